Context: an optimization exercise on an open-source flow, tuned for small area. The choices shown serve that exercise and are no tape-out recipe. RTL that was checked went through simulation tests only; none was proved equivalent to the original. Order is by start time. A run may have started before the one above it ended, and the first run may already hold edits. Some runs may be left out. An edit can pass the tests and still lose a function that they never use. Only the layout flow was run in runs 13, 16 and 17; the RTL was not checked for function there.

==> flow/design.v <==
`timescale 1ns / 1ps
module calculator_hex(
    input clk,
    input rst,
    input button,
    input [7:0]num1,
    input [7:0]num2,
    input [2:0]func,
    output reg [31:0]cal_result
    );
    reg flag;
    always @(posedge clk or posedge rst) begin
        if(rst)
            flag <= 1'b0;
        else if(button)
            flag <= 1'b1;
        else;
    end
    reg button_pos;
    always @(posedge clk or posedge rst) begin
        if(rst)
            button_pos <= 1'b0;
        else
            button_pos <= button;
    end
    always @(negedge clk or posedge rst) begin
        if(rst)
            cal_result <= 32'b0;
        else if(button&&!button_pos)
        begin
            case({flag,func})
                4'b0000: cal_result <= num1 + num2;
                4'b0001: cal_result <= num1 - num2;
                4'b0010: cal_result <= num1 * num2;
                4'b0011: cal_result <= num1 / num2;
                4'b0100: cal_result <= num1 % num2;
                4'b0101: cal_result <= num1 * num1;
                4'b1000: cal_result <= cal_result + num2;
                4'b1001: cal_result <= cal_result - num2;
                4'b1010: cal_result <= cal_result * num2;
                4'b1011: cal_result <= cal_result / num2;
                4'b1100: cal_result <= cal_result % num2;
                4'b1101: cal_result <= cal_result * cal_result;
            endcase
        end
        else;
    end
endmodule
==> flow/run.sh <==
#!/bin/bash
# synth_recipe.tcl (not shown) runs the flow's synth.tcl, then flattens the netlist and writes it again
# the make line also repeats each setting of config.mk as NAME=value (left out here)
make -C /OpenROAD-flow-scripts/flow DESIGN_CONFIG=/design/flow/config.mk WORK_HOME=/design/flow/orfs CLKGATE_MAP_FILE= SYNTH_SCRIPT=/design/flow/synth_recipe.tcl finish
==> flow/config.mk <==
export PLATFORM = sky130hd
export DESIGN_NAME = calculator_hex
export DESIGN_NICKNAME = calculator_hex
export VERILOG_FILES = /design/flow/design.v
export SDC_FILE = /design/flow/constraint.sdc
export NUM_CORES = 8
export LEC_CHECK = 0
export CAP_MARGIN = 20
export CORE_MARGIN = 2
export CORE_UTILIZATION = 40
export SLEW_MARGIN = 20
==> flow/constraint.sdc <==
create_clock -name core_clock -period 350.0 [get_ports {clk}]
set_input_delay 70.0000 -clock core_clock [delete_from_list [all_inputs] [get_ports {clk}]]
set_output_delay 70.0000 -clock core_clock [all_outputs]
set_load 0.01 [all_outputs]
==> results.txt, run 1 <==
- Measured along the y axis, the die boundary spans 407 µm.
- The final setup slack of the worst path is between 7 and 8 ns.
- The final number of hold-violating endpoints is 0.
- The data arrival time of the critical path is 167.18 ns.
- The path with the worst hold slack has its endpoint at cal_result[10].
- The total half-perimeter wirelength after legalization and detailed placement is 178 mm.
- The library cell contributing the largest single delay on the critical path is sky130_fd_sc_hd__or4_1.
- 54 I/O pins were placed.
- The setup slack of the most critical reg-to-reg path is 78.02 ns.
- The die covers 166000 µm².
- Summed over all layers, the global routing overflow is 0.
- The root buffer cell chosen for the clock tree is sky130_fd_sc_hd__clkbuf_16.
- The final count of negative-setup-slack endpoints is 0.
- The synthesized design contains 0 enable-type register cells.
- The net count of the mapped netlist is between 9000 and 10000.
- The fraction of layout instances using a drive strength above 1 is 6.41%.
- The tool flagged a number of max-cap violations equal to 0.
- The number of hold buffers added after CTS was 0.
- The final layout contains routed wiring with a total length of 223 mm.
- The pin count of the biggest net entering global routing is 51.
- The endpoint identified for the worst register-to-register timing path is cal_result[0].
- The library cells used most frequently in the layout, excluding fill and tap cells, are sky130_fd_sc_hd__nand2_1, sky130_fd_sc_hd__inv_1, sky130_fd_sc_hd__ha_1, sky130_fd_sc_hd__nor2_1, sky130_fd_sc_hd__fa_1.
- The width of the die is 407 µm.
- In this run the critical register-to-register path is launched from flag.
- The setup path with the least slack is of type input port to flop.
- For this run, asynchronously set or reset flops after synthesis account for 100%.
- The class of the tightest hold or removal check is flop to flop.
- Once layout is complete, the cells apart from fillers number 10700.
- The total number of yosys warnings is 1.
- The via count of the first global-routing pass came to 63000.
- The largest driver fanout on the critical path is 43.
- TritonCTS built the clock tree.
- STA classifies the critical path endpoint as a flop.
- The floorplan has 148 rows.
- The growth of design area from synthesis to finish is 4.79%.
- The total number of clock tree sinks is 34.
- The critical path required time is 175.10 ns.
- The worst register-to-register path has a depth of about 400.
- The layout has 16800 filler cells.
- Dividing the detail-routed wire length by the instance count gives 20.8 µm.
- The cell total after placement is 10700.
- The peak per-stage delay on the critical path is 0.78 ns.
- Clock-pin slew was measured on the worst setup and hold paths at approximately 0.050 ns.
- The worst hold path passes through 2 cells.
- Setup total negative slack on the finished layout was measured at 0 ns.
- The flip-flop and latch count after synthesis is 34.
- The run finished with no timing, DRC or antenna violations.
- The count of unique library cells instantiated by Yosys is 153.
- The clock skew after layout is between 0.015 and 0.02 ns.
- Tracing the worst setup path back leads to its startpoint at num2[0].
- By instance count, the cell type seen most on the critical path is sky130_fd_sc_hd__o21a_1.
- The maximum buffer depth of the clock tree is 2.
- Clock latency on the worst-skew pair, taken at its later pin, is 0.31 ns.
- Once the floorplan was initialized, standard cells occupied 40.1% of the core.
- After detailed routing, the number of remaining DRC violations is 0.
- The tightest hold margin is 0.522 ns.
- The number of search-and-repair iterations in the first detailed-routing pass is 6.
- The most common library cell in the layout ignoring fill and taps is sky130_fd_sc_hd__nand2_1.
- The first routing iteration left 4832 violations.
- The number of buffers created by CTS is 5.
- In this run the most critical hold path is launched from cal_result[10].
- In the synthesized netlist the dominant register cell turns out to be sky130_fd_sc_hd__dfrtn_1.
- After synthesis, flip-flops and latches occupy 1.31% of the total area.
- Before CTS, the worst setup slack after placement is 7.50 ns.
- The pin slew with the least headroom to its limit is approximately 1.1 ns.
- The count of nets left with antenna violations after detail routing is 0.
- The overall global routing resource usage is 26.1%.
- Setup repair after global routing left no endpoint under its margin.
- In the routed layout, each cell is associated on average with a via count of 6.02.
- The cell count after synthesis came out at 8646.
- For this run, the post-layout net count is 9893.
- The standard cell core area is 162000 µm².
- The post-synthesis instance area is ~65000 µm².
- The initial antenna violation count was 9.
- The max-slew violation total from the final report is 0.
- The headroom to the max-slew limit is 24.1%.
- The total via count in the routed design is 64600.
- The synthesized area per cell is 7.53 µm².
- During placement, the flow inserted port buffers numbering 53.
- The level count of the clock H-tree is 2.
- STA classifies the critical path startpoint as an input port.
- The first global-routing pass estimated roughly 350 mm of wire.
- The final RePlAce weighted congestion is between 0.9 and 1.
==> cell usage after synthesis, drive strengths merged, types with 32 or more instances <==
master	number	area (µm²)
nor4	65	601
o21a	322	2420
nand2b	83	519
nor3	376	1950
and2	311	1950
nand4	102	644
buf	87	504
nor2	702	2660
mux2	112	1270
and3	86	544
a21boi	44	338
a21o	180	1350
inv	830	3120
o22ai	49	325
a221oi	38	358
dfrtn	32	801
and4	36	320
or4	42	357
ha	741	9270
nand2	856	3230
o21ai	330	1680
xnor2	339	2980
nand3	175	901
a211oi	70	583
nor2b	67	419
o31ai	132	1030
fa	588	11800
a31oi	88	572
o211ai	87	688
o21bai	82	616
a22oi	38	290
clkbuf	198	746
or3	89	557
mux2i	89	923
a21oi	476	2470
or2	100	628
xor2	158	1390
==> worst max-delay path: cells and delay by family <==
family | cells | cell delay, ns
compound gates | 220 | 48.30
simple gates | 123 | 33.34
fa+ha+maj | 32 | 9.87
buf+inv | 22 | 3.71
mux | 5 | 1.65
==> final cells by class <==
class / count / area (µm²) / area share, %
Multi-Input combinational cell: 7493 / 59900 / 87.8
Inverter: 834 / 3140 / 4.60
Tap cell: 2175 / 2720 / 3.99
Timing Repair Buffer: 174 / 1430 / 2.10
Sequential cell: 34 / 851 / 1.25
Clock buffer: 7 / 143 / 0.209
Antenna cell: 5 / 12.5 / 0.0183
Clock inverter: 1 / 5.00 / 0.00733
==> flip-flops by register name, indices dropped and copies added, names as in the netlist <==
| signal | count |
|---|---|
| cal_result | 32 |
| button_pos | 1 |
| flag | 1 |
==> worst max-delay path by stage <==
stage | to | cells after the start
detailed placement | cal_result[0] | 399
floorplan | cal_result[0] | 429
global placement | cal_result[0] | 395
global route | cal_result[0] | 402
finish | cal_result[0] | 402
CTS | cal_result[0] | 399
==> metrics by stage <==
step | cell area [µm²] | utilization [%]
floorplan | 65100 | -
global placement | 68000 | 41.9
detailed placement | 68000 | 41.9
CTS | 68200 | 42.0
global route | 68200 | 42.1
finish | 68200 | 42.1
==> cells by family after synthesis <==
kind of cell / share of synthesized area, %
AOI/OAI and AO/OA: 24.4
xor gates and xnor gates: 6.72
adders and majority gates: 32.4
buffers and inverters: 6.73
DFF: 1.31
muxes: 3.37
and+or+nand+nor: 25.1
==> metal layers <==
layer	global-route usage (%)	routed length, µm
met3	2.51	12500
met5	0	13
met2	44.4	104000
met1	34.1	96700
met4	9.41	9520
==> what timing repair did <==
| item | CTS | global route |
|---|---|---|
| gates resized for setup | 0 | 4 |
| buffers inserted | 0 | 3 |
| setup endpoints to repair | 0 | 1 |
Power of run 1 is not shown: default switching activity piles up to over one toggle a cycle in this logic, so the estimate is an artifact.
==> run 2, diff against run 1 <==
==> flow/design.v (replaced) <==
`timescale 1ns / 1ps
module calculator_hex(
    input clk,
    input rst,
    input button,
    input [7:0]num1,
    input [7:0]num2,
    input [2:0]func,
    output [31:0]cal_result
    );
    reg flag;           
    reg button_pos;     
    reg [31:0] R;       
    reg p;              
    reg q;              
    reg [23:0] T;       
    reg [15:0] U;       
    always @(posedge clk or posedge rst) begin
        if (rst)
            flag <= 1'b0;
        else if (button)
            flag <= 1'b1;
    end
    always @(posedge clk or posedge rst) begin
        if (rst)
            button_pos <= 1'b0;
        else
            button_pos <= button;
    end
    always @(posedge clk or posedge rst) begin
        if (rst)
            p <= 1'b1;
        else
            p <= ~p;
    end
    always @(negedge clk or posedge rst) begin
        if (rst)
            q <= 1'b0;
        else
            q <= p;
    end
    wire h2 = ~(p ^ q);                      
    wire take = button & ~button_pos & ~rst;
    wire f_add = (func == 3'd0);
    wire f_sub = (func == 3'd1);
    wire f_mul = (func == 3'd2);
    wire f_div = (func == 3'd3);
    wire f_mod = (func == 3'd4);
    wire f_sq  = (func == 3'd5);
    wire [31:0] A = {R[31:8], R[7:0] | (num1 & {8{~flag}})};
    wire [7:0]  B = num2;
    wire [7:0] y = h2 ? (take ? (f_mul ? B : A[7:0]) : A[23:16])
                      : (take ? A[15:8] : A[31:24]);
    wire [23:0] Z = h2 ? ((take & (f_mul | ~flag)) ? 24'd0 : T)
                       : (take ? {8'd0, U} : 24'd0);
    wire [31:0] acc [0:8];
    assign acc[0] = {Z, 8'd0};
    genvar k, i;
    generate
        for (k = 0; k < 8; k = k + 1) begin : mrow
            wire [32:0] c;
            assign c[k] = 1'b0;
            for (i = 0; i < 32; i = i + 1) begin : mbit
                if (i < k) begin : lo
                    assign acc[k+1][i] = acc[k][i];
                end else begin : fa
                    wire pp = A[i-k] & y[k];
                    assign acc[k+1][i] = acc[k][i] ^ pp ^ c[i];
                    assign c[i+1] = (acc[k][i] & pp) | (acc[k][i] & c[i]) | (pp & c[i]);
                end
            end
        end
    endgenerate
    wire [31:0] mac = acc[8];
    wire [15:0] dd = h2 ? A[15:0] : A[31:16];
    wire [7:0] rem [0:16];
    wire [15:0] qb;
    assign rem[0] = h2 ? T[7:0] : 8'd0;
    generate
        for (k = 0; k < 16; k = k + 1) begin : drow
            wire [8:0] x = {rem[k], dd[15-k]};
            wire [8:0] c;
            wire [7:0] s;
            assign c[0] = 1'b1;
            for (i = 0; i < 8; i = i + 1) begin : dbit
                assign s[i] = x[i] ^ ~B[i] ^ c[i];
                assign c[i+1] = (x[i] & ~B[i]) | (x[i] & c[i]) | (~B[i] & c[i]);
            end
            assign qb[15-k] = x[8] | c[8];
            assign rem[k+1] = qb[15-k] ? s : x[7:0];
        end
    endgenerate
    wire [31:0] addsub;
    wire [32:0] ca;
    assign ca[0] = f_sub;
    generate
        for (i = 0; i < 32; i = i + 1) begin : abit
            wire bb = (i < 8 ? B[i] : 1'b0) ^ f_sub;
            assign addsub[i] = A[i] ^ bb ^ ca[i];
            assign ca[i+1] = (A[i] & bb) | (A[i] & ca[i]) | (bb & ca[i]);
        end
    endgenerate
    always @(negedge clk or posedge rst) begin
        if (rst)
            T <= 24'd0;
        else
            T <= (take & (f_div | f_mod)) ? {qb, rem[16]} : mac[23:0];
    end
    always @(posedge clk or posedge rst) begin
        if (rst)
            U <= 16'd0;
        else
            U <= mac[15:0];
    end
    reg [31:0] Y;
    always @(*) begin
        case (func)
            3'd0, 3'd1: Y = addsub;
            3'd2, 3'd5: Y = mac;
            3'd3:       Y = {T[23:8], qb};
            3'd4:       Y = {24'd0, rem[16]};
            default:    Y = R;
        endcase
    end
    wire [31:0] N = take ? Y : R;
    assign cal_result = N;
    always @(posedge clk or posedge rst) begin
        if (rst)
            R <= 32'd0;
        else
            R <= N;
    end
endmodule
==> run 2 against run 1 <==
  * Clock skew shrank 0.0047 ns
  * Synthesized area fell by 76%
  * Still clean
  * Global-route usage decreased by 0.77 points
  * Flip-flop and latch count is 42 higher
  * Via count down 81%
  * Wire length decreased by 78%
  * Non-clock buffer count down 86
  * Setup slack better by 38 ns
  * Die area down 76%
  * Utilization grew 2.2 points
  * Critical path type is now flop to output pin
  * First-iteration DRC count is 77% lower
==> results.txt, run 2 <==
- The endpoint of the lowest-slack register-to-register path is R[7].
- The combined buffer and inverter count along the critical path is 22 (unchanged).
- The antenna cell count is 0 (-5).
- The count of buffers inserted at the top-level ports is 53 (unchanged).
- The global-route wire length before repair is 78.3 mm (-78%).
- The sequential element share of the synthesized area was 12.2% (+11 points).
- The library cell used most frequently in the layout, excluding fill and tap cells, is sky130_fd_sc_hd__fa_1.
- The total negative setup slack is 0 ns (unchanged).
- The final count of negative-setup-slack endpoints is 0 (unchanged).
- The depth of the most critical reg-to-reg path is 193 (-52%).
- The final routed DRC violation total is 0 (unchanged).
- The net count of the mapped netlist is 2005 (-80%).
- The launching element type of the critical path is a flop.
- The clock root buffer is sky130_fd_sc_hd__clkbuf_16.
- The largest driver fanout on the critical path is 54 (+26%).
- The final number of hold-violating endpoints is 0 (unchanged).
- The violation count after the first detailed-route iteration was 1096 (-77%).
- The insertion delay of the later-clocked pin in the worst-skew pair is 0.36 ns (+0.05 ns).
- Compared with the post-synthesis result, the final layout area differs by 9.41%.
- The post-detailed-route via-to-cell ratio is 5.78 (-4.0%).
- The largest registers in the layout are R: 32 flops, T: 24 flops, U: 16 flops.
- The headroom to the max-slew limit was 26.7% (+2.6 points).
- The initial antenna violation count is 1 (-8).
- The critical path is of the flop to output pin type.
- The buffer count from post-CTS setup fixing is 0 (unchanged).
- The filler cell count is 3807 (-77%).
- By area the synthesized netlist is led by sky130_fd_sc_hd__fa_1, sky130_fd_sc_hd__dfrtp_1, sky130_fd_sc_hd__nor2_1.
- The number of buffers created by CTS was 9 (+4).
- The flow ran to the end and the layout has no timing, DRC or antenna violations.
- The mean routed wirelength per cell is 23.0 µm (+11%).
- The most common flop cell mapped by yosys is sky130_fd_sc_hd__dfrtp_1.
- The width of the die came to 202 µm (-51%).
- The flip-flop count of the largest register after layout was 32 (unchanged).
- The die boundary height is 202 µm (-51%).
- The count of nets after finishing was 2021 (-80%).
- The pin count of the biggest net entering global routing is 67 (+31%).
- The detailed-route wire length is 49.6 mm (-78%).
- The maximum buffer depth of the clock tree was 2 (unchanged).
- The number of synthesized flops with an enable pin is 0 (unchanged).
- The fraction of layout instances using a drive strength above 1 is 8.81% (+2.4 points).
- The cell type group with the largest total delay on the critical path is adder cells.
- The total number of yosys warnings is 1 (unchanged).
- The post-synthesis instance area is 15600 µm² (-76%).
- The clock skew after layout came to 0.0150 ns (-0.00473 ns).
- The clock transition at the register clock pins on the worst setup and hold paths after CTS is 0.06 ns (about the same).
- The total half-perimeter wirelength after legalization and detailed placement is 39.0 mm (-78%).
- The number of placement rows is 72 (-51%).
- The count of unique library cells instantiated by Yosys is 91 (-41%).
- The number of max-cap violations is 0 (unchanged).
- Leaving out fill and tap cells, the most frequent cells in the layout are sky130_fd_sc_hd__fa_1, sky130_fd_sc_hd__nor2_1, sky130_fd_sc_hd__inv_1, sky130_fd_sc_hd__nand2_1, sky130_fd_sc_hd__a21oi_1.
- The CTS tree is done.
- The total area of sequential cells is 1900 µm² (+120%).
- The max-slew violation total from the final report was 0 (unchanged).
- The library cell contributing the largest single delay on the critical path is sky130_fd_sc_hd__clkdlybuf4s50_1.
- The level count of the clock H-tree is 3 (+1).
- The startpoint identified for the worst register-to-register timing path is q.
- The critical path required time is 280.00 ns (+104.90 ns).
- The total via count in the routed design is 12500 (-81%).
- The flip-flop and latch count after synthesis came to 76 (+120%).
- The leftover overflow at the end of global routing was 0 (unchanged).
- The register with the most flip-flops is R.
- The number of top-level design ports is 54 (unchanged).
- The area occupied by multi-input gates was 12900 µm² (-79%).
- The effective utilization at floorplan is 40.5% (+0.34 points).
- The final RePlAce weighted congestion was 0.969 (-0.27%).
- The overall die area is 40600 µm² (-76%).
- The post-cts sizing count is 0 (unchanged).
- The beginning of the critical path is q.
- The number of search-and-repair iterations in the first detailed-routing pass is 5 (-1).
- The logic depth of the worst setup path including buffers came to 194 (-52%).
- The synthesized area per cell is 9.67 µm² (+28%).
- The fraction of registers with async set or reset after synthesis came to 100% (unchanged).
- The commonest cells after synthesis are sky130_fd_sc_hd__fa_1, sky130_fd_sc_hd__nor2_1, sky130_fd_sc_hd__inv_1, sky130_fd_sc_hd__nand2_1, sky130_fd_sc_hd__a21oi_1.
- In the post-synthesis netlist, the cell with the most instances is sky130_fd_sc_hd__fa_1.
- Of all cell types, the one taking the most synthesized area is sky130_fd_sc_hd__fa_1.
- The via count of the first global-routing pass came to 13200 (-79%).
- The total number of clock tree sinks is 76 (+120%).
- The data arrival time of the critical path was 233.62 ns (+66.44 ns).
- The class of the tightest hold or removal check is flop to flop.
- The kind of end point of the critical path is an output pin.
- The setup slack of the most critical reg-to-reg path is 117.22 ns (+39.20 ns).
- The area share of the largest cell type after synthesis is 44.1% (+26 points).
- The number of buffers inserted for hold repair after clock tree synthesis is 0 (unchanged).
- The count of nets left with antenna violations after detail routing is 0 (unchanged).
- The pin slew with the least headroom to its limit is 1.10 ns (-0.0292 ns).
- The setup slack at placement is 46.75 ns (+39.25 ns).
- The overall global routing resource usage is 25.3% (-0.77 points).
- The peak per-stage delay on the critical path came to 0.65 ns (-0.13 ns).
- The final setup slack of the worst path is 46.38 ns (+38.46 ns).
- The standard cell core area is 38600 µm² (-76%).
- Counting stages on the worst path, the most repeated cell is sky130_fd_sc_hd__fa_1.
- The cell count after synthesis is 1614 (-81%).
- Setup repair after global routing left no endpoint under its margin.
- The timing endpoint of the critical path is cal_result[7].
-- run 2: final cells by class --
| cell class | instances | area share (%) |
|---|---|---|
| Multi-Input combinational cell | 1300 | 75.3 |
| Sequential cell | 76 | 11.1 |
| Timing Repair Buffer | 88 | 4.64 |
| Tap cell | 518 | 3.79 |
| Inverter | 155 | 3.41 |
| Clock buffer | 12 | 1.44 |
| Clock inverter | 4 | 0.293 |
-- run 2: worst reg2reg max path, delay by kind of cell (launching register included) --
kind / cells / cell delay, ns
XOR/XNOR: 1 / 0.13
AND/OR/NAND/NOR: 22 / 4.66
AO/OA/AOI/OAI: 24 / 4.44
multiplexers: 13 / 4.68
flip-flops: 1 / 0.51
buffers and inverters: 21 / 2.29
adder cells (fa/ha/maj): 112 / 40.93
-- run 2: how the worst min path moves through the flow --
stage          endpoint  startpoint  depth (start not counted)
6_report              p           p                          1
3_3_place_gp          p           p                          1
5_1_grt               p           p                          1
2_1_floorplan         p           p                          1
3_5_place_dp          p           p                          1
4_1_cts               p           p                          1
-- run 2: logic make-up (layout without fill, tap and decap cells) --
logic type               Yosys count  after routing  share of synthesized area [%]
AND/OR/NAND/NOR                  506            506                           14.7
adder cells (fa/ha/maj)          369            369                           46.1
AO/OA/AOI/OAI                    331            331                           14.8
buffers and inverters            238            259                           5.88
flip-flops                        76             76                           12.2
multiplexers                      66             66                           4.64
XOR/XNOR                          28             28                           1.62
-- run 2: routing by layer --
metal	wire length (µm)	track usage [%]
met3	3600	3.47
met2	23200	40.8
met1	20900	34.8
met5	13	0
met4	1870	9.74
-- run 2: per-stage QoR --
| stage | instance area [µm²] | hold slack (ns) | instances | util [%] |
|---|---|---|---|---|
| after floorplan | 15600 | 0.452 | 1614 | - |
| after global placement | 16800 | 0.482 | 2136 | 43.5 |
| after detailed placement | 16800 | 0.484 | 2136 | 43.5 |
| after CTS | 17100 | 0.498 | 2152 | 44.3 |
| final | 17100 | 0.499 | 2153 | 44.3 |
| after global routing | 17100 | 0.508 | 2153 | 44.3 |
Power of run 2 is left out for the same reason.
==> run 3, diff against run 2 <==
--- a/flow/design.v
+++ b/flow/design.v
@@ -14,5 +14,5 @@
     reg p;              
     reg q;              
-    reg [23:0] T;       
+    reg [27:0] T;       
     reg [15:0] U;       
     always @(posedge clk or posedge rst) begin
@@ -50,20 +50,70 @@
     wire [31:0] A = {R[31:8], R[7:0] | (num1 & {8{~flag}})};
     wire [7:0]  B = num2;
-    wire [7:0] y = h2 ? (take ? (f_mul ? B : A[7:0]) : A[23:16])
-                      : (take ? A[15:8] : A[31:24]);
-    wire [23:0] Z = h2 ? ((take & (f_mul | ~flag)) ? 24'd0 : T)
-                       : (take ? {8'd0, U} : 24'd0);
-    wire [31:0] acc [0:8];
-    assign acc[0] = {Z, 8'd0};
+    wire sqp  = ~take | (f_sq & flag);           
+    wire mulp = take & (f_mul | (f_sq & ~flag));  
+    wire addp = take & (f_add | f_sub) & h2;
+    wire subp = take & f_sub;
+    wire [1:0] j = {~take, ~h2};                  
+    wire [7:0] M = f_mul ? B : A[7:0];
+    reg [31:0] X;
+    always @(*) begin
+        if (!sqp)
+            X = A;
+        else begin
+            X = 32'd0;
+            case (j)
+                2'd0: X = {A[30:4], 1'b0, A[3:0]};
+                2'd1: X = {A[26:8], 1'b0, A[7:4]} & 32'h00ffffff;
+                2'd2: X = {A[22:12], 1'b0, A[11:8]} & 32'h0000ffff;
+                2'd3: X = {A[18:16], 1'b0, A[15:12]} & 32'h000000ff;
+            endcase
+        end
+    end
+    reg [3:0] n;
+    always @(*) begin
+        if (sqp) begin
+            case (j)
+                2'd0: n = A[3:0];
+                2'd1: n = A[7:4];
+                2'd2: n = A[11:8];
+                default: n = A[15:12];
+            endcase
+        end else if (mulp)
+            n = h2 ? M[3:0] : M[7:4];
+        else if (addp)
+            n = 4'd1;
+        else
+            n = 4'd0;
+    end
+    reg [31:0] AD;
+    reg [3:0]  cin;
+    always @(*) begin
+        AD = 32'd0;
+        cin = 4'd0;
+        if (sqp) begin
+            if (h2)
+                AD = {T[23:0], 8'd0};
+            else if (take)
+                AD = {8'd0, U, 8'd0};
+        end else if (mulp) begin
+            if (h2)
+                AD = {T, 4'd0};
+        end else if (addp) begin
+            AD = {{24{subp}}, B[7:4] ^ {4{subp}}, 3'd0, subp};
+            cin = B[3:0] ^ {4{subp}};
+        end
+    end
+    wire [31:0] acc [0:4];
+    assign acc[0] = AD;
     genvar k, i;
     generate
-        for (k = 0; k < 8; k = k + 1) begin : mrow
+        for (k = 0; k < 4; k = k + 1) begin : mrow
             wire [32:0] c;
-            assign c[k] = 1'b0;
+            assign c[k] = cin[k];
             for (i = 0; i < 32; i = i + 1) begin : mbit
                 if (i < k) begin : lo
                     assign acc[k+1][i] = acc[k][i];
                 end else begin : fa
-                    wire pp = A[i-k] & y[k];
+                    wire pp = X[i-k] & n[k];
                     assign acc[k+1][i] = acc[k][i] ^ pp ^ c[i];
                     assign c[i+1] = (acc[k][i] & pp) | (acc[k][i] & c[i]) | (pp & c[i]);
@@ -72,5 +122,5 @@
         end
     endgenerate
-    wire [31:0] mac = acc[8];
+    wire [31:0] mac = acc[4];
     wire [15:0] dd = h2 ? A[15:0] : A[31:16];
     wire [7:0] rem [0:16];
@@ -91,19 +141,9 @@
         end
     endgenerate
-    wire [31:0] addsub;
-    wire [32:0] ca;
-    assign ca[0] = f_sub;
-    generate
-        for (i = 0; i < 32; i = i + 1) begin : abit
-            wire bb = (i < 8 ? B[i] : 1'b0) ^ f_sub;
-            assign addsub[i] = A[i] ^ bb ^ ca[i];
-            assign ca[i+1] = (A[i] & bb) | (A[i] & ca[i]) | (bb & ca[i]);
-        end
-    endgenerate
     always @(negedge clk or posedge rst) begin
         if (rst)
-            T <= 24'd0;
+            T <= 28'd0;
         else
-            T <= (take & (f_div | f_mod)) ? {qb, rem[16]} : mac[23:0];
+            T <= (take & (f_div | f_mod)) ? {4'd0, qb, rem[16]} : mac[27:0];
     end
     always @(posedge clk or posedge rst) begin
@@ -116,9 +156,8 @@
     always @(*) begin
         case (func)
-            3'd0, 3'd1: Y = addsub;
-            3'd2, 3'd5: Y = mac;
             3'd3:       Y = {T[23:8], qb};
             3'd4:       Y = {24'd0, rem[16]};
-            default:    Y = R;
+            3'd6, 3'd7: Y = R;
+            default:    Y = mac;
         endcase
     end
==> run 3 against run 2 <==
  * Worst hold slack gained 0.015 ns
  * Synthesized area fell by 13%
  * Via count fell by 4.4%
  * Sequential share of layout area increased by 2.3 points
  * Critical path type unchanged
  * Largest cell class unchanged
  * Highest routed layer unchanged
==> results.txt, run 3 <==
- Setup repair after global routing left no endpoint under its margin.
- The critical path required time is 280.00 ns (about the same).
- The level count of the clock H-tree came to 3 (unchanged).
- The net count of the mapped netlist came to 1827 (-8.9%).
- The count of nets after finishing is 1831 (-9.4%).
- The final RePlAce weighted congestion is 0.932 (-3.9%).
- The library cells used most frequently in the layout, excluding fill and tap cells, are sky130_fd_sc_hd__nand2_1, sky130_fd_sc_hd__fa_1, sky130_fd_sc_hd__nor2_1, sky130_fd_sc_hd__inv_1, sky130_fd_sc_hd__a21oi_1.
- The leading area contributor after synthesis is sky130_fd_sc_hd__fa_1.
- The leftover overflow at the end of global routing is 0 (unchanged).
- The final number of hold-violating endpoints came to 0 (unchanged).
- The class of the tightest hold or removal check is flop to flop.
- The fraction of layout instances using a drive strength above 1 was 8.67% (-0.14 points).
- The total number of clock tree sinks is 80 (+5.3%).
- The core occupancy in the finished layout came to 44.5% (+0.25 points).
- The most frequently used cell type in the post-synthesis netlist is sky130_fd_sc_hd__nand2_1.
- The headroom to the max-slew limit is 23.2% (-3.5 points).
- The via count of the first global-routing pass came to 12000 (-9.3%).
- The post-cts sizing count is 0 (unchanged).
- The final routed DRC violation total came to 0 (unchanged).
- The most numerous cell type found on the critical path is sky130_fd_sc_hd__fa_1.
- The post-synthesis instance area is 13600 µm² (-13%).
- The die boundary height is 188 µm (-6.6%).
- The startpoint of the worst hold path is flag.
- The total number of yosys warnings is 1 (unchanged).
- The total negative setup slack is 0 ns (unchanged).
- The critical path start-end classification is flop to output pin.
- Relative to the synthesized area, the layout overhead comes to 9.73%.
- The violation count after the first detailed-route iteration is 1215 (+11%).
- The synthesized area per cell is 8.70 µm² (-10%).
- The most common library cell in the layout ignoring fill and taps is sky130_fd_sc_hd__nand2_1.
- The count of unique library cells instantiated by Yosys is 83 (-8.8%).
- The peak per-stage delay on the critical path is 0.73 ns (+0.08 ns).
- The width of the die is 188 µm (-6.6%).
- The pin count of the biggest net entering global routing is 82 (+22%).
- The mean routed wirelength per cell is 22.3 µm (-3.0%).
- The global-route wire length before repair is 70.8 mm (-9.5%).
- The total via count in the routed design is 11900 (-4.4%).
- The number of top-level design ports is 54 (unchanged).
- The detailed-route wire length was 45.1 mm (-9.1%).
- The number of placement rows is 67 (-6.9%).
- The overall global routing resource usage is 26.1% (+0.83 points).
- The run finished with no timing, DRC or antenna violations.
- The kind of end point of the critical path is an output pin.
- The flip-flop and latch count after synthesis is 80 (+5.3%).
- The slowest stage of the critical path belongs to the cell sky130_fd_sc_hd__a221o_1.
- The largest driver fanout on the critical path came to 28 (-48%).
- The tightest hold margin is 0.514 ns (+0.0147 ns).
- The count of buffers inserted at the top-level ports came to 53 (unchanged).
- Tracing the worst setup path back leads to its startpoint at q.
- Counting instances in the post-synthesis netlist gives the leading cell types as sky130_fd_sc_hd__nand2_1, sky130_fd_sc_hd__fa_1, sky130_fd_sc_hd__nor2_1, sky130_fd_sc_hd__inv_1, sky130_fd_sc_hd__a21oi_1.
- The number of max-cap violations is 0 (unchanged).
- The tree is rooted in a sky130_fd_sc_hd__clkbuf_16.
- The number of buffers inserted for hold repair after clock tree synthesis is 0 (unchanged).
- The count of nets left with antenna violations after detail routing is 0 (unchanged).
- The register with the most flip-flops is R.
- The clock transition at the register clock pins on the worst setup and hold paths after CTS is 0.07 ns (about the same).
- The number of search-and-repair iterations in the first detailed-routing pass is 7 (+2).
- The effective utilization at floorplan was 40.6% (+0.11 points).
- The total half-perimeter wirelength after legalization and detailed placement is 35.9 mm (-8.0%).
- The flip-flop count of the largest register after layout is 32 (unchanged).
- The startpoint identified for the worst register-to-register timing path is q.
- The number of buffers created by CTS is 9 (unchanged).
- The standard cell core area came to 33400 µm² (-13%).
- The most common flop cell mapped by yosys is sky130_fd_sc_hd__dfrtp_1.
- The buffer count from post-CTS setup fixing came to 0 (unchanged).
- The data arrival time of the critical path is 233.80 ns (+0.18 ns).
- The max-slew violation total from the final report is 0 (unchanged).
- The maximum buffer depth of the clock tree was 2 (unchanged).
- By area the synthesized netlist is led by sky130_fd_sc_hd__fa_1, sky130_fd_sc_hd__dfrtp_1, sky130_fd_sc_hd__nand2_1.
- The initial antenna violation count is 2 (+1).
- The number of synthesized flops with an enable pin is 0 (unchanged).
- The overall die area came to 35400 µm² (-13%).
- The post-detailed-route via-to-cell ratio was 5.90 (+2.0%).
- The fraction of registers with async set or reset after synthesis is 100% (unchanged).
- STA classifies the critical path startpoint as a flop.
- The largest registers in the layout are R: 32 flops, T: 28 flops, U: 16 flops.
- The insertion delay of the later-clocked pin in the worst-skew pair is 0.36 ns (about the same).
- The area share of the largest cell type after synthesis is 33.2% (-11 points).
- The cell count after synthesis was 1560 (-3.3%).
- The pin slew with the least headroom to its limit was 1.15 ns (+0.0529 ns).
- The final count of negative-setup-slack endpoints came to 0 (unchanged).
- The clock skew after layout is 0.0118 ns (-0.00314 ns).
- TritonCTS built the clock tree.
- The sequential element share of the synthesized area is 14.8% (+2.6 points).
run 3: cell types whose count changed after synthesis, sizes merged, moves of 15 or more:
cell	change
fa	-119
nand2	+109
nor2	-100
o21ai	+59
and2	-41
inv	-21
a21oi	+15
run 3: worst paths after layout:
kind                                       to  slack (ns)  cells past startpoint
worst max-delay path            cal_result[3]       46.20                    191
worst min-delay path                     flag        0.51                      1
worst max register to register           R[7]      116.95                    190
worst min register to register           flag        0.51                      1
max in group asynchronous               T[27]      103.92                      3
min in group asynchronous          button_pos       70.08                      2
run 3: stage by stage:
step | setup WS [ns] | instances | instance area (µm²)
after CTS | 46.27 | 2017 | 14900
after global routing | 43.23 | 2017 | 14900
final | 46.20 | 2018 | 14900
after global placement | 47.40 | 2001 | 14600
after floorplan | 50.79 | 1560 | 13600
after detailed placement | 46.77 | 2001 | 14600
run 3: critical path: cells and delay by family (launching register included):
family                     cells  cell delay [ns]
AOI/OAI and AO/OA             28             5.89
xor gates and xnor gates       1             0.31
adders and majority gates    112            40.67
buffers and inverters         20             2.16
DFF                            1             0.59
muxes                         15             5.54
and+or+nand+nor               15             3.14
run 3: routing by layer:
| layer | track usage [%] | vias up | wire length (µm) |
|---|---|---|---|
| met2 | 40.2 | 538 | 20300 |
| met4 | 10.5 | 2 | 1760 |
| met1 | 36.6 | 5978 | 19600 |
| met5 | 0 | - | 12 |
| li1 | - | 5291 | - |
| met3 | 4.47 | 96 | 3450 |
run 3: logic make-up after synthesis:
family / after synthesis / synth area share [%]
AND/OR/NAND/NOR: 507 / 16.4
multiplexers: 74 / 5.99
buffers and inverters: 222 / 6.30
adder cells (fa/ha/maj): 246 / 35.1
flip-flops: 80 / 14.8
AO/OA/AOI/OAI: 411 / 20.1
XOR/XNOR: 20 / 1.35
run 3: layout make-up:
| cell class | instances | area (µm²) |
|---|---|---|
| Antenna cell | 1 | 2.50 |
| Clock buffer | 9 | 225 |
| Clock inverter | 7 | 77.6 |
| Fill cell | 3339 | 18500 |
| Inverter | 134 | 504 |
| Multi-Input combinational cell | 1258 | 10800 |
| Sequential cell | 80 | 2000 |
| Tap cell | 448 | 561 |
| Timing Repair Buffer | 81 | 741 |
Power of run 3 is left out for the same reason.
==> run 4, diff against run 3 <==
==> flow/design.v (replaced) <==
`timescale 1ns / 1ps
module calculator_hex(
    input clk,
    input rst,
    input button,
    input [7:0]num1,
    input [7:0]num2,
    input [2:0]func,
    output [31:0]cal_result
    );
    reg flag;           
    reg button_pos;     
    reg [31:0] R;       
    reg p;              
    reg q;              
    reg [27:0] T;       
    reg [15:0] U;       
    always @(posedge clk or posedge rst) begin
        if (rst)
            flag <= 1'b0;
        else if (button)
            flag <= 1'b1;
    end
    always @(posedge clk or posedge rst) begin
        if (rst)
            button_pos <= 1'b0;
        else
            button_pos <= button;
    end
    always @(posedge clk or posedge rst) begin
        if (rst)
            p <= 1'b1;
        else
            p <= ~p;
    end
    always @(negedge clk or posedge rst) begin
        if (rst)
            q <= 1'b0;
        else
            q <= p;
    end
    wire h2 = ~(p ^ q);                      
    wire take = button & ~button_pos & ~rst;
    wire f_add = (func == 3'd0);
    wire f_sub = (func == 3'd1);
    wire f_mul = (func == 3'd2);
    wire f_div = (func == 3'd3);
    wire f_mod = (func == 3'd4);
    wire f_sq  = (func == 3'd5);
    wire [31:0] A = {R[31:8], R[7:0] | (num1 & {8{~flag}})};
    wire [7:0]  B = num2;
    wire divp = take & (f_div | f_mod);
    wire sqp  = ~take | (f_sq & flag);            
    wire mulp = take & (f_mul | (f_sq & ~flag));  
    wire addp = take & (f_add | f_sub) & h2;
    wire subp = f_sub;
    wire [1:0] j = {~take, ~h2};                  
    wire [7:0] M = f_mul ? B : A[7:0];
    wire [15:0] D = h2 ? A[15:0] : A[31:16];      
    reg [35:0] X;
    always @(*) begin
        X = 36'd0;
        if (divp)
            X = {4{1'b1, ~B}};
        else if (!sqp)
            X = {4'd0, A};
        else begin
            case (j)
                2'd0: X = {4'd0, A[30:4], 1'b0, A[3:0]};
                2'd1: X = {12'd0, A[26:8], 1'b0, A[7:4]};
                2'd2: X = {20'd0, A[22:12], 1'b0, A[11:8]};
                2'd3: X = {28'd0, A[18:16], 1'b0, A[15:12]};
            endcase
        end
    end
    reg [3:0] n;
    always @(*) begin
        if (divp)
            n = 4'b1111;
        else if (sqp) begin
            case (j)
                2'd0: n = A[3:0];
                2'd1: n = A[7:4];
                2'd2: n = A[11:8];
                default: n = A[15:12];
            endcase
        end else if (mulp)
            n = h2 ? M[3:0] : M[7:4];
        else if (addp)
            n = 4'd1;
        else
            n = 4'd0;
    end
    wire [3:0] nn = {n[0], n[1], n[2], n[3]};
    reg [35:0] ADm;
    reg [3:0]  cin;
    reg [3:1]  inj;
    always @(*) begin
        ADm = 36'd0;
        cin = 4'd0;
        inj = 3'd0;
        if (divp) begin
            cin = 4'b1111;
            inj = {D[12], D[13], D[14]};
        end else if (sqp) begin
            if (h2)
                ADm[28:5] = T[23:0];
            else if (take)
                ADm[20:5] = U;
        end else if (mulp) begin
            if (h2)
                ADm[28:1] = T;
        end else if (addp) begin
            ADm[28:0] = {{24{subp}}, B[7:3] ^ {5{subp}}};
            cin = {B[0], B[1], B[2], 1'b0} ^ {4{subp}} & 4'b1110;
            inj = {subp, 2'b00};
        end
    end
    wire [15:0] Drev;
    genvar k, i, s;
    generate
        for (i = 0; i < 16; i = i + 1) begin : drv
            assign Drev[i] = D[15 - i];
        end
    endgenerate
    wire [15:0] qb;
    wire [31:0] mac;
    wire [7:0]  rem;
    generate
        for (k = 0; k < 4; k = k + 1) begin : mrow
            for (s = 0; s < 4; s = s + 1) begin : seg
                wire [8:0] in;
                wire [8:0] sum;
                wire [8:0] o;
                wire [9:0] c;
                wire       ci0;
                wire [8:0] pp = X[9*s+8:9*s] & {9{nn[k]}};
                if (k == 0) begin : r0
                    if (s == 0) begin : s0
                        assign in = divp ? {(h2 ? T[7:0] : 8'd0), D[15]} : ADm[8:0];
                    end else begin : sn
                        assign in = divp ? {mrow[3].seg[s-1].o[7:0], Drev[4*s]} : ADm[9*s+8:9*s];
                    end
                end else begin : rk
                    if (s == 0) begin : s0
                        assign in = {mrow[k-1].seg[0].o[7:0], inj[k]};
                    end else begin : sn
                        assign in = {mrow[k-1].seg[s].o[7:0],
                                     divp ? Drev[4*s+k] : mrow[k-1].seg[s-1].o[8]};
                    end
                end
                if (s == 0) begin : c0
                    assign ci0 = cin[k];
                end else begin : cn
                    assign ci0 = mrow[k].seg[s-1].c[9] | divp;
                end
                assign c[0] = ci0;
                for (i = 0; i < 9; i = i + 1) begin : fab
                    assign sum[i] = in[i] ^ pp[i] ^ c[i];
                    assign c[i+1] = (in[i] & pp[i]) | (in[i] & c[i]) | (pp[i] & c[i]);
                end
                assign qb[15 - (4*s + k)] = c[9];
                wire keep = divp & ~c[9];
                assign o[7:0] = keep ? in[7:0] : sum[7:0];
                assign o[8] = sum[8];
            end
        end
    endgenerate
    assign mac = {mrow[3].seg[3].o[4:0], mrow[3].seg[2].o, mrow[3].seg[1].o, mrow[3].seg[0].o};
    assign rem = mrow[3].seg[3].o[7:0];
    always @(negedge clk or posedge rst) begin
        if (rst)
            T <= 28'd0;
        else
            T <= divp ? {4'd0, qb, rem} : mac[27:0];
    end
    always @(posedge clk or posedge rst) begin
        if (rst)
            U <= 16'd0;
        else
            U <= mac[15:0];
    end
    reg [31:0] Y;
    always @(*) begin
        case (func)
            3'd3:       Y = {T[23:8], qb};
            3'd4:       Y = {24'd0, rem};
            3'd6, 3'd7: Y = R;
            default:    Y = mac;
        endcase
    end
    wire [31:0] N = take ? Y : R;
    assign cal_result = N;
    always @(posedge clk or posedge rst) begin
        if (rst)
            R <= 32'd0;
        else
            R <= N;
    end
endmodule
==> run 4 against run 3 <==
  * Critical path type unchanged
  * Still clean on timing, DRC and antenna
  * Utilization rose by 0.52 points
  * Setup slack got worse by 12 ns
  * Synthesized area fell by 14%
  * Flip-flop and latch count did not move
  * Clock skew rose by 0.0061 ns
  * Non-clock buffer count rose by 10
  * Final cell count fell by 10%
  * Sequential share of layout area rose by 2.0 points
  * Register-to-register slack got worse by 12 ns
  * First-iteration DRC count rose by 63%
  * Die area fell by 14%
  * Wire length rose by 23%
==> results.txt, run 4 <==
- The run finished with no timing, DRC or antenna violations.
- The initial antenna violation count was 1 (-1).
- The data arrival time of the critical path is 246.19 ns (+12.39 ns).
- The total number of clock tree sinks is 80 (unchanged).
- The area share of the largest cell type after synthesis was 23.5% (-9.6 points).
- The combined buffer and inverter count along the critical path came to 37 (+85%).
- Compared with the post-synthesis result, the final layout area differs by 11.0%.
- The total via count in the routed design is 12000 (+0.79%).
- Leaving out fill and tap cells, the most frequent cells in the layout are sky130_fd_sc_hd__nor2_1, sky130_fd_sc_hd__nand2_1, sky130_fd_sc_hd__fa_1, sky130_fd_sc_hd__a21oi_1, sky130_fd_sc_hd__o21ai_0.
- On the critical path, the stage with the largest delay is an instance of sky130_fd_sc_hd__and3_1.
- The number of buffers created by CTS came to 9 (unchanged).
- The pin slew with the least headroom to its limit was 1.14 ns (-0.00986 ns).
- The placement-stage cell area is 12600 µm² (-13%).
- The synthesized area per cell was 8.23 µm² (-5.5%).
- The net count of the mapped netlist is 1576 (-14%).
- The cell type group with the largest total delay on the critical path is adder cells.
- The pin count of the biggest net entering global routing is 98 (+20%).
- The final count of negative-setup-slack endpoints was 0 (unchanged).
- TritonCTS built the clock tree.
- The final number of hold-violating endpoints is 0 (unchanged).
- The area of all placed cells without fillers was 12900 µm² (-13%).
- The most common library cell in the layout ignoring fill and taps is sky130_fd_sc_hd__nor2_1.
- The final setup slack of the worst path is 33.81 ns (-12.39 ns).
- The leading area contributor after synthesis is sky130_fd_sc_hd__fa_1.
- The largest registers in the layout are R: 32 flops, T: 28 flops, U: 16 flops.
- The count of buffers inserted at the top-level ports is 53 (unchanged).
- The final RePlAce weighted congestion is 1.00 (+7.5%).
- The worst hold path belongs to the class flop to flop.
- The fraction of layout instances using a drive strength above 1 was 11.7% (+3.1 points).
- The commonest cells after synthesis are sky130_fd_sc_hd__nor2_1, sky130_fd_sc_hd__nand2_1, sky130_fd_sc_hd__fa_1, sky130_fd_sc_hd__a21oi_1, sky130_fd_sc_hd__o21ai_0.
- The count of unique library cells instantiated by Yosys was 93 (+12%).
- The buffer count from post-CTS setup fixing is 0 (unchanged).
- The number of synthesized flops with an enable pin is 0 (unchanged).
- The overall global routing resource usage is 36.6% (+11 points).
- The number of max-cap violations is 0 (unchanged).
- The clock skew after layout is 0.0179 ns (+0.00612 ns).
- The critical path required time was 280.00 ns (about the same).
- The filler cell count was 2882 (-14%).
- The largest driver fanout on the critical path is 48 (+71%).
- Clock tree synthesis selected as its root buffer the cell sky130_fd_sc_hd__clkbuf_16.
- The width of the die is 175 µm (-7.2%).
- The count of nets left with antenna violations after detail routing is 0 (unchanged).
- The cell count after synthesis is 1416 (-9.2%).
- The clock transition at the register clock pins on the worst setup and hold paths after CTS was 0.07 ns (about the same).
- In the post-synthesis netlist, the biggest area contributors are sky130_fd_sc_hd__fa_1, sky130_fd_sc_hd__dfrtp_1, sky130_fd_sc_hd__dfrtn_1.
- The insertion delay of the later-clocked pin in the worst-skew pair is 0.37 ns (about the same).
- The max-slew violation total from the final report came to 0 (unchanged).
- The global-route wire length before repair is 81.6 mm (+15%).
- The total negative setup slack is 0 ns (unchanged).
- The number of search-and-repair iterations in the first detailed-routing pass is 8 (+1).
- STA classifies the critical path startpoint as a flop.
- The number of top-level design ports is 54 (unchanged).
- The detailed-route wire length is 55.4 mm (+23%).
- The fraction of registers with async set or reset after synthesis is 100% (unchanged).
- The total half-perimeter wirelength after legalization and detailed placement was 42.2 mm (+18%).
- The via count of the first global-routing pass is 11700 (-2.4%).
- The mean routed wirelength per cell is 30.5 µm (+37%).
- The final routed DRC violation total is 0 (unchanged).
- The headroom to the max-slew limit is 23.2% (about the same).
- The maximum buffer depth of the clock tree is 2 (unchanged).
- The most common cell type on the critical path is sky130_fd_sc_hd__fa_1.
- The most common flop cell mapped by yosys is sky130_fd_sc_hd__dfrtp_1.
- The setup slack at placement is 34.78 ns (-11.99 ns).
- The flip-flop and latch count after synthesis came to 80 (unchanged).
- The overall die area was 30500 µm² (-14%).
- The die boundary height is 175 µm (-7.2%).
- The leftover overflow at the end of global routing is 0 (unchanged).
- The worst setup path is captured at an output pin.
- The effective utilization at floorplan is 40.6% (about the same).
- Setup repair after global routing left no endpoint under its margin.
- The post-detailed-route via-to-cell ratio is 6.61 (+12%).
- The violation count after the first detailed-route iteration is 1982 (+63%).
- More flip-flops sit in one register than any other, and that register is R.
- The level count of the clock H-tree is 3 (unchanged).
- The post-cts sizing count is 0 (unchanged).
- The standard cell core area is 28700 µm² (-14%).
- The critical path in this run is classified as flop to output pin.
- The count of nets after finishing is 1585 (-13%).
- The sequential element share of the synthesized area came to 17.2% (+2.4 points).
- The peak per-stage delay on the critical path is 0.75 ns (+0.02 ns).
- The total number of yosys warnings is 1 (unchanged).
- The number of buffers inserted for hold repair after clock tree synthesis is 0 (unchanged).
- The number of placement rows came to 62 (-7.5%).
- Among all cell types in the netlist, the one instantiated most often is sky130_fd_sc_hd__nor2_1.
- The flip-flop count of the largest register after layout is 32 (unchanged).
- The post-synthesis instance area is 11600 µm² (-14%).
-- run 4: cell count changes in the layout (fill, tap and decap cells not counted), sizes merged, moves of 10 or more --
cell,change
a22oi,+11
and2,-11
buf,+10
fa,-88
ha,-19
inv,-51
mux2,-13
mux2i,+29
nand2,-72
nor2,+36
o211ai,+10
o22ai,+11
or2,+22
xnor2,-12
-- run 4: per-stage QoR --
step / hold WS [ns] / std cells / utilization, %
6_report: 0.525 / 1815 / 45.1
5_1_grt: 0.548 / 1814 / 45.1
4_1_cts: 0.530 / 1814 / 45.1
3_5_place_dp: 0.513 / 1798 / 44.1
3_3_place_gp: 0.506 / 1798 / 44.1
2_1_floorplan: 0.461 / 1416 / -
-- run 4: final cells by class --
type	count	area, µm²	share of cell area, %
multi-input combinational	1162	9030	69.8
tap	384	480	3.71
inverter	81	305	2.36
clock buffer	9	225	1.74
clock inverter	7	60.1	0.464
antenna	1	2.50	0.0193
timing repair buffer	91	828	6.40
sequential	80	2000	15.5
-- run 4: cell families after synthesis --
group | share of synthesized area (%)
simple gates | 19.2
compound gates | 24.6
buf+inv | 5.82
fa+ha+maj | 23.7
mux | 8.68
flops | 17.2
xor+xnor | 0.881
-- run 4: final timing paths --
check	startpoint	end	slack [ns]	depth (start not counted)
worst min register to register	p	p	0.52	1
worst min-delay path	p	p	0.52	1
max in group asynchronous	rst	T[1]	103.85	3
worst max-delay path	q	cal_result[2]	33.81	208
min in group asynchronous	rst	button_pos	70.02	2
worst max register to register	q	R[2]	104.64	207
-- run 4: metal layers --
layer | vias up | routed length (µm) | global-route usage, %
li1 | 5012 | - | -
met1 | 5939 | 21500 | 49.0
met2 | 848 | 24000 | 54.7
met3 | 200 | 6590 | 9.81
met4 | 0 | 3300 | 18.3
met5 | - | 0 | 0
Power of run 4 is not shown: the default activity estimate is doubtful for this run.
==> run 5, diff against run 4 <==
--- a/flow/config.mk
+++ b/flow/config.mk
@@ -9,3 +9,4 @@
 export CORE_MARGIN = 2
 export CORE_UTILIZATION = 40
+export CTS_BUF_LIST = sky130_fd_sc_hd__clkbuf_8
 export SLEW_MARGIN = 20
==> run 5 against run 4 <==
  * Critical path depth is 1 lower
  * Die area unchanged
  * Wire length down 0.30%
  * Final area down 0.76%
  * Still clean
  * Global-route usage about the same
  * Non-clock buffer count is the same
  * Via count is 0.69% lower
  * Critical endpoint unchanged
  * Synthesized area unchanged
  * Critical path type unchanged
  * Flip-flop and latch count is the same
  * Final cell count hardly changed
  * Sequential share of layout area increased by 0.12 points
  * Clock-buffer cell count unchanged
==> results.txt, run 5 <==
- The final routed DRC violation total is 0 (unchanged).
- Ranked by total cell area, the synthesized netlist is headed by sky130_fd_sc_hd__fa_1, sky130_fd_sc_hd__dfrtp_1, sky130_fd_sc_hd__dfrtn_1.
- The post-cts sizing count is 0 (unchanged).
- The die boundary height is 175 µm (unchanged).
- The total area of sequential cells is 2000 µm² (unchanged).
- The data arrival time of the critical path was 246.21 ns (+0.02 ns).
- In the post-synthesis netlist, the cell with the most instances is sky130_fd_sc_hd__nor2_1.
- The flip-flop and latch count after synthesis is 80 (unchanged).
- The final RePlAce weighted congestion came to 1.00 (unchanged).
- The largest registers in the layout are R: 32 flops, T: 28 flops, U: 16 flops.
- The clock skew after layout is 0.0506 ns (+0.0327 ns).
- The standard cell core area came to 28700 µm² (unchanged).
- The width of the die is 175 µm (unchanged).
- The area occupied by multi-input gates is 9030 µm² (unchanged).
- The worst hold path cell count is 1 (unchanged).
- By area, the combinational part of the netlist is dominated by compound AO/OA/AOI/OAI gates.
- The fraction of registers with async set or reset after synthesis was 100% (unchanged).
- The level count of the clock H-tree is 3 (unchanged).
- The leftover overflow at the end of global routing is 0 (unchanged).
- The top routing layer in use is met4.
- The overall die area is 30500 µm² (unchanged).
- The count of unique library cells instantiated by Yosys was 93 (unchanged).
- The number of top-level design ports is 54 (unchanged).
- The most critical setup path has its startpoint at q.
- The growth of design area from synthesis to finish is 10.2%.
- The global-route wire length before repair is 81.5 mm (-0.20%).
- The overall global routing resource usage came to 36.7% (about the same).
- The endpoint of the lowest-slack register-to-register path is R[2].
- The flip-flop count of the largest register after layout is 32 (unchanged).
- The sequential element share of the synthesized area is 17.2% (unchanged).
- The largest driver fanout on the critical path came to 48 (unchanged).
- The cell count after synthesis is 1416 (unchanged).
- The number of search-and-repair iterations in the first detailed-routing pass is 9 (+1).
- The clock transition at the register clock pins on the worst setup and hold paths after CTS came to 0.10 ns (+0.03 ns).
- The final count of negative-setup-slack endpoints came to 0 (unchanged).
- In the synthesized netlist, the cells that appear most often are sky130_fd_sc_hd__nor2_1, sky130_fd_sc_hd__nand2_1, sky130_fd_sc_hd__fa_1, sky130_fd_sc_hd__a21oi_1, sky130_fd_sc_hd__o21ai_0.
- The count of buffers inserted at the top-level ports was 53 (unchanged).
- The mux contribution to synthesized area is 8.68% (unchanged).
- The pin slew with the least headroom to its limit is 1.17 ns (+0.0308 ns).
- The pin count of the biggest net entering global routing was 98 (unchanged).
- The via count of the first global-routing pass is 11700 (+0.11%).
- The library cells used most frequently in the layout, excluding fill and tap cells, are sky130_fd_sc_hd__nor2_1, sky130_fd_sc_hd__nand2_1, sky130_fd_sc_hd__fa_1, sky130_fd_sc_hd__a21oi_1, sky130_fd_sc_hd__o21ai_0.
- The core occupancy in the finished layout was 44.7% (-0.34 points).
- The setup slack of the most critical reg-to-reg path came to 104.65 ns (about the same).
- The count of nets after finishing is 1585 (unchanged).
- The number of max-cap violations is 0 (unchanged).
- The area fraction in compound gates after synthesis was 24.6% (unchanged).
- The initial antenna violation count came to 3 (+2).
- The insertion delay of the later-clocked pin in the worst-skew pair was 0.41 ns (+0.04 ns).
- The source of the worst register-to-register timing path is q.
- The depth of the most critical reg-to-reg path is 206 (-0.48%).
- In this design, the critical path's most frequently occurring cell is sky130_fd_sc_hd__fa_1.
- The clock root buffer is sky130_fd_sc_hd__clkbuf_8.
- The peak per-stage delay on the critical path is 0.88 ns (+0.13 ns).
- The area share of the largest cell type after synthesis is 23.5% (unchanged).
- The max-slew violation total from the final report came to 0 (unchanged).
- In this run the most critical hold path is launched from p.
- The buffer count from post-CTS setup fixing came to 0 (unchanged).
- The terminating pin of the worst hold path is p.
- The wire length on met1 came to 21.3 mm (-1.2%).
- The most common flop cell mapped by yosys is sky130_fd_sc_hd__dfrtp_1.
- The total via count in the routed design is 11900 (-0.69%).
- The register with the most flip-flops is R.
- The number of placement rows was 62 (unchanged).
- The total met3 wirelength after detailed routing is 6.87 mm (+4.2%).
- The maximum buffer depth of the clock tree is 2 (unchanged).
- The mean routed wirelength per cell was 30.4 µm (-0.35%).
- The path class of the tightest hold or removal check is flop to flop.
- The filler cell count is 2893 (+0.38%).
- The adder-cell share of the synthesized area is 23.7% (unchanged).
- The number of buffers inserted for hold repair after clock tree synthesis is 0 (unchanged).
- The wire length on met2 is 23.7 mm (-1.3%).
- The detailed-route wire length is 55.2 mm (-0.30%).
- The headroom to the max-slew limit is 21.1% (-2.1 points).
- The total negative setup slack is 0 ns (unchanged).
- The final setup slack of the worst path was 33.79 ns (-0.0191 ns).
- TritonCTS built the clock tree.
- The synthesized area per cell was 8.23 µm² (unchanged).
- The critical path in this run is classified as flop to output pin.
- The worst setup path is launched from a flop.
- STA classifies the critical path endpoint as an output pin.
- The leading area contributor after synthesis is sky130_fd_sc_hd__fa_1.
- The slowest stage of the critical path belongs to the cell sky130_fd_sc_hd__a311oi_1.
- The violation count after the first detailed-route iteration is 1841 (-7.1%).
- The count of nets left with antenna violations after detail routing is 0 (unchanged).
- The final number of hold-violating endpoints came to 0 (unchanged).
- The total number of clock tree sinks came to 80 (unchanged).
- The total half-perimeter wirelength after legalization and detailed placement was 42.2 mm (unchanged).
- The fraction of layout instances using a drive strength above 1 is 11.7% (unchanged).
- The fraction of synthesized cell area in xor and xnor cells came to 0.881% (unchanged).
- The number of buffers created by CTS is 9 (unchanged).
- The setup slack at placement is 34.78 ns (unchanged).
- The tightest hold margin is 0.532 ns (+0.00756 ns).
- The post-detailed-route via-to-cell ratio is 6.56 (-0.75%).
- The post-synthesis instance area was 11600 µm² (unchanged).
- The net count of the mapped netlist was 1576 (unchanged).
- The most common library cell in the layout ignoring fill and taps is sky130_fd_sc_hd__nor2_1.
- The simple logic cell fraction of the synthesized area is 19.2% (unchanged).
- Setup repair after global routing left no endpoint under its margin.
- The run finished with no timing, DRC or antenna violations.
- The effective utilization at floorplan was 40.6% (unchanged).
- The total number of yosys warnings was 1 (unchanged).
- The number of synthesized flops with an enable pin is 0 (unchanged).
- The critical path required time came to 280.00 ns (about the same).
==> run 5: cell counts after synthesis <==
No cell type changed its count.
==> run 5: worst max path at each step <==
| stage | cells after the start | end |
|---|---|---|
| detailed placement | 208 | cal_result[2] |
| global placement | 208 | cal_result[1] |
| finish | 207 | cal_result[2] |
| global route | 208 | cal_result[2] |
| floorplan | 223 | cal_result[2] |
| CTS | 208 | cal_result[2] |
==> run 5: worst max-delay path, delay by kind of cell, from the launching register on <==
| kind | cells | cell delay, ns |
|---|---|---|
| fa+ha+maj | 122 | 51.63 |
| compound gates | 26 | 7.58 |
| xor+xnor | 1 | 0.53 |
| mux | 5 | 1.91 |
| buf+inv | 37 | 4.85 |
| simple gates | 16 | 3.79 |
| flops | 1 | 0.46 |
==> run 5: through the flow <==
step	instance area (µm²)	instances
5_1_grt	12800	1814
2_1_floorplan	11600	1416
3_3_place_gp	12600	1798
3_5_place_dp	12600	1798
4_1_cts	12800	1814
6_report	12800	1816
==> run 5: logic make-up after synthesis <==
kind of cell | after synthesis
flip-flops | 80
adder cells (fa/ha/maj) | 138
XOR/XNOR | 10
AO/OA/AOI/OAI | 435
multiplexers | 92
AND/OR/NAND/NOR | 487
buffers and inverters | 174
==> run 5: cell type report <==
| cell class | count | share of cell area, % |
|---|---|---|
| Multi-Input combinational cell | 1162 | 70.3 |
| Sequential cell | 80 | 15.6 |
| Timing Repair Buffer | 91 | 6.45 |
| Tap cell | 384 | 3.74 |
| Inverter | 81 | 2.38 |
| Clock buffer | 9 | 0.965 |
| Clock inverter | 7 | 0.468 |
| Antenna cell | 2 | 0.0390 |
==> run 5: layer usage <==
layer | global-route usage, % | vias up
li1 | - | 5004
met1 | 48.9 | 5850
met2 | 53.9 | 881
met3 | 10.2 | 181
met4 | 20.1 | 0
met5 | 0 | -
Power of run 5 is not shown: the default activity estimate is doubtful for this run.
==> run 6, diff against run 5 <==
--- a/flow/design.v
+++ b/flow/design.v
@@ -15,5 +15,4 @@
     reg q;              
     reg [27:0] T;       
-    reg [15:0] U;       
     always @(posedge clk or posedge rst) begin
         if (rst)
@@ -50,12 +49,18 @@
     wire [31:0] A = {R[31:8], R[7:0] | (num1 & {8{~flag}})};
     wire [7:0]  B = num2;
-    wire divp = take & (f_div | f_mod);
-    wire sqp  = ~take | (f_sq & flag);            
-    wire mulp = take & (f_mul | (f_sq & ~flag));  
-    wire addp = take & (f_add | f_sub) & h2;
-    wire subp = f_sub;
-    wire [1:0] j = {~take, ~h2};                  
+    wire divp  = take & (f_div | f_mod);
+    wire sqsel = f_sq & flag;
+    wire sqdbl = ~take & ~h2;                     
+    wire sq1   = take & sqsel & ~h2;              
+    wire sq0   = take & sqsel & h2;               
+    wire mulp  = take & (f_mul | (f_sq & ~flag));  
+    wire addp  = take & (f_add | f_sub) & h2;
+    wire subp  = f_sub;
     wire [7:0] M = f_mul ? B : A[7:0];
     wire [15:0] D = h2 ? A[15:0] : A[31:16];      
+    wire [7:0]  W3 = {A[18:16], 1'b0, A[15:12]};
+    wire [15:0] W2 = {A[22:12], 1'b0, A[11:8]};
+    wire [23:0] W1 = {A[26:8], 1'b0, A[7:4]};
+    wire [31:0] W0 = {A[30:4], 1'b0, A[3:0]};
     reg [35:0] X;
     always @(*) begin
@@ -63,14 +68,12 @@
         if (divp)
             X = {4{1'b1, ~B}};
-        else if (!sqp)
+        else if (sqdbl)
+            X = {11'd0, W2, 1'b0, W3};
+        else if (sq1)
+            X = {12'd0, W1};
+        else if (sq0)
+            X = {4'd0, W0};
+        else
             X = {4'd0, A};
-        else begin
-            case (j)
-                2'd0: X = {4'd0, A[30:4], 1'b0, A[3:0]};
-                2'd1: X = {12'd0, A[26:8], 1'b0, A[7:4]};
-                2'd2: X = {20'd0, A[22:12], 1'b0, A[11:8]};
-                2'd3: X = {28'd0, A[18:16], 1'b0, A[15:12]};
-            endcase
-        end
     end
     reg [3:0] n;
@@ -78,12 +81,11 @@
         if (divp)
             n = 4'b1111;
-        else if (sqp) begin
-            case (j)
-                2'd0: n = A[3:0];
-                2'd1: n = A[7:4];
-                2'd2: n = A[11:8];
-                default: n = A[15:12];
-            endcase
-        end else if (mulp)
+        else if (sqdbl)
+            n = A[11:8];
+        else if (sq1)
+            n = A[7:4];
+        else if (sq0)
+            n = A[3:0];
+        else if (mulp)
             n = h2 ? M[3:0] : M[7:4];
         else if (addp)
@@ -92,5 +94,7 @@
             n = 4'd0;
     end
-    wire [3:0] nn = {n[0], n[1], n[2], n[3]};
+    wire [3:0] n3 = sqdbl ? A[15:12] : n;
+    wire [3:0] nn  = {n[0], n[1], n[2], n[3]};
+    wire [3:0] nn3 = {n3[0], n3[1], n3[2], n3[3]};
     reg [35:0] ADm;
     reg [3:0]  cin;
@@ -103,10 +107,9 @@
             cin = 4'b1111;
             inj = {D[12], D[13], D[14]};
-        end else if (sqp) begin
-            if (h2)
-                ADm[28:5] = T[23:0];
-            else if (take)
-                ADm[20:5] = U;
-        end else if (mulp) begin
+        end else if (sq1)
+            ADm[20:5] = T[24:9];
+        else if (sq0)
+            ADm[28:5] = T[23:0];
+        else if (mulp) begin
             if (h2)
                 ADm[28:1] = T;
@@ -126,5 +129,4 @@
     wire [15:0] qb;
     wire [31:0] mac;
-    wire [7:0]  rem;
     generate
         for (k = 0; k < 4; k = k + 1) begin : mrow
@@ -134,15 +136,25 @@
                 wire [8:0] o;
                 wire [9:0] c;
-                wire       ci0;
-                wire [8:0] pp = X[9*s+8:9*s] & {9{nn[k]}};
+                wire [8:0] pp = X[9*s+8:9*s] & {9{(s == 0) ? nn3[k] : nn[k]}};
                 if (k == 0) begin : r0
                     if (s == 0) begin : s0
-                        assign in = divp ? {(h2 ? T[7:0] : 8'd0), D[15]} : ADm[8:0];
-                    end else begin : sn
-                        assign in = divp ? {mrow[3].seg[s-1].o[7:0], Drev[4*s]} : ADm[9*s+8:9*s];
+                        assign in = divp ? {(h2 ? T[7:0] : 8'd0), Drev[0]} : ADm[8:0];
+                    end else if (s == 1) begin : s1
+                        assign in = divp ? {mrow[3].seg[0].o[7:0], Drev[4]}
+                                  : sqdbl ? {mrow[3].seg[0].o[3:0], 5'd0}
+                                  : ADm[17:9];
+                    end else if (s == 2) begin : s2
+                        assign in = divp ? {mrow[3].seg[1].o[7:0], Drev[8]}
+                                  : sqdbl ? {5'd0, mrow[3].seg[0].o[7:4]}
+                                  : ADm[26:18];
+                    end else begin : s3
+                        assign in = divp ? {mrow[3].seg[2].o[7:0], Drev[12]} : ADm[35:27];
                     end
                 end else begin : rk
                     if (s == 0) begin : s0
                         assign in = {mrow[k-1].seg[0].o[7:0], inj[k]};
+                    end else if (s == 1) begin : s1
+                        assign in = {mrow[k-1].seg[1].o[7:0],
+                                     divp ? Drev[4*s+k] : (mrow[k-1].seg[0].o[8] & ~sqdbl)};
                     end else begin : sn
                         assign in = {mrow[k-1].seg[s].o[7:0],
@@ -151,9 +163,10 @@
                 end
                 if (s == 0) begin : c0
-                    assign ci0 = cin[k];
+                    assign c[0] = cin[k];
+                end else if (s == 1) begin : c1
+                    assign c[0] = (mrow[k].seg[0].c[9] & ~sqdbl) | divp;
                 end else begin : cn
-                    assign ci0 = mrow[k].seg[s-1].c[9] | divp;
+                    assign c[0] = mrow[k].seg[s-1].c[9] | divp;
                 end
-                assign c[0] = ci0;
                 for (i = 0; i < 9; i = i + 1) begin : fab
                     assign sum[i] = in[i] ^ pp[i] ^ c[i];
@@ -167,6 +180,6 @@
         end
     endgenerate
+    wire [7:0] rem = mrow[3].seg[3].o[7:0];
     assign mac = {mrow[3].seg[3].o[4:0], mrow[3].seg[2].o, mrow[3].seg[1].o, mrow[3].seg[0].o};
-    assign rem = mrow[3].seg[3].o[7:0];
     always @(negedge clk or posedge rst) begin
         if (rst)
@@ -174,10 +187,4 @@
         else
             T <= divp ? {4'd0, qb, rem} : mac[27:0];
-    end
-    always @(posedge clk or posedge rst) begin
-        if (rst)
-            U <= 16'd0;
-        else
-            U <= mac[15:0];
     end
     reg [31:0] Y;
--- a/flow/config.mk
+++ b/flow/config.mk
@@ -9,4 +9,3 @@
 export CORE_MARGIN = 2
 export CORE_UTILIZATION = 40
-export CTS_BUF_LIST = sky130_fd_sc_hd__clkbuf_8
 export SLEW_MARGIN = 20
==> run 6 against run 5 <==
  * Synthesized area decreased by 2.0%
  * Critical path depth grew 7
  * Via count is 6.5% higher
  * Final area down 0.70%
  * Utilization is 0.91 points higher
  * Clock skew is 0.039 ns lower
  * Wire length up 9.1%
  * Worst hold slack got worse by 0.0054 ns
  * Non-clock buffer count is 10 higher
  * Largest cell class unchanged
==> results.txt, run 6 <==
- The mean routed wirelength per cell is 32.3 µm (+6.1%).
- The standard cell core area is 27900 µm² (-2.7%).
- The insertion delay of the later-clocked pin in the worst-skew pair came to 0.36 ns (-0.05 ns).
- The total number of yosys warnings was 1 (unchanged).
- Setup repair after global routing left no endpoint under its margin.
- The pin count of the biggest net entering global routing was 53 (-46%).
- The CTS tree is done.
- The leftover overflow at the end of global routing is 0 (unchanged).
- The number of top-level design ports is 54 (unchanged).
- The final count of negative-setup-slack endpoints is 0 (unchanged).
- The width of the die came to 173 µm (-0.98%).
- The final RePlAce weighted congestion came to 1.08 (+7.8%).
- The net count of the mapped netlist is 1634 (+3.7%).
- The clock skew after layout is 0.0116 ns (-0.0390 ns).
- The setup slack of the most critical reg-to-reg path is 102.92 ns (-1.73 ns).
- The flow ran to the end and the layout has no timing, DRC or antenna violations.
- The area occupied by multi-input gates is 9180 µm² (+1.6%).
- The setup slack at placement is 33.08 ns (-1.70 ns).
- The worst setup path is captured at an output pin.
- The area share of the largest cell type after synthesis is 24.2% (+0.66 points).
- The number of max-cap violations came to 0 (unchanged).
- The filler cell count is 2902 (+0.31%).
- The startpoint identified for the worst hold timing path is p.
- The number of synthesized flops with an enable pin was 0 (unchanged).
- The critical path is of the flop to output pin type.
- Sorting the synthesized cells by how often they occur yields sky130_fd_sc_hd__nor2_1, sky130_fd_sc_hd__nand2_1, sky130_fd_sc_hd__fa_1, sky130_fd_sc_hd__a21oi_1, sky130_fd_sc_hd__o21ai_0.
- The final setup slack of the worst path is 32.20 ns (-1.59 ns).
- The maximum buffer depth of the clock tree is 2 (unchanged).
- The leading area contributor after synthesis is sky130_fd_sc_hd__fa_1.
- The total number of clock tree sinks is 64 (-20%).
- sky130_fd_sc_hd__nor2_1 is the most common cell in the netlist.
- The startpoint identified for the worst register-to-register timing path is q.
- The level count of the clock H-tree came to 3 (unchanged).
- The largest registers in the layout are R: 32 flops, T: 28 flops.
- The die boundary height is 173 µm (-0.98%).
- The register with the most flip-flops is R.
- The overall die area is 29900 µm² (-2.0%).
- The sequential element share of the synthesized area is 14.0% (-3.2 points).
- The max-slew violation total from the final report was 0 (unchanged).
- The count of buffers inserted at the top-level ports is 53 (unchanged).
- The library cells used most frequently in the layout, excluding fill and tap cells, are sky130_fd_sc_hd__nor2_1, sky130_fd_sc_hd__nand2_1, sky130_fd_sc_hd__fa_1, sky130_fd_sc_hd__a21oi_1, sky130_fd_sc_hd__o21ai_0.
- The overall global routing resource usage came to 40.3% (+3.6 points).
- The number of placement rows was 61 (-1.6%).
- The peak per-stage delay on the critical path is 0.83 ns (-0.05 ns).
- The most common cell type on the critical path is sky130_fd_sc_hd__fa_1.
- Among all flip-flop cells after synthesis, the most frequent one is sky130_fd_sc_hd__dfrtp_1.
- The largest driver fanout on the critical path is 45 (-6.3%).
- The count of nets left with antenna violations after detail routing is 0 (unchanged).
- The worst hold path cell count came to 1 (unchanged).
- The cell count after synthesis is 1474 (+4.1%).
- The fraction of layout instances using a drive strength above 1 was 9.21% (-2.5 points).
- The growth of design area from synthesis to finish is 11.7%.
- The final routed DRC violation total was 0 (unchanged).
- The most common library cell in the layout ignoring fill and taps is sky130_fd_sc_hd__nor2_1.
- The final number of hold-violating endpoints is 0 (unchanged).
- The clock transition at the register clock pins on the worst setup and hold paths after CTS is 0.07 ns (-0.03 ns).
- The total half-perimeter wirelength after legalization and detailed placement came to 46.9 mm (+11%).
- The post-synthesis instance area was 11400 µm² (-2.0%).
- The count of unique library cells instantiated by Yosys came to 92 (-1.1%).
- The tightest hold margin is 0.527 ns (-0.00535 ns).
- The total negative setup slack came to 0 ns (unchanged).
- The pin slew with the least headroom to its limit is 1.14 ns (-0.0296 ns).
- The library cell contributing the largest single delay on the critical path is sky130_fd_sc_hd__or4bb_1.
- The global-route wire length before repair is 87.3 mm (+7.2%).
- The worst setup path is launched from a flop.
- The buffer count from post-CTS setup fixing is 0 (unchanged).
- The clock root buffer is sky130_fd_sc_hd__clkbuf_16.
- The number of buffers created by CTS was 9 (unchanged).
- The total via count in the routed design is 12700 (+6.5%).
- The via count of the first global-routing pass came to 12300 (+4.4%).
- The violation count after the first detailed-route iteration is 1707 (-7.3%).
- In this run the worst hold path is classified as flop to flop.
- The headroom to the max-slew limit came to 23.6% (+2.5 points).
- The data arrival time of the critical path is 247.80 ns (+1.59 ns).
- The detailed-route wire length was 60.2 mm (+9.1%).
- The fraction of registers with async set or reset after synthesis is 100% (unchanged).
- The endpoint identified for the worst register-to-register timing path is R[2].
- The post-detailed-route via-to-cell ratio is 6.80 (+3.7%).
- The effective utilization at floorplan is 40.9% (+0.28 points).
- The terminating pin of the worst hold path is p.
- The number of search-and-repair iterations in the first detailed-routing pass was 6 (-3).
- The initial antenna violation count was 2 (-1).
- The critical path required time is 280.00 ns (about the same).
- The count of nets after finishing was 1642 (+3.6%).
- The flip-flop count of the largest register after layout is 32 (unchanged).
- The total area of sequential cells is 1600 µm² (-20%).
- The flip-flop and latch count after synthesis is 64 (-20%).
- The depth of the most critical reg-to-reg path is 213 (+3.4%).
- The synthesized area per cell came to 7.74 µm² (-5.9%).
- The number of buffers inserted for hold repair after clock tree synthesis was 0 (unchanged).
- By area the synthesized netlist is led by sky130_fd_sc_hd__fa_1, sky130_fd_sc_hd__nor2_1, sky130_fd_sc_hd__dfrtp_1.
- The post-cts sizing count is 0 (unchanged).
-- run 6: worst max-delay path by stage --
stage          cells past startpoint  from       endpoint  slack, ns
6_report                         214     q  cal_result[2]      32.20
3_3_place_gp                     213     q  cal_result[2]      33.71
5_1_grt                          216     q  cal_result[2]      28.47
4_1_cts                          213     q  cal_result[2]      32.65
2_1_floorplan                    229     q  cal_result[2]      39.69
3_5_place_dp                     213     q  cal_result[2]      33.08
-- run 6: cell families (layout without fill, tap and decap cells) --
family / Yosys count / in the layout / share of synthesized area [%]
AO/OA/AOI/OAI: 487 / 487 / 27.7
other: 0 / 1 / 0
multiplexers: 72 / 72 / 6.93
adder cells (fa/ha/maj): 138 / 138 / 24.2
flip-flops: 64 / 64 / 14.0
XOR/XNOR: 11 / 11 / 0.910
buffers and inverters: 172 / 185 / 6.03
AND/OR/NAND/NOR: 530 / 530 / 20.2
-- run 6: metrics by stage --
stage	std cells	cell area (µm²)	utilization, %
after floorplan	1474	11400	-
after global placement	1848	12400	44.4
after detailed placement	1848	12400	44.4
after CTS	1864	12700	45.6
after global routing	1865	12700	45.6
final	1866	12700	45.6
-- run 6: worst max-delay path, delay by kind of cell (launching register included) --
family / cells / cell delay (ns)
multiplexers: 10 / 3.09
AND/OR/NAND/NOR: 18 / 5.05
adder cells (fa/ha/maj): 122 / 51.09
buffers and inverters: 37 / 5.54
AO/OA/AOI/OAI: 25 / 6.59
flip-flops: 1 / 0.59
XOR/XNOR: 2 / 0.35
-- run 6: layout make-up --
cell class                 instances  area share (%)
clock inverter                     4           0.422
multi-input combinational       1238            72.0
timing repair buffer             101            6.99
clock buffer                      12            2.27
sequential                        64            12.6
antenna                            1          0.0196
inverter                          68            2.00
tap                              378            3.71
-- run 6: layer usage --
| metal | vias up | routed length, µm | GRT usage, % |
|---|---|---|---|
| met5 | - | 13 | 0 |
| met4 | 2 | 4910 | 26.0 |
| met3 | 266 | 7160 | 10.6 |
| met2 | 998 | 24900 | 58.6 |
| met1 | 6220 | 23200 | 52.9 |
| li1 | 5208 | - | - |
Power of run 6 is not shown: the default activity estimate is doubtful for this run.
==> run 7, diff against run 6 <==
--- a/flow/design.v
+++ b/flow/design.v
@@ -71,5 +71,5 @@
             X = {11'd0, W2, 1'b0, W3};
         else if (sq1)
-            X = {12'd0, W1};
+            X = {8'd0, W1, 4'd0};
         else if (sq0)
             X = {4'd0, W0};
@@ -97,4 +97,5 @@
     wire [3:0] nn  = {n[0], n[1], n[2], n[3]};
     wire [3:0] nn3 = {n3[0], n3[1], n3[2], n3[3]};
+    wire selT1 = take & h2 & (f_mul | f_sq | f_div | f_mod);
     reg [35:0] ADm;
     reg [3:0]  cin;
@@ -104,15 +105,13 @@
         cin = 4'd0;
         inj = 3'd0;
+        if (selT1)
+            ADm[28:1] = T;
+        if (sq1)
+            ADm[24:9] = T[24:9];
         if (divp) begin
             cin = 4'b1111;
             inj = {D[12], D[13], D[14]};
-        end else if (sq1)
-            ADm[20:5] = T[24:9];
-        else if (sq0)
-            ADm[28:5] = T[23:0];
-        else if (mulp) begin
-            if (h2)
-                ADm[28:1] = T;
-        end else if (addp) begin
+        end
+        if (addp) begin
             ADm[28:0] = {{24{subp}}, B[7:3] ^ {5{subp}}};
             cin = {B[0], B[1], B[2], 1'b0} ^ {4{subp}} & 4'b1110;
@@ -136,8 +135,9 @@
                 wire [8:0] o;
                 wire [9:0] c;
-                wire [8:0] pp = X[9*s+8:9*s] & {9{(s == 0) ? nn3[k] : nn[k]}};
+                wire [8:0] ppm = (s == 3) ? 9'h01f : 9'h1ff;
+                wire [8:0] pp = X[9*s+8:9*s] & ({9{(s == 0) ? nn3[k] : nn[k]}} | ~ppm);
                 if (k == 0) begin : r0
                     if (s == 0) begin : s0
-                        assign in = divp ? {(h2 ? T[7:0] : 8'd0), Drev[0]} : ADm[8:0];
+                        assign in = {ADm[8:1], divp ? Drev[0] : ADm[0]};
                     end else if (s == 1) begin : s1
                         assign in = divp ? {mrow[3].seg[0].o[7:0], Drev[4]}
==> run 7 against run 6 <==
  * Register-to-register slack better by 1.3 ns
  * Utilization down 0.57 points
  * Worst hold slack worse by 0.026 ns
  * Global-route usage decreased by 5.8 points
  * Setup slack gained 1.3 ns
  * Clock skew hardly changed
  * Clock-buffer cell count shrank 1
  * Die area decreased by 5.4%
  * Final cell count down 9.1%
==> results.txt, run 7 <==
- The width of the die is 168 µm (-2.7%).
- The effective utilization at floorplan is 40.4% (-0.50 points).
- The growth of design area from synthesis to finish was 11.6% (about the same).
- Counting flops per register, the top entry is R.
- The die boundary height came to 168 µm (-2.7%).
- In the synthesized netlist the dominant register cell turns out to be sky130_fd_sc_hd__dfrtp_1.
- The overall global routing resource usage is 34.5% (-5.8 points).
- The final RePlAce weighted congestion came to 1.02 (-5.6%).
- The buffer count from post-CTS setup fixing is 0 (unchanged).
- The antenna cell count is 0 (-1).
- The critical path in this run is classified as flop to output pin.
- The class of the tightest hold or removal check is flop to flop.
- The sequential element share of the synthesized area was 14.9% (+0.82 points).
- The most common library cell in the layout ignoring fill and taps is sky130_fd_sc_hd__nor2_1.
- The initial antenna violation count came to 0 (-2).
- The data arrival time of the critical path is 246.52 ns (-1.28 ns).
- Among all cell types in the netlist, the one instantiated most often is sky130_fd_sc_hd__nor2_1.
- The violation count after the first detailed-route iteration is 1710 (+0.18%).
- Setup repair after global routing left no endpoint under its margin.
- The global-route wire length before repair was 71.5 mm (-18%).
- The combined buffer and inverter count along the critical path is 29 (-22%).
- The global routing met1 resource utilization is 46.2% (-6.7 points).
- The total area of sequential cells was 1600 µm² (unchanged).
- The final number of hold-violating endpoints is 0 (unchanged).
- The fraction of registers with async set or reset after synthesis was 100% (unchanged).
- The area share of the largest cell type after synthesis is 26.0% (+1.8 points).
- The maximum buffer depth of the clock tree is 2 (unchanged).
- The headroom to the max-slew limit is 20.3% (-3.3 points).
- The total half-perimeter wirelength after legalization and detailed placement is 37.4 mm (-20%).
- The mean routed wirelength per cell was 28.6 µm (-11%).
- The max-slew violation total from the final report is 0 (unchanged).
- The total negative setup slack is 0 ns (unchanged).
- The level count of the clock H-tree came to 3 (unchanged).
- By instance count, the cell type seen most on the critical path is sky130_fd_sc_hd__fa_1.
- The met3 global-route usage was 10.2% (-0.44 points).
- The peak per-stage delay on the critical path came to 0.65 ns (-0.18 ns).
- The final count of negative-setup-slack endpoints is 0 (unchanged).
- The cell count after synthesis is 1337 (-9.3%).
- The count of unique library cells instantiated by Yosys is 79 (-14%).
- The post-cts sizing count is 0 (unchanged).
- The count of buffers inserted at the top-level ports was 53 (unchanged).
- The standard cell core area was 26700 µm² (-4.3%).
- The number of buffers inserted for hold repair after clock tree synthesis came to 0 (unchanged).
- Sorting the synthesized cells by area gives the leading types as sky130_fd_sc_hd__fa_1, sky130_fd_sc_hd__dfrtp_1, sky130_fd_sc_hd__nor2_1.
- TritonCTS built the clock tree.
- STA classifies the critical path endpoint as an output pin.
- The global-route met2 utilization came to 50.7% (-7.9 points).
- The total number of clock tree sinks is 64 (unchanged).
- The clock transition at the register clock pins on the worst setup and hold paths after CTS was 0.06 ns (about the same).
- The clock skew after layout is 0.0117 ns (+0.0000915 ns).
- The insertion delay of the later-clocked pin in the worst-skew pair is 0.36 ns (about the same).
- The number of placement rows is 60 (-1.6%).
- The global-route layer with the greatest usage is met2.
- The number of synthesized flops with an enable pin is 0 (unchanged).
- The net count of the mapped netlist came to 1501 (-8.1%).
- The synthesized area per cell is 8.07 µm² (+4.2%).
- The number of max-cap violations is 0 (unchanged).
- sky130_fd_sc_hd__fa_1 takes more of the synthesized area than any other cell.
- The pin count of the biggest net entering global routing is 54 (+1.9%).
- The fraction of layout instances using a drive strength above 1 is 10.0% (+0.82 points).
- The total via count in the routed design is 11000 (-13%).
- The setup slack of the most critical reg-to-reg path is 104.25 ns (+1.33 ns).
- The filler cell count was 2756 (-5.0%).
- The leftover overflow at the end of global routing is 0 (unchanged).
- The post-detailed-route via-to-cell ratio is 6.47 (-4.8%).
- The count of nets left with antenna violations after detail routing is 0 (unchanged).
- The total number of yosys warnings is 1 (unchanged).
- The overall die area is 28300 µm² (-5.4%).
- The library cell contributing the largest single delay on the critical path is sky130_fd_sc_hd__fa_1.
- The cell type group with the largest total delay on the critical path is adder cells.
- The number of top-level design ports is 54 (unchanged).
- The largest driver fanout on the critical path is 33 (-27%).
- The final routed DRC violation total was 0 (unchanged).
- The number of buffers created by CTS is 9 (unchanged).
- The number of search-and-repair iterations in the first detailed-routing pass is 8 (+2).
- The critical path required time came to 280.00 ns (about the same).
- The largest registers in the layout are R: 32 flops, T: 28 flops.
- The detailed-route wire length is 48.6 mm (-19%).
- The count of nets after finishing is 1515 (-7.7%).
- In the layout the commonest cells are sky130_fd_sc_hd__nor2_1, sky130_fd_sc_hd__nand2_1, sky130_fd_sc_hd__fa_1, sky130_fd_sc_hd__a21oi_1, sky130_fd_sc_hd__o21ai_0.
- The post-synthesis instance area was 10800 µm² (-5.5%).
- The via count of the first global-routing pass is 10700 (-13%).
- The flip-flop and latch count after synthesis is 64 (unchanged).
- The area occupied by multi-input gates is 8630 µm² (-6.0%).
- By count the netlist is led by sky130_fd_sc_hd__nor2_1, sky130_fd_sc_hd__nand2_1, sky130_fd_sc_hd__fa_1, sky130_fd_sc_hd__a21oi_1, sky130_fd_sc_hd__o21ai_0.
- The tree is rooted in a sky130_fd_sc_hd__clkbuf_16.
- The run finished with no timing, DRC or antenna violations.
- The flip-flop count of the largest register after layout is 32 (unchanged).
- The pin slew with the least headroom to its limit is 1.19 ns (+0.0518 ns).
- The launching element type of the critical path is a flop.
==> run 7: logic make-up after synthesis <==
kind of cell               Yosys count  share of synthesized area, %
buffers and inverters              154                          5.60
muxes                               88                          8.78
AOI/OAI and AO/OA                  363                          22.4
xor gates and xnor gates            10                         0.882
adders and majority gates          142                          26.2
and+or+nand+nor                    516                          21.2
DFF                                 64                          14.9
==> run 7: final timing paths <==
kind	start	to	depth (start not counted)
worst max-delay path	q	cal_result[28]	207
worst min register to register	p	p	1
min in group asynchronous	rst	R[16]	2
max in group asynchronous	rst	T[12]	3
worst max register to register	p	T[0]	206
worst min-delay path	p	p	1
==> run 7: metrics by stage <==
step                      cells  setup slack [ns]  hold WS [ns]  area (µm²)  utilization [%]
final                      1697             33.48         0.501       12000             45.1
after global routing       1697             30.28         0.532       12000             45.1
after global placement     1680             34.98         0.489       11700             43.8
after CTS                  1696             33.55         0.505       12000             45.0
after floorplan            1337             39.04         0.452       10800                -
after detailed placement   1680             33.84         0.491       11700             43.8
==> run 7: metal layers <==
metal / wire length (µm) / vias to the layer above
li1: - / 4652
met1: 19000 / 5394
met2: 20600 / 756
met3: 5960 / 184
met4: 3040 / 0
met5: 0 / -
==> run 7: area by class of cell <==
class                           count  share of cell area [%]
Multi-Input combinational cell   1119                    71.6
Tap cell                          341                    3.54
Clock buffer                       11                    2.02
Timing Repair Buffer               91                    6.77
Inverter                           66                    2.06
Clock inverter                      5                   0.665
Sequential cell                    64                    13.3
Power of run 7 is not shown: the default activity estimate is doubtful for this run.
==> run 8, diff against run 7 <==
--- a/flow/design.v
+++ b/flow/design.v
@@ -63,17 +63,16 @@
     wire [23:0] W1 = {A[26:8], 1'b0, A[7:4]};
     wire [31:0] W0 = {A[30:4], 1'b0, A[3:0]};
-    reg [35:0] X;
-    always @(*) begin
-        X = 36'd0;
+    reg [31:0] X;
+    always @(*) begin
         if (divp)
-            X = {4{1'b1, ~B}};
+            X = {4{~B}};
         else if (sqdbl)
-            X = {11'd0, W2, 1'b0, W3};
+            X = {8'd0, W2, W3};
         else if (sq1)
-            X = {8'd0, W1, 4'd0};
+            X = {4'd0, W1, 4'd0};
         else if (sq0)
-            X = {4'd0, W0};
-        else
-            X = {4'd0, A};
+            X = W0;
+        else
+            X = A;
     end
     reg [3:0] n;
@@ -98,9 +97,9 @@
     wire [3:0] nn3 = {n3[0], n3[1], n3[2], n3[3]};
     wire selT1 = take & h2 & (f_mul | f_sq | f_div | f_mod);
-    reg [35:0] ADm;
+    reg [31:0] ADm;
     reg [3:0]  cin;
     reg [3:1]  inj;
     always @(*) begin
-        ADm = 36'd0;
+        ADm = 32'd0;
         cin = 4'd0;
         inj = 3'd0;
@@ -108,5 +107,5 @@
             ADm[28:1] = T;
         if (sq1)
-            ADm[24:9] = T[24:9];
+            ADm[24:9] = T[23:8];
         if (divp) begin
             cin = 4'b1111;
@@ -128,58 +127,63 @@
     wire [15:0] qb;
     wire [31:0] mac;
+    wire [7:0]  rem;
     generate
         for (k = 0; k < 4; k = k + 1) begin : mrow
             for (s = 0; s < 4; s = s + 1) begin : seg
-                wire [8:0] in;
-                wire [8:0] sum;
-                wire [8:0] o;
-                wire [9:0] c;
-                wire [8:0] ppm = (s == 3) ? 9'h01f : 9'h1ff;
-                wire [8:0] pp = X[9*s+8:9*s] & ({9{(s == 0) ? nn3[k] : nn[k]}} | ~ppm);
+                wire [7:0] in;          
+                wire       x8;          
+                wire [7:0] sum;
+                wire [7:0] o;
+                wire [8:0] c;
+                wire [7:0] pp = X[8*s+7:8*s] & {8{(s == 0) ? nn3[k] : nn[k]}};
                 if (k == 0) begin : r0
                     if (s == 0) begin : s0
-                        assign in = {ADm[8:1], divp ? Drev[0] : ADm[0]};
-                    end else if (s == 1) begin : s1
-                        assign in = divp ? {mrow[3].seg[0].o[7:0], Drev[4]}
-                                  : sqdbl ? {mrow[3].seg[0].o[3:0], 5'd0}
-                                  : ADm[17:9];
-                    end else if (s == 2) begin : s2
-                        assign in = divp ? {mrow[3].seg[1].o[7:0], Drev[8]}
-                                  : sqdbl ? {5'd0, mrow[3].seg[0].o[7:4]}
-                                  : ADm[26:18];
-                    end else begin : s3
-                        assign in = divp ? {mrow[3].seg[2].o[7:0], Drev[12]} : ADm[35:27];
+                        assign in = {ADm[7:1], divp ? Drev[0] : ADm[0]};
+                        assign x8 = ADm[8];
+                    end else begin : sn
+                        wire [7:0] sq;   
+                        if (s == 1) begin : q1
+                            assign sq = sqdbl ? {mrow[3].seg[0].o[2:0], 5'd0} : 8'd0;
+                        end else if (s == 2) begin : q2
+                            assign sq = sqdbl ? {3'd0, mrow[3].seg[0].o[7:3]} : 8'd0;
+                        end else begin : q3
+                            assign sq = 8'd0;
+                        end
+                        assign in = divp ? {mrow[3].seg[s-1].o[6:0], Drev[4*s]}
+                                         : (ADm[8*s+7:8*s] | sq);
+                        assign x8 = mrow[3].seg[s-1].o[7];
                     end
                 end else begin : rk
                     if (s == 0) begin : s0
-                        assign in = {mrow[k-1].seg[0].o[7:0], inj[k]};
+                        assign in = {mrow[k-1].seg[0].o[6:0], inj[k]};
                     end else if (s == 1) begin : s1
-                        assign in = {mrow[k-1].seg[1].o[7:0],
-                                     divp ? Drev[4*s+k] : (mrow[k-1].seg[0].o[8] & ~sqdbl)};
+                        assign in = {mrow[k-1].seg[1].o[6:0],
+                                     divp ? Drev[4*s+k] : (mrow[k-1].seg[0].o[7] & ~sqdbl)};
                     end else begin : sn
-                        assign in = {mrow[k-1].seg[s].o[7:0],
-                                     divp ? Drev[4*s+k] : mrow[k-1].seg[s-1].o[8]};
+                        assign in = {mrow[k-1].seg[s].o[6:0],
+                                     divp ? Drev[4*s+k] : mrow[k-1].seg[s-1].o[7]};
                     end
+                    assign x8 = mrow[k-1].seg[s].o[7];
                 end
                 if (s == 0) begin : c0
                     assign c[0] = cin[k];
                 end else if (s == 1) begin : c1
-                    assign c[0] = (mrow[k].seg[0].c[9] & ~sqdbl) | divp;
+                    assign c[0] = (mrow[k].seg[0].c[8] & ~sqdbl) | divp;
                 end else begin : cn
-                    assign c[0] = mrow[k].seg[s-1].c[9] | divp;
+                    assign c[0] = mrow[k].seg[s-1].c[8] | divp;
                 end
-                for (i = 0; i < 9; i = i + 1) begin : fab
+                for (i = 0; i < 8; i = i + 1) begin : fab
                     assign sum[i] = in[i] ^ pp[i] ^ c[i];
                     assign c[i+1] = (in[i] & pp[i]) | (in[i] & c[i]) | (pp[i] & c[i]);
                 end
-                assign qb[15 - (4*s + k)] = c[9];
-                wire keep = divp & ~c[9];
-                assign o[7:0] = keep ? in[7:0] : sum[7:0];
-                assign o[8] = sum[8];
+                wire qq = x8 | c[8];
+                assign qb[15 - (4*s + k)] = qq;
+                wire keep = divp & ~qq;
+                assign o = keep ? in : sum;
             end
         end
     endgenerate
-    wire [7:0] rem = mrow[3].seg[3].o[7:0];
-    assign mac = {mrow[3].seg[3].o[4:0], mrow[3].seg[2].o, mrow[3].seg[1].o, mrow[3].seg[0].o};
+    assign mac = {mrow[3].seg[3].o, mrow[3].seg[2].o, mrow[3].seg[1].o, mrow[3].seg[0].o};
+    assign rem = mrow[3].seg[3].o;
     always @(negedge clk or posedge rst) begin
         if (rst)
==> run 8 against run 7 <==
  * Synthesized area is 2.2% lower
  * Non-clock buffer count decreased by 19
  * Sequential share of layout area rose by 0.35 points
  * Setup slack improved by 0.96 ns
  * Critical endpoint is now cal_result[5]
  * Largest cell class unchanged
==> results.txt, run 8 <==
- The final routed DRC violation total was 0 (unchanged).
- The initial antenna violation count is 2 (+2).
- The violation count after the first detailed-route iteration is 1409 (-18%).
- The area share of the largest cell type after synthesis is 24.3% (-1.7 points).
- The root buffer cell chosen for the clock tree is sky130_fd_sc_hd__clkbuf_16.
- The largest driver fanout on the critical path is 32 (-3.0%).
- The pin count of the biggest net entering global routing is 58 (+7.4%).
- The global routing met1 resource utilization is 41.0% (-5.3 points).
- The insertion delay of the later-clocked pin in the worst-skew pair is 0.36 ns (about the same).
- The critical path starts at q.
- The post-cts sizing count is 0 (unchanged).
- The most common library cell in the layout ignoring fill and taps is sky130_fd_sc_hd__nand2_1.
- The fraction of registers with async set or reset after synthesis is 100% (unchanged).
- The startpoint identified for the worst register-to-register timing path is button_pos.
- The register with the most flip-flops is R.
- The count of buffers inserted at the top-level ports is 53 (unchanged).
- The total number of yosys warnings is 1 (unchanged).
- The post-synthesis instance area is 10600 µm² (-2.2%).
- The post-detailed-route via-to-cell ratio is 6.44 (-0.50%).
- The number of synthesized flops with an enable pin is 0 (unchanged).
- The count of nets left with antenna violations after detail routing is 0 (unchanged).
- The effective utilization at floorplan is 40.6% (+0.24 points).
- The timing endpoint of the critical path is cal_result[5].
- The cell count after synthesis is 1231 (-7.9%).
- The fraction of layout instances using a drive strength above 1 was 12.3% (+2.2 points).
- The flip-flop count of the largest register after layout is 32 (unchanged).
- The number of buffers created by CTS came to 9 (unchanged).
- The setup path with the least slack is of type flop to output pin.
- The antenna cell count came to 0 (unchanged).
- The final number of hold-violating endpoints came to 0 (unchanged).
- In this run the critical register-to-register path is captured at T[5].
- The number of placement rows is 59 (-1.7%).
- The slowest stage of the critical path is the sky130_fd_sc_hd__o41ai_4 cell.
- The number of max-cap violations is 0 (unchanged).
- The peak per-stage delay on the critical path is 0.84 ns (+0.19 ns).
- From synthesis to final layout, the design area changed by 11.2%.
- The data arrival time of the critical path is 245.56 ns (-0.96 ns).
- The clock transition at the register clock pins on the worst setup and hold paths after CTS is 0.06 ns (about the same).
- The maximum buffer depth of the clock tree is 2 (unchanged).
- By area, the combinational part of the netlist is dominated by adder cells.
- The leading area contributor after synthesis is sky130_fd_sc_hd__fa_1.
- The overall global routing resource usage was 30.6% (-3.9 points).
- The net count of the mapped netlist is 1383 (-7.9%).
- The class of the tightest hold or removal check is flop to flop.
- The commonest cells after synthesis are sky130_fd_sc_hd__nand2_1, sky130_fd_sc_hd__nor2_1, sky130_fd_sc_hd__fa_1, sky130_fd_sc_hd__a21oi_1, sky130_fd_sc_hd__inv_1.
- The largest registers in the layout are R: 32 flops, T: 28 flops.
- The area of all placed cells without fillers is 11700 µm² (-2.6%).
- The total negative setup slack is 0 ns (unchanged).
- met2 is the most crowded layer.
- The detailed-route wire length is 42.2 mm (-13%).
- The global-route met2 utilization is 46.9% (-3.8 points).
- The number of buffers inserted for hold repair after clock tree synthesis is 0 (unchanged).
- The global-route wire length before repair was 64.0 mm (-11%).
- The critical path required time is 280.00 ns (about the same).
- The final RePlAce weighted congestion is 1.01 (-1.3%).
- In the layout the commonest cells are sky130_fd_sc_hd__nand2_1, sky130_fd_sc_hd__nor2_1, sky130_fd_sc_hd__fa_1, sky130_fd_sc_hd__a21oi_1, sky130_fd_sc_hd__inv_1.
- The most frequently used cell type in the post-synthesis netlist is sky130_fd_sc_hd__nand2_1.
- The adder-cell share of the synthesized area was 24.5% (-1.7 points).
- The max-slew violation total from the final report is 0 (unchanged).
- STA classifies the critical path startpoint as a flop.
- Setup repair after global routing left no endpoint under its margin.
- The width of the die came to 166 µm (-1.1%).
- The kind of end point of the critical path is an output pin.
- The standard cell core area is 26000 µm² (-2.8%).
- After synthesis, the cell types taking the most area are sky130_fd_sc_hd__fa_1, sky130_fd_sc_hd__dfrtp_1, sky130_fd_sc_hd__dfrtn_1.
- The setup slack of the most critical reg-to-reg path is 104.92 ns (+0.67 ns).
- TritonCTS built the clock tree.
- The pin slew with the least headroom to its limit is 1.03 ns (-0.163 ns).
- The via count of the first global-routing pass is 10100 (-5.1%).
- The fraction of synthesized cell area in xor and xnor cells is 0.498% (-0.38 points).
- The count of nets after finishing is 1402 (-7.5%).
- The overall die area is 27700 µm² (-2.2%).
- The number of top-level design ports came to 54 (unchanged).
- The total half-perimeter wirelength after legalization and detailed placement is 33.3 mm (-11%).
- The number of search-and-repair iterations in the first detailed-routing pass came to 8 (unchanged).
- The die boundary height is 166 µm (-1.1%).
- The flip-flop and latch count after synthesis was 64 (unchanged).
- The mux contribution to synthesized area is 11.5% (+2.7 points).
- The placement-stage cell area is 11400 µm² (-2.3%).
- In the synthesized netlist the dominant register cell turns out to be sky130_fd_sc_hd__dfrtp_1.
- The headroom to the max-slew limit was 29.5% (+9.3 points).
- The filler cell count is 2625 (-4.8%).
- The count of unique library cells instantiated by Yosys is 97 (+23%).
- The depth of the most critical reg-to-reg path is 215 (+4.4%).
- The area fraction in compound gates after synthesis is 22.9% (+0.41 points).
- The level count of the clock H-tree came to 3 (unchanged).
- The synthesized area per cell is 8.57 µm² (+6.2%).
- The leftover overflow at the end of global routing came to 0 (unchanged).
- The sequential element share of the synthesized area is 15.2% (+0.33 points).
- The most common cell type on the critical path is sky130_fd_sc_hd__fa_1.
- The final count of negative-setup-slack endpoints was 0 (unchanged).
- The met3 global-route usage was 7.55% (-2.6 points).
- The buffer count from post-CTS setup fixing was 0 (unchanged).
- The total via count in the routed design came to 10200 (-6.8%).
- The run finished with no timing, DRC or antenna violations.
- The mean routed wirelength per cell is 26.5 µm (-7.3%).
- The total number of clock tree sinks came to 64 (unchanged).
- The clock skew after layout is 0.0109 ns (-0.000842 ns).
- The simple logic cell fraction of the synthesized area is 20.5% (-0.76 points).
-- run 8: layer usage --
| metal | share of wire, % | vias up |
|---|---|---|
| li1 | - | 4378 |
| met1 | 40 | 5074 |
| met2 | 45 | 667 |
| met3 | 11 | 123 |
| met4 | 5.0 | 0 |
| met5 | 0 | - |
-- run 8: worst min path at each step --
stage | endpoint | start | depth (start not counted)
floorplan | p | p | 1
global placement | p | p | 1
detailed placement | p | p | 1
CTS | p | p | 1
global route | p | p | 1
finish | p | p | 1
-- run 8: logic make-up after synthesis --
group,count (synthesis)
simple gates,447
compound gates,342
buf+inv,131
fa+ha+maj,130
mux,111
flops,64
xor+xnor,6
-- run 8: cell type report --
type	count	area, µm²	area share, %
Sequential cell	64	1600	13.7
Tap cell	335	419	3.57
Clock buffer	10	250	2.13
Inverter	67	251	2.14
Clock inverter	6	41.3	0.352
Multi-Input combinational cell	1036	8490	72.4
Timing Repair Buffer	72	673	5.74
-- run 8: through the flow --
step | hold slack [ns] | worst slack, ns | util, % | cells
floorplan | 0.442 | 41.69 | - | 1231
global placement | 0.486 | 36.23 | 44.0 | 1574
detailed placement | 0.491 | 35.13 | 44.0 | 1574
CTS | 0.505 | 34.86 | 45.1 | 1590
global route | 0.533 | 31.21 | 45.1 | 1590
finish | 0.500 | 34.44 | 45.1 | 1590
-- run 8: critical path, delay by kind of cell, from the launching register on --
family,cells,cell delay [ns]
and+or+nand+nor,32,7.96
AOI/OAI and AO/OA,28,7.66
buffers and inverters,32,3.27
xor gates and xnor gates,1,0.14
DFF,1,0.54
muxes,12,4.41
adders and majority gates,113,46.06
Power of run 8 is not shown: the default activity estimate is doubtful for this run.
==> run 9, diff against run 8 <==
==> flow/flow/run.sh (new file) <==
#!/bin/bash
# Own layout flow: the standard synthesis, then the combinational logic
# re-mapped for area with ABC (registers untouched), then the standard
# layout, with the port buffers made of the smallest buffer cell.
set -euo pipefail
export BUFFER_PORTS_ARGS="-buffer_cell sky130_fd_sc_hd__buf_1"
RES=orfs/results/sky130hd/calculator_hex/base
bash standard.sh synth > standard_synth.log 2>&1
cp $RES/1_2_yosys.v standard_synth_netlist.v
python3 flow/genmodels.py $RES > genmodels.log 2>&1
yosys -s resyn.ys > resyn.log 2>&1
bash standard.sh > standard.log 2>&1
==> flow/flow/area.abc (new file) <==
strash
ifraig
scorr
dc2
strash
&get -n
&deepsyn -T 60
&put
dch -f
map -a
topo
dnsize
==> flow/flow/genmodels.py (new file) <==
# Writes comb_models.v (the platform's combinational cells as Verilog, so that
# Yosys can flatten them into logic) and resyn.ys (the re-mapping script).
import os, re, sys
flow_home = os.environ['FLOW_HOME']
lib = flow_home + '/platforms/sky130hd/lib/sky130_fd_sc_hd__tt_025C_1v80.lib'
cfg = open(flow_home + '/platforms/sky130hd/config.mk').read()
m = re.search(r'export DONT_USE_CELLS \+= \\\n((?:.*\\\n)*.*\n)', cfg)
dont_use = re.findall(r'sky130_fd_sc_hd__\w+', m.group(1))
txt = open(lib).read()
cells = re.split(r'\n\s*cell\s*\(', txt)[1:]
out = []
def conv(f):
    f = f.replace('!', '~').replace('+', '|').replace('*', '&')
    f = re.sub(r'([\w\)])\s+([\w~\(])', r'\1 & \2', f)
    return f
for c in cells:
    name = re.match(r'"?([\w]+)"?', c).group(1)
    if re.search(r'\b(ff|latch|statetable)\s*\(', c):
        continue
    pins = re.findall(r'pin\s*\(\s*"?(\w+)"?\s*\)\s*\{(.*?)\n\s{8}\}', c, re.S)
    ins = []; outs = []
    ok = True
    for p, body in pins:
        d = re.search(r'direction\s*:\s*"?(\w+)"?', body)
        if not d:
            continue
        if d.group(1) == 'input':
            ins.append(p)
        elif d.group(1) == 'output':
            f = re.search(r'function\s*:\s*"([^"]*)"', body)
            if not f:
                ok = False
                break
            outs.append((p, f.group(1)))
        else:
            ok = False
    if not ok or not outs:
        continue
    s = 'module %s(%s);\n' % (name, ', '.join(ins + [o for o, _ in outs]))
    for i in ins:
        s += '  input %s;\n' % i
    for o, f in outs:
        s += '  output %s;\n  assign %s = %s;\n' % (o, o, conv(f))
    s += 'endmodule\n'
    out.append(s)
open('comb_models.v', 'w').write('\n'.join(out))
res = sys.argv[1]
du = ' '.join('-dont_use ' + d for d in dont_use)
open('resyn.ys', 'w').write(f'''read_verilog comb_models.v
read_liberty -lib -ignore_redef {lib}
read_verilog {res}/1_2_yosys.v
hierarchy -check -top calculator_hex
flatten
opt -purge
techmap
opt -purge
abc -liberty {lib} -script flow/area.abc {du}
read_liberty -lib -overwrite {lib}
hierarchy -check -top calculator_hex
opt_clean -purge
splitnets
opt_clean -purge
hilomap -singleton -hicell sky130_fd_sc_hd__conb_1 HI -locell sky130_fd_sc_hd__conb_1 LO
opt_clean -purge
tee -o resyn_stat.log stat -liberty {lib}
check -assert -mapped
write_verilog -noattr -nohex -nodec {res}/1_2_yosys.v
''')
print(len(out), 'cell models,', len(dont_use), 'dont_use cells')
==> flow/standard.sh (new file) <==
#!/bin/bash
# synth_recipe.tcl (not shown) runs the flow's synth.tcl, then flattens the netlist and writes it again
# the make line also repeats each setting of config.mk as NAME=value (left out here)
make -C /OpenROAD-flow-scripts/flow DESIGN_CONFIG=/design/flow/config.mk WORK_HOME=/design/flow/orfs CLKGATE_MAP_FILE= SYNTH_SCRIPT=/design/flow/synth_recipe.tcl "${@:-finish}"
removed: flow/run.sh
==> run 9 against run 8 <==
  * Global-route usage is 6.9 points higher
  * Clock-buffer cell count up 4
  * Register-to-register slack gained 14 ns
  * Wire length up 5.6%
  * Utilization up 0.82 points
  * Synthesized cell count is 26% higher
  * Final cell count up 21%
  * Sequential share of layout area up 2.3 points
  * Largest cell class unchanged
  * Critical path type unchanged
  * Via count grew 12%
  * Highest routed layer unchanged
  * Critical path depth grew 129
  * Synthesized area decreased by 15%
==> results.txt, run 9 <==
- The count of buffers inserted at the top-level ports is 53 (unchanged).
- The setup slack at placement was 50.23 ns (+15.10 ns).
- The CTS tree is done.
- The critical path starts at q.
- The number of placement rows is 54 (-8.5%).
- The largest individual stage delay along the critical path comes from the cell sky130_fd_sc_hd__a21boi_0.
- The logic depth of the worst setup path including buffers is 347 (+59%).
- The final setup slack of the worst path is 49.12 ns (+14.68 ns).
- The effective utilization at floorplan was 41.0% (+0.40 points).
- The most common library cell in the layout ignoring fill and taps is sky130_fd_sc_hd__nand2_1.
- The violation count after the first detailed-route iteration is 1357 (-3.7%).
- The path class of the tightest hold or removal check is flop to flop.
- The via count of the first global-routing pass is 10700 (+5.3%).
- The net count of the mapped netlist is 1573 (+14%).
- The data arrival time of the critical path is 230.88 ns (-14.68 ns).
- The source of the worst register-to-register timing path is button_pos.
- The detailed-route wire length came to 44.5 mm (+5.6%).
- The number of buffers created by CTS came to 9 (unchanged).
- The post-detailed-route via-to-cell ratio is 5.95 (-7.7%).
- The register with the most flip-flops in the final layout is R.
- The post-synthesis instance area came to 8970 µm² (-15%).
- The total via count in the routed design is 11500 (+12%).
- The cell type group with the largest total delay on the critical path is simple AND/OR/NAND/NOR gates.
- The kind of end point of the critical path is an output pin.
- The pin slew with the least headroom to its limit is 1.01 ns (-0.0189 ns).
- The cell count after synthesis was 1551 (+26%).
- The setup slack of the most critical reg-to-reg path is 118.78 ns (+13.86 ns).
- The headroom to the max-slew limit is 32.0% (+2.4 points).
- The final RePlAce weighted congestion is 1.10 (+9.2%).
- The clock root buffer is sky130_fd_sc_hd__clkbuf_16.
- The buffer count from post-CTS setup fixing is 0 (unchanged).
- The number of buffers inserted for hold repair after clock tree synthesis is 0 (unchanged).
- Setup repair after global routing left no endpoint under its margin.
- The number of search-and-repair iterations in the first detailed-routing pass was 6 (-2).
- The count of nets left with antenna violations after detail routing is 0 (unchanged).
- In the final layout, the registers with the most flip-flops are R: 32 flops, T: 28 flops.
- The number of top-level design ports is 54 (unchanged).
- The overall global routing resource usage was 37.5% (+6.9 points).
- The width of the die is 154 µm (-7.6%).
- The endpoint of the lowest-slack register-to-register path is T[4].
- The number of max-cap violations is 0 (unchanged).
- The clock transition at the register clock pins on the worst setup and hold paths after CTS is 0.05 ns (about the same).
- In this design, the critical path's most frequently occurring cell is sky130_fd_sc_hd__nand2_1.
- The worst setup path is of the flop to output pin kind.
- The flip-flop count of the largest register after layout was 32 (unchanged).
- The post-cts sizing count is 0 (unchanged).
- The insertion delay of the later-clocked pin in the worst-skew pair was 0.36 ns (about the same).
- The maximum buffer depth of the clock tree is 2 (unchanged).
- The synthesized area per cell is 5.79 µm² (-32%).
- The count of nets after finishing was 1664 (+19%).
- The critical path required time is 280.00 ns (about the same).
- The peak per-stage delay on the critical path is 0.83 ns (about the same).
- The initial antenna violation count is 1 (-1).
- The combined buffer and inverter count along the critical path is 49 (+53%).
- Following the worst setup path forward leads to its endpoint at cal_result[1].
- The max-slew violation total from the final report is 0 (unchanged).
- The run finished with no timing, DRC or antenna violations.
- The total half-perimeter wirelength after legalization and detailed placement is 35.8 mm (+7.7%).
- The clock skew after layout is 0.0142 ns (+0.00326 ns).
- The standard cell core area was 21900 µm² (-16%).
- The mean routed wirelength per cell was 23.1 µm (-13%).
- The pin count of the biggest net entering global routing is 64 (+10%).
- The leftover overflow at the end of global routing is 0 (unchanged).
- The total number of yosys warnings is 1 (unchanged).
- The level count of the clock H-tree is 3 (unchanged).
- The worst setup path is launched from a flop.
- The overall die area is 23700 µm² (-15%).
- Leaving out fill and tap cells, the most frequent cells in the layout are sky130_fd_sc_hd__nand2_1, sky130_fd_sc_hd__nor2_1, sky130_fd_sc_hd__clkinv_1, sky130_fd_sc_hd__a21oi_1, sky130_fd_sc_hd__o21ai_0.
- The total number of clock tree sinks is 64 (unchanged).
- The depth of the most critical reg-to-reg path is 351 (+63%).
- The final count of negative-setup-slack endpoints was 0 (unchanged).
- The fraction of layout instances using a drive strength above 1 is 4.68% (-7.6 points).
- The die boundary height is 154 µm (-7.6%).
- From synthesis to final layout, the design area changed by 12.1%.
- The total negative setup slack is 0 ns (unchanged).
- The core occupancy in the finished layout was 46.0% (+0.82 points).
- The final number of hold-violating endpoints is 0 (unchanged).
- The final routed DRC violation total was 0 (unchanged).
- The global-route wire length before repair is 66.2 mm (+3.5%).
- The largest driver fanout on the critical path came to 24 (-25%).
==> run 9: per-stage QoR <==
stage / hold slack, ns / instances / cell area (µm²)
floorplan: 0.423 / 1551 / 8970
global placement: 0.431 / 1911 / 9740
detailed placement: 0.436 / 1911 / 9740
CTS: 0.449 / 1927 / 10100
global route: 0.465 / 1927 / 10100
finish: 0.446 / 1928 / 10100
==> run 9: worst min path at each step <==
stage               start  to  cells past startpoint
floorplan               p   p                      1
global placement        p   p                      1
detailed placement      p   p                      1
CTS                     p   p                      1
global route            p   p                      1
finish                  p   p                      1
==> run 9: worst register-to-register path, delay by kind of cell (launching register included) <==
| family | cells | cell delay, ns |
|---|---|---|
| compound gates | 94 | 16.88 |
| xor+xnor | 22 | 4.18 |
| fa+ha+maj | 5 | 1.89 |
| buf+inv | 50 | 6.45 |
| flops | 1 | 0.33 |
| mux | 1 | 0.11 |
| simple gates | 179 | 26.13 |
==> run 9: per-layer routing <==
metal / wire length, µm / global-route usage, %
met5: 0 / 0
met4: 3430 / 23.8
met3: 4340 / 6.62
met2: 18800 / 57.1
met1: 18000 / 49.1
==> run 9: area by class of cell <==
cell class              count  area (µm²)
clock buffers              14         285
multi-input cells        1296        6670
flip-flops and latches     64        1600
diodes                      1        2.50
fillers                  2452       11800
repair buffers             80         402
clock inverters             2        35.0
well taps                 280         350
inverters                 191         717
Power of run 9 is not shown: the default activity estimate is doubtful for this run.
==> run 10, diff against run 9 <==
==> flow/flow/area.abc (replaced) <==
strash
&get -n
&deepsyn -T 60
&put
dch -f
amap
topo
dnsize
==> run 10 against run 9 <==
  * Sequential share of layout area is 1.2 points higher
  * Wire length is 11% lower
  * Clock-buffer cell count is 5 lower
  * Setup slack worse by 8.5 ns
  * Critical path type is now input port to flop
  * Critical endpoint is now T[3]
  * Largest cell class unchanged
==> results.txt, run 10 <==
- The flow ran to the end and the layout has no timing, DRC or antenna violations.
- The library cells used most frequently in the layout, excluding fill and tap cells, are sky130_fd_sc_hd__nor2_1, sky130_fd_sc_hd__o21ai_0, sky130_fd_sc_hd__nand2_1, sky130_fd_sc_hd__a21oi_1, sky130_fd_sc_hd__clkinv_1.
- The effective utilization at floorplan came to 41.0% (about the same).
- The post-detailed-route via-to-cell ratio is 6.33 (+6.4%).
- The total area of sequential cells came to 1600 µm² (unchanged).
- The overall global routing resource usage was 35.6% (-1.9 points).
- The largest driver fanout on the critical path is 25 (+4.2%).
- The met3 global-route usage is 8.10% (+1.5 points).
- The max-slew violation total from the final report is 0 (unchanged).
- The total number of yosys warnings is 1 (unchanged).
- The cell total after placement came to 1757 (-8.1%).
- The pin slew with the least headroom to its limit is 1.14 ns (+0.128 ns).
- The filler cell count came to 2189 (-11%).
- The flip-flop count of the largest register after layout is 32 (unchanged).
- The overall die area is 22000 µm² (-7.1%).
- The final number of hold-violating endpoints is 0 (unchanged).
- The final count of negative-setup-slack endpoints is 0 (unchanged).
- The level count of the clock H-tree is 3 (unchanged).
- The most common cell type on the critical path is sky130_fd_sc_hd__o21ai_0.
- The depth of the most critical reg-to-reg path was 337 (-4.0%).
- The headroom to the max-slew limit is 23.6% (-8.4 points).
- The startpoint of the worst hold path is p.
- The global routing met1 resource utilization is 48.5% (-0.67 points).
- The synthesized area per cell was 5.90 µm² (+2.0%).
- The mean routed wirelength per cell was 22.4 µm (-3.0%).
- The count of buffers inserted at the top-level ports is 53 (unchanged).
- The critical path start-end classification is input port to flop.
- The pin count of the biggest net entering global routing is 49 (-23%).
- The die boundary height was 148 µm (-3.6%).
- The terminating pin of the worst hold path is p.
- The growth of design area from synthesis to finish is 12.6%.
- The number of search-and-repair iterations in the first detailed-routing pass was 6 (unchanged).
- The buffer count from post-CTS setup fixing was 0 (unchanged).
- The standard cell core area was 20300 µm² (-7.3%).
- The clock skew after layout is 0.0127 ns (-0.00147 ns).
- The setup slack of the most critical reg-to-reg path is 110.10 ns (-8.68 ns).
- Setup repair after global routing left no endpoint under its margin.
- The number of buffers created by CTS is 9 (unchanged).
- The antenna cell count is 0 (-1).
- The kind of end point of the critical path is a flop.
- The number of max-cap violations is 0 (unchanged).
- The detailed-route wire length is 39.7 mm (-11%).
- The total half-perimeter wirelength after legalization and detailed placement is 31.0 mm (-13%).
- The total via count in the routed design is 11200 (-2.1%).
- The endpoint of the lowest-slack register-to-register path is T[3].
- The cell count after synthesis is 1410 (-9.1%).
- The total number of clock tree sinks is 64 (unchanged).
- The via count of the first global-routing pass is 9964 (-6.5%).
- The peak per-stage delay on the critical path is 0.80 ns (-0.03 ns).
- The min-delay analysis places its worst path in the category flop to flop.
- The violation count after the first detailed-route iteration is 1500 (+11%).
- The critical path required time is 175.17 ns (-104.83 ns).
- The initial antenna violation count is 1 (unchanged).
- Among all stages on the critical path, the largest delay is contributed by sky130_fd_sc_hd__o21ai_0.
- The fraction of layout instances using a drive strength above 1 was 3.13% (-1.6 points).
- The clock transition at the register clock pins on the worst setup and hold paths after CTS is 0.06 ns (about the same).
- The count of nets after finishing is 1521 (-8.6%).
- The kind of cell with the highest combined delay along the critical path is compound AO/OA/AOI/OAI gates.
- The global-route met2 utilization is 54.7% (-2.3 points).
- The most common library cell in the layout ignoring fill and taps is sky130_fd_sc_hd__nor2_1.
- The launching element type of the critical path is an input port.
- The count of nets left with antenna violations after detail routing is 0 (unchanged).
- The largest registers in the layout are R: 32 flops, T: 28 flops.
- The final RePlAce weighted congestion is 1.04 (-5.5%).
- The post-synthesis instance area was 8320 µm² (-7.3%).
- The area occupied by multi-input gates is 6320 µm² (-5.2%).
- The final standard cell count with taps included and fillers excluded is 1774 (-8.0%).
- The clock root buffer is sky130_fd_sc_hd__clkbuf_16.
- The insertion delay of the later-clocked pin in the worst-skew pair is 0.36 ns (about the same).
- The width of the die is 148 µm (-3.6%).
- The source of the worst register-to-register timing path is button_pos.
- The placement-stage cell area is 9050 µm² (-7.0%).
- The leftover overflow at the end of global routing came to 0 (unchanged).
- The area of all placed cells without fillers came to 9370 µm² (-6.9%).
- The maximum buffer depth of the clock tree is 2 (unchanged).
- Counting flops per register, the top entry is R.
- The worst hold path cell count is 1 (unchanged).
- The combined buffer and inverter count along the critical path is 28 (-43%).
- The global-route wire length before repair is 59.1 mm (-11%).
- The number of placement rows is 52 (-3.7%).
- The total negative setup slack came to 0 ns (unchanged).
- The net count of the mapped netlist is 1432 (-9.0%).
- The number of top-level design ports was 54 (unchanged).
- The number of buffers inserted for hold repair after clock tree synthesis is 0 (unchanged).
- The final routed DRC violation total is 0 (unchanged).
- The core occupancy in the finished layout is 46.1% (+0.17 points).
- The global-route layer with the greatest usage is met2.
- The CTS tree is done.
- The post-cts sizing count came to 0 (unchanged).
- The data arrival time of the critical path is 134.54 ns (-96.34 ns).
==> run 10: through the flow <==
step,hold WS (ns),setup slack [ns]
4_1_cts,0.463,42.50
3_5_place_dp,0.447,42.52
6_report,0.459,40.63
2_1_floorplan,0.429,49.37
3_3_place_gp,0.445,44.23
5_1_grt,0.482,33.47
==> run 10: area by class of cell <==
| class | instances | area share, % |
|---|---|---|
| multi-input combinational | 1236 | 67.5 |
| sequential | 64 | 17.1 |
| inverter | 110 | 4.41 |
| timing repair buffer | 78 | 4.10 |
| tap | 270 | 3.61 |
| clock buffer | 9 | 2.40 |
| clock inverter | 7 | 0.855 |
==> run 10: layer usage <==
| layer | up-vias | part of all wire, % |
|---|---|---|
| met5 | - | 0.025 |
| met1 | 5093 | 42 |
| met4 | 2 | 4.0 |
| li1 | 5322 | - |
| met2 | 688 | 43 |
| met3 | 119 | 11 |
==> run 10: worst register-to-register path, delay by kind of cell (launching register included) <==
| family | cells | cell delay (ns) |
|---|---|---|
| flops | 1 | 0.32 |
| compound gates | 155 | 34.46 |
| simple gates | 155 | 24.19 |
| buf+inv | 27 | 5.68 |
==> run 10: worst max-delay path by stage <==
stage | slack, ns | cells after the start | to | from
floorplan | 49.37 | 329 | T[1] | func[1]
global placement | 44.23 | 338 | T[2] | rst
detailed placement | 42.52 | 336 | T[3] | func[1]
CTS | 42.50 | 336 | T[3] | func[1]
global route | 33.47 | 336 | T[2] | func[1]
finish | 40.63 | 336 | T[3] | func[1]
Power of run 10 is not shown: default switching activity piles up to over one toggle a cycle in this logic, so the estimate is an artifact.
==> run 11, diff against run 10 <==
--- a/flow/config.mk
+++ b/flow/config.mk
@@ -9,3 +9,6 @@
 export CORE_MARGIN = 2
 export CORE_UTILIZATION = 40
+export CTS_BUF_LIST = sky130_fd_sc_hd__clkbuf_4 sky130_fd_sc_hd__clkbuf_8
+export CTS_CLUSTER_SIZE = 10
+export GPL_TIMING_DRIVEN = 0
 export SLEW_MARGIN = 20
==> run 11 against run 10 <==
  * Wire length is 3.8% lower
  * Flip-flop and latch count did not move
  * Die area stayed put
  * Final area decreased by 1.9%
  * Clock skew increased by 0.021 ns
  * First-iteration DRC count fell by 4.7%
  * Utilization is 0.89 points lower
  * Final cell count shrank 1.1%
==> results.txt, run 11 <==
- The flow ran to the end and the layout has no timing, DRC or antenna violations.
- The detailed-route wire length is 38.2 mm (-3.8%).
- The clock transition at the register clock pins on the worst setup and hold paths after CTS is 0.09 ns (+0.03 ns).
- The maximum buffer depth of the clock tree is 2 (unchanged).
- The via count of the first global-routing pass is 9913 (-0.51%).
- The insertion delay of the later-clocked pin in the worst-skew pair is 0.38 ns (+0.02 ns).
- The total half-perimeter wirelength after legalization and detailed placement came to 29.8 mm (-3.9%).
- The total number of clock tree sinks was 64 (unchanged).
- The startpoint identified for the worst register-to-register timing path is button_pos.
- In the layout the commonest cells are sky130_fd_sc_hd__nor2_1, sky130_fd_sc_hd__o21ai_0, sky130_fd_sc_hd__nand2_1, sky130_fd_sc_hd__a21oi_1, sky130_fd_sc_hd__clkinv_1.
- The filler cell count was 2232 (+2.0%).
- The post-detailed-route via-to-cell ratio is 6.36 (+0.46%).
- The violation count after the first detailed-route iteration is 1429 (-4.7%).
- The pin slew with the least headroom to its limit came to 1.25 ns (+0.110 ns).
- The most common cell type on the critical path is sky130_fd_sc_hd__o21ai_0.
- The total number of yosys warnings was 1 (unchanged).
- The post-cts sizing count is 0 (unchanged).
- The critical path required time is 175.17 ns (about the same).
- The clock skew after layout is 0.0342 ns (+0.0215 ns).
- The number of placement rows came to 52 (unchanged).
- The leftover overflow at the end of global routing is 0 (unchanged).
- The overall die area is 22000 µm² (unchanged).
- The total negative setup slack is 0 ns (unchanged).
- The level count of the clock H-tree is 3 (unchanged).
- The cell count after synthesis was 1410 (unchanged).
- The headroom to the max-slew limit came to 15.8% (-7.8 points).
- The area occupied by multi-input gates is 6360 µm² (+0.61%).
- The antenna cell count came to 0 (unchanged).
- The global-route wire length before repair is 57.5 mm (-2.8%).
- The peak per-stage delay on the critical path is 1.06 ns (+0.26 ns).
- The setup slack at placement came to 38.07 ns (-4.45 ns).
- Setup repair after global routing left no endpoint under its margin.
- The data arrival time of the critical path is 139.44 ns (+4.90 ns).
- The effective utilization at floorplan is 41.0% (unchanged).
- The register with the most flip-flops is R.
- The count of buffers inserted at the top-level ports is 53 (unchanged).
- The mean routed wirelength per cell is 21.8 µm (-2.7%).
- The buffer count from post-CTS setup fixing was 0 (unchanged).
- The final count of negative-setup-slack endpoints is 0 (unchanged).
- The post-synthesis instance area is 8320 µm² (unchanged).
- The final number of hold-violating endpoints is 0 (unchanged).
- The fraction of layout instances using a drive strength above 1 came to 2.22% (-0.90 points).
- The net count of the mapped netlist is 1432 (unchanged).
- The number of max-cap violations came to 0 (unchanged).
- The total area of sequential cells is 1600 µm² (unchanged).
- The count of nets left with antenna violations after detail routing is 0 (unchanged).
- The slowest stage of the critical path is the sky130_fd_sc_hd__o21ai_0 cell.
- The library cell used most frequently in the layout, excluding fill and tap cells, is sky130_fd_sc_hd__nor2_1.
- The beginning of the critical path is func[1].
- The number of buffers inserted for hold repair after clock tree synthesis was 0 (unchanged).
- In this run the most critical hold path is launched from p.
- The synthesized area per cell is 5.90 µm² (unchanged).
- The die boundary height is 148 µm (unchanged).
- The max-slew violation total from the final report was 0 (unchanged).
- The path class of the tightest hold or removal check is flop to flop.
- The kind of end point of the critical path is a flop.
- The flip-flop count of the largest register after layout is 32 (unchanged).
- The count of nets after finishing is 1501 (-1.3%).
- The pin count of the biggest net entering global routing is 65 (+33%).
- The setup slack of the most critical reg-to-reg path came to 105.46 ns (-4.64 ns).
- The initial antenna violation count is 1 (unchanged).
- The growth of design area from synthesis to finish is 10.4%.
- The clock root buffer is sky130_fd_sc_hd__clkbuf_8.
- The final RePlAce weighted congestion is 1.05 (+1.3%).
- The number of top-level design ports is 54 (unchanged).
- The number of search-and-repair iterations in the first detailed-routing pass came to 9 (+3).
- The final setup slack of the worst path is 35.73 ns (-4.90 ns).
- The largest registers in the layout are R: 32 flops, T: 28 flops.
- The standard cell core area is 20300 µm² (unchanged).
- The tightest hold margin is 0.481 ns (+0.0214 ns).
- The total via count in the routed design was 11100 (-0.68%).
- TritonCTS built the clock tree.
- The overall global routing resource usage was 34.2% (-1.5 points).
- The largest driver fanout on the critical path was 37 (+48%).
- The width of the die was 148 µm (unchanged).
- The critical path start-end classification is input port to flop.
- The final routed DRC violation total is 0 (unchanged).
- The number of buffers created by CTS was 9 (unchanged).
- The worst setup path is launched from an input port.
==> run 11: final timing paths <==
path / endpoint / depth (start not counted)
worst min register to register: p / 1
worst max-delay path: T[3] / 331
min in group asynchronous: R[6] / 2
worst max register to register: T[3] / 332
worst min-delay path: p / 1
max in group asynchronous: T[7] / 2
==> run 11: final cells by class <==
cell class                      count  share of cell area (%)
Sequential cell                    64                    17.5
Inverter                          110                    4.56
Tap cell                          270                    3.68
Multi-Input combinational cell   1236                    69.3
Clock inverter                      6                   0.531
Clock buffer                       10                    1.50
Timing Repair Buffer               58                    3.01
==> run 11: metal layers <==
metal | share of wire, % | global-route usage (%) | wire length, µm | up-vias
met2 | 43 | 52.7 | 16300 | 670
met4 | 4.9 | 15.1 | 1880 | 2
met5 | 0.044 | 0 | 17 | -
li1 | - | - | - | 5281
met1 | 41 | 46.1 | 15600 | 5077
met3 | 12 | 7.27 | 4410 | 118
==> run 11: critical path, delay by kind of cell <==
family / cells / cell delay (ns)
buffers and inverters: 27 / 6.78
AO/OA/AOI/OAI: 154 / 36.75
AND/OR/NAND/NOR: 150 / 25.77
==> run 11: per-stage QoR <==
step | area (µm²) | utilization [%] | cells
detailed placement | 8980 | 44.2 | 1736
CTS | 9160 | 45.1 | 1752
finish | 9180 | 45.2 | 1754
floorplan | 8320 | - | 1410
global route | 9180 | 45.2 | 1754
global placement | 8860 | 43.6 | 1733
Power of run 11 is left out for the same reason.
==> run 12, diff against run 11 <==
--- a/flow/config.mk
+++ b/flow/config.mk
@@ -9,6 +9,4 @@
 export CORE_MARGIN = 2
 export CORE_UTILIZATION = 40
-export CTS_BUF_LIST = sky130_fd_sc_hd__clkbuf_4 sky130_fd_sc_hd__clkbuf_8
-export CTS_CLUSTER_SIZE = 10
 export GPL_TIMING_DRIVEN = 0
 export SLEW_MARGIN = 20
==> run 12 against run 11 <==
  * Final cell count increased by 0.11%
  * Die area is the same
  * Flip-flop and latch count stayed put
  * Global-route usage about the same
  * Final area up 1.2%
  * Clock-buffer cell count unchanged
  * Largest cell class unchanged
  * Synthesized cell count is the same
  * Setup slack better by 0.074 ns
  * Clock skew shrank 0.022 ns
  * Wire length barely moved
  * Worst hold slack worse by 0.0056 ns
==> results.txt, run 12 <==
- The setup slack of the most critical reg-to-reg path is 105.61 ns (+0.15 ns).
- The tightest min-delay check is of the flop to flop type.
- The most common cell type on the critical path is sky130_fd_sc_hd__o21ai_0.
- The violation count after the first detailed-route iteration is 1437 (+0.56%).
- The standard cell core area came to 20300 µm² (unchanged).
- The maximum buffer depth of the clock tree came to 2 (unchanged).
- The post-detailed-route via-to-cell ratio is 6.33 (-0.45%).
- The count of buffers inserted at the top-level ports was 53 (unchanged).
- The flip-flop count of the largest register after layout is 32 (unchanged).
- The max-slew violation total from the final report was 0 (unchanged).
- The pin count of the biggest net entering global routing is 65 (unchanged).
- The cell type group with the largest total delay on the critical path is compound AO/OA/AOI/OAI gates.
- The library cell contributing the largest single delay on the critical path is sky130_fd_sc_hd__o21ai_0.
- The total via count in the routed design is 11100 (-0.33%).
- The mean routed wirelength per cell came to 21.7 µm (-0.17%).
- The overall die area is 22000 µm² (unchanged).
- Setup repair after global routing left no endpoint under its margin.
- The filler cell count was 2218 (-0.63%).
- The critical path required time came to 175.16 ns (about the same).
- The synthesized area per cell was 5.90 µm² (unchanged).
- The final count of negative-setup-slack endpoints came to 0 (unchanged).
- The effective utilization at floorplan is 41.0% (unchanged).
- The buffer count from post-CTS setup fixing is 0 (unchanged).
- The global-route wire length before repair is 57.5 mm (about the same).
- The total half-perimeter wirelength after legalization and detailed placement is 29.8 mm (unchanged).
- The timing endpoint of the critical path is T[3].
- The largest driver fanout on the critical path came to 37 (unchanged).
- The combined buffer and inverter count along the critical path came to 27 (unchanged).
- The detailed-route wire length is 38.2 mm (about the same).
- The critical path start-end classification is input port to flop.
- The headroom to the max-slew limit is 17.5% (+1.7 points).
- The final number of hold-violating endpoints is 0 (unchanged).
- The peak per-stage delay on the critical path is 1.02 ns (-0.04 ns).
- TritonCTS built the clock tree.
- The total number of yosys warnings is 1 (unchanged).
- The growth of design area from synthesis to finish is 11.7%.
- The logic depth of the worst setup path including buffers is 330 (-0.30%).
- The number of buffers inserted for hold repair after clock tree synthesis is 0 (unchanged).
- The depth of the most critical reg-to-reg path is 331 (-0.30%).
- The total negative setup slack is 0 ns (unchanged).
- The post-synthesis instance area was 8320 µm² (unchanged).
- The cell count after synthesis is 1410 (unchanged).
- The critical path starts at func[1].
- The pin slew with the least headroom to its limit is 1.23 ns (-0.0191 ns).
- The count of nets left with antenna violations after detail routing is 0 (unchanged).
- The level count of the clock H-tree is 3 (unchanged).
- The total number of clock tree sinks is 64 (unchanged).
- The number of buffers created by CTS is 9 (unchanged).
- The leftover overflow at the end of global routing was 0 (unchanged).
- The worst register-to-register path begins at button_pos.
- The post-cts sizing count is 0 (unchanged).
- The number of max-cap violations is 0 (unchanged).
- The net count of the mapped netlist is 1432 (unchanged).
- The launching element type of the critical path is an input port.
- The number of placement rows was 52 (unchanged).
- The register with the most flip-flops is R.
- The initial antenna violation count is 1 (unchanged).
- The insertion delay of the later-clocked pin in the worst-skew pair is 0.36 ns (-0.02 ns).
- The final RePlAce weighted congestion is 1.05 (unchanged).
- The number of search-and-repair iterations in the first detailed-routing pass is 8 (-1).
- The clock transition at the register clock pins on the worst setup and hold paths after CTS is 0.06 ns (-0.03 ns).
- The width of the die was 148 µm (unchanged).
- The largest registers in the layout are R: 32 flops, T: 28 flops.
- The data arrival time of the critical path is 139.36 ns (-0.08 ns).
- Leaving out fill and tap cells, the most frequent cells in the layout are sky130_fd_sc_hd__nor2_1, sky130_fd_sc_hd__o21ai_0, sky130_fd_sc_hd__nand2_1, sky130_fd_sc_hd__a21oi_1, sky130_fd_sc_hd__clkinv_1.
- The count of nets after finishing was 1502 (+0.067%).
- The clock skew after layout came to 0.0122 ns (-0.0220 ns).
- The clock root buffer is sky130_fd_sc_hd__clkbuf_16.
- The most common library cell in the layout ignoring fill and taps is sky130_fd_sc_hd__nor2_1.
- The overall global routing resource usage is 34.2% (+0.050 points).
- The worst setup path is captured at a flop.
- The endpoint of the lowest-slack register-to-register path is T[3].
- The final routed DRC violation total came to 0 (unchanged).
- The fraction of layout instances using a drive strength above 1 came to 2.29% (+0.066 points).
- The number of top-level design ports is 54 (unchanged).
- The via count of the first global-routing pass was 9916 (+0.030%).
- The run finished with no timing, DRC or antenna violations.
- The die boundary height is 148 µm (unchanged).
[run 12: layout make-up]
cell class	count	area, µm²	share of cell area (%)
multi-input combinational	1236	6360	68.5
sequential	64	1600	17.2
inverter	110	419	4.51
tap	270	338	3.64
timing repair buffer	59	282	3.03
clock buffer	10	239	2.57
clock inverter	6	48.8	0.525
antenna	1	2.50	0.0269
[run 12: stage by stage]
stage	setup WS, ns	area (µm²)	hold slack, ns	instances	utilization (%)
2_1_floorplan	49.37	8320	0.429	1410	-
3_3_place_gp	27.04	8860	0.440	1733	43.6
3_5_place_dp	38.07	8980	0.460	1736	44.2
4_1_cts	38.08	9270	0.478	1752	45.6
5_1_grt	28.48	9290	0.508	1755	45.8
6_report	35.80	9290	0.475	1756	45.8
[run 12: worst min path at each step]
stage / from / to / slack (ns) / cells past startpoint
3_5_place_dp: p / p / 0.46 / 1
3_3_place_gp: p / p / 0.44 / 1
5_1_grt: p / p / 0.51 / 1
6_report: p / p / 0.48 / 1
2_1_floorplan: p / p / 0.43 / 1
4_1_cts: p / p / 0.48 / 1
[run 12: per-layer routing]
metal  wire (µm)  vias up  track usage (%)
li1            -     5292                -
met1       15600     5011             45.9
met2       16200      672             52.3
met3        4460      132             8.50
met4        1910        4             15.0
met5          46        -                0
Power of run 12 is left out for the same reason.
==> run 13, diff against run 12 <==
--- a/flow/design.v
+++ b/flow/design.v
@@ -186,9 +186,6 @@
     assign mac = {mrow[3].seg[3].o, mrow[3].seg[2].o, mrow[3].seg[1].o, mrow[3].seg[0].o};
     assign rem = mrow[3].seg[3].o;
-    always @(negedge clk or posedge rst) begin
-        if (rst)
-            T <= 28'd0;
-        else
-            T <= divp ? {4'd0, qb, rem} : mac[27:0];
+    always @(negedge clk) begin
+        T <= divp ? {4'd0, qb, rem} : mac[27:0];
     end
     reg [31:0] Y;
--- a/flow/config.mk
+++ b/flow/config.mk
@@ -9,4 +9,6 @@
 export CORE_MARGIN = 2
 export CORE_UTILIZATION = 40
+export CTS_BUF_LIST = sky130_fd_sc_hd__clkbuf_4 sky130_fd_sc_hd__clkbuf_8
+export CTS_CLUSTER_SIZE = 10
 export GPL_TIMING_DRIVEN = 0
 export SLEW_MARGIN = 20
==> run 13 against run 12 <==
  * Still clean on timing, DRC and antenna
  * Utilization grew 0.095 points
  * Global-route usage shrank 0.076 points
  * Setup slack gained 4.9 ns
  * First-iteration DRC count shrank 7.2%
  * Clock skew grew 0.040 ns
  * Worst hold slack gained 0.0077 ns
  * Flip-flop and latch count is the same
  * Clock-buffer cell count shrank 1
  * Final area shrank 1.1%
  * Critical path type is now flop to output pin
==> results.txt, run 13 <==
- The final count of negative-setup-slack endpoints was 0 (unchanged).
- The post-synthesis instance area was 8090 µm² (-2.8%).
- Counting stages on the worst path, the most repeated cell is sky130_fd_sc_hd__nor2_1.
- The overall die area is 21400 µm² (-2.7%).
- The class of the tightest hold or removal check is flop to flop.
- The detailed-route wire length is 37.6 mm (-1.4%).
- The root buffer cell chosen for the clock tree is sky130_fd_sc_hd__clkbuf_8.
- The critical path is of the flop to output pin type.
- The peak per-stage delay on the critical path is 0.89 ns (-0.13 ns).
- The largest driver fanout on the critical path came to 21 (-43%).
- The final routed DRC violation total is 0 (unchanged).
- In this design, the largest share of critical-path delay is due to compound AO/OA/AOI/OAI gates.
- The flow ran to the end and the layout has no timing, DRC or antenna violations.
- The global-route wire length before repair is 56.5 mm (-1.8%).
- The insertion delay of the later-clocked pin in the worst-skew pair is 0.42 ns (+0.06 ns).
- The fraction of layout instances using a drive strength above 1 is 3.22% (+0.93 points).
- The pin slew with the least headroom to its limit is 1.15 ns (-0.0784 ns).
- The via count of the first global-routing pass was 9844 (-0.73%).
- The mean routed wirelength per cell was 21.4 µm (-1.8%).
- The pin count of the biggest net entering global routing came to 70 (+7.7%).
- The initial antenna violation count is 1 (unchanged).
- The die boundary height is 146 µm (-1.3%).
- The width of the die was 146 µm (-1.3%).
- The number of placement rows was 52 (unchanged).
- The kind of end point of the critical path is an output pin.
- The synthesized area per cell is 5.86 µm² (-0.71%).
- The count of nets after finishing was 1509 (+0.47%).
- The clock skew after layout is 0.0518 ns (+0.0396 ns).
- The final number of hold-violating endpoints is 0 (unchanged).
- In the final layout, the registers with the most flip-flops are R: 32 flops, T: 28 flops.
- The number of buffers created by CTS is 9 (unchanged).
- TritonCTS built the clock tree.
- The data arrival time of the critical path was 239.34 ns (+99.98 ns).
- The flip-flop count of the largest register after layout is 32 (unchanged).
- The total negative setup slack is 0 ns (unchanged).
- The post-cts sizing count came to 0 (unchanged).
- The most common library cell in the layout ignoring fill and taps is sky130_fd_sc_hd__nor2_1.
- The number of search-and-repair iterations in the first detailed-routing pass is 8 (unchanged).
- The total number of yosys warnings is 1 (unchanged).
- The buffer count from post-CTS setup fixing is 0 (unchanged).
- The maximum buffer depth of the clock tree came to 2 (unchanged).
- The net count of the mapped netlist is 1403 (-2.0%).
- Setup repair after global routing left no endpoint under its margin.
- Ranked by flip-flop count, first place goes to R.
- The number of max-cap violations was 0 (unchanged).
- The post-detailed-route via-to-cell ratio is 6.29 (-0.62%).
- The critical path required time is 280.00 ns (+104.84 ns).
- The total via count in the routed design is 11100 (-0.28%).
- The count of buffers inserted at the top-level ports is 53 (unchanged).
- In the layout the commonest cells are sky130_fd_sc_hd__nor2_1, sky130_fd_sc_hd__o21ai_0, sky130_fd_sc_hd__nand2_1, sky130_fd_sc_hd__a21oi_1, sky130_fd_sc_hd__clkinv_1.
- The number of buffers inserted for hold repair after clock tree synthesis was 0 (unchanged).
- The violation count after the first detailed-route iteration was 1334 (-7.2%).
- The cell count after synthesis came to 1381 (-2.1%).
- The worst setup path is launched from a flop.
- The combined buffer and inverter count along the critical path came to 19 (-30%).
- The headroom to the max-slew limit is 22.4% (+4.9 points).
- The max-slew violation total from the final report came to 0 (unchanged).
- The level count of the clock H-tree came to 3 (unchanged).
- The slowest stage of the critical path belongs to the cell sky130_fd_sc_hd__nor2_2.
- The effective utilization at floorplan came to 40.4% (-0.61 points).
- The leftover overflow at the end of global routing came to 0 (unchanged).
- The total half-perimeter wirelength after legalization and detailed placement is 29.4 mm (-1.4%).
- The count of nets left with antenna violations after detail routing is 0 (unchanged).
- The antenna cell count is 0 (-1).
- The clock transition at the register clock pins on the worst setup and hold paths after CTS came to 0.09 ns (+0.03 ns).
- The number of top-level design ports came to 54 (unchanged).
- From synthesis to final layout, the design area changed by 13.6%.
- The standard cell core area is 20000 µm² (-1.3%).
- The overall global routing resource usage was 34.2% (-0.076 points).
- The total number of clock tree sinks is 64 (unchanged).
- The final RePlAce weighted congestion came to 1.00 (-4.5%).
run 13: final cells by class:
cell class	count	area (µm²)
sequential	64	1460
fill	2220	10800
clock inverter	35	185
clock buffer	9	124
multi-input combinational	1222	6360
timing repair buffer	68	364
inverter	94	359
tap	270	338
run 13: final timing paths:
check,endpoint,slack (ns),cells past startpoint,from
max,cal_result[27],40.67,335,q
min,p,0.48,1,p
max reg2reg,T[3],110.84,335,p
min reg2reg,p,0.48,1,p
max in group asynchronous,q,104.95,2,rst
min in group asynchronous,R[2],69.68,2,rst
run 13: metrics by stage:
step                instance area, µm²  hold slack, ns  utilization [%]  std cells  setup WS (ns)
floorplan                         8090           0.429                -       1381          51.45
global placement                  8630           0.441             43.1       1704          31.30
detailed placement                8870           0.459             44.2       1715          42.99
CTS                               9170           0.483             45.8       1758          42.45
global route                      9190           0.501             45.9       1762          33.65
finish                            9190           0.483             45.9       1762          40.67
run 13: metal layers:
metal,global-route usage (%),part of all wire (%)
met2,53.6,43
met5,0,0.035
met1,45.0,41
met3,6.22,10
met4,17.4,5.7
Power of run 13 is not shown: the default activity estimate is doubtful for this run.
==> run 14, diff against run 13 <==
--- a/flow/design.v
+++ b/flow/design.v
@@ -186,6 +186,9 @@
     assign mac = {mrow[3].seg[3].o, mrow[3].seg[2].o, mrow[3].seg[1].o, mrow[3].seg[0].o};
     assign rem = mrow[3].seg[3].o;
-    always @(negedge clk) begin
-        T <= divp ? {4'd0, qb, rem} : mac[27:0];
+    always @(negedge clk or posedge rst) begin
+        if (rst)
+            T <= 28'd0;
+        else
+            T <= divp ? {4'd0, qb, rem} : mac[27:0];
     end
     reg [31:0] Y;
==> flow/flow/run.sh (replaced) <==
#!/bin/bash
# Own layout flow: the standard synthesis, then the combinational logic
# re-mapped for area with ABC (registers untouched; several random seeds run
# in parallel and the smallest netlist kept), then the standard layout,
# with the port buffers made of the smallest buffer cell.
set -euo pipefail
export BUFFER_PORTS_ARGS="-buffer_cell sky130_fd_sc_hd__buf_1"
RES=orfs/results/sky130hd/calculator_hex/base
SEEDS="1 2 3 4 5 6 7 8"
bash standard.sh synth > standard_synth.log 2>&1
cp $RES/1_2_yosys.v standard_synth_netlist.v
python3 flow/genmodels.py $RES $SEEDS > genmodels.log 2>&1
for s in $SEEDS; do
    yosys -s resyn_$s.ys > resyn_$s.log 2>&1 &
done
wait
python3 flow/pick.py $SEEDS > pick.log 2>&1
cp resyn_$(cat best_seed.txt).v $RES/1_2_yosys.v
bash standard.sh > standard.log 2>&1
==> flow/flow/area.abc (replaced) <==
strash
&get -n
&deepsyn -T 60 -S SEED
&put
dch -f
amap
topo
dnsize
--- a/flow/flow/genmodels.py
+++ b/flow/flow/genmodels.py
@@ -1,4 +1,5 @@
 # Writes comb_models.v (the platform's combinational cells as Verilog, so that
-# Yosys can flatten them into logic) and resyn.ys (the re-mapping script).
+# Yosys can flatten them into logic) and resyn_<seed>.ys, one re-mapping
+# script per ABC random seed.  Usage: genmodels.py RESULTS_DIR SEED...
 import os, re, sys
 flow_home = os.environ['FLOW_HOME']
@@ -47,5 +48,8 @@
 res = sys.argv[1]
 du = ' '.join('-dont_use ' + d for d in dont_use)
-open('resyn.ys', 'w').write(f'''read_verilog comb_models.v
+abc = open('flow/area.abc').read()
+for seed in sys.argv[2:]:
+    open(f'area_{seed}.abc', 'w').write(abc.replace('SEED', seed))
+    open(f'resyn_{seed}.ys', 'w').write(f'''read_verilog comb_models.v
 read_liberty -lib -ignore_redef {lib}
 read_verilog {res}/1_2_yosys.v
@@ -55,5 +59,5 @@
 techmap
 opt -purge
-abc -liberty {lib} -script flow/area.abc {du}
+abc -liberty {lib} -script area_{seed}.abc {du}
 read_liberty -lib -overwrite {lib}
 hierarchy -check -top calculator_hex
@@ -63,7 +67,7 @@
 hilomap -singleton -hicell sky130_fd_sc_hd__conb_1 HI -locell sky130_fd_sc_hd__conb_1 LO
 opt_clean -purge
-tee -o resyn_stat.log stat -liberty {lib}
+tee -o resyn_{seed}_stat.log stat -liberty {lib}
 check -assert -mapped
-write_verilog -noattr -nohex -nodec {res}/1_2_yosys.v
+write_verilog -noattr -nohex -nodec resyn_{seed}.v
 ''')
 print(len(out), 'cell models,', len(dont_use), 'dont_use cells')
==> flow/flow/pick.py (new file) <==
# Picks the smallest of the re-mapped netlists. Usage: pick.py SEED...
import re, sys
best = None
for seed in sys.argv[1:]:
    try:
        a = float(re.search(r'Chip area for module .*: ([\d.]+)', open(f'resyn_{seed}_stat.log').read()).group(1))
    except Exception as e:
        print(seed, 'failed', e)
        continue
    print(seed, a)
    if best is None or a < best[1]:
        best = (seed, a)
print('best', best[0], best[1])
open('best_seed.txt', 'w').write(best[0] + '\n')
==> run 14 against run 13 <==
  * Critical path type is now input port to flop
  * Clock skew is 0.019 ns lower
  * Final area rose by 0.48%
  * Sequential share of layout area rose by 1.4 points
  * Register-to-register slack got worse by 5.2 ns
  * Flip-flop and latch count unchanged
  * Critical path depth up 16
  * Worst hold slack got worse by 0.0059 ns
  * Largest cell class unchanged
==> results.txt, run 14 <==
- The flow ran to the end and the layout has no timing, DRC or antenna violations.
- The source of the worst register-to-register timing path is button_pos.
- In this design, the critical path's most frequently occurring cell is sky130_fd_sc_hd__nor2_1.
- The post-cts sizing count was 0 (unchanged).
- The total half-perimeter wirelength after legalization and detailed placement is 30.1 mm (+2.5%).
- The fraction of layout instances using a drive strength above 1 was 2.33% (-0.89 points).
- The die boundary height came to 149 µm (+1.8%).
- The post-synthesis instance area came to 8390 µm² (+3.7%).
- Setup repair after global routing left no endpoint under its margin.
- The number of top-level design ports came to 54 (unchanged).
- The insertion delay of the later-clocked pin in the worst-skew pair is 0.40 ns (-0.02 ns).
- The final RePlAce weighted congestion was 1.04 (+3.9%).
- The overall die area is 22200 µm² (+3.6%).
- The slowest stage of the critical path belongs to the cell sky130_fd_sc_hd__nor3_1.
- In the layout the commonest cells are sky130_fd_sc_hd__nor2_1, sky130_fd_sc_hd__o21ai_0, sky130_fd_sc_hd__nand2_1, sky130_fd_sc_hd__a21oi_1, sky130_fd_sc_hd__clkinv_1.
- The critical path start-end classification is input port to flop.
- The width of the die is 149 µm (+1.8%).
- The number of max-cap violations is 0 (unchanged).
- The register with the most flip-flops in the final layout is R.
- The mean routed wirelength per cell is 22.1 µm (+3.6%).
- The final count of negative-setup-slack endpoints is 0 (unchanged).
- The level count of the clock H-tree was 3 (unchanged).
- The area growth from synthesis to layout is 10.1%.
- The pin count of the biggest net entering global routing came to 80 (+14%).
- The total number of yosys warnings is 1 (unchanged).
- The setup slack of the most critical reg-to-reg path is 105.69 ns (-5.15 ns).
- The global-route wire length before repair came to 58.8 mm (+4.1%).
- The initial antenna violation count is 0 (-1).
- The buffer count from post-CTS setup fixing is 0 (unchanged).
- The beginning of the critical path is rst.
- The tightest min-delay check is of the flop to flop type.
- The count of buffers inserted at the top-level ports was 53 (unchanged).
- The net count of the mapped netlist was 1450 (+3.3%).
- The final setup slack of the worst path is 36.34 ns (-4.33 ns).
- The detailed-route wire length is 39.2 mm (+4.3%).
- The effective utilization at floorplan is 41.1% (+0.70 points).
- The data arrival time of the critical path came to 138.84 ns (-100.50 ns).
- The post-detailed-route via-to-cell ratio was 6.38 (+1.5%).
- The cell count after synthesis came to 1428 (+3.4%).
- The peak per-stage delay on the critical path is 0.82 ns (-0.07 ns).
- The largest driver fanout on the critical path was 79 (+280%).
- The launching element type of the critical path is an input port.
- The final number of hold-violating endpoints is 0 (unchanged).
- The setup slack at placement is 38.08 ns (-4.91 ns).
- The leftover overflow at the end of global routing is 0 (unchanged).
- The clock transition at the register clock pins on the worst setup and hold paths after CTS is 0.08 ns (about the same).
- The violation count after the first detailed-route iteration is 1516 (+14%).
- The CTS tree is done.
- The number of buffers created by CTS was 9 (unchanged).
- The antenna cell count was 0 (unchanged).
- The via count of the first global-routing pass is 9949 (+1.1%).
- The overall global routing resource usage came to 35.2% (+1.0 points).
- The kind of end point of the critical path is a flop.
- The clock skew after layout is 0.0323 ns (-0.0195 ns).
- The flip-flop count of the largest register after layout is 32 (unchanged).
- The number of placement rows is 52 (unchanged).
- The count of nets left with antenna violations after detail routing is 0 (unchanged).
- The max-slew violation total from the final report was 0 (unchanged).
- The total number of clock tree sinks came to 64 (unchanged).
- In the final layout, the registers with the most flip-flops are R: 32 flops, T: 28 flops.
- The depth of the most critical reg-to-reg path is 350 (+4.5%).
- The headroom to the max-slew limit is 17.5% (-4.9 points).
- The standard cell core area is 20400 µm² (+1.9%).
- The number of buffers inserted for hold repair after clock tree synthesis came to 0 (unchanged).
- The critical path required time came to 175.18 ns (-104.82 ns).
- The total via count in the routed design came to 11300 (+2.1%).
- The number of search-and-repair iterations in the first detailed-routing pass is 8 (unchanged).
- The maximum buffer depth of the clock tree is 2 (unchanged).
- The tree is rooted in a sky130_fd_sc_hd__clkbuf_8.
- The count of nets after finishing is 1520 (+0.73%).
- The synthesized area per cell came to 5.88 µm² (+0.30%).
- In this run the worst setup path terminates at T[2].
- The endpoint of the lowest-slack register-to-register path is T[2].
- The most common library cell in the layout ignoring fill and taps is sky130_fd_sc_hd__nor2_1.
- The pin slew with the least headroom to its limit was 1.22 ns (+0.0730 ns).
- The total negative setup slack is 0 ns (unchanged).
- The final routed DRC violation total was 0 (unchanged).
[run 14: cell count changes in the layout (fill, tap and decap cells not counted), sizes merged, moves of 10 or more]
cell / change
dfrtn: +28
dfxtp: -28
a221oi: -27
a211oi: +20
nand2: +13
clkinv: -21
o221ai: +10
nor2: +21
[run 14: layout make-up]
cell class,instances,area (µm²)
Multi-Input combinational cell,1261,6440
Clock inverter,4,53.8
Tap cell,270,338
Clock buffer,12,153
Fill cell,2260,11200
Sequential cell,64,1600
Timing Repair Buffer,59,249
Inverter,103,397
[run 14: worst max-delay path, delay by kind of cell]
kind / cells / cell delay (ns)
and+or+nand+nor: 168 / 27.72
buffers and inverters: 24 / 5.82
AOI/OAI and AO/OA: 159 / 35.03
[run 14: per-stage QoR]
step	instance area, µm²	hold WS (ns)	utilization, %	std cells
detailed placement	9010	0.459	44.1	1756
floorplan	8390	0.429	-	1428
CTS	9220	0.481	45.1	1772
global route	9240	0.497	45.2	1773
finish	9240	0.477	45.2	1773
global placement	8930	0.442	43.7	1751
[run 14: how the worst min path moves through the flow]
stage	start	to	slack [ns]	cells after the start
after floorplan	p	p	0.43	1
after global placement	p	p	0.44	1
after detailed placement	p	p	0.46	1
after CTS	p	p	0.48	1
after global routing	p	p	0.50	1
final	p	p	0.48	1
[run 14: per-layer routing]
layer  vias up  wire length [µm]  global-route usage [%]
li1       5346                 -                       -
met1      5165             16100                    47.2
met2       667             16800                    54.7
met3       133              4550                    8.07
met4         0              1850                    14.5
met5         -                 0                       0
Power of run 14 is not shown: default switching activity piles up to over one toggle a cycle in this logic, so the estimate is an artifact.
==> run 15, diff against run 14 <==
--- a/flow/flow/run.sh
+++ b/flow/flow/run.sh
@@ -3,9 +3,11 @@
 # re-mapped for area with ABC (registers untouched; several random seeds run
 # in parallel and the smallest netlist kept), then the standard layout,
-# with the port buffers made of the smallest buffer cell.
+# with the port buffers made of the smallest buffer cell and a clock tree
+# without dummy loads.
 set -euo pipefail
 export BUFFER_PORTS_ARGS="-buffer_cell sky130_fd_sc_hd__buf_1"
+export CTS_ARGS="-sink_clustering_enable -repair_clock_nets -sink_clustering_size 10 -buf_list {sky130_fd_sc_hd__clkbuf_4 sky130_fd_sc_hd__clkbuf_8} -dont_use_dummy_load"
 RES=orfs/results/sky130hd/calculator_hex/base
-SEEDS="1 2 3 4 5 6 7 8"
+SEEDS="0 1 2 3 4 5 6 7"
 bash standard.sh synth > standard_synth.log 2>&1
 cp $RES/1_2_yosys.v standard_synth_netlist.v
--- a/flow/config.mk
+++ b/flow/config.mk
@@ -9,6 +9,4 @@
 export CORE_MARGIN = 2
 export CORE_UTILIZATION = 40
-export CTS_BUF_LIST = sky130_fd_sc_hd__clkbuf_4 sky130_fd_sc_hd__clkbuf_8
-export CTS_CLUSTER_SIZE = 10
 export GPL_TIMING_DRIVEN = 0
 export SLEW_MARGIN = 20
==> run 15 against run 14 <==
  * Still clean on timing, DRC and antenna
  * First-iteration DRC count down 3.2%
  * Flip-flop and latch count unchanged
  * Die area down 0.83%
  * Worst hold slack better by 0.0022 ns
  * Non-clock buffer count down 1
  * Final cell count down 1.5%
  * Synthesized area down 0.85%
  * Critical endpoint is now T[3]
==> results.txt, run 15 <==
- The flow ran to the end and the layout has no timing, DRC or antenna violations.
- The clock skew after layout was 0.0450 ns (+0.0127 ns).
- The cell that appears most often on the critical path is sky130_fd_sc_hd__o21ai_0.
- The growth of design area from synthesis to finish is 9.62%.
- The kind of end point of the critical path is a flop.
- The total number of clock tree sinks is 64 (unchanged).
- The number of buffers created by CTS is 9 (unchanged).
- The number of search-and-repair iterations in the first detailed-routing pass is 9 (+1).
- The total half-perimeter wirelength after legalization and detailed placement is 29.8 mm (-1.0%).
- The final number of hold-violating endpoints is 0 (unchanged).
- The final routed DRC violation total is 0 (unchanged).
- The tightest hold margin is 0.479 ns (+0.00221 ns).
- On the critical path, the stage with the largest delay is an instance of sky130_fd_sc_hd__o21ai_0.
- The overall global routing resource usage is 34.2% (-0.98 points).
- The count of buffers inserted at the top-level ports is 53 (unchanged).
- The number of max-cap violations is 0 (unchanged).
- The post-detailed-route via-to-cell ratio is 6.33 (-0.75%).
- The via count of the first global-routing pass is 9900 (-0.49%).
- The peak per-stage delay on the critical path was 1.05 ns (+0.23 ns).
- The max-slew violation total from the final report is 0 (unchanged).
- The die boundary height was 148 µm (-0.42%).
- The setup path with the least slack is of type input port to flop.
- The number of top-level design ports is 54 (unchanged).
- The min-delay analysis places its worst path in the category flop to flop.
- In the layout the commonest cells are sky130_fd_sc_hd__nor2_1, sky130_fd_sc_hd__o21ai_0, sky130_fd_sc_hd__nand2_1, sky130_fd_sc_hd__a21oi_1, sky130_fd_sc_hd__clkinv_1.
- The filler cell count is 2235 (-1.1%).
- The synthesized area per cell is 5.90 µm² (+0.42%).
- The final count of negative-setup-slack endpoints was 0 (unchanged).
- The maximum buffer depth of the clock tree is 2 (unchanged).
- The total negative setup slack was 0 ns (unchanged).
- STA classifies the critical path startpoint as an input port.
- The antenna cell count came to 0 (unchanged).
- The cell count after synthesis is 1410 (-1.3%).
- The global-route wire length before repair is 57.4 mm (-2.3%).
- The effective utilization at floorplan is 41.0% (-0.088 points).
- The number of buffers inserted for hold repair after clock tree synthesis came to 0 (unchanged).
- The net count of the mapped netlist is 1432 (-1.2%).
- The largest driver fanout on the critical path came to 37 (-53%).
- The register with the most flip-flops is R.
- The violation count after the first detailed-route iteration is 1467 (-3.2%).
- The largest registers in the layout are R: 32 flops, T: 28 flops.
- The data arrival time of the critical path is 139.09 ns (+0.25 ns).
- The final setup slack of the worst path is 36.06 ns (-0.277 ns).
- The clock root buffer is sky130_fd_sc_hd__clkbuf_8.
- Setup repair after global routing left no endpoint under its margin.
- The pin slew with the least headroom to its limit was 1.25 ns (+0.0303 ns).
- The number of placement rows came to 52 (unchanged).
- The setup slack at placement is 38.07 ns (-0.0143 ns).
- The mean routed wirelength per cell is 21.8 µm (-1.7%).
- The standard cell core area is 20300 µm² (-0.64%).
- The pin count of the biggest net entering global routing is 65 (-19%).
- The count of nets left with antenna violations after detail routing is 0 (unchanged).
- The critical path required time was 175.15 ns (-0.03 ns).
- The initial antenna violation count is 0 (unchanged).
- The leftover overflow at the end of global routing came to 0 (unchanged).
- The fraction of layout instances using a drive strength above 1 is 1.76% (-0.57 points).
- The headroom to the max-slew limit is 15.8% (-1.7 points).
- The detailed-route wire length came to 38.0 mm (-3.1%).
- The CTS tree is done.
- The count of nets after finishing was 1501 (-1.3%).
- The most common library cell in the layout ignoring fill and taps is sky130_fd_sc_hd__nor2_1.
- The insertion delay of the later-clocked pin in the worst-skew pair was 0.38 ns (-0.02 ns).
- The level count of the clock H-tree came to 3 (unchanged).
- The total number of yosys warnings is 1 (unchanged).
- The width of the die is 148 µm (-0.42%).
- The overall die area is 22000 µm² (-0.83%).
- The buffer count from post-CTS setup fixing is 0 (unchanged).
- The total via count in the routed design is 11100 (-2.2%).
- The clock transition at the register clock pins on the worst setup and hold paths after CTS is 0.08 ns (about the same).
- The flip-flop count of the largest register after layout is 32 (unchanged).
- The post-cts sizing count is 0 (unchanged).
- The post-synthesis instance area is 8320 µm² (-0.85%).
- The final RePlAce weighted congestion is 1.05 (+0.86%).
[run 15: cell types whose count changed in the layout (fill, tap and decap cells not counted), moves of 4 or more]
cell                       before  now
sky130_fd_sc_hd__a221oi_1       9   22
sky130_fd_sc_hd__o22ai_1       46   56
sky130_fd_sc_hd__nand2_1      175  163
sky130_fd_sc_hd__nor3_1        40   35
sky130_fd_sc_hd__a211oi_1      34   19
sky130_fd_sc_hd__clkinv_1     101  108
sky130_fd_sc_hd__nor3b_1       14    9
sky130_fd_sc_hd__nor2_1       371  354
sky130_fd_sc_hd__a21oi_1      144  158
sky130_fd_sc_hd__nand3_1       10    4
sky130_fd_sc_hd__and2_0        11    7
[run 15: final timing paths]
check                      startpoint         end  slack [ns]  depth (start not counted)
max                           func[1]        T[3]       36.06                        330
min                                 p           p        0.48                          1
max reg2reg                button_pos        T[3]      105.82                        331
min reg2reg                         p           p        0.48                          1
max in group asynchronous         rst        T[7]      104.90                          2
min in group asynchronous         rst  button_pos       69.71                          2
[run 15: per-stage QoR]
step / cells / instance area (µm²) / util, %
after floorplan: 1410 / 8320 / -
after global placement: 1733 / 8860 / 43.6
after detailed placement: 1736 / 8980 / 44.2
after CTS: 1745 / 9100 / 44.8
after global routing: 1747 / 9120 / 44.9
final: 1747 / 9120 / 44.9
[run 15: worst max-delay path: cells and delay by family]
family / cells / cell delay (ns)
simple gates: 148 / 25.21
buf+inv: 27 / 6.77
compound gates: 155 / 36.93
[run 15: final cells by class]
type	count	area [µm²]	area share, %
clock buffers	9	124	1.36
inverters	110	419	4.60
multi-input cells	1236	6360	69.7
flip-flops and latches	64	1600	17.6
well taps	270	338	3.70
repair buffers	58	277	3.03
[run 15: layer usage]
layer  track usage, %  vias to the layer above  part of all wire, %
met5                0                        -                    0
met4             16.1                        0                  5.5
met3             7.45                      131                   11
met2             52.2                      623                   42
met1             46.0                     5023                   41
li1                 -                     5285                    -
Power of run 15 is left out for the same reason.
==> run 16, diff against run 15 <==
--- a/flow/design.v
+++ b/flow/design.v
@@ -41,19 +41,20 @@
     wire h2 = ~(p ^ q);                      
     wire take = button & ~button_pos & ~rst;
-    wire f_add = (func == 3'd0);
-    wire f_sub = (func == 3'd1);
-    wire f_mul = (func == 3'd2);
-    wire f_div = (func == 3'd3);
-    wire f_mod = (func == 3'd4);
-    wire f_sq  = (func == 3'd5);
+    wire f_as  = ~func[2] & ~func[1];             
+    wire f_sub = func[0];                         
+    wire f_mul = ~func[2] & func[1] & ~func[0];   
+    wire f_div = ~func[2] & func[1] & func[0];    
+    wire f_mod = func[2] & ~func[0];              
+    wire f_sq  = func[2] & func[0];               
+    wire f_nop = func[2] & func[1];               
     wire [31:0] A = {R[31:8], R[7:0] | (num1 & {8{~flag}})};
     wire [7:0]  B = num2;
     wire divp  = take & (f_div | f_mod);
     wire sqsel = f_sq & flag;
-    wire sqdbl = ~take & ~h2;                     
+    wire sqdbl = ~take;                           
     wire sq1   = take & sqsel & ~h2;              
     wire sq0   = take & sqsel & h2;               
     wire mulp  = take & (f_mul | (f_sq & ~flag));  
-    wire addp  = take & (f_add | f_sub) & h2;
+    wire addp  = take & f_as;                     
     wire subp  = f_sub;
     wire [7:0] M = f_mul ? B : A[7:0];
@@ -194,12 +195,12 @@
     reg [31:0] Y;
     always @(*) begin
-        case (func)
-            3'd3:       Y = {T[23:8], qb};
-            3'd4:       Y = {24'd0, rem};
-            3'd6, 3'd7: Y = R;
-            default:    Y = mac;
-        endcase
-    end
-    wire [31:0] N = take ? Y : R;
+        if (f_div)
+            Y = {T[23:8], qb};
+        else if (f_mod)
+            Y = {24'd0, rem};
+        else
+            Y = mac;
+    end
+    wire [31:0] N = (take & ~f_nop) ? Y : R;
     assign cal_result = N;
     always @(posedge clk or posedge rst) begin
==> run 16 against run 15 <==
  * Sequential share of layout area decreased by 0.086 points
  * Utilization increased by 0.22 points
  * First-iteration DRC count decreased by 4.8%
  * Still clean on timing, DRC and antenna
  * Critical endpoint is now T[0]
  * Die area about the same
  * Highest routed layer unchanged
==> results.txt, run 16 <==
- The run finished with no timing, DRC or antenna violations.
- The number of search-and-repair iterations in the first detailed-routing pass came to 8 (-1).
- The standard cell core area is 20300 µm² (unchanged).
- The endpoint of the lowest-slack register-to-register path is T[0].
- The pin slew with the least headroom to its limit was 1.25 ns (-0.00981 ns).
- The beginning of the critical path is rst.
- The cell total after placement is 1756 (+1.2%).
- The post-cts sizing count is 0 (unchanged).
- In this run the critical register-to-register path is launched from button_pos.
- The final number of hold-violating endpoints is 0 (unchanged).
- The number of buffers inserted for hold repair after clock tree synthesis came to 0 (unchanged).
- The global-route wire length before repair is 59.9 mm (+4.3%).
- The via count of the first global-routing pass is 9981 (+0.82%).
- The flip-flop count of the largest register after layout is 32 (unchanged).
- The startpoint of the worst hold path is p.
- The final RePlAce weighted congestion is 1.06 (+0.99%).
- Ranked by flip-flop count, first place goes to R.
- The clock root buffer is sky130_fd_sc_hd__clkbuf_8.
- The kind of end point of the critical path is a flop.
- The clock transition at the register clock pins on the worst setup and hold paths after CTS is 0.06 ns (-0.02 ns).
- The post-synthesis instance area is 8320 µm² (about the same).
- The maximum buffer depth of the clock tree is 2 (unchanged).
- The total number of clock tree sinks is 64 (unchanged).
- By startpoint and endpoint, the worst setup path is classified as input port to flop.
- The count of nets after finishing was 1519 (+1.2%).
- The terminating pin of the worst hold path is p.
- The worst hold path belongs to the class flop to flop.
- The effective utilization at floorplan is 41.0% (about the same).
- The width of the die is 148 µm (about the same).
- The total number of yosys warnings is 1 (unchanged).
- The library cells used most frequently in the layout, excluding fill and tap cells, are sky130_fd_sc_hd__nor2_1, sky130_fd_sc_hd__o21ai_0, sky130_fd_sc_hd__nand2_1, sky130_fd_sc_hd__a21oi_1, sky130_fd_sc_hd__clkinv_1.
- The final standard cell count with taps included and fillers excluded came to 1766 (+1.1%).
- The leftover overflow at the end of global routing is 0 (unchanged).
- The total half-perimeter wirelength after legalization and detailed placement is 31.8 mm (+6.7%).
- The level count of the clock H-tree was 3 (unchanged).
- The total via count in the routed design is 11200 (+1.5%).
- The die boundary height is 148 µm (about the same).
- The critical path required time is 175.16 ns (about the same).
- The final setup slack of the worst path came to 42.12 ns (+6.06 ns).
- The worst hold path cell count was 1 (unchanged).
- The most common cell type on the critical path is sky130_fd_sc_hd__nor2_1.
- The cell count after synthesis is 1426 (+1.1%).
- In the final layout, the registers with the most flip-flops are R: 32 flops, T: 28 flops.
- The largest driver fanout on the critical path is 65 (+76%).
- The area occupied by multi-input gates is 6380 µm² (+0.35%).
- The violation count after the first detailed-route iteration came to 1397 (-4.8%).
- The depth of the most critical reg-to-reg path is 323 (-2.4%).
- The tightest hold margin is 0.469 ns (-0.0101 ns).
- The overall global routing resource usage was 36.1% (+1.9 points).
- The pin count of the biggest net entering global routing is 66 (+1.5%).
- The count of buffers inserted at the top-level ports is 53 (unchanged).
- The peak per-stage delay on the critical path is 0.81 ns (-0.24 ns).
- The fraction of layout instances using a drive strength above 1 is 2.34% (+0.58 points).
- The final count of negative-setup-slack endpoints was 0 (unchanged).
- The post-detailed-route via-to-cell ratio is 6.36 (+0.41%).
- The max-slew violation total from the final report came to 0 (unchanged).
- The number of buffers created by CTS is 9 (unchanged).
- The setup slack of the most critical reg-to-reg path was 112.10 ns (+6.28 ns).
- The count of nets left with antenna violations after detail routing was 0 (unchanged).
- The data arrival time of the critical path is 133.04 ns (-6.05 ns).
- The mean routed wirelength per cell is 22.7 µm (+4.1%).
- The buffer count from post-CTS setup fixing came to 0 (unchanged).
- The number of max-cap violations is 0 (unchanged).
- The overall die area came to 22000 µm² (about the same).
- The worst setup path is launched from an input port.
- The insertion delay of the later-clocked pin in the worst-skew pair came to 0.38 ns (about the same).
- The clock skew after layout is 0.0374 ns (-0.00764 ns).
- The initial antenna violation count is 1 (+1).
- The final routed DRC violation total came to 0 (unchanged).
- The CTS tree is done.
- The number of top-level design ports is 54 (unchanged).
- The net count of the mapped netlist came to 1448 (+1.1%).
- The filler cell count is 2280 (+2.0%).
- The total negative setup slack is 0 ns (unchanged).
- The total area of sequential cells is 1600 µm² (unchanged).
- The number of placement rows is 52 (unchanged).
- The synthesized area per cell is 5.83 µm² (-1.1%).
- The library cell contributing the largest single delay on the critical path is sky130_fd_sc_hd__o21ai_1.
- The growth of design area from synthesis to finish is 10.2%.
- The setup slack at placement is 43.67 ns (+5.61 ns).
- Leaving out fill and tap cells, the most frequent cell in the layout is sky130_fd_sc_hd__nor2_1.
- Setup repair after global routing left no endpoint under its margin.
- The headroom to the max-slew limit is 17.0% (+1.2 points).
- The detailed-route wire length is 40.0 mm (+5.3%).
[run 16: cell count changes in the layout (fill, tap and decap cells not counted), moves of 6 or more]
cell	change
sky130_fd_sc_hd__nand2_1	-8
sky130_fd_sc_hd__o21a_1	+10
sky130_fd_sc_hd__nor2_1	+28
sky130_fd_sc_hd__o21ai_0	+17
sky130_fd_sc_hd__and2_0	+7
sky130_fd_sc_hd__nor3_1	+17
sky130_fd_sc_hd__or2_0	-13
sky130_fd_sc_hd__a21oi_1	-11
sky130_fd_sc_hd__nor2b_1	-14
sky130_fd_sc_hd__o22ai_1	-6
sky130_fd_sc_hd__a221oi_1	-7
[run 16: final cells by class]
cell class                 instances  share of cell area (%)
clock buffer                       9                    1.35
sequential                        64                    17.5
inverter                         112                    4.65
timing repair buffer              60                    3.15
tap                              270                    3.69
multi-input combinational       1250                    69.6
antenna                            1                  0.0273
[run 16: worst max path at each step]
stage / endpoint / slack [ns] / cells after the start
3_5_place_dp: T[0] / 43.67 / 326
4_1_cts: T[0] / 43.74 / 326
6_report: T[0] / 42.12 / 326
3_3_place_gp: T[0] / 34.65 / 319
5_1_grt: T[4] / 34.54 / 327
2_1_floorplan: T[0] / 53.84 / 318
[run 16: per-layer routing]
layer	track usage, %	routed length [µm]
met5	0	0
met3	8.40	4190
met2	55.3	17100
met4	18.2	2450
met1	47.7	16300
[run 16: per-stage QoR]
step | utilization [%] | instance area (µm²)
global route | 45.1 | 9160
CTS | 45.1 | 9150
global placement | 43.6 | 8860
floorplan | - | 8320
finish | 45.2 | 9170
detailed placement | 44.4 | 9020
[run 16: worst max-delay path: cells and delay by family]
family | cells | cell delay, ns
AO/OA/AOI/OAI | 157 | 33.04
AND/OR/NAND/NOR | 147 | 23.97
buffers and inverters | 22 | 5.86
Power of run 16 is not shown: the default activity estimate is doubtful for this run.
==> run 17, diff against run 16 <==
--- a/flow/design.v
+++ b/flow/design.v
@@ -187,9 +187,6 @@
     assign mac = {mrow[3].seg[3].o, mrow[3].seg[2].o, mrow[3].seg[1].o, mrow[3].seg[0].o};
     assign rem = mrow[3].seg[3].o;
-    always @(negedge clk or posedge rst) begin
-        if (rst)
-            T <= 28'd0;
-        else
-            T <= divp ? {4'd0, qb, rem} : mac[27:0];
+    always @(negedge clk) begin
+        T <= divp ? {4'd0, qb, rem} : mac[27:0];
     end
     reg [31:0] Y;
==> run 17 against run 16 <==
  * Sequential share of layout area shrank 1.5 points
  * Worst hold slack better by 0.0081 ns
  * First-iteration DRC count increased by 1.6%
  * Synthesized cell count grew 0.21%
  * Wire length is 1.3% lower
  * Utilization rose by 0.34 points
  * Global-route usage is 0.29 points lower
==> results.txt, run 17 <==
- The flow ran to the end and the layout has no timing, DRC or antenna violations.
- The standard cell core area is 20200 µm² (-0.64%).
- The via count of the first global-routing pass was 9834 (-1.5%).
- The violation count after the first detailed-route iteration is 1419 (+1.6%).
- The post-detailed-route via-to-cell ratio is 6.27 (-1.3%).
- The clock root buffer is sky130_fd_sc_hd__clkbuf_8.
- The insertion delay of the later-clocked pin in the worst-skew pair came to 0.42 ns (+0.04 ns).
- The pin slew with the least headroom to its limit is 1.16 ns (-0.0810 ns).
- The maximum buffer depth of the clock tree came to 2 (unchanged).
- TritonCTS built the clock tree.
- The global-route met2 utilization was 54.3% (-1.0 points).
- The total negative setup slack is 0 ns (unchanged).
- The final setup slack of the worst path was 45.34 ns (+3.22 ns).
- The number of buffers created by CTS came to 9 (unchanged).
- The overall die area is 21700 µm² (-1.4%).
- The final routed DRC violation total was 0 (unchanged).
- The library cell contributing the largest single delay on the critical path is sky130_fd_sc_hd__clkinv_1.
- The met3 global-route usage came to 7.08% (-1.3 points).
- The total number of yosys warnings was 1 (unchanged).
- The pin count of the biggest net entering global routing is 47 (-29%).
- The total via count in the routed design is 11300 (+0.45%).
- STA classifies the critical path startpoint as an input port.
- The effective utilization at floorplan is 40.7% (-0.32 points).
- By startpoint and endpoint, the worst setup path is classified as input port to flop.
- The library cells used most frequently in the layout, excluding fill and tap cells, are sky130_fd_sc_hd__nor2_1, sky130_fd_sc_hd__o21ai_0, sky130_fd_sc_hd__nand2_1, sky130_fd_sc_hd__clkinv_1, sky130_fd_sc_hd__a21oi_1.
- The peak per-stage delay on the critical path is 1.15 ns (+0.34 ns).
- The largest registers in the layout are R: 32 flops, T: 28 flops.
- The level count of the clock H-tree is 3 (unchanged).
- The antenna cell count came to 0 (-1).
- The count of nets after finishing came to 1552 (+2.2%).
- The total number of clock tree sinks is 64 (unchanged).
- The overall global routing resource usage is 35.9% (-0.29 points).
- The number of buffers inserted for hold repair after clock tree synthesis is 0 (unchanged).
- The headroom to the max-slew limit is 22.1% (+5.1 points).
- The largest driver fanout on the critical path is 46 (-29%).
- The total half-perimeter wirelength after legalization and detailed placement is 31.6 mm (-0.68%).
- The register with the most flip-flops is R.
- The final number of hold-violating endpoints is 0 (unchanged).
- The flip-flop count of the largest register after layout was 32 (unchanged).
- The number of placement rows was 52 (unchanged).
- The final RePlAce weighted congestion was 1.03 (-3.1%).
- Relative to the synthesized area, the layout overhead comes to 11.9%.
- Setup repair after global routing left no endpoint under its margin.
- The leftover overflow at the end of global routing is 0 (unchanged).
- The synthesized area per cell came to 5.74 µm² (-1.6%).
- The detailed-route wire length is 39.5 mm (-1.3%).
- The die boundary height was 147 µm (-0.69%).
- Among the stages of the critical path, the cell type that occurs most often is sky130_fd_sc_hd__nor2_1.
- The number of top-level design ports is 54 (unchanged).
- The fraction of layout instances using a drive strength above 1 is 2.49% (+0.15 points).
- The global routing stage identified its most utilized layer as met2.
- The critical path required time is 175.24 ns (+0.08 ns).
- The buffer count from post-CTS setup fixing is 0 (unchanged).
- The cell count after synthesis is 1429 (+0.21%).
- The net count of the mapped netlist is 1451 (+0.21%).
- The post-synthesis instance area is 8200 µm² (-1.4%).
- The setup slack at placement came to 46.35 ns (+2.68 ns).
- The data arrival time of the critical path came to 129.90 ns (-3.14 ns).
- The kind of end point of the critical path is a flop.
- The global routing met1 resource utilization was 49.3% (+1.6 points).
- The core occupancy in the finished layout was 45.5% (+0.34 points).
- The class of the tightest hold or removal check is flop to flop.
- The count of buffers inserted at the top-level ports is 53 (unchanged).
- The global-route wire length before repair is 59.0 mm (-1.6%).
- The tightest hold margin is 0.477 ns (+0.00807 ns).
- The clock skew after layout is 0.0654 ns (+0.0280 ns).
- The width of the die is 147 µm (-0.69%).
- The number of search-and-repair iterations in the first detailed-routing pass came to 8 (unchanged).
- The final count of negative-setup-slack endpoints came to 0 (unchanged).
- The count of nets left with antenna violations after detail routing came to 0 (unchanged).
- The clock transition at the register clock pins on the worst setup and hold paths after CTS is 0.07 ns (about the same).
- The post-cts sizing count is 0 (unchanged).
- The initial antenna violation count came to 1 (unchanged).
- The number of max-cap violations is 0 (unchanged).
- The mean routed wirelength per cell came to 22.0 µm (-3.1%).
- The most common library cell in the layout ignoring fill and taps is sky130_fd_sc_hd__nor2_1.
- The filler cell count is 2245 (-1.5%).
- The max-slew violation total from the final report is 0 (unchanged).
run 17: cell type report:
class | count | area [µm²] | area share (%)
Multi-Input combinational cell | 1262 | 6430 | 70.1
Sequential cell | 64 | 1460 | 15.9
Inverter | 102 | 385 | 4.20
Tap cell | 270 | 338 | 3.68
Timing Repair Buffer | 63 | 327 | 3.56
Clock buffer | 9 | 124 | 1.35
Clock inverter | 28 | 105 | 1.15
run 17: worst paths after layout:
check	from	to	slack, ns	depth (start not counted)
max	rst	T[5]	45.34	307
min	p	p	0.48	1
max reg2reg	button_pos	T[5]	115.21	303
min reg2reg	p	p	0.48	1
max in group asynchronous	rst	q	105.28	2
min in group asynchronous	rst	R[1]	69.54	2
run 17: routing by layer:
layer | part of all wire (%) | vias to the layer above
li1 | - | 5383
met1 | 42 | 5102
met2 | 42 | 675
met3 | 11 | 117
met4 | 5.0 | 2
met5 | 0.033 | -
run 17: critical path: cells and delay by family:
family	cells	cell delay, ns
AOI/OAI and AO/OA	136	27.77
buffers and inverters	18	5.28
and+or+nand+nor	153	26.69
run 17: through the flow:
step                area [µm²]  instances
global placement          8740       1752
detailed placement        8940       1762
CTS                       9170       1798
finish                    9180       1798
floorplan                 8200       1429
global route              9180       1798
Power of run 17 is not shown: the default activity estimate is doubtful for this run.
==> run 18, diff against run 17 <==
--- a/flow/design.v
+++ b/flow/design.v
@@ -29,5 +29,5 @@
     always @(posedge clk or posedge rst) begin
         if (rst)
-            p <= 1'b1;
+            p <= 1'b0;
         else
             p <= ~p;
@@ -37,7 +37,7 @@
             q <= 1'b0;
         else
-            q <= p;
-    end
-    wire h2 = ~(p ^ q);                      
+            q <= ~p;
+    end
+    wire h2 = p ^ q;                      
     wire take = button & ~button_pos & ~rst;
     wire f_as  = ~func[2] & ~func[1];             
@@ -51,12 +51,11 @@
     wire [7:0]  B = num2;
     wire divp  = take & (f_div | f_mod);
-    wire sqsel = f_sq & flag;
+    wire sqsel = f_sq;
     wire sqdbl = ~take;                           
     wire sq1   = take & sqsel & ~h2;              
     wire sq0   = take & sqsel & h2;               
-    wire mulp  = take & (f_mul | (f_sq & ~flag));  
+    wire mulp  = take & f_mul;                    
     wire addp  = take & f_as;                     
     wire subp  = f_sub;
-    wire [7:0] M = f_mul ? B : A[7:0];
     wire [15:0] D = h2 ? A[15:0] : A[31:16];      
     wire [7:0]  W3 = {A[18:16], 1'b0, A[15:12]};
@@ -88,5 +87,5 @@
             n = A[3:0];
         else if (mulp)
-            n = h2 ? M[3:0] : M[7:4];
+            n = h2 ? B[3:0] : B[7:4];
         else if (addp)
             n = 4'd1;
@@ -107,5 +106,5 @@
         if (selT1)
             ADm[28:1] = T;
-        if (sq1)
+        if (sq1 & flag)      
             ADm[24:9] = T[23:8];
         if (divp) begin
@@ -187,6 +186,9 @@
     assign mac = {mrow[3].seg[3].o, mrow[3].seg[2].o, mrow[3].seg[1].o, mrow[3].seg[0].o};
     assign rem = mrow[3].seg[3].o;
-    always @(negedge clk) begin
-        T <= divp ? {4'd0, qb, rem} : mac[27:0];
+    always @(negedge clk or posedge rst) begin
+        if (rst)
+            T <= 28'd0;
+        else
+            T <= divp ? {4'd0, qb, rem} : mac[27:0];
     end
     reg [31:0] Y;
==> run 18 against run 17 <==
  * Via count is 3.1% lower
  * Synthesized cell count is 2.9% lower
  * Non-clock buffer count is 5 higher
  * Final area hardly changed
  * First-iteration DRC count is 6.1% lower
  * Still clean on timing, DRC and antenna
  * Worst hold slack better by 0.0079 ns
  * Critical path depth is 25 higher
  * Highest routed layer is now met4
  * Utilization is 0.15 points lower
  * Wire length is 1.4% lower
  * Synthesized area is 0.32% higher
  * Clock skew is 0.024 ns lower
  * Critical path type unchanged
==> results.txt, run 18 <==
- The clock transition at the register clock pins on the worst setup and hold paths after CTS is 0.06 ns (about the same).
- The insertion delay of the later-clocked pin in the worst-skew pair is 0.39 ns (-0.03 ns).
- The leftover overflow at the end of global routing was 0 (unchanged).
- The total negative setup slack is 0 ns (unchanged).
- In the final layout, the registers with the most flip-flops are R: 32 flops, T: 28 flops.
- The data arrival time of the critical path is 132.99 ns (+3.09 ns).
- The mean routed wirelength per cell is 22.4 µm (+2.2%).
- The antenna cell count is 0 (unchanged).
- The placement-stage cell area is 9040 µm² (+1.1%).
- The overall global routing resource usage is 35.3% (-0.53 points).
- The final routed DRC violation total is 0 (unchanged).
- The total via count in the routed design is 10900 (-3.1%).
- The standard cell core area is 20200 µm² (+0.32%).
- The maximum buffer depth of the clock tree came to 2 (unchanged).
- The number of search-and-repair iterations in the first detailed-routing pass is 8 (unchanged).
- The area occupied by multi-input gates is 6320 µm² (-1.8%).
- The count of nets after finishing is 1489 (-4.1%).
- The effective utilization at floorplan is 40.7% (about the same).
- The overall die area is 21700 µm² (+0.31%).
- The most common library cell in the layout ignoring fill and taps is sky130_fd_sc_hd__nor2_1.
- The filler cell count is 2214 (-1.4%).
- The fraction of layout instances using a drive strength above 1 is 2.59% (+0.11 points).
- The worst hold path belongs to the class flop to flop.
- The final setup slack of the worst path is 42.18 ns (-3.16 ns).
- The total area of sequential cells is 1600 µm² (+9.5%).
- STA classifies the critical path endpoint as a flop.
- The area growth from synthesis to layout is 11.5%.
- The global-route wire length before repair came to 58.2 mm (-1.2%).
- The register with the most flip-flops is R.
- The number of buffers inserted for hold repair after clock tree synthesis was 0 (unchanged).
- The area of all placed cells without fillers is 9180 µm² (about the same).
- The total half-perimeter wirelength after legalization and detailed placement came to 31.0 mm (-2.1%).
- The post-cts sizing count is 0 (unchanged).
- The tree is rooted in a sky130_fd_sc_hd__clkbuf_8.
- The die boundary height is 147 µm (+0.16%).
- On the critical path, the stage with the largest delay is an instance of sky130_fd_sc_hd__clkinv_1.
- The post-synthesis instance area is 8230 µm² (+0.32%).
- The number of max-cap violations was 0 (unchanged).
- The CTS tree is done.
- The detailed-route wire length is 38.9 mm (-1.4%).
- The max-slew violation total from the final report is 0 (unchanged).
- The synthesized area per cell is 5.93 µm² (+3.3%).
- The count of buffers inserted at the top-level ports is 53 (unchanged).
- The cell count after synthesis was 1388 (-2.9%).
- By instance count, the cell type seen most on the critical path is sky130_fd_sc_hd__nor2_1.
- The buffer count from post-CTS setup fixing is 0 (unchanged).
- The final count of negative-setup-slack endpoints is 0 (unchanged).
- The clock skew after layout came to 0.0413 ns (-0.0241 ns).
- The setup slack at placement is 43.92 ns (-2.43 ns).
- The largest driver fanout on the critical path is 65 (+41%).
- The final RePlAce weighted congestion is 1.03 (-0.26%).
- The level count of the clock H-tree is 3 (unchanged).
- The initial antenna violation count was 0 (-1).
- The number of top-level design ports is 54 (unchanged).
- The number of placement rows came to 52 (unchanged).
- The post-detailed-route via-to-cell ratio is 6.30 (+0.38%).
- The critical path required time is 175.17 ns (-0.07 ns).
- The pin slew with the least headroom to its limit is 1.26 ns (+0.0948 ns).
- The flow ran to the end and the layout has no timing, DRC or antenna violations.
- In the layout the commonest cells are sky130_fd_sc_hd__nor2_1, sky130_fd_sc_hd__o21ai_0, sky130_fd_sc_hd__nand2_1, sky130_fd_sc_hd__a21oi_1, sky130_fd_sc_hd__clkinv_1.
- The peak per-stage delay on the critical path was 0.84 ns (-0.31 ns).
- The count of nets left with antenna violations after detail routing came to 0 (unchanged).
- The via count of the first global-routing pass was 9612 (-2.3%).
- The width of the die is 147 µm (+0.16%).
- The pin count of the biggest net entering global routing is 66 (+40%).
- The combined buffer and inverter count along the critical path came to 19 (+1).
- The headroom to the max-slew limit came to 15.2% (-6.9 points).
- The violation count after the first detailed-route iteration is 1332 (-6.1%).
- The total number of yosys warnings is 1 (unchanged).
- Setup repair after global routing left no endpoint under its margin.
- The total number of clock tree sinks came to 64 (unchanged).
- STA classifies the critical path startpoint as an input port.
- The flip-flop count of the largest register after layout is 32 (unchanged).
- The final number of hold-violating endpoints is 0 (unchanged).
- The net count of the mapped netlist is 1410 (-2.8%).
- The cell type group with the largest total delay on the critical path is compound AO/OA/AOI/OAI gates.
- The critical path start-end classification is input port to flop.
- The number of buffers created by CTS is 9 (unchanged).
run 18: area by class of cell:
type | instances | share of cell area (%)
timing repair buffer | 68 | 4.50
sequential | 64 | 17.5
inverter | 99 | 4.12
multi-input combinational | 1225 | 68.9
tap | 270 | 3.68
clock buffer | 9 | 1.35
run 18: through the flow:
step	cells	hold slack (ns)	utilization (%)
after floorplan	1388	0.441	-
after global placement	1711	0.450	43.3
after detailed placement	1724	0.471	44.7
after CTS	1733	0.486	45.3
after global routing	1735	0.531	45.3
final	1735	0.485	45.3
run 18: worst paths after layout:
check | startpoint | end | slack, ns | cells past startpoint
min | p | p | 0.48 | 1
min reg2reg | p | p | 0.48 | 1
max in group asynchronous | rst | T[18] | 104.93 | 2
max reg2reg | button_pos | T[0] | 112.17 | 329
max | rst | T[0] | 42.18 | 332
min in group asynchronous | rst | flag | 69.69 | 2
run 18: metal layers:
metal  part of all wire [%]  vias up  wire length, µm  track usage [%]
met5                      0        -                0                0
met4                    4.0        0             1570             14.1
met3                     11      115             4130             6.14
met2                     44      593            17000             55.0
met1                     42     5011            16300             48.8
li1                       -     5206                -                -
Power of run 18 is not shown: the default activity estimate is doubtful for this run.
==> run 19, diff against run 18 <==
--- a/flow/design.v
+++ b/flow/design.v
@@ -114,6 +114,6 @@
         if (addp) begin
             ADm[28:0] = {{24{subp}}, B[7:3] ^ {5{subp}}};
-            cin = {B[0], B[1], B[2], 1'b0} ^ {4{subp}} & 4'b1110;
-            inj = {subp, 2'b00};
+            cin = {subp, 3'b000};
+            inj = {B[0], B[1], B[2]} ^ {3{subp}};
         end
     end
@@ -136,5 +136,6 @@
                 wire [7:0] o;
                 wire [8:0] c;
-                wire [7:0] pp = X[8*s+7:8*s] & {8{(s == 0) ? nn3[k] : nn[k]}};
+                wire       dig = (s == 0) ? nn3[k] : nn[k];
+                wire [7:0] pp = X[8*s+7:8*s];
                 if (k == 0) begin : r0
                     if (s == 0) begin : s0
@@ -179,5 +180,5 @@
                 wire qq = x8 | c[8];
                 assign qb[15 - (4*s + k)] = qq;
-                wire keep = divp & ~qq;
+                wire keep = divp ? ~qq : ~dig;
                 assign o = keep ? in : sum;
             end
==> run 19 against run 18 <==
  * Still clean on timing, DRC and antenna
  * Utilization rose by 0.14 points
  * Critical path depth fell by 6
  * Register-to-register slack got worse by 8.4 ns
  * Clock skew fell by 0.0029 ns
  * Flip-flop and latch count did not move
  * Final area fell by 2.9%
  * Largest cell class unchanged
==> results.txt, run 19 <==
- The run finished with no timing, DRC or antenna violations.
- The kind of end point of the critical path is a flop.
- The number of buffers created by CTS is 9 (unchanged).
- The leftover overflow at the end of global routing is 0 (unchanged).
- The timing endpoint of the critical path is T[2].
- The global-route met2 utilization is 50.3% (-4.7 points).
- The count of nets left with antenna violations after detail routing came to 0 (unchanged).
- The area growth from synthesis to layout is 11.1%.
- The largest driver fanout on the critical path came to 65 (unchanged).
- The fraction of layout instances using a drive strength above 1 was 2.86% (+0.27 points).
- TritonCTS built the clock tree.
- The cell count after synthesis is 1354 (-2.4%).
- The met3 global-route usage is 9.06% (+2.9 points).
- The headroom to the max-slew limit is 22.4% (+7.2 points).
- The net count of the mapped netlist was 1376 (-2.4%).
- The total number of clock tree sinks is 64 (unchanged).
- The global routing met1 resource utilization is 49.0% (+0.27 points).
- The critical path start-end classification is input port to flop.
- The worst setup path is launched from an input port.
- The mean routed wirelength per cell was 22.7 µm (+1.1%).
- The layer flagged by global routing as most heavily used is met2.
- The final number of hold-violating endpoints is 0 (unchanged).
- The number of max-cap violations came to 0 (unchanged).
- The effective utilization at floorplan is 40.9% (+0.26 points).
- The total via count in the routed design is 10700 (-1.9%).
- The register with the most flip-flops is R.
- The endpoint identified for the worst register-to-register timing path is T[2].
- The insertion delay of the later-clocked pin in the worst-skew pair was 0.37 ns (-0.02 ns).
- The largest registers in the layout are R: 32 flops, T: 28 flops.
- The pin count of the biggest net entering global routing is 66 (unchanged).
- The clock skew after layout is 0.0384 ns (-0.00286 ns).
- The via count of the first global-routing pass was 9102 (-5.3%).
- The critical path required time is 175.09 ns (-0.08 ns).
- The cell sitting at the root of the clock tree is a sky130_fd_sc_hd__clkbuf_8.
- The pin slew with the least headroom to its limit is 1.16 ns (-0.0972 ns).
- In the layout the commonest cells are sky130_fd_sc_hd__nor2_1, sky130_fd_sc_hd__nand2_1, sky130_fd_sc_hd__o21ai_0, sky130_fd_sc_hd__a21oi_1, sky130_fd_sc_hd__clkinv_1.
- The post-detailed-route via-to-cell ratio is 6.31 (+0.26%).
- The overall die area is 21200 µm² (-2.5%).
- The antenna cell count was 0 (unchanged).
- The die boundary height is 146 µm (-1.3%).
- The slowest stage of the critical path is the sky130_fd_sc_hd__a211oi_1 cell.
- The detailed-route wire length is 38.5 mm (-1.1%).
- The final RePlAce weighted congestion came to 1.08 (+5.7%).
- The number of buffers inserted for hold repair after clock tree synthesis came to 0 (unchanged).
- The width of the die is 146 µm (-1.3%).
- The total half-perimeter wirelength after legalization and detailed placement is 30.6 mm (-1.2%).
- The post-synthesis instance area is 8020 µm² (-2.6%).
- The overall global routing resource usage was 35.0% (-0.34 points).
- The initial antenna violation count is 1 (+1).
- The startpoint of the worst hold path is p.
- The beginning of the critical path is rst.
- The max-slew violation total from the final report is 0 (unchanged).
- The data arrival time of the critical path is 141.53 ns (+8.54 ns).
- The count of nets after finishing is 1456 (-2.2%).
- The peak per-stage delay on the critical path is 0.87 ns (+0.03 ns).
- The setup slack of the most critical reg-to-reg path came to 103.80 ns (-8.37 ns).
- The most common cell type on the critical path is sky130_fd_sc_hd__nor2_1.
- The final count of negative-setup-slack endpoints is 0 (unchanged).
- The level count of the clock H-tree came to 3 (unchanged).
- The violation count after the first detailed-route iteration is 1289 (-3.2%).
- The total number of yosys warnings is 1 (unchanged).
- The count of buffers inserted at the top-level ports is 53 (unchanged).
- The standard cell core area is 19600 µm² (-3.2%).
- The global-route wire length before repair is 56.2 mm (-3.5%).
- The post-cts sizing count came to 0 (unchanged).
- In this run the critical register-to-register path is launched from button_pos.
- The final routed DRC violation total is 0 (unchanged).
- The buffer count from post-CTS setup fixing is 0 (unchanged).
- The depth of the most critical reg-to-reg path was 323 (-1.8%).
- Leaving out fill and tap cells, the most frequent cell in the layout is sky130_fd_sc_hd__nor2_1.
- The flip-flop count of the largest register after layout is 32 (unchanged).
- The clock transition at the register clock pins on the worst setup and hold paths after CTS is 0.06 ns (about the same).
- Setup repair after global routing left no endpoint under its margin.
- The number of search-and-repair iterations in the first detailed-routing pass is 5 (-3).
- The synthesized area per cell is 5.92 µm² (-0.12%).
- The number of top-level design ports is 54 (unchanged).
- The number of placement rows came to 51 (-1.9%).
- The maximum buffer depth of the clock tree came to 2 (unchanged).
- The class of the tightest hold or removal check is flop to flop.
- The total negative setup slack is 0 ns (unchanged).
==> run 19: critical path, delay by kind of cell <==
family / cells / cell delay (ns)
and+or+nand+nor: 160 / 25.41
AOI/OAI and AO/OA: 144 / 40.71
buffers and inverters: 22 / 5.11
==> run 19: layer usage <==
| layer | routed length [µm] | vias to the layer above |
|---|---|---|
| met2 | 15500 | 606 |
| met5 | 0 | - |
| met4 | 2060 | 0 |
| li1 | - | 5113 |
| met3 | 4290 | 121 |
| met1 | 16700 | 4874 |
==> run 19: worst min path at each step <==
stage	to	slack (ns)	cells after the start
2_1_floorplan	p	0.44	1
3_3_place_gp	p	0.46	1
3_5_place_dp	p	0.48	1
4_1_cts	p	0.49	1
5_1_grt	p	0.51	1
6_report	p	0.48	1
==> run 19: final cells by class <==
class                           instances  area (µm²)
Fill cell                            2142       10700
Multi-Input combinational cell       1167        6030
Sequential cell                        64        1600
Inverter                              123         468
Timing Repair Buffer                   69         354
Tap cell                              265         332
Clock buffer                            9         124
==> run 19: per-stage QoR <==
stage | hold slack (ns) | setup WS (ns) | instance area [µm²] | util (%) | cells
2_1_floorplan | 0.441 | 49.74 | 8020 | - | 1354
3_3_place_gp | 0.459 | 25.49 | 8550 | 43.6 | 1672
3_5_place_dp | 0.478 | 34.68 | 8740 | 44.6 | 1683
4_1_cts | 0.491 | 34.47 | 8860 | 45.2 | 1692
5_1_grt | 0.514 | 26.73 | 8910 | 45.5 | 1697
6_report | 0.484 | 33.56 | 8910 | 45.5 | 1697
Power of run 19 is not shown: the default activity estimate is doubtful for this run.
==> run 20, diff against run 19 <==
--- a/flow/flow/run.sh
+++ b/flow/flow/run.sh
@@ -1,6 +1,7 @@
 #!/bin/bash
 # Own layout flow: the standard synthesis, then the combinational logic
-# re-mapped for area with ABC (registers untouched; several random seeds run
-# in parallel and the smallest netlist kept), then the standard layout,
+# re-mapped for area with ABC (registers untouched; several random seeds, with
+# the adder cells flattened or kept, run in parallel and the smallest netlist
+# kept), then the standard layout,
 # with the port buffers made of the smallest buffer cell and a clock tree
 # without dummy loads.
@@ -9,5 +10,5 @@
 export CTS_ARGS="-sink_clustering_enable -repair_clock_nets -sink_clustering_size 10 -buf_list {sky130_fd_sc_hd__clkbuf_4 sky130_fd_sc_hd__clkbuf_8} -dont_use_dummy_load"
 RES=orfs/results/sky130hd/calculator_hex/base
-SEEDS="0 1 2 3 4 5 6 7"
+SEEDS="f0 f1 f2 f3 k0 k1 k2 k3"
 bash standard.sh synth > standard_synth.log 2>&1
 cp $RES/1_2_yosys.v standard_synth_netlist.v
--- a/flow/flow/genmodels.py
+++ b/flow/flow/genmodels.py
@@ -1,5 +1,8 @@
 # Writes comb_models.v (the platform's combinational cells as Verilog, so that
-# Yosys can flatten them into logic) and resyn_<seed>.ys, one re-mapping
-# script per ABC random seed.  Usage: genmodels.py RESULTS_DIR SEED...
+# Yosys can flatten them into logic), comb_models_keepfa.v (the same without
+# the full and half adders, which then stay as they are) and resyn_<run>.ys,
+# one re-mapping script per run.  A run is f<seed> (flatten everything) or
+# k<seed> (keep the adder cells), seed being ABC's random seed.
+# Usage: genmodels.py RESULTS_DIR RUN...
 import os, re, sys
 flow_home = os.environ['FLOW_HOME']
@@ -46,10 +49,14 @@
     out.append(s)
 open('comb_models.v', 'w').write('\n'.join(out))
+open('comb_models_keepfa.v', 'w').write('\n'.join(
+    m for m in out if not re.match(r'module sky130_fd_sc_hd__(fa|ha)_\d', m)))
 res = sys.argv[1]
 du = ' '.join('-dont_use ' + d for d in dont_use)
 abc = open('flow/area.abc').read()
-for seed in sys.argv[2:]:
-    open(f'area_{seed}.abc', 'w').write(abc.replace('SEED', seed))
-    open(f'resyn_{seed}.ys', 'w').write(f'''read_verilog comb_models.v
+for run in sys.argv[2:]:
+    seed = run[1:]
+    models = 'comb_models_keepfa.v' if run[0] == 'k' else 'comb_models.v'
+    open(f'area_{run}.abc', 'w').write(abc.replace('SEED', seed))
+    open(f'resyn_{run}.ys', 'w').write(f'''read_verilog {models}
 read_liberty -lib -ignore_redef {lib}
 read_verilog {res}/1_2_yosys.v
@@ -59,5 +66,5 @@
 techmap
 opt -purge
-abc -liberty {lib} -script area_{seed}.abc {du}
+abc -liberty {lib} -script area_{run}.abc {du}
 read_liberty -lib -overwrite {lib}
 hierarchy -check -top calculator_hex
@@ -67,7 +74,7 @@
 hilomap -singleton -hicell sky130_fd_sc_hd__conb_1 HI -locell sky130_fd_sc_hd__conb_1 LO
 opt_clean -purge
-tee -o resyn_{seed}_stat.log stat -liberty {lib}
+tee -o resyn_{run}_stat.log stat -liberty {lib}
 check -assert -mapped
-write_verilog -noattr -nohex -nodec resyn_{seed}.v
+write_verilog -noattr -nohex -nodec resyn_{run}.v
 ''')
 print(len(out), 'cell models,', len(dont_use), 'dont_use cells')
==> run 20 against run 19 <==
  * Final cell count decreased by 29%
  * Clock-buffer cell count unchanged
  * Synthesized area shrank 2.7%
  * Critical endpoint is now T[0]
  * Utilization decreased by 0.58 points
  * Still clean on timing, DRC and antenna
  * Critical path type unchanged
==> results.txt, run 20 <==
- The worst hold path belongs to the class flop to flop.
- The headroom to the max-slew limit is 22.7% (+0.37 points).
- Compared with the post-synthesis result, the final layout area differs by 11.0%.
- The global-route wire length before repair was 49.1 mm (-13%).
- The fraction of layout instances using a drive strength above 1 is 3.51% (+0.64 points).
- The final number of hold-violating endpoints came to 0 (unchanged).
- The buffer count from post-CTS setup fixing is 0 (unchanged).
- The net count of the mapped netlist is 1019 (-26%).
- STA classifies the critical path startpoint as an input port.
- The standard cell core area is 19300 µm² (-1.6%).
- In the final layout, the registers with the most flip-flops are R: 32 flops, T: 28 flops.
- The run finished with no timing, DRC or antenna violations.
- In this run the most critical hold path is launched from p.
- The depth of the most critical reg-to-reg path is 218 (-33%).
- The post-detailed-route via-to-cell ratio is 6.48 (+2.6%).
- The synthesized area per cell was 8.95 µm² (+51%).
- The final RePlAce weighted congestion is 1.02 (-5.6%).
- The final routed DRC violation total is 0 (unchanged).
- The total negative setup slack was 0 ns (unchanged).
- The detailed-route wire length is 32.4 mm (-16%).
- The overall die area is 20600 µm² (-2.6%).
- The total number of yosys warnings is 1 (unchanged).
- The CTS tree is done.
- The critical path in this run is classified as input port to flop.
- The peak per-stage delay on the critical path is 0.90 ns (+0.03 ns).
- The most common library cell in the layout ignoring fill and taps is sky130_fd_sc_hd__clkinv_1.
- The number of buffers created by CTS is 9 (unchanged).
- The critical path required time is 175.10 ns (about the same).
- The library cell contributing the largest single delay on the critical path is sky130_fd_sc_hd__o21ai_0.
- The number of max-cap violations is 0 (unchanged).
- The setup slack of the most critical reg-to-reg path was 102.11 ns (-1.69 ns).
- The mean routed wirelength per cell came to 26.9 µm (+18%).
- R holds more flip-flops than any other register.
- The die boundary height is 144 µm (-1.3%).
- The final count of negative-setup-slack endpoints came to 0 (unchanged).
- The number of search-and-repair iterations in the first detailed-routing pass was 8 (+3).
- The total number of clock tree sinks is 64 (unchanged).
- The number of top-level design ports was 54 (unchanged).
- The leftover overflow at the end of global routing is 0 (unchanged).
- The post-synthesis instance area is 7800 µm² (-2.7%).
- The number of placement rows came to 51 (unchanged).
- The clock transition at the register clock pins on the worst setup and hold paths after CTS is 0.06 ns (about the same).
- The kind of end point of the critical path is a flop.
- The count of nets left with antenna violations after detail routing was 0 (unchanged).
- The total via count in the routed design is 7824 (-27%).
- The count of buffers inserted at the top-level ports was 53 (unchanged).
- The post-cts sizing count was 0 (unchanged).
- The level count of the clock H-tree came to 3 (unchanged).
- In the layout the commonest cells are sky130_fd_sc_hd__clkinv_1, sky130_fd_sc_hd__fa_1, sky130_fd_sc_hd__nor2_1, sky130_fd_sc_hd__o22ai_1, sky130_fd_sc_hd__nand2_1.
- Setup repair after global routing left no endpoint under its margin.
- The initial antenna violation count is 2 (+1).
- The insertion delay of the later-clocked pin in the worst-skew pair was 0.38 ns (about the same).
- The core occupancy in the finished layout is 44.9% (-0.58 points).
- The effective utilization at floorplan is 40.5% (-0.45 points).
- The width of the die is 144 µm (-1.3%).
- The clock root buffer is sky130_fd_sc_hd__clkbuf_8.
- The number of buffers inserted for hold repair after clock tree synthesis is 0 (unchanged).
- The violation count after the first detailed-route iteration is 984 (-24%).
- The worst hold path cell count came to 1 (unchanged).
- The most numerous cell type found on the critical path is sky130_fd_sc_hd__fa_1.
- The maximum buffer depth of the clock tree is 2 (unchanged).
- The flip-flop count of the largest register after layout came to 32 (unchanged).
- The overall global routing resource usage is 32.7% (-2.3 points).
- The largest driver fanout on the critical path is 65 (unchanged).
- The via count of the first global-routing pass is 7654 (-16%).
- The pin slew with the least headroom to its limit came to 1.15 ns (-0.00702 ns).
- The clock skew after layout is 0.0421 ns (+0.00370 ns).
- The total half-perimeter wirelength after legalization and detailed placement is 26.2 mm (-14%).
- The max-slew violation total from the final report came to 0 (unchanged).
- The source of the worst register-to-register timing path is button_pos.
- The pin count of the biggest net entering global routing came to 66 (unchanged).
- The cell count after synthesis was 871 (-36%).
- The path with the worst hold slack has its endpoint at p.
- The count of nets after finishing is 1091 (-25%).
- The data arrival time of the critical path was 143.21 ns (+1.68 ns).
- The endpoint of the lowest-slack register-to-register path is T[0].
==> run 20: cell type report <==
cell class	count	area [µm²]
Multi-Input combinational cell	672	5760
Tap cell	265	332
Sequential cell	64	1600
Inverter	135	513
Fill cell	1971	10600
Clock buffer	9	124
Timing Repair Buffer	61	323
Antenna cell	2	5.00
==> run 20: worst max-delay path by stage <==
stage | from | endpoint
after floorplan | rst | T[0]
after global placement | rst | T[0]
after detailed placement | rst | T[0]
after CTS | rst | T[0]
after global routing | rst | T[0]
final | rst | T[0]
==> run 20: per-layer routing <==
metal	wire length (µm)	up-vias	part of all wire, %	global-route usage (%)
met5	0	-	0	0
met4	1790	0	5.5	15.8
met3	3400	120	10	7.06
met2	14300	492	44	48.8
met1	13000	3883	40	45.2
li1	-	3329	-	-
==> run 20: critical path, delay by kind of cell <==
kind / cells / cell delay [ns]
AO/OA/AOI/OAI: 38 / 14.70
adder cells (fa/ha/maj): 109 / 41.67
buffers and inverters: 45 / 8.47
AND/OR/NAND/NOR: 29 / 8.26
==> run 20: metrics by stage <==
stage,std cells,hold WS (ns),worst slack [ns],area [µm²]
6_report,1208,0.471,31.89,8650
5_1_grt,1206,0.526,28.62,8650
4_1_cts,1206,0.478,31.85,8640
3_5_place_dp,1197,0.462,31.69,8510
3_3_place_gp,1189,0.451,23.01,8330
2_1_floorplan,871,0.441,39.82,7800
Power of run 20 is not shown: the default activity estimate is doubtful for this run.
